Context: an optimization exercise on an open-source flow, tuned for small area. The choices shown serve that exercise and are no tape-out recipe. At most, simulation tests tie the RTL to the original design; equivalence was not proved. The runs stand in the order in which they began. Some may have run side by side, so a run need not build on the results above it, and the first need not be the original design. Some runs may be left out. An edit can pass the tests and still lose a function that they never use. For runs 7 and 8, only the layout was checked, not whether the RTL still works. Power is estimated from default activity; no workload was simulated.

### flow/config.mk
export PLATFORM = sky130hd
export DESIGN_NAME = MatMul_top
export DESIGN_NICKNAME = MatMul_top
export VERILOG_FILES = /design/flow/design.v
export SDC_FILE = /design/flow/constraint.sdc
export NUM_CORES = 4
export LEC_CHECK = 0
export CAP_MARGIN = 20
export CORE_MARGIN = 2
export CORE_UTILIZATION = 40
export SLEW_MARGIN = 20
### flow/constraint.sdc
create_clock -name core_clock -period 12.0 [get_ports {clk}]
set_input_delay 2.4000 -clock core_clock [delete_from_list [all_inputs] [get_ports {clk}]]
set_output_delay 2.4000 -clock core_clock [all_outputs]
set_load 0.01 [all_outputs]
### flow/design.v
module TwoByTwoMatMul(
	input [31:0] a, b,
	output [63:0] c
);
wire[7:0] a0, a1, a2, a3, b0, b1, b2, b3;
assign a0 = a[31:24];
assign a1 = a[23:16];
assign a2 = a[15:8];
assign a3 = a[7:0];
assign b0 = b[31:24];
assign b1 = b[23:16];
assign b2 = b[15:8];
assign b3 = b[7:0];
assign c[63:48] = a0*b0+a1*b1;
assign c[47:32] = a0*b2+a1*b3;
assign c[31:16] = a2*b0+a3*b1;
assign c[15:0]  = a2*b2+a3*b3;
endmodule
module TwoByEightMatMul (
	input [127:0] a, b,
	output[63:0] c
);
wire [63:0] ca, cb, cc, cd;
TwoByTwoMatMul matmul1({a[127-:16],a[63-:16]},{b[127-:16],b[63-:16]},ca);
TwoByTwoMatMul matmul2({a[111-:16],a[47-:16]},{b[111-:16],b[47-:16]},cb);
TwoByTwoMatMul matmul3({a[95-:16],a[31-:16]},{b[95-:16],b[31-:16]},cc);
TwoByTwoMatMul matmul4({a[79-:16],a[15:0]},{b[79-:16],b[15:0]},cd);
genvar i;
generate
for(i=16; i<=64; i=i+16) begin: gen
	assign c[(i-1)-:16] = ca[(i-1)-:16] + cb[(i-1)-:16] + cc[(i-1)-:16] + cd[(i-1)-:16];
end
endgenerate
endmodule
module MatMul (
	input clk,
	input rw, cs, comdat,
	input[7:0] data_in,
	output[7:0] data_out
);
reg[7:0] ram_a[0:63], ram_b[0:63];
reg[7:0] a[0:15], b[0:15];
wire[63:0] c;
reg[7:0] ab[0:127];
reg[6:0] addr, ab_addr;
TwoByEightMatMul mm({a[0],a[1],a[2],a[3],a[4],a[5],a[6],a[7],a[8],a[9],a[10],a[11],a[12],a[13],a[14],a[15]},
					  {b[0],b[1],b[2],b[3],b[4],b[5],b[6],b[7],b[8],b[9],b[10],b[11],b[12],b[13],b[14],b[15]},
						c);
assign data_out = ab[addr];
localparam S0 = 4'd0, S1 = 4'd1, S2 = 4'd3, S3 = 4'd2, S4 = 4'd4, S5 = 4'd5, S6 = 4'd7, S7 = 4'd6, S8 = 4'd8, S9 = 4'd9, S10 = 4'd11, S11 = 4'd10,
			  S12 = 4'd12, S13 = 4'd13, S14 = 4'd15, S15 
			  = 4'd14;
reg[3:0] state, nextstate;
integer i;
always @(posedge clk) begin
	if(cs) begin
		if(rw == 1) begin								 
			addr <= addr + 7'b0000001;
		end else begin									 
			if(comdat == 0) begin					 
				addr <= addr + 7'b0000001;
				if(addr[6] == 0)
					ram_a[addr[5:0]] <= data_in;
				else
					ram_b[addr[5:0]] <= data_in;
			end else begin								 
				addr <= data_in[6:0];
			end
		end
	end
end
always @(posedge clk) begin
	state <= nextstate;
	ab[ab_addr] <= c[63-:8];
	ab[ab_addr+1] <= c[55-:8];
	ab[ab_addr+2] <= c[47-:8];
	ab[ab_addr+3] <= c[39-:8];
	ab[ab_addr+16] <= c[31-:8];
	ab[ab_addr+17] <= c[23-:8];
	ab[ab_addr+18] <= c[15-:8];
	ab[ab_addr+19] <= c[7:0]; 
end
always @(*)begin
	nextstate = state + 4'b1;
	case(state)
		S0: begin
			for(i=0; i<8; i=i+1)begin
				a[i] = ram_a[i];
				b[i] = ram_b[8*i];
			end
			for(i=0; i<8; i=i+1)begin
				a[8+i] = ram_a[8+i];
				b[8+i] = ram_b[8*i+1];
			end
			ab_addr = 0; 
		end
		S1: begin
			for(i=0; i<8; i=i+1)begin
				a[i] = ram_a[i];
				b[i] = ram_b[8*i+2];
			end
			for(i=0; i<8; i=i+1)begin
				a[8+i] = ram_a[8+i];
				b[8+i] = ram_b[8*i+3];
			end
			ab_addr = 4;
		end
		S2: begin
			for(i=0; i<8; i=i+1)begin
				a[i] = ram_a[i];
				b[i] = ram_b[8*i+4];
			end
			for(i=0; i<8; i=i+1)begin
				a[8+i] = ram_a[8+i];
				b[8+i] = ram_b[8*i+5];
			end
			ab_addr = 8;
		end
		S3: begin
			for(i=0; i<8; i=i+1)begin
				a[i] = ram_a[i];
				b[i] = ram_b[8*i+6];
			end
			for(i=0; i<8; i=i+1)begin
				a[8+i] = ram_a[8+i];
				b[8+i] = ram_b[8*i+7];
			end
			ab_addr = 12;
		end
		S4: begin
			for(i=0; i<8; i=i+1)begin
				a[i] = ram_a[i+16];
				b[i] = ram_b[8*i];
			end
			for(i=0; i<8; i=i+1)begin
				a[8+i] = ram_a[i+24];
				b[8+i] = ram_b[8*i+1];
			end
			ab_addr = 32;
		end
		S5: begin
			for(i=0; i<8; i=i+1)begin
				a[i] = ram_a[i+16];
				b[i] = ram_b[8*i+2];
			end
			for(i=0; i<8; i=i+1)begin
				a[8+i] = ram_a[i+24];
				b[8+i] = ram_b[8*i+3];
			end
			ab_addr = 36;
		end
		S6: begin
			for(i=0; i<8; i=i+1)begin
				a[i] = ram_a[i+16];
				b[i] = ram_b[8*i+4];
			end
			for(i=0; i<8; i=i+1)begin
				a[8+i] = ram_a[i+24];
				b[8+i] = ram_b[8*i+5];
			end
			ab_addr = 40;
		end
		S7: begin
			for(i=0; i<8; i=i+1)begin
				a[i] = ram_a[i+16];
				b[i] = ram_b[8*i+6];
			end
			for(i=0; i<8; i=i+1)begin
				a[8+i] = ram_a[i+24];
				b[8+i] = ram_b[8*i+7];
			end
			ab_addr = 44;
		end
		S8: begin
			for(i=0; i<8; i=i+1)begin
				a[i] = ram_a[i+32];
				b[i] = ram_b[8*i];
			end
			for(i=0; i<8; i=i+1)begin
				a[8+i] = ram_a[i+40];
				b[8+i] = ram_b[8*i+1];
			end
			ab_addr = 64;
		end
		S9: begin
			for(i=0; i<8; i=i+1)begin
				a[i] = ram_a[i+32];
				b[i] = ram_b[8*i+2];
			end
			for(i=0; i<8; i=i+1)begin
				a[8+i] = ram_a[i+40];
				b[8+i] = ram_b[8*i+3];
			end
			ab_addr = 68;
		end
		S10: begin
			for(i=0; i<8; i=i+1)begin
				a[i] = ram_a[i+32];
				b[i] = ram_b[8*i+4];
			end
			for(i=0; i<8; i=i+1)begin
				a[8+i] = ram_a[i+40];
				b[8+i] = ram_b[8*i+5];
			end
			ab_addr = 72;
		end
		S11: begin
			for(i=0; i<8; i=i+1)begin
				a[i] = ram_a[i+32];
				b[i] = ram_b[8*i+6];
			end
			for(i=0; i<8; i=i+1)begin
				a[8+i] = ram_a[i+40];
				b[8+i] = ram_b[8*i+7];
			end
			ab_addr = 76;
		end
		S12: begin
			for(i=0; i<8; i=i+1)begin
				a[i] = ram_a[i+48];
				b[i] = ram_b[8*i];
			end
			for(i=0; i<8; i=i+1)begin
				a[8+i] = ram_a[i+56];
				b[8+i] = ram_b[8*i+1];
			end
			ab_addr = 96;
		end
		S13: begin
			for(i=0; i<8; i=i+1)begin
				a[i] = ram_a[i+48];
				b[i] = ram_b[8*i+2];
			end
			for(i=0; i<8; i=i+1)begin
				a[8+i] = ram_a[i+56];
				b[8+i] = ram_b[8*i+3];
			end
			ab_addr = 100;
		end
		S14: begin
			for(i=0; i<8; i=i+1)begin
				a[i] = ram_a[i+48];
				b[i] = ram_b[8*i+4];
			end
			for(i=0; i<8; i=i+1)begin
				a[8+i] = ram_a[i+56];
				b[8+i] = ram_b[8*i+5];
			end
			ab_addr = 104;
		end
		S15: begin
			for(i=0; i<8; i=i+1)begin
				a[i] = ram_a[i+48];
				b[i] = ram_b[8*i+6];
			end
			for(i=0; i<8; i=i+1)begin
				a[8+i] = ram_a[i+56];
				b[8+i] = ram_b[8*i+7];
			end
			ab_addr = 108;
		end
		default: begin
			for(i=0; i<16; i=i+1)begin
				a[i] = 8'd0;
				b[i] = 8'd0;
			end
			ab_addr = 0;
		end
	endcase
end
endmodule
module MatMul_top (
	input clk, read, resetn, cs,
	input[31:0] writedata,
	output[31:0] readdata,
	output[7:0] conduit
);
wire[7:0] from_mm, to_mm;
assign conduit = from_mm;
assign readdata = {24'b0, from_mm};
assign to_mm = writedata[7:0];
MatMul mm(.clk(clk), .cs(cs), .rw(read), .comdat(to_mm[7]), .data_in({1'b0, to_mm[6:0]}), .data_out(from_mm));
endmodule 
### flow/run.sh
#!/bin/bash
# synth_recipe.tcl (not shown) runs the flow's synth.tcl, then flattens the netlist and writes it again
# the make line also repeats each setting of config.mk as NAME=value (left out here)
make -C /OpenROAD-flow-scripts/flow DESIGN_CONFIG=/design/flow/config.mk WORK_HOME=/design/flow/orfs CLKGATE_MAP_FILE= SYNTH_SCRIPT=/design/flow/synth_recipe.tcl finish
==> results of run 1 <==
[final cells by class]
| type | instances | share of cell area [%] |
|---|---|---|
| antenna | 18 | 0.0313 |
| clock buffer | 251 | 3.68 |
| clock inverter | 119 | 0.701 |
| inverter | 1884 | 4.92 |
| multi-input combinational | 5961 | 44.4 |
| sequential | 1938 | 40.4 |
| tap | 4325 | 3.77 |
| timing repair buffer | 383 | 2.12 |
[routing by layer]
metal	up-vias	track usage [%]
met2	3271	39.8
met3	679	4.66
met4	2	11.3
met5	-	0
met1	42000	33.0
li1	34300	-
[placed cells by master (no fill, tap or decap), drive strengths merged, types with 11 or more instances in the layout]
cell | synthesis | final
clkinv | 0 | 89
a222oi | 112 | 112
diode | 0 | 18
o22ai | 104 | 104
clkbuf | 351 | 251
conb | 1 | 24
a2111oi | 11 | 11
mux2i | 275 | 275
ha | 889 | 889
dfxtp | 11 | 11
buf | 127 | 364
nand3 | 15 | 15
o221ai | 48 | 48
o221a | 22 | 22
nand2 | 453 | 453
xnor2 | 52 | 52
a21oi | 139 | 139
o21a | 38 | 38
inv | 1884 | 1901
a211oi | 20 | 20
a22oi | 17 | 17
fa | 1432 | 1432
or2 | 229 | 229
nor2 | 1414 | 1414
xor2 | 18 | 18
and2 | 31 | 31
o21ai | 144 | 144
a21o | 20 | 20
bufinv | 0 | 11
and3 | 18 | 18
nor2b | 20 | 20
edfxtp | 1927 | 1927
o22a | 12 | 12
nor3 | 22 | 22
o211ai | 12 | 12
clkdlybuf4s50 | 0 | 19
nand2b | 49 | 49
mux4 | 216 | 216
[where the power goes]
group	switching, mW	total [mW]	leakage [nW]	internal [mW]
registers	0.0485	7.88	17.3	7.83
logic	1.37	2.07	38.0	0.702
clock network	2.66	6.04	3.08	3.38
total	4.08	16.0	58.4	11.9
[final timing paths]
path	endpoint	from	cells after the start
setup / recovery	mm.ab[62][7]	mm.state[0]	34
hold / removal	mm.state[0]	mm.state[0]	1
setup reg to reg	mm.ab[62][7]	mm.state[0]	34
hold reg to reg	mm.state[0]	mm.state[0]	1
[registers in the layout, summed over array words and instances, names as in the netlist, named ones only]
register  cells
mm.ab      1024
mm.addr       7
mm.ram_a    448
mm.ram_b    448
mm.state      4
[through the flow]
| step | instances | instance area (sq um) |
|---|---|---|
| after global routing | 14900 | 144000 |
| after floorplan | 10300 | 130000 |
| after global placement | 14500 | 137000 |
| final | 14900 | 144000 |
| after CTS | 14900 | 144000 |
| after detailed placement | 14500 | 137000 |
[cells by family after synthesis]
group           share of synthesized area [%]
buf+inv                                  7.00
other cells                           0.00288
flops                                    44.6
fa+ha+maj                                30.5
simple gates                             7.48
xor+xnor                                0.470
compound gates                           4.04
mux                                      5.91
==> summary.txt, run 1 <==
Route
  – Average detailed-routed wire length per instance: 27.5 um
  – Top layer reached by signal wires: met5
  – Post-route DRC: 0
  – DRT met1 WL: between 150000 and 200000 um
  – Vias post-DR: about 80000
  – Total length of routed met3 wires: 31800 um
  – Initial detailed-routing violation count: 8218
  – DRT Wirelength: between 400000 and 500000 um
  – Antenna-violating nets left: 0
  – Total iterations of the first detailed-routing run: 9
  – Drt via density: ~5.4
  – Total length of routed met2 wires: 190000 um

Synthesis
  – Most used flip-flop cell after synthesis: edfxtp_1
  – Register area share after synthesis: 44.6%
  – Most frequent cell after synthesis: edfxtp_1
  – Unique cell type count in the Yosys netlist: between 70 and 80
  – Synth Area per Inst: about 13 sq um
  – Gate count of the mapped netlist: around 10000
  – Yosys warning count: 3
  – Number of synthesized register bits: between 1500 and 2000
  – Cell accounting for the most synthesized area: edfxtp_1
  – Area share of the leading cell type in the synthesized netlist: approximately 44%
  – Number of flops mapped to enable cells by yosys: 1927
  – Main area contributors after synthesis: edfxtp_1 44%, fa_1 22%, ha_1 8.5%
  – Post-synth design cell area: 0.130 sq mm
  – Post-synth top cells: 1927 x edfxtp_1, 1884 x inv_1, 1432 x fa_1
  – Proportion of synthesized flip-flops having asynchronous set or reset: 0%

Floorplanning
  – X dimension of the die: between 500 and 600 um
  – Floorplan core area: 0.324 sq mm
  – Number of placement rows: approximately 210
  – Total die area: about 0.33 sq mm
  – Boundary pin count: 76
  – Die Span Y: ~570 um
  – Starting density of the core: about two fifths

Setup path
  – Category of the worst setup path launch point: flip-flop
  – Delay-heaviest family, CP: adder cells
  – Crit path capture type: flip-flop
  – Maximum fanout encountered on the critical timing path: 23
  – Data required, critical path: roughly 13 ns
  – CP max stage delay: 0.79 ns
  – Slack of the worst reg-to-reg path: 0.61 ns
  – Library cell contributing the largest single delay on the critical path: nor3b_2
  – Arrival time of the worst setup path: 11.92 ns
  – Path type of the worst setup path: reg2reg
  – Buf+Inv Stages, Crit Path: 10

Timing
  – Final cycle utilization of the critical path: 94.9%
  – Pin slew with the least headroom to its limit: 1.45 ns
  – Final Max Tran Viols: 0
  – Setup TNS Final: 0 ns
  – RSZ-0062 raised after global routing: false
  – Number of hold-slack violations in the final timing report: 0
  – Final Critical Period: 11.39 ns
  – Clock Skew: a little over 0.09 ns
  – Worst hold slack: 0.610 ns
  – Worst relative slew slack: under 10%
  – Setup slack of the critical path after layout: just over 0.6 ns
  – Maximum clock rate: 87.8 MHz
  – Number of endpoints failing setup at the final stage: 0

Cells and area
  – Fraction of final layout cells sized beyond drive strength 1: 11.5%
  – Fin nets: approximately 13000
  – Filler Cell Count: 29600
  – Core utilization of the finished layout: 44.3%
  – Multi-input logic area: between 0.06 and 0.07 sq mm
  – Storage element area: 0.0581 sq mm
  – Layout-stage area growth over the synthesis result: 10.3%

Global routing
  – Number of global-route vias before repair: 83800
  – GR Util All Layers: 24.9%
  – Initial antenna violation count: 15
  – Global-route wire length before repair: 590000 um
  – Maximum number of pins on one net before global-route repair: 126
  – Overflow left after global routing: 0

Clock tree
  – Worst-path clk slew: 0.08 ns
  – Hold-fix buffers, CTS: 0
  – Number of sinks on the clock net: 1938
  – H-tree depth: 4
  – Clock buffers created by TritonCTS: 203
  – Post-CTS Resized: 0
  – Clock buffer depth: 4
  – Clock latency at the later pin of the worst-skew pair: 0.95 ns
  – Clock tree from TritonCTS: yes
  – Setup repair bufs after CTS: 0
  – Root Driver: clkbuf_16

Placed design
  – Worst setup slack after placement: 0.689 ns
  – HPWL after detailed placement: 306000 um
  – PortBufs: 26
  – Gpl congestion: 1.02

Min path
  – Tightest Hold Check Type: reg2reg

Job
  – Number of maximum-capacitance violations: 0

Pwr
  – Standby leakage power: between 50 and 60 nW
  – Max VDD drop: 0.151 mV
  – Total power density per cell area: approximately 110 mW/mm^2
  – Power Total: 16.0 mW

Run status
  – Run status: timing/DRC/antenna clean
==> run 2: changes to the inputs <==
==> flow/design.v (replaced) <==
module TwoByEightMatMul (
	input [55:0] a, b,
	output[15:0] c
);
assign c = a[6:0]*b[6:0] + a[13:7]*b[13:7] + a[20:14]*b[20:14] + a[27:21]*b[27:21]
         + a[34:28]*b[34:28] + a[41:35]*b[41:35] + a[48:42]*b[48:42] + a[55:49]*b[55:49];
endmodule
module MatMul (
	input clk,
	input rw, cs, comdat,
	input[6:0] data_in,
	output[7:0] data_out
);
reg[6:0] addr;
reg[6:0] ram_a[0:63], ram_b[0:63];
always @(posedge clk) begin
	if(cs) begin
		if(rw || !comdat)
			addr <= addr + 7'd1;
		else
			addr <= data_in;
	end
end
wire we = cs && !rw && !comdat;
integer n;
always @(posedge clk) begin
	for(n=0; n<64; n=n+1) begin
		if(we && addr == n)
			ram_a[n] <= data_in;
		if(we && addr == 64+n)
			ram_b[n] <= data_in;
	end
end
wire[2:0] row = addr[6:4];
wire[2:0] col = addr[3:1];
wire[55:0] arow, bcol;
genvar k;
generate
for(k=0; k<8; k=k+1) begin: sel
	assign arow[7*k+:7] = ram_a[{row, k[2:0]}];
	assign bcol[7*k+:7] = ram_b[{k[2:0], col}];
end
endgenerate
wire[15:0] c;
TwoByEightMatMul dot(.a(arow), .b(bcol), .c(c));
assign data_out = addr[0] ? c[7:0] : c[15:8];
endmodule
module MatMul_top (
	input clk, read, resetn, cs,
	input[31:0] writedata,
	output[31:0] readdata,
	output[7:0] conduit
);
wire[7:0] from_mm;
assign conduit = from_mm;
assign readdata = {24'b0, from_mm};
MatMul mm(.clk(clk), .cs(cs), .rw(read), .comdat(writedata[7]), .data_in(writedata[6:0]), .data_out(from_mm));
endmodule
==> summary.txt, run 2 <==
Clock tree
  – Number of sinks on the clock net: 903 (was 1938)
  – Root Driver: clkbuf_16 (unchanged)
  – Worst-path clk slew: 0.06 ns (was 0.08 ns)
  – Clock tree from TritonCTS: yes (unchanged)
  – H-tree depth: 3 (was 4)
  – Clock latency at the later pin of the worst-skew pair: 0.68 ns (was 0.95 ns)
  – Clock buffers created by TritonCTS: 89 (was 203)
  – Hold-fix buffers, CTS: 0 (unchanged)
  – Clock buffer depth: 3 (was 4)

Global routing
  – Maximum number of pins on one net before global-route repair: 98 (was 126)
  – Initial antenna violation count: 0 (was 15)
  – Number of global-route vias before repair: 30100 (was 83800)
  – Global-route wire length before repair: 201000 um (was 590000 um)
  – GR Util All Layers: 21.7% (was 24.9%)
  – Overflow left after global routing: 0 (unchanged)

Cells and area
  – Core utilization of the finished layout: 46.6% (was 44.3%)
  – Fraction of final layout cells sized beyond drive strength 1: 20.5% (was 11.5%)
  – Layout-stage area growth over the synthesis result: 15.3% (was 10.3%)
  – Most common library cell in the layout ignoring fill and taps: edfxtp_1 (unchanged)
  – Filler Cell Count: 10700 (was 29600)
  – Multi-input logic area: 0.0200 sq mm (was 0.0637 sq mm)
  – Storage element area: 0.0271 sq mm (was 0.0581 sq mm)
  – Fin nets: 4349 (was 12700)
  – Top library cells by usage in the layout, fill and taps aside: 903 x edfxtp_1, 462 x inv_1, 425 x nor2_1 (was 1927 x edfxtp_1, 1884 x inv_1, 1432 x fa_1)

Timing
  – Final Max Tran Viols: 0 (unchanged)
  – Pin slew with the least headroom to its limit: 1.11 ns (was 1.45 ns)
  – Clock Skew: 0.0442 ns (was 0.0923 ns)
  – Number of hold-slack violations in the final timing report: 0 (unchanged)
  – Number of endpoints failing setup at the final stage: 0 (unchanged)
  – Maximum clock rate: 85.3 MHz (was 87.8 MHz)
  – Final Critical Period: 11.72 ns (was 11.39 ns)
  – Worst relative slew slack: 26.2% (was 3.38%)
  – Final cycle utilization of the critical path: 97.7% (was 94.9%)
  – Worst hold slack: 1.01 ns (was 0.610 ns)

Setup path
  – Category of the worst setup path launch point: flip-flop (unchanged)
  – Arrival time of the worst setup path: 9.32 ns (was 11.92 ns)
  – Top cell by count, worst path: fa_1
  – CP max stage delay: 0.57 ns (was 0.79 ns)
  – Launch instance of the worst register-to-register path: mm.addr[0] (was mm.state[0])
  – Data required, critical path: 9.60 ns (was 12.53 ns)
  – Path type of the worst setup path: reg2out (was reg2reg)
  – Maximum fanout encountered on the critical timing path: 15 (was 23)
  – Number of cells traversed by the worst register-to-register path: 5 (was 34)
  – Slack of the worst reg-to-reg path: 8.39 ns (was 0.61 ns)
  – R2R Path End: mm.ram_b[2][0] (was mm.ab[62][7])
  – Library cell contributing the largest single delay on the critical path: fa_1 (was nor3b_2)
  – Crit path capture type: primary output (was flip-flop)

Route
  – Average detailed-routed wire length per instance: 25.0 um (was 27.5 um)
  – Drt via density: 5.39 (about the same)
  – Initial detailed-routing violation count: 2869 (was 8218)
  – Post-route DRC: 0 (unchanged)
  – DRT Wirelength: 137000 um (was 409000 um)
  – Antenna-violating nets left: 0 (unchanged)
  – Total iterations of the first detailed-routing run: 5 (was 9)
  – Vias post-DR: 29400 (was 80200)

Synthesis
  – Post-synth top cells: 903 x edfxtp_1, 465 x inv_1, 428 x nor2_1 (was 1927 x edfxtp_1, 1884 x inv_1, 1432 x fa_1)
  – Synth Area per Inst: 14.2 sq um (was 12.7 sq um)
  – Most frequent cell after synthesis: edfxtp_1 (unchanged)
  – Unique cell type count in the Yosys netlist: 72 (was 73)
  – Gate count of the mapped netlist: 3469 (was 10200)
  – Area share of the leading cell type in the synthesized netlist: 55.0% (was 44.4%)
  – Most used flip-flop cell after synthesis: edfxtp_1 (unchanged)
  – Main area contributors after synthesis: edfxtp_1 55%, fa_1 14%, ha_1 5.0% (was edfxtp_1 44%, fa_1 22%, ha_1 8.5%)
  – Proportion of synthesized flip-flops having asynchronous set or reset: 0% (unchanged)
  – Yosys warning count: 3 (unchanged)
  – Cell accounting for the most synthesized area: edfxtp_1 (unchanged)
  – Number of flops mapped to enable cells by yosys: 903 (was 1927)
  – Number of synthesized register bits: 903 (was 1938)
  – Post-synth design cell area: 0.0493 sq mm (was 0.130 sq mm)
  – Register area share after synthesis: 55.0% (was 44.6%)

Floorplanning
  – Starting density of the core: 40.4% (was 40.2%)
  – Total die area: 0.126 sq mm (was 0.330 sq mm)
  – Floorplan core area: 0.122 sq mm (was 0.324 sq mm)
  – Boundary pin count: 76 (unchanged)
  – Number of placement rows: 128 (was 209)
  – X dimension of the die: 355 um (was 575 um)
  – Die Span Y: 355 um (was 575 um)

Job
  – Number of maximum-capacitance violations: 0 (unchanged)

Placed design
  – PortBufs: 26 (unchanged)
  – Gpl congestion: 0.912 (was 1.02)
  – HPWL after detailed placement: 97000 um (was 306000 um)

Min path
  – Beginning of the worst hold path: mm.addr[4] (was mm.state[0])
  – Endpoint, Worst Hold: mm.addr[5] (was mm.state[0])
  – Tightest Hold Check Type: reg2reg (unchanged)
  – Min-Delay Path Depth: 4 (was 1)

Run status
  – Run status: timing/DRC/antenna clean (unchanged)
==> run 2: worst max-delay path by stage <==
| stage | from | to | slack, ns |
|---|---|---|---|
| after floorplan | mm.addr[1] | readdata[6] | 1.21 |
| after global placement | mm.addr[5] | conduit[6] | -0.25 |
| after detailed placement | mm.addr[5] | readdata[6] | -0.20 |
| after CTS | mm.addr[1] | readdata[6] | -0.14 |
| after global routing | mm.addr[6] | conduit[6] | -0.02 |
| final | mm.addr[6] | conduit[7] | 0.28 |
==> run 2: kinds of logic after synthesis <==
kind of cell               synth area share [%]
muxes                                      7.13
buffers and inverters                      5.43
AOI/OAI and AO/OA                          6.15
DFF                                        55.0
other                                   0.00761
adders and majority gates                  19.2
and+or+nand+nor                            6.63
xor gates and xnor gates                  0.462
==> run 2: critical path: cells and delay by family, from the launching register on <==
kind	cells	cell delay, ns
and+or+nand+nor	3	0.80
buffers and inverters	10	1.21
AOI/OAI and AO/OA	6	1.25
DFF	1	0.47
adders and majority gates	10	4.87
==> run 2: repair_timing <==
item                                    in CTS  in global routing
endpoints found under the setup margin      16                 16
gates cloned                                 4                  3
pin swaps                                    7                 29
buffers inserted                            29                 36
resized for setup                           76                 84
==> run 2: layout make-up <==
type / instances / area share, %
diodes: 2 / 0.00881
clock buffers: 108 / 4.05
clock inverters: 52 / 0.879
inverters: 466 / 3.10
multi-input cells: 1967 / 35.3
flip-flops and latches: 903 / 47.7
well taps: 1625 / 3.58
repair buffers: 340 / 5.40
==> run 2: metrics by stage <==
| stage | setup TNS, ns | worst slack (ns) | cells | cell area, sq um |
|---|---|---|---|---|
| after detailed placement | -0.551 | -0.200 | 5230 | 52700 |
| after global routing | -0.0737 | -0.0207 | 5461 | 56800 |
| after CTS | -0.556 | -0.141 | 5423 | 56200 |
| final | 0 | 0.282 | 5463 | 56800 |
| after floorplan | 0 | 1.21 | 3492 | 49400 |
| after global placement | -0.644 | -0.247 | 5230 | 52700 |
==> run 2: layer usage <==
metal  track usage (%)  wire length, um  vias up
met3              2.43             8770      179
li1                  -                -    12800
met4              7.02             4930        0
met2              35.8            65400     1073
met1              30.0            57600    15300
met5                 0                0        -
Power of run 2 is left out: the tool's default activity adds up to more than one toggle a clock period on the data nets, which glitch-free logic cannot reach.
==> run 3: changes to the inputs <==
==> flow/design.v (replaced) <==
module TwoByEightMatMul (
	input [55:0] a, b,
	output[15:0] c
);
wire p0_0_0 = ~(a[0] & b[0]);
wire p0_0_1 = ~(a[0] & b[1]);
wire p0_0_2 = ~(a[0] & b[2]);
wire p0_0_3 = ~(a[0] & b[3]);
wire p0_0_4 = ~(a[0] & b[4]);
wire p0_0_5 = ~(a[0] & b[5]);
wire p0_0_6 = ~(a[0] & b[6]);
wire p0_1_0 = ~(a[1] & b[0]);
wire p0_1_1 = ~(a[1] & b[1]);
wire p0_1_2 = ~(a[1] & b[2]);
wire p0_1_3 = ~(a[1] & b[3]);
wire p0_1_4 = ~(a[1] & b[4]);
wire p0_1_5 = ~(a[1] & b[5]);
wire p0_1_6 = ~(a[1] & b[6]);
wire p0_2_0 = ~(a[2] & b[0]);
wire p0_2_1 = ~(a[2] & b[1]);
wire p0_2_2 = ~(a[2] & b[2]);
wire p0_2_3 = ~(a[2] & b[3]);
wire p0_2_4 = ~(a[2] & b[4]);
wire p0_2_5 = ~(a[2] & b[5]);
wire p0_2_6 = ~(a[2] & b[6]);
wire p0_3_0 = ~(a[3] & b[0]);
wire p0_3_1 = ~(a[3] & b[1]);
wire p0_3_2 = ~(a[3] & b[2]);
wire p0_3_3 = ~(a[3] & b[3]);
wire p0_3_4 = ~(a[3] & b[4]);
wire p0_3_5 = ~(a[3] & b[5]);
wire p0_3_6 = ~(a[3] & b[6]);
wire p0_4_0 = ~(a[4] & b[0]);
wire p0_4_1 = ~(a[4] & b[1]);
wire p0_4_2 = ~(a[4] & b[2]);
wire p0_4_3 = ~(a[4] & b[3]);
wire p0_4_4 = ~(a[4] & b[4]);
wire p0_4_5 = ~(a[4] & b[5]);
wire p0_4_6 = ~(a[4] & b[6]);
wire p0_5_0 = ~(a[5] & b[0]);
wire p0_5_1 = ~(a[5] & b[1]);
wire p0_5_2 = ~(a[5] & b[2]);
wire p0_5_3 = ~(a[5] & b[3]);
wire p0_5_4 = ~(a[5] & b[4]);
wire p0_5_5 = ~(a[5] & b[5]);
wire p0_5_6 = ~(a[5] & b[6]);
wire p0_6_0 = ~(a[6] & b[0]);
wire p0_6_1 = ~(a[6] & b[1]);
wire p0_6_2 = ~(a[6] & b[2]);
wire p0_6_3 = ~(a[6] & b[3]);
wire p0_6_4 = ~(a[6] & b[4]);
wire p0_6_5 = ~(a[6] & b[5]);
wire p0_6_6 = ~(a[6] & b[6]);
wire p1_0_0 = ~(a[7] & b[7]);
wire p1_0_1 = ~(a[7] & b[8]);
wire p1_0_2 = ~(a[7] & b[9]);
wire p1_0_3 = ~(a[7] & b[10]);
wire p1_0_4 = ~(a[7] & b[11]);
wire p1_0_5 = ~(a[7] & b[12]);
wire p1_0_6 = ~(a[7] & b[13]);
wire p1_1_0 = ~(a[8] & b[7]);
wire p1_1_1 = ~(a[8] & b[8]);
wire p1_1_2 = ~(a[8] & b[9]);
wire p1_1_3 = ~(a[8] & b[10]);
wire p1_1_4 = ~(a[8] & b[11]);
wire p1_1_5 = ~(a[8] & b[12]);
wire p1_1_6 = ~(a[8] & b[13]);
wire p1_2_0 = ~(a[9] & b[7]);
wire p1_2_1 = ~(a[9] & b[8]);
wire p1_2_2 = ~(a[9] & b[9]);
wire p1_2_3 = ~(a[9] & b[10]);
wire p1_2_4 = ~(a[9] & b[11]);
wire p1_2_5 = ~(a[9] & b[12]);
wire p1_2_6 = ~(a[9] & b[13]);
wire p1_3_0 = ~(a[10] & b[7]);
wire p1_3_1 = ~(a[10] & b[8]);
wire p1_3_2 = ~(a[10] & b[9]);
wire p1_3_3 = ~(a[10] & b[10]);
wire p1_3_4 = ~(a[10] & b[11]);
wire p1_3_5 = ~(a[10] & b[12]);
wire p1_3_6 = ~(a[10] & b[13]);
wire p1_4_0 = ~(a[11] & b[7]);
wire p1_4_1 = ~(a[11] & b[8]);
wire p1_4_2 = ~(a[11] & b[9]);
wire p1_4_3 = ~(a[11] & b[10]);
wire p1_4_4 = ~(a[11] & b[11]);
wire p1_4_5 = ~(a[11] & b[12]);
wire p1_4_6 = ~(a[11] & b[13]);
wire p1_5_0 = ~(a[12] & b[7]);
wire p1_5_1 = ~(a[12] & b[8]);
wire p1_5_2 = ~(a[12] & b[9]);
wire p1_5_3 = ~(a[12] & b[10]);
wire p1_5_4 = ~(a[12] & b[11]);
wire p1_5_5 = ~(a[12] & b[12]);
wire p1_5_6 = ~(a[12] & b[13]);
wire p1_6_0 = ~(a[13] & b[7]);
wire p1_6_1 = ~(a[13] & b[8]);
wire p1_6_2 = ~(a[13] & b[9]);
wire p1_6_3 = ~(a[13] & b[10]);
wire p1_6_4 = ~(a[13] & b[11]);
wire p1_6_5 = ~(a[13] & b[12]);
wire p1_6_6 = ~(a[13] & b[13]);
wire p2_0_0 = ~(a[14] & b[14]);
wire p2_0_1 = ~(a[14] & b[15]);
wire p2_0_2 = ~(a[14] & b[16]);
wire p2_0_3 = ~(a[14] & b[17]);
wire p2_0_4 = ~(a[14] & b[18]);
wire p2_0_5 = ~(a[14] & b[19]);
wire p2_0_6 = ~(a[14] & b[20]);
wire p2_1_0 = ~(a[15] & b[14]);
wire p2_1_1 = ~(a[15] & b[15]);
wire p2_1_2 = ~(a[15] & b[16]);
wire p2_1_3 = ~(a[15] & b[17]);
wire p2_1_4 = ~(a[15] & b[18]);
wire p2_1_5 = ~(a[15] & b[19]);
wire p2_1_6 = ~(a[15] & b[20]);
wire p2_2_0 = ~(a[16] & b[14]);
wire p2_2_1 = ~(a[16] & b[15]);
wire p2_2_2 = ~(a[16] & b[16]);
wire p2_2_3 = ~(a[16] & b[17]);
wire p2_2_4 = ~(a[16] & b[18]);
wire p2_2_5 = ~(a[16] & b[19]);
wire p2_2_6 = ~(a[16] & b[20]);
wire p2_3_0 = ~(a[17] & b[14]);
wire p2_3_1 = ~(a[17] & b[15]);
wire p2_3_2 = ~(a[17] & b[16]);
wire p2_3_3 = ~(a[17] & b[17]);
wire p2_3_4 = ~(a[17] & b[18]);
wire p2_3_5 = ~(a[17] & b[19]);
wire p2_3_6 = ~(a[17] & b[20]);
wire p2_4_0 = ~(a[18] & b[14]);
wire p2_4_1 = ~(a[18] & b[15]);
wire p2_4_2 = ~(a[18] & b[16]);
wire p2_4_3 = ~(a[18] & b[17]);
wire p2_4_4 = ~(a[18] & b[18]);
wire p2_4_5 = ~(a[18] & b[19]);
wire p2_4_6 = ~(a[18] & b[20]);
wire p2_5_0 = ~(a[19] & b[14]);
wire p2_5_1 = ~(a[19] & b[15]);
wire p2_5_2 = ~(a[19] & b[16]);
wire p2_5_3 = ~(a[19] & b[17]);
wire p2_5_4 = ~(a[19] & b[18]);
wire p2_5_5 = ~(a[19] & b[19]);
wire p2_5_6 = ~(a[19] & b[20]);
wire p2_6_0 = ~(a[20] & b[14]);
wire p2_6_1 = ~(a[20] & b[15]);
wire p2_6_2 = ~(a[20] & b[16]);
wire p2_6_3 = ~(a[20] & b[17]);
wire p2_6_4 = ~(a[20] & b[18]);
wire p2_6_5 = ~(a[20] & b[19]);
wire p2_6_6 = ~(a[20] & b[20]);
wire p3_0_0 = ~(a[21] & b[21]);
wire p3_0_1 = ~(a[21] & b[22]);
wire p3_0_2 = ~(a[21] & b[23]);
wire p3_0_3 = ~(a[21] & b[24]);
wire p3_0_4 = ~(a[21] & b[25]);
wire p3_0_5 = ~(a[21] & b[26]);
wire p3_0_6 = ~(a[21] & b[27]);
wire p3_1_0 = ~(a[22] & b[21]);
wire p3_1_1 = ~(a[22] & b[22]);
wire p3_1_2 = ~(a[22] & b[23]);
wire p3_1_3 = ~(a[22] & b[24]);
wire p3_1_4 = ~(a[22] & b[25]);
wire p3_1_5 = ~(a[22] & b[26]);
wire p3_1_6 = ~(a[22] & b[27]);
wire p3_2_0 = ~(a[23] & b[21]);
wire p3_2_1 = ~(a[23] & b[22]);
wire p3_2_2 = ~(a[23] & b[23]);
wire p3_2_3 = ~(a[23] & b[24]);
wire p3_2_4 = ~(a[23] & b[25]);
wire p3_2_5 = ~(a[23] & b[26]);
wire p3_2_6 = ~(a[23] & b[27]);
wire p3_3_0 = ~(a[24] & b[21]);
wire p3_3_1 = ~(a[24] & b[22]);
wire p3_3_2 = ~(a[24] & b[23]);
wire p3_3_3 = ~(a[24] & b[24]);
wire p3_3_4 = ~(a[24] & b[25]);
wire p3_3_5 = ~(a[24] & b[26]);
wire p3_3_6 = ~(a[24] & b[27]);
wire p3_4_0 = ~(a[25] & b[21]);
wire p3_4_1 = ~(a[25] & b[22]);
wire p3_4_2 = ~(a[25] & b[23]);
wire p3_4_3 = ~(a[25] & b[24]);
wire p3_4_4 = ~(a[25] & b[25]);
wire p3_4_5 = ~(a[25] & b[26]);
wire p3_4_6 = ~(a[25] & b[27]);
wire p3_5_0 = ~(a[26] & b[21]);
wire p3_5_1 = ~(a[26] & b[22]);
wire p3_5_2 = ~(a[26] & b[23]);
wire p3_5_3 = ~(a[26] & b[24]);
wire p3_5_4 = ~(a[26] & b[25]);
wire p3_5_5 = ~(a[26] & b[26]);
wire p3_5_6 = ~(a[26] & b[27]);
wire p3_6_0 = ~(a[27] & b[21]);
wire p3_6_1 = ~(a[27] & b[22]);
wire p3_6_2 = ~(a[27] & b[23]);
wire p3_6_3 = ~(a[27] & b[24]);
wire p3_6_4 = ~(a[27] & b[25]);
wire p3_6_5 = ~(a[27] & b[26]);
wire p3_6_6 = ~(a[27] & b[27]);
wire p4_0_0 = ~(a[28] & b[28]);
wire p4_0_1 = ~(a[28] & b[29]);
wire p4_0_2 = ~(a[28] & b[30]);
wire p4_0_3 = ~(a[28] & b[31]);
wire p4_0_4 = ~(a[28] & b[32]);
wire p4_0_5 = ~(a[28] & b[33]);
wire p4_0_6 = ~(a[28] & b[34]);
wire p4_1_0 = ~(a[29] & b[28]);
wire p4_1_1 = ~(a[29] & b[29]);
wire p4_1_2 = ~(a[29] & b[30]);
wire p4_1_3 = ~(a[29] & b[31]);
wire p4_1_4 = ~(a[29] & b[32]);
wire p4_1_5 = ~(a[29] & b[33]);
wire p4_1_6 = ~(a[29] & b[34]);
wire p4_2_0 = ~(a[30] & b[28]);
wire p4_2_1 = ~(a[30] & b[29]);
wire p4_2_2 = ~(a[30] & b[30]);
wire p4_2_3 = ~(a[30] & b[31]);
wire p4_2_4 = ~(a[30] & b[32]);
wire p4_2_5 = ~(a[30] & b[33]);
wire p4_2_6 = ~(a[30] & b[34]);
wire p4_3_0 = ~(a[31] & b[28]);
wire p4_3_1 = ~(a[31] & b[29]);
wire p4_3_2 = ~(a[31] & b[30]);
wire p4_3_3 = ~(a[31] & b[31]);
wire p4_3_4 = ~(a[31] & b[32]);
wire p4_3_5 = ~(a[31] & b[33]);
wire p4_3_6 = ~(a[31] & b[34]);
wire p4_4_0 = ~(a[32] & b[28]);
wire p4_4_1 = ~(a[32] & b[29]);
wire p4_4_2 = ~(a[32] & b[30]);
wire p4_4_3 = ~(a[32] & b[31]);
wire p4_4_4 = ~(a[32] & b[32]);
wire p4_4_5 = ~(a[32] & b[33]);
wire p4_4_6 = ~(a[32] & b[34]);
wire p4_5_0 = ~(a[33] & b[28]);
wire p4_5_1 = ~(a[33] & b[29]);
wire p4_5_2 = ~(a[33] & b[30]);
wire p4_5_3 = ~(a[33] & b[31]);
wire p4_5_4 = ~(a[33] & b[32]);
wire p4_5_5 = ~(a[33] & b[33]);
wire p4_5_6 = ~(a[33] & b[34]);
wire p4_6_0 = ~(a[34] & b[28]);
wire p4_6_1 = ~(a[34] & b[29]);
wire p4_6_2 = ~(a[34] & b[30]);
wire p4_6_3 = ~(a[34] & b[31]);
wire p4_6_4 = ~(a[34] & b[32]);
wire p4_6_5 = ~(a[34] & b[33]);
wire p4_6_6 = ~(a[34] & b[34]);
wire p5_0_0 = ~(a[35] & b[35]);
wire p5_0_1 = ~(a[35] & b[36]);
wire p5_0_2 = ~(a[35] & b[37]);
wire p5_0_3 = ~(a[35] & b[38]);
wire p5_0_4 = ~(a[35] & b[39]);
wire p5_0_5 = ~(a[35] & b[40]);
wire p5_0_6 = ~(a[35] & b[41]);
wire p5_1_0 = ~(a[36] & b[35]);
wire p5_1_1 = ~(a[36] & b[36]);
wire p5_1_2 = ~(a[36] & b[37]);
wire p5_1_3 = ~(a[36] & b[38]);
wire p5_1_4 = ~(a[36] & b[39]);
wire p5_1_5 = ~(a[36] & b[40]);
wire p5_1_6 = ~(a[36] & b[41]);
wire p5_2_0 = ~(a[37] & b[35]);
wire p5_2_1 = ~(a[37] & b[36]);
wire p5_2_2 = ~(a[37] & b[37]);
wire p5_2_3 = ~(a[37] & b[38]);
wire p5_2_4 = ~(a[37] & b[39]);
wire p5_2_5 = ~(a[37] & b[40]);
wire p5_2_6 = ~(a[37] & b[41]);
wire p5_3_0 = ~(a[38] & b[35]);
wire p5_3_1 = ~(a[38] & b[36]);
wire p5_3_2 = ~(a[38] & b[37]);
wire p5_3_3 = ~(a[38] & b[38]);
wire p5_3_4 = ~(a[38] & b[39]);
wire p5_3_5 = ~(a[38] & b[40]);
wire p5_3_6 = ~(a[38] & b[41]);
wire p5_4_0 = ~(a[39] & b[35]);
wire p5_4_1 = ~(a[39] & b[36]);
wire p5_4_2 = ~(a[39] & b[37]);
wire p5_4_3 = ~(a[39] & b[38]);
wire p5_4_4 = ~(a[39] & b[39]);
wire p5_4_5 = ~(a[39] & b[40]);
wire p5_4_6 = ~(a[39] & b[41]);
wire p5_5_0 = ~(a[40] & b[35]);
wire p5_5_1 = ~(a[40] & b[36]);
wire p5_5_2 = ~(a[40] & b[37]);
wire p5_5_3 = ~(a[40] & b[38]);
wire p5_5_4 = ~(a[40] & b[39]);
wire p5_5_5 = ~(a[40] & b[40]);
wire p5_5_6 = ~(a[40] & b[41]);
wire p5_6_0 = ~(a[41] & b[35]);
wire p5_6_1 = ~(a[41] & b[36]);
wire p5_6_2 = ~(a[41] & b[37]);
wire p5_6_3 = ~(a[41] & b[38]);
wire p5_6_4 = ~(a[41] & b[39]);
wire p5_6_5 = ~(a[41] & b[40]);
wire p5_6_6 = ~(a[41] & b[41]);
wire p6_0_0 = ~(a[42] & b[42]);
wire p6_0_1 = ~(a[42] & b[43]);
wire p6_0_2 = ~(a[42] & b[44]);
wire p6_0_3 = ~(a[42] & b[45]);
wire p6_0_4 = ~(a[42] & b[46]);
wire p6_0_5 = ~(a[42] & b[47]);
wire p6_0_6 = ~(a[42] & b[48]);
wire p6_1_0 = ~(a[43] & b[42]);
wire p6_1_1 = ~(a[43] & b[43]);
wire p6_1_2 = ~(a[43] & b[44]);
wire p6_1_3 = ~(a[43] & b[45]);
wire p6_1_4 = ~(a[43] & b[46]);
wire p6_1_5 = ~(a[43] & b[47]);
wire p6_1_6 = ~(a[43] & b[48]);
wire p6_2_0 = ~(a[44] & b[42]);
wire p6_2_1 = ~(a[44] & b[43]);
wire p6_2_2 = ~(a[44] & b[44]);
wire p6_2_3 = ~(a[44] & b[45]);
wire p6_2_4 = ~(a[44] & b[46]);
wire p6_2_5 = ~(a[44] & b[47]);
wire p6_2_6 = ~(a[44] & b[48]);
wire p6_3_0 = ~(a[45] & b[42]);
wire p6_3_1 = ~(a[45] & b[43]);
wire p6_3_2 = ~(a[45] & b[44]);
wire p6_3_3 = ~(a[45] & b[45]);
wire p6_3_4 = ~(a[45] & b[46]);
wire p6_3_5 = ~(a[45] & b[47]);
wire p6_3_6 = ~(a[45] & b[48]);
wire p6_4_0 = ~(a[46] & b[42]);
wire p6_4_1 = ~(a[46] & b[43]);
wire p6_4_2 = ~(a[46] & b[44]);
wire p6_4_3 = ~(a[46] & b[45]);
wire p6_4_4 = ~(a[46] & b[46]);
wire p6_4_5 = ~(a[46] & b[47]);
wire p6_4_6 = ~(a[46] & b[48]);
wire p6_5_0 = ~(a[47] & b[42]);
wire p6_5_1 = ~(a[47] & b[43]);
wire p6_5_2 = ~(a[47] & b[44]);
wire p6_5_3 = ~(a[47] & b[45]);
wire p6_5_4 = ~(a[47] & b[46]);
wire p6_5_5 = ~(a[47] & b[47]);
wire p6_5_6 = ~(a[47] & b[48]);
wire p6_6_0 = ~(a[48] & b[42]);
wire p6_6_1 = ~(a[48] & b[43]);
wire p6_6_2 = ~(a[48] & b[44]);
wire p6_6_3 = ~(a[48] & b[45]);
wire p6_6_4 = ~(a[48] & b[46]);
wire p6_6_5 = ~(a[48] & b[47]);
wire p6_6_6 = ~(a[48] & b[48]);
wire p7_0_0 = ~(a[49] & b[49]);
wire p7_0_1 = ~(a[49] & b[50]);
wire p7_0_2 = ~(a[49] & b[51]);
wire p7_0_3 = ~(a[49] & b[52]);
wire p7_0_4 = ~(a[49] & b[53]);
wire p7_0_5 = ~(a[49] & b[54]);
wire p7_0_6 = ~(a[49] & b[55]);
wire p7_1_0 = ~(a[50] & b[49]);
wire p7_1_1 = ~(a[50] & b[50]);
wire p7_1_2 = ~(a[50] & b[51]);
wire p7_1_3 = ~(a[50] & b[52]);
wire p7_1_4 = ~(a[50] & b[53]);
wire p7_1_5 = ~(a[50] & b[54]);
wire p7_1_6 = ~(a[50] & b[55]);
wire p7_2_0 = ~(a[51] & b[49]);
wire p7_2_1 = ~(a[51] & b[50]);
wire p7_2_2 = ~(a[51] & b[51]);
wire p7_2_3 = ~(a[51] & b[52]);
wire p7_2_4 = ~(a[51] & b[53]);
wire p7_2_5 = ~(a[51] & b[54]);
wire p7_2_6 = ~(a[51] & b[55]);
wire p7_3_0 = ~(a[52] & b[49]);
wire p7_3_1 = ~(a[52] & b[50]);
wire p7_3_2 = ~(a[52] & b[51]);
wire p7_3_3 = ~(a[52] & b[52]);
wire p7_3_4 = ~(a[52] & b[53]);
wire p7_3_5 = ~(a[52] & b[54]);
wire p7_3_6 = ~(a[52] & b[55]);
wire p7_4_0 = ~(a[53] & b[49]);
wire p7_4_1 = ~(a[53] & b[50]);
wire p7_4_2 = ~(a[53] & b[51]);
wire p7_4_3 = ~(a[53] & b[52]);
wire p7_4_4 = ~(a[53] & b[53]);
wire p7_4_5 = ~(a[53] & b[54]);
wire p7_4_6 = ~(a[53] & b[55]);
wire p7_5_0 = ~(a[54] & b[49]);
wire p7_5_1 = ~(a[54] & b[50]);
wire p7_5_2 = ~(a[54] & b[51]);
wire p7_5_3 = ~(a[54] & b[52]);
wire p7_5_4 = ~(a[54] & b[53]);
wire p7_5_5 = ~(a[54] & b[54]);
wire p7_5_6 = ~(a[54] & b[55]);
wire p7_6_0 = ~(a[55] & b[49]);
wire p7_6_1 = ~(a[55] & b[50]);
wire p7_6_2 = ~(a[55] & b[51]);
wire p7_6_3 = ~(a[55] & b[52]);
wire p7_6_4 = ~(a[55] & b[53]);
wire p7_6_5 = ~(a[55] & b[54]);
wire p7_6_6 = ~(a[55] & b[55]);
wire fc0, fs0;
assign {fc0, fs0} = p0_0_0 + p1_0_0 + p2_0_0;
wire fc1, fs1;
assign {fc1, fs1} = p3_0_0 + p4_0_0 + p5_0_0;
wire fc2, fs2;
assign {fc2, fs2} = p6_0_0 + p7_0_0 + fs0;
wire fc3, fs3;
assign {fc3, fs3} = p0_0_1 + p0_1_0 + p1_0_1;
wire fc4, fs4;
assign {fc4, fs4} = p1_1_0 + p2_0_1 + p2_1_0;
wire fc5, fs5;
assign {fc5, fs5} = p3_0_1 + p3_1_0 + p4_0_1;
wire fc6, fs6;
assign {fc6, fs6} = p4_1_0 + p5_0_1 + p5_1_0;
wire fc7, fs7;
assign {fc7, fs7} = p6_0_1 + p6_1_0 + p7_0_1;
wire fc8, fs8;
assign {fc8, fs8} = p7_1_0 + fc0 + fc1;
wire fc9, fs9;
assign {fc9, fs9} = fs3 + fs4 + fs5;
wire fc10, fs10;
assign {fc10, fs10} = fs6 + fs7 + fc2;
wire fc11, fs11;
assign {fc11, fs11} = fs8 + fs9 + fs10;
wire fc12, fs12;
assign {fc12, fs12} = p0_0_2 + p0_1_1 + p0_2_0;
wire fc13, fs13;
assign {fc13, fs13} = p1_0_2 + p1_1_1 + p1_2_0;
wire fc14, fs14;
assign {fc14, fs14} = p2_0_2 + p2_1_1 + p2_2_0;
wire fc15, fs15;
assign {fc15, fs15} = p3_0_2 + p3_1_1 + p3_2_0;
wire fc16, fs16;
assign {fc16, fs16} = p4_0_2 + p4_1_1 + p4_2_0;
wire fc17, fs17;
assign {fc17, fs17} = p5_0_2 + p5_1_1 + p5_2_0;
wire fc18, fs18;
assign {fc18, fs18} = p6_0_2 + p6_1_1 + p6_2_0;
wire fc19, fs19;
assign {fc19, fs19} = p7_0_2 + p7_1_1 + p7_2_0;
wire fc20, fs20;
assign {fc20, fs20} = fc3 + fc4 + fc5;
wire fc21, fs21;
assign {fc21, fs21} = fc6 + fc7 + fs12;
wire fc22, fs22;
assign {fc22, fs22} = fs13 + fs14 + fs15;
wire fc23, fs23;
assign {fc23, fs23} = fs16 + fs17 + fs18;
wire fc24, fs24;
assign {fc24, fs24} = fs19 + fc8 + fc9;
wire fc25, fs25;
assign {fc25, fs25} = fs20 + fs21 + fs22;
wire fc26, fs26;
assign {fc26, fs26} = fs23 + fc10 + fs24;
wire fc27, fs27;
assign {fc27, fs27} = fs25 + fc11 + fs26;
wire fc28, fs28;
assign {fc28, fs28} = p0_0_3 + p0_1_2 + p0_2_1;
wire fc29, fs29;
assign {fc29, fs29} = p0_3_0 + p1_0_3 + p1_1_2;
wire fc30, fs30;
assign {fc30, fs30} = p1_2_1 + p1_3_0 + p2_0_3;
wire fc31, fs31;
assign {fc31, fs31} = p2_1_2 + p2_2_1 + p2_3_0;
wire fc32, fs32;
assign {fc32, fs32} = p3_0_3 + p3_1_2 + p3_2_1;
wire fc33, fs33;
assign {fc33, fs33} = p3_3_0 + p4_0_3 + p4_1_2;
wire fc34, fs34;
assign {fc34, fs34} = p4_2_1 + p4_3_0 + p5_0_3;
wire fc35, fs35;
assign {fc35, fs35} = p5_1_2 + p5_2_1 + p5_3_0;
wire fc36, fs36;
assign {fc36, fs36} = p6_0_3 + p6_1_2 + p6_2_1;
wire fc37, fs37;
assign {fc37, fs37} = p6_3_0 + p7_0_3 + p7_1_2;
wire fc38, fs38;
assign {fc38, fs38} = p7_2_1 + p7_3_0 + fc12;
wire fc39, fs39;
assign {fc39, fs39} = fc13 + fc14 + fc15;
wire fc40, fs40;
assign {fc40, fs40} = fc16 + fc17 + fc18;
wire fc41, fs41;
assign {fc41, fs41} = fc19 + fs28 + fs29;
wire fc42, fs42;
assign {fc42, fs42} = fs30 + fs31 + fs32;
wire fc43, fs43;
assign {fc43, fs43} = fs33 + fs34 + fs35;
wire fc44, fs44;
assign {fc44, fs44} = fs36 + fs37 + fc20;
wire fc45, fs45;
assign {fc45, fs45} = fc21 + fc22 + fc23;
wire fc46, fs46;
assign {fc46, fs46} = fs38 + fs39 + fs40;
wire fc47, fs47;
assign {fc47, fs47} = fs41 + fs42 + fs43;
wire fc48, fs48;
assign {fc48, fs48} = fc24 + fs44 + fc25;
wire fc49, fs49;
assign {fc49, fs49} = fs45 + fs46 + fs47;
wire fc50, fs50;
assign {fc50, fs50} = fc26 + fs48 + fs49;
wire fc51, fs51;
assign {fc51, fs51} = p0_0_4 + p0_1_3 + p0_2_2;
wire fc52, fs52;
assign {fc52, fs52} = p0_3_1 + p0_4_0 + p1_0_4;
wire fc53, fs53;
assign {fc53, fs53} = p1_1_3 + p1_2_2 + p1_3_1;
wire fc54, fs54;
assign {fc54, fs54} = p1_4_0 + p2_0_4 + p2_1_3;
wire fc55, fs55;
assign {fc55, fs55} = p2_2_2 + p2_3_1 + p2_4_0;
wire fc56, fs56;
assign {fc56, fs56} = p3_0_4 + p3_1_3 + p3_2_2;
wire fc57, fs57;
assign {fc57, fs57} = p3_3_1 + p3_4_0 + p4_0_4;
wire fc58, fs58;
assign {fc58, fs58} = p4_1_3 + p4_2_2 + p4_3_1;
wire fc59, fs59;
assign {fc59, fs59} = p4_4_0 + p5_0_4 + p5_1_3;
wire fc60, fs60;
assign {fc60, fs60} = p5_2_2 + p5_3_1 + p5_4_0;
wire fc61, fs61;
assign {fc61, fs61} = p6_0_4 + p6_1_3 + p6_2_2;
wire fc62, fs62;
assign {fc62, fs62} = p6_3_1 + p6_4_0 + p7_0_4;
wire fc63, fs63;
assign {fc63, fs63} = p7_1_3 + p7_2_2 + p7_3_1;
wire fc64, fs64;
assign {fc64, fs64} = p7_4_0 + fc28 + fc29;
wire fc65, fs65;
assign {fc65, fs65} = fc30 + fc31 + fc32;
wire fc66, fs66;
assign {fc66, fs66} = fc33 + fc34 + fc35;
wire fc67, fs67;
assign {fc67, fs67} = fc36 + fc37 + fs51;
wire fc68, fs68;
assign {fc68, fs68} = fs52 + fs53 + fs54;
wire fc69, fs69;
assign {fc69, fs69} = fs55 + fs56 + fs57;
wire fc70, fs70;
assign {fc70, fs70} = fs58 + fs59 + fs60;
wire fc71, fs71;
assign {fc71, fs71} = fs61 + fs62 + fs63;
wire fc72, fs72;
assign {fc72, fs72} = fc38 + fc39 + fc40;
wire fc73, fs73;
assign {fc73, fs73} = fc41 + fc42 + fc43;
wire fc74, fs74;
assign {fc74, fs74} = fs64 + fs65 + fs66;
wire fc75, fs75;
assign {fc75, fs75} = fs67 + fs68 + fs69;
wire fc76, fs76;
assign {fc76, fs76} = fs70 + fs71 + fc44;
wire fc77, fs77;
assign {fc77, fs77} = fc45 + fc46 + fs72;
wire fc78, fs78;
assign {fc78, fs78} = fc47 + fs73 + fs74;
wire fc79, fs79;
assign {fc79, fs79} = fs75 + fs76 + fc48;
wire fc80, fs80;
assign {fc80, fs80} = fs77 + fc49 + fs78;
wire hs0 = ~(fs79 ^ fc50);
wire hc0 = fs79 | fc50;
wire fc81, fs81;
assign {fc81, fs81} = p0_0_5 + p0_1_4 + p0_2_3;
wire fc82, fs82;
assign {fc82, fs82} = p0_3_2 + p0_4_1 + p0_5_0;
wire fc83, fs83;
assign {fc83, fs83} = p1_0_5 + p1_1_4 + p1_2_3;
wire fc84, fs84;
assign {fc84, fs84} = p1_3_2 + p1_4_1 + p1_5_0;
wire fc85, fs85;
assign {fc85, fs85} = p2_0_5 + p2_1_4 + p2_2_3;
wire fc86, fs86;
assign {fc86, fs86} = p2_3_2 + p2_4_1 + p2_5_0;
wire fc87, fs87;
assign {fc87, fs87} = p3_0_5 + p3_1_4 + p3_2_3;
wire fc88, fs88;
assign {fc88, fs88} = p3_3_2 + p3_4_1 + p3_5_0;
wire fc89, fs89;
assign {fc89, fs89} = p4_0_5 + p4_1_4 + p4_2_3;
wire fc90, fs90;
assign {fc90, fs90} = p4_3_2 + p4_4_1 + p4_5_0;
wire fc91, fs91;
assign {fc91, fs91} = p5_0_5 + p5_1_4 + p5_2_3;
wire fc92, fs92;
assign {fc92, fs92} = p5_3_2 + p5_4_1 + p5_5_0;
wire fc93, fs93;
assign {fc93, fs93} = p6_0_5 + p6_1_4 + p6_2_3;
wire fc94, fs94;
assign {fc94, fs94} = p6_3_2 + p6_4_1 + p6_5_0;
wire fc95, fs95;
assign {fc95, fs95} = p7_0_5 + p7_1_4 + p7_2_3;
wire fc96, fs96;
assign {fc96, fs96} = p7_3_2 + p7_4_1 + p7_5_0;
wire fc97, fs97;
assign {fc97, fs97} = fc51 + fc52 + fc53;
wire fc98, fs98;
assign {fc98, fs98} = fc54 + fc55 + fc56;
wire fc99, fs99;
assign {fc99, fs99} = fc57 + fc58 + fc59;
wire fc100, fs100;
assign {fc100, fs100} = fc60 + fc61 + fc62;
wire fc101, fs101;
assign {fc101, fs101} = fc63 + fs81 + fs82;
wire fc102, fs102;
assign {fc102, fs102} = fs83 + fs84 + fs85;
wire fc103, fs103;
assign {fc103, fs103} = fs86 + fs87 + fs88;
wire fc104, fs104;
assign {fc104, fs104} = fs89 + fs90 + fs91;
wire fc105, fs105;
assign {fc105, fs105} = fs92 + fs93 + fs94;
wire fc106, fs106;
assign {fc106, fs106} = fs95 + fs96 + fc64;
wire fc107, fs107;
assign {fc107, fs107} = fc65 + fc66 + fc67;
wire fc108, fs108;
assign {fc108, fs108} = fc68 + fc69 + fc70;
wire fc109, fs109;
assign {fc109, fs109} = fc71 + fs100 + fs97;
wire fc110, fs110;
assign {fc110, fs110} = fs98 + fs99 + fs101;
wire fc111, fs111;
assign {fc111, fs111} = fs102 + fs103 + fs104;
wire fc112, fs112;
assign {fc112, fs112} = fs105 + fc72 + fc73;
wire fc113, fs113;
assign {fc113, fs113} = fc74 + fs106 + fc75;
wire fc114, fs114;
assign {fc114, fs114} = fs107 + fs108 + fs109;
wire fc115, fs115;
assign {fc115, fs115} = fs110 + fs111 + fc76;
wire fc116, fs116;
assign {fc116, fs116} = fc77 + fc78 + fs112;
wire fc117, fs117;
assign {fc117, fs117} = fs113 + fs114 + fs115;
wire fc118, fs118;
assign {fc118, fs118} = fc79 + fc80 + fs116;
wire hs1 = ~(fs117 ^ hc0);
wire hc1 = fs117 | hc0;
wire fc119, fs119;
assign {fc119, fs119} = p0_0_6 + p0_1_5 + p0_2_4;
wire fc120, fs120;
assign {fc120, fs120} = p0_3_3 + p0_4_2 + p0_5_1;
wire fc121, fs121;
assign {fc121, fs121} = p0_6_0 + p1_0_6 + p1_1_5;
wire fc122, fs122;
assign {fc122, fs122} = p1_2_4 + p1_3_3 + p1_4_2;
wire fc123, fs123;
assign {fc123, fs123} = p1_5_1 + p1_6_0 + p2_0_6;
wire fc124, fs124;
assign {fc124, fs124} = p2_1_5 + p2_2_4 + p2_3_3;
wire fc125, fs125;
assign {fc125, fs125} = p2_4_2 + p2_5_1 + p2_6_0;
wire fc126, fs126;
assign {fc126, fs126} = p3_0_6 + p3_1_5 + p3_2_4;
wire fc127, fs127;
assign {fc127, fs127} = p3_3_3 + p3_4_2 + p3_5_1;
wire fc128, fs128;
assign {fc128, fs128} = p3_6_0 + p4_0_6 + p4_1_5;
wire fc129, fs129;
assign {fc129, fs129} = p4_2_4 + p4_3_3 + p4_4_2;
wire fc130, fs130;
assign {fc130, fs130} = p4_5_1 + p4_6_0 + p5_0_6;
wire fc131, fs131;
assign {fc131, fs131} = p5_1_5 + p5_2_4 + p5_3_3;
wire fc132, fs132;
assign {fc132, fs132} = p5_4_2 + p5_5_1 + p5_6_0;
wire fc133, fs133;
assign {fc133, fs133} = p6_0_6 + p6_1_5 + p6_2_4;
wire fc134, fs134;
assign {fc134, fs134} = p6_3_3 + p6_4_2 + p6_5_1;
wire fc135, fs135;
assign {fc135, fs135} = p6_6_0 + p7_0_6 + p7_1_5;
wire fc136, fs136;
assign {fc136, fs136} = p7_2_4 + p7_3_3 + p7_4_2;
wire fc137, fs137;
assign {fc137, fs137} = p7_5_1 + p7_6_0 + fc81;
wire fc138, fs138;
assign {fc138, fs138} = fc82 + fc83 + fc84;
wire fc139, fs139;
assign {fc139, fs139} = fc85 + fc86 + fc87;
wire fc140, fs140;
assign {fc140, fs140} = fc88 + fc89 + fc90;
wire fc141, fs141;
assign {fc141, fs141} = fc91 + fc92 + fc93;
wire fc142, fs142;
assign {fc142, fs142} = fc94 + fc95 + fc96;
wire fc143, fs143;
assign {fc143, fs143} = fs119 + fs120 + fs121;
wire fc144, fs144;
assign {fc144, fs144} = fs122 + fs123 + fs124;
wire fc145, fs145;
assign {fc145, fs145} = fs125 + fs126 + fs127;
wire fc146, fs146;
assign {fc146, fs146} = fs128 + fs129 + fs130;
wire fc147, fs147;
assign {fc147, fs147} = fs131 + fs132 + fs133;
wire fc148, fs148;
assign {fc148, fs148} = fs134 + fs135 + fs136;
wire fc149, fs149;
assign {fc149, fs149} = fc100 + fc97 + fc98;
wire fc150, fs150;
assign {fc150, fs150} = fc99 + fc101 + fc102;
wire fc151, fs151;
assign {fc151, fs151} = fc103 + fc104 + fc105;
wire fc152, fs152;
assign {fc152, fs152} = fs137 + fs138 + fs139;
wire fc153, fs153;
assign {fc153, fs153} = fs140 + fs141 + fs142;
wire fc154, fs154;
assign {fc154, fs154} = fs143 + fs144 + fs145;
wire fc155, fs155;
assign {fc155, fs155} = fs146 + fs147 + fs148;
wire fc156, fs156;
assign {fc156, fs156} = fc106 + fc107 + fc108;
wire fc157, fs157;
assign {fc157, fs157} = fc109 + fs149 + fc110;
wire fc158, fs158;
assign {fc158, fs158} = fc111 + fs150 + fs151;
wire fc159, fs159;
assign {fc159, fs159} = fs152 + fs153 + fs154;
wire fc160, fs160;
assign {fc160, fs160} = fs155 + fc112 + fc113;
wire fc161, fs161;
assign {fc161, fs161} = fc114 + fs156 + fs157;
wire fc162, fs162;
assign {fc162, fs162} = fs158 + fc115 + fs159;
wire fc163, fs163;
assign {fc163, fs163} = fc116 + fs160 + fs161;
wire fc164, fs164;
assign {fc164, fs164} = fc117 + fs162 + fc118;
wire hs2 = ~(fs163 ^ hc1);
wire hc2 = fs163 | hc1;
wire fc165, fs165;
assign {fc165, fs165} = p0_1_6 + p0_2_5 + p0_3_4;
wire fc166, fs166;
assign {fc166, fs166} = p0_4_3 + p0_5_2 + p0_6_1;
wire fc167, fs167;
assign {fc167, fs167} = p1_1_6 + p1_2_5 + p1_3_4;
wire fc168, fs168;
assign {fc168, fs168} = p1_4_3 + p1_5_2 + p1_6_1;
wire fc169, fs169;
assign {fc169, fs169} = p2_1_6 + p2_2_5 + p2_3_4;
wire fc170, fs170;
assign {fc170, fs170} = p2_4_3 + p2_5_2 + p2_6_1;
wire fc171, fs171;
assign {fc171, fs171} = p3_1_6 + p3_2_5 + p3_3_4;
wire fc172, fs172;
assign {fc172, fs172} = p3_4_3 + p3_5_2 + p3_6_1;
wire fc173, fs173;
assign {fc173, fs173} = p4_1_6 + p4_2_5 + p4_3_4;
wire fc174, fs174;
assign {fc174, fs174} = p4_4_3 + p4_5_2 + p4_6_1;
wire fc175, fs175;
assign {fc175, fs175} = p5_1_6 + p5_2_5 + p5_3_4;
wire fc176, fs176;
assign {fc176, fs176} = p5_4_3 + p5_5_2 + p5_6_1;
wire fc177, fs177;
assign {fc177, fs177} = p6_1_6 + p6_2_5 + p6_3_4;
wire fc178, fs178;
assign {fc178, fs178} = p6_4_3 + p6_5_2 + p6_6_1;
wire fc179, fs179;
assign {fc179, fs179} = p7_1_6 + p7_2_5 + p7_3_4;
wire fc180, fs180;
assign {fc180, fs180} = p7_4_3 + p7_5_2 + p7_6_1;
wire fc181, fs181;
assign {fc181, fs181} = fc119 + fc120 + fc121;
wire fc182, fs182;
assign {fc182, fs182} = fc122 + fc123 + fc124;
wire fc183, fs183;
assign {fc183, fs183} = fc125 + fc126 + fc127;
wire fc184, fs184;
assign {fc184, fs184} = fc128 + fc129 + fc130;
wire fc185, fs185;
assign {fc185, fs185} = fc131 + fc132 + fc133;
wire fc186, fs186;
assign {fc186, fs186} = fc134 + fc135 + fc136;
wire fc187, fs187;
assign {fc187, fs187} = fs165 + fs166 + fs167;
wire fc188, fs188;
assign {fc188, fs188} = fs168 + fs169 + fs170;
wire fc189, fs189;
assign {fc189, fs189} = fs171 + fs172 + fs173;
wire fc190, fs190;
assign {fc190, fs190} = fs174 + fs175 + fs176;
wire fc191, fs191;
assign {fc191, fs191} = fs177 + fs178 + fs179;
wire fc192, fs192;
assign {fc192, fs192} = fs180 + fc137 + fc138;
wire fc193, fs193;
assign {fc193, fs193} = fc139 + fc140 + fc141;
wire fc194, fs194;
assign {fc194, fs194} = fc142 + fc143 + fc144;
wire fc195, fs195;
assign {fc195, fs195} = fc145 + fc146 + fc147;
wire fc196, fs196;
assign {fc196, fs196} = fc148 + fs181 + fs182;
wire fc197, fs197;
assign {fc197, fs197} = fs183 + fs184 + fs185;
wire fc198, fs198;
assign {fc198, fs198} = fs186 + fs187 + fs188;
wire fc199, fs199;
assign {fc199, fs199} = fs189 + fs190 + fs191;
wire fc200, fs200;
assign {fc200, fs200} = fc149 + fc150 + fc151;
wire fc201, fs201;
assign {fc201, fs201} = fc152 + fc153 + fs192;
wire fc202, fs202;
assign {fc202, fs202} = fs193 + fc154 + fc155;
wire fc203, fs203;
assign {fc203, fs203} = fs194 + fs195 + fs196;
wire fc204, fs204;
assign {fc204, fs204} = fs197 + fs198 + fs199;
wire fc205, fs205;
assign {fc205, fs205} = fc156 + fc157 + fc158;
wire fc206, fs206;
assign {fc206, fs206} = fs200 + fs201 + fc159;
wire fc207, fs207;
assign {fc207, fs207} = fs202 + fs203 + fs204;
wire fc208, fs208;
assign {fc208, fs208} = fc160 + fc161 + fs205;
wire fc209, fs209;
assign {fc209, fs209} = fc162 + fs206 + fs207;
wire fc210, fs210;
assign {fc210, fs210} = fc163 + fs208 + fs209;
wire hs3 = ~(fc164 ^ hc2);
wire hc3 = fc164 | hc2;
wire fc211, fs211;
assign {fc211, fs211} = p0_2_6 + p0_3_5 + p0_4_4;
wire fc212, fs212;
assign {fc212, fs212} = p0_5_3 + p0_6_2 + p1_2_6;
wire fc213, fs213;
assign {fc213, fs213} = p1_3_5 + p1_4_4 + p1_5_3;
wire fc214, fs214;
assign {fc214, fs214} = p1_6_2 + p2_2_6 + p2_3_5;
wire fc215, fs215;
assign {fc215, fs215} = p2_4_4 + p2_5_3 + p2_6_2;
wire fc216, fs216;
assign {fc216, fs216} = p3_2_6 + p3_3_5 + p3_4_4;
wire fc217, fs217;
assign {fc217, fs217} = p3_5_3 + p3_6_2 + p4_2_6;
wire fc218, fs218;
assign {fc218, fs218} = p4_3_5 + p4_4_4 + p4_5_3;
wire fc219, fs219;
assign {fc219, fs219} = p4_6_2 + p5_2_6 + p5_3_5;
wire fc220, fs220;
assign {fc220, fs220} = p5_4_4 + p5_5_3 + p5_6_2;
wire fc221, fs221;
assign {fc221, fs221} = p6_2_6 + p6_3_5 + p6_4_4;
wire fc222, fs222;
assign {fc222, fs222} = p6_5_3 + p6_6_2 + p7_2_6;
wire fc223, fs223;
assign {fc223, fs223} = p7_3_5 + p7_4_4 + p7_5_3;
wire fc224, fs224;
assign {fc224, fs224} = p7_6_2 + fc165 + fc166;
wire fc225, fs225;
assign {fc225, fs225} = fc167 + fc168 + fc169;
wire fc226, fs226;
assign {fc226, fs226} = fc170 + fc171 + fc172;
wire fc227, fs227;
assign {fc227, fs227} = fc173 + fc174 + fc175;
wire fc228, fs228;
assign {fc228, fs228} = fc176 + fc177 + fc178;
wire fc229, fs229;
assign {fc229, fs229} = fc179 + fc180 + fs211;
wire fc230, fs230;
assign {fc230, fs230} = fs212 + fs213 + fs214;
wire fc231, fs231;
assign {fc231, fs231} = fs215 + fs216 + fs217;
wire fc232, fs232;
assign {fc232, fs232} = fs218 + fs219 + fs220;
wire fc233, fs233;
assign {fc233, fs233} = fs221 + fs222 + fs223;
wire fc234, fs234;
assign {fc234, fs234} = fc181 + fc182 + fc183;
wire fc235, fs235;
assign {fc235, fs235} = fc184 + fc185 + fc186;
wire fc236, fs236;
assign {fc236, fs236} = fc187 + fc188 + fc189;
wire fc237, fs237;
assign {fc237, fs237} = fc190 + fc191 + fs224;
wire fc238, fs238;
assign {fc238, fs238} = fs225 + fs226 + fs227;
wire fc239, fs239;
assign {fc239, fs239} = fs228 + fs229 + fs230;
wire fc240, fs240;
assign {fc240, fs240} = fs231 + fs232 + fs233;
wire fc241, fs241;
assign {fc241, fs241} = fc192 + fc193 + fc194;
wire fc242, fs242;
assign {fc242, fs242} = fc195 + fc196 + fc197;
wire fc243, fs243;
assign {fc243, fs243} = fs234 + fs235 + fc198;
wire fc244, fs244;
assign {fc244, fs244} = fc199 + fs236 + fs237;
wire fc245, fs245;
assign {fc245, fs245} = fs238 + fs239 + fs240;
wire fc246, fs246;
assign {fc246, fs246} = fc200 + fc201 + fc202;
wire fc247, fs247;
assign {fc247, fs247} = fc203 + fs241 + fs242;
wire fc248, fs248;
assign {fc248, fs248} = fc204 + fs243 + fs244;
wire fc249, fs249;
assign {fc249, fs249} = fs245 + fc205 + fc206;
wire fc250, fs250;
assign {fc250, fs250} = fs246 + fs247 + fc207;
wire fc251, fs251;
assign {fc251, fs251} = fs248 + fc208 + fs249;
wire fc252, fs252;
assign {fc252, fs252} = fc209 + fs250 + fs251;
wire hs4 = ~(fc210 ^ hc3);
wire hc4 = fc210 | hc3;
wire fc253, fs253;
assign {fc253, fs253} = p0_3_6 + p0_4_5 + p0_5_4;
wire fc254, fs254;
assign {fc254, fs254} = p0_6_3 + p1_3_6 + p1_4_5;
wire fc255, fs255;
assign {fc255, fs255} = p1_5_4 + p1_6_3 + p2_3_6;
wire fc256, fs256;
assign {fc256, fs256} = p2_4_5 + p2_5_4 + p2_6_3;
wire fc257, fs257;
assign {fc257, fs257} = p3_3_6 + p3_4_5 + p3_5_4;
wire fc258, fs258;
assign {fc258, fs258} = p3_6_3 + p4_3_6 + p4_4_5;
wire fc259, fs259;
assign {fc259, fs259} = p4_5_4 + p4_6_3 + p5_3_6;
wire fc260, fs260;
assign {fc260, fs260} = p5_4_5 + p5_5_4 + p5_6_3;
wire fc261, fs261;
assign {fc261, fs261} = p6_3_6 + p6_4_5 + p6_5_4;
wire fc262, fs262;
assign {fc262, fs262} = p6_6_3 + p7_3_6 + p7_4_5;
wire fc263, fs263;
assign {fc263, fs263} = p7_5_4 + p7_6_3 + fc211;
wire fc264, fs264;
assign {fc264, fs264} = fc212 + fc213 + fc214;
wire fc265, fs265;
assign {fc265, fs265} = fc215 + fc216 + fc217;
wire fc266, fs266;
assign {fc266, fs266} = fc218 + fc219 + fc220;
wire fc267, fs267;
assign {fc267, fs267} = fc221 + fc222 + fc223;
wire fc268, fs268;
assign {fc268, fs268} = fs253 + fs254 + fs255;
wire fc269, fs269;
assign {fc269, fs269} = fs256 + fs257 + fs258;
wire fc270, fs270;
assign {fc270, fs270} = fs259 + fs260 + fs261;
wire fc271, fs271;
assign {fc271, fs271} = fs262 + fc224 + fc225;
wire fc272, fs272;
assign {fc272, fs272} = fc226 + fc227 + fc228;
wire fc273, fs273;
assign {fc273, fs273} = fc229 + fc230 + fc231;
wire fc274, fs274;
assign {fc274, fs274} = fc232 + fc233 + fs263;
wire fc275, fs275;
assign {fc275, fs275} = fs264 + fs265 + fs266;
wire fc276, fs276;
assign {fc276, fs276} = fs267 + fs268 + fs269;
wire fc277, fs277;
assign {fc277, fs277} = fs270 + fc234 + fc235;
wire fc278, fs278;
assign {fc278, fs278} = fc236 + fc237 + fc238;
wire fc279, fs279;
assign {fc279, fs279} = fs271 + fs272 + fc239;
wire fc280, fs280;
assign {fc280, fs280} = fc240 + fs273 + fs274;
wire fc281, fs281;
assign {fc281, fs281} = fs275 + fs276 + fc241;
wire fc282, fs282;
assign {fc282, fs282} = fc242 + fs277 + fc243;
wire fc283, fs283;
assign {fc283, fs283} = fc244 + fs278 + fc245;
wire fc284, fs284;
assign {fc284, fs284} = fs279 + fs280 + fc246;
wire fc285, fs285;
assign {fc285, fs285} = fc247 + fs281 + fc248;
wire fc286, fs286;
assign {fc286, fs286} = fs282 + fs283 + fc249;
wire fc287, fs287;
assign {fc287, fs287} = fs284 + fc250 + fs285;
wire fc288, fs288;
assign {fc288, fs288} = fc251 + fs286 + fs287;
wire hs5 = ~(hc4 ^ fc252);
wire hc5 = hc4 | fc252;
wire fc289, fs289;
assign {fc289, fs289} = p0_4_6 + p0_5_5 + p0_6_4;
wire fc290, fs290;
assign {fc290, fs290} = p1_4_6 + p1_5_5 + p1_6_4;
wire fc291, fs291;
assign {fc291, fs291} = p2_4_6 + p2_5_5 + p2_6_4;
wire fc292, fs292;
assign {fc292, fs292} = p3_4_6 + p3_5_5 + p3_6_4;
wire fc293, fs293;
assign {fc293, fs293} = p4_4_6 + p4_5_5 + p4_6_4;
wire fc294, fs294;
assign {fc294, fs294} = p5_4_6 + p5_5_5 + p5_6_4;
wire fc295, fs295;
assign {fc295, fs295} = p6_4_6 + p6_5_5 + p6_6_4;
wire fc296, fs296;
assign {fc296, fs296} = p7_4_6 + p7_5_5 + p7_6_4;
wire fc297, fs297;
assign {fc297, fs297} = fc253 + fc254 + fc255;
wire fc298, fs298;
assign {fc298, fs298} = fc256 + fc257 + fc258;
wire fc299, fs299;
assign {fc299, fs299} = fc259 + fc260 + fc261;
wire fc300, fs300;
assign {fc300, fs300} = fc262 + fs289 + fs290;
wire fc301, fs301;
assign {fc301, fs301} = fs291 + fs292 + fs293;
wire fc302, fs302;
assign {fc302, fs302} = fs294 + fs295 + fs296;
wire fc303, fs303;
assign {fc303, fs303} = fc263 + fc264 + fc265;
wire fc304, fs304;
assign {fc304, fs304} = fc266 + fc267 + fc268;
wire fc305, fs305;
assign {fc305, fs305} = fc269 + fc270 + fs297;
wire fc306, fs306;
assign {fc306, fs306} = fs298 + fs299 + fs300;
wire fc307, fs307;
assign {fc307, fs307} = fs301 + fs302 + fc271;
wire fc308, fs308;
assign {fc308, fs308} = fc272 + fc273 + fc274;
wire fc309, fs309;
assign {fc309, fs309} = fc275 + fs303 + fc276;
wire fc310, fs310;
assign {fc310, fs310} = fs304 + fs305 + fs306;
wire fc311, fs311;
assign {fc311, fs311} = fc277 + fc278 + fs307;
wire fc312, fs312;
assign {fc312, fs312} = fc279 + fc280 + fs308;
wire fc313, fs313;
assign {fc313, fs313} = fs309 + fs310 + fc281;
wire fc314, fs314;
assign {fc314, fs314} = fc282 + fs311 + fc283;
wire fc315, fs315;
assign {fc315, fs315} = fs312 + fc284 + fs313;
wire fc316, fs316;
assign {fc316, fs316} = fc285 + fs314 + fc286;
wire fc317, fs317;
assign {fc317, fs317} = fs315 + fc287 + fs316;
wire hs6 = ~(fc288 ^ hc5);
wire hc6 = fc288 | hc5;
wire fc318, fs318;
assign {fc318, fs318} = p0_5_6 + p0_6_5 + p1_5_6;
wire fc319, fs319;
assign {fc319, fs319} = p1_6_5 + p2_5_6 + p2_6_5;
wire fc320, fs320;
assign {fc320, fs320} = p3_5_6 + p3_6_5 + p4_5_6;
wire fc321, fs321;
assign {fc321, fs321} = p4_6_5 + p5_5_6 + p5_6_5;
wire fc322, fs322;
assign {fc322, fs322} = p6_5_6 + p6_6_5 + p7_5_6;
wire fc323, fs323;
assign {fc323, fs323} = p7_6_5 + fc289 + fc290;
wire fc324, fs324;
assign {fc324, fs324} = fc291 + fc292 + fc293;
wire fc325, fs325;
assign {fc325, fs325} = fc294 + fc295 + fc296;
wire fc326, fs326;
assign {fc326, fs326} = fs318 + fs319 + fs320;
wire fc327, fs327;
assign {fc327, fs327} = fs321 + fs322 + fc297;
wire fc328, fs328;
assign {fc328, fs328} = fc298 + fc299 + fc300;
wire fc329, fs329;
assign {fc329, fs329} = fc301 + fc302 + fs323;
wire fc330, fs330;
assign {fc330, fs330} = fs324 + fs325 + fs326;
wire fc331, fs331;
assign {fc331, fs331} = fc303 + fc304 + fc305;
wire fc332, fs332;
assign {fc332, fs332} = fs327 + fc306 + fs328;
wire fc333, fs333;
assign {fc333, fs333} = fs329 + fs330 + fc307;
wire fc334, fs334;
assign {fc334, fs334} = fc308 + fc309 + fs331;
wire fc335, fs335;
assign {fc335, fs335} = fc310 + fs332 + fc311;
wire fc336, fs336;
assign {fc336, fs336} = fs333 + fc312 + fs334;
wire fc337, fs337;
assign {fc337, fs337} = fc313 + fs335 + fc314;
wire fc338, fs338;
assign {fc338, fs338} = fs336 + fc315 + fs337;
wire fc339, fs339;
assign {fc339, fs339} = fc316 + fs338 + fc317;
wire fc340, fs340;
assign {fc340, fs340} = p0_6_6 + p1_6_6 + p2_6_6;
wire fc341, fs341;
assign {fc341, fs341} = p3_6_6 + p4_6_6 + p5_6_6;
wire fc342, fs342;
assign {fc342, fs342} = p6_6_6 + p7_6_6 + fc318;
wire fc343, fs343;
assign {fc343, fs343} = fc319 + fc320 + fc321;
wire fc344, fs344;
assign {fc344, fs344} = fc322 + fs340 + fs341;
wire fc345, fs345;
assign {fc345, fs345} = fc323 + fc324 + fc325;
wire fc346, fs346;
assign {fc346, fs346} = fc326 + fs342 + fs343;
wire fc347, fs347;
assign {fc347, fs347} = fs344 + fc327 + fc328;
wire fc348, fs348;
assign {fc348, fs348} = fc329 + fs345 + fc330;
wire fc349, fs349;
assign {fc349, fs349} = fs346 + fc331 + fc332;
wire fc350, fs350;
assign {fc350, fs350} = fs347 + fs348 + fc333;
wire fc351, fs351;
assign {fc351, fs351} = fc334 + fs349 + fc335;
wire fc352, fs352;
assign {fc352, fs352} = fs350 + fc336 + fs351;
wire fc353, fs353;
assign {fc353, fs353} = fc337 + fs352 + fc338;
wire fc354, fs354;
assign {fc354, fs354} = fc340 + fc341 + fc342;
wire fc355, fs355;
assign {fc355, fs355} = fc343 + fc344 + fc345;
wire fc356, fs356;
assign {fc356, fs356} = fc346 + fs354 + fc347;
wire fc357, fs357;
assign {fc357, fs357} = fs355 + fc348 + fc349;
wire fc358, fs358;
assign {fc358, fs358} = fs356 + fc350 + fs357;
wire fc359, fs359;
assign {fc359, fs359} = fc351 + fs358 + fc352;
wire fc360, fs360;
assign {fc360, fs360} = fc354 + fc355 + fc356;
wire fc361, fs361;
assign {fc361, fs361} = fc357 + fs360 + fc358;
wire[15:0] xn = {fc360, fs361, fs359, fs353, hc6, fs317, fs288, hs4, fs210, fs164, fs118, fs80, fc27, fs27, fs11, fs1};
wire[15:0] yn = {fc361, fc359, fc353, fc339, fs339, hs6, hs5, fs252, hs3, hs2, hs1, hs0, fs50, 1'b1, 1'b1, fs2};
wire[15:0] cn = xn + yn + 16'd1;
assign c = ~cn;
endmodule
module MatMul (
	input clk,
	input rw, cs, comdat,
	input[6:0] data_in,
	output[7:0] data_out
);
reg[6:0] addr;
reg[6:0] ram_a[0:63], ram_b[0:63];
reg[7:0] rsel, csel;
wire[6:0] addr_next = !cs ? addr : (rw || !comdat) ? addr + 7'd1 : data_in;
always @(posedge clk) begin
	addr <= addr_next;
	rsel <= 8'd1 << addr_next[6:4];
	csel <= 8'd1 << addr_next[3:1];
end
wire we = cs && !rw && !comdat;
integer n;
always @(posedge clk) begin
	for(n=0; n<64; n=n+1) begin
		if(we && addr == n)
			ram_a[n] <= data_in;
		if(we && addr == 64+n)
			ram_b[n] <= data_in;
	end
end
reg[55:0] arow, bcol;
integer k, r;
always @(*) begin
	arow = 56'd0;
	bcol = 56'd0;
	for(k=0; k<8; k=k+1)
		for(r=0; r<8; r=r+1) begin
			arow[7*k+:7] = arow[7*k+:7] | ({7{rsel[r]}} & ram_a[8*r+k]);
			bcol[7*k+:7] = bcol[7*k+:7] | ({7{csel[r]}} & ram_b[8*k+r]);
		end
end
wire[15:0] c;
TwoByEightMatMul dot(.a(arow), .b(bcol), .c(c));
assign data_out = addr[0] ? c[7:0] : c[15:8];
endmodule
module MatMul_top (
	input clk, read, resetn, cs,
	input[31:0] writedata,
	output[31:0] readdata,
	output[7:0] conduit
);
wire[7:0] from_mm;
assign conduit = from_mm;
assign readdata = {24'b0, from_mm};
MatMul mm(.clk(clk), .cs(cs), .rw(read), .comdat(writedata[7]), .data_in(writedata[6:0]), .data_out(from_mm));
endmodule
==> summary.txt, run 3 <==
Synthesis
  – Cell accounting for the most synthesized area: edfxtp_1 (unchanged)
  – Most used flip-flop cell after synthesis: edfxtp_1 (unchanged)
  – Yosys warning count: 3 (unchanged)
  – Register area share after synthesis: 62.5% (was 55.0%)
  – Number of synthesized register bits: 919 (was 903)
  – Area share of the leading cell type in the synthesized netlist: 61.5% (was 55.0%)
  – Number of flops mapped to enable cells by yosys: 897 (was 903)
  – Post-synth top cells: 897 x edfxtp_1, 542 x nor2_1, 449 x a22oi_1 (was 903 x edfxtp_1, 465 x inv_1, 428 x nor2_1)
  – Synth Area per Inst: 15.1 sq um (was 14.2 sq um)
  – Proportion of synthesized flip-flops having asynchronous set or reset: 0% (unchanged)
  – Main area contributors after synthesis: edfxtp_1 62%, fa_1 17%, a22oi_1 7.7% (was edfxtp_1 55%, fa_1 14%, ha_1 5.0%)
  – Post-synth design cell area: 0.0438 sq mm (was 0.0493 sq mm)
  – Unique cell type count in the Yosys netlist: 66 (was 72)
  – Gate count of the mapped netlist: 2892 (was 3469)
  – Most frequent cell after synthesis: edfxtp_1 (unchanged)

Placed design
  – Worst setup slack after placement: 0.608 ns (was -0.200 ns)
  – PortBufs: 26 (unchanged)
  – HPWL after detailed placement: 84000 um (was 97000 um)
  – Gpl congestion: 1.00 (was 0.912)

Clock tree
  – Number of sinks on the clock net: 919 (was 903)
  – Clock buffer depth: 3 (unchanged)
  – H-tree depth: 3 (unchanged)
  – Clock tree from TritonCTS: yes (unchanged)
  – Clock latency at the later pin of the worst-skew pair: 0.67 ns (was 0.68 ns)
  – Root Driver: clkbuf_16 (unchanged)
  – Clock buffers created by TritonCTS: 87 (was 89)
  – Worst-path clk slew: 0.06 ns (about the same)

Cells and area
  – Fin nets: 3244 (was 4349)
  – Fraction of final layout cells sized beyond drive strength 1: 8.72% (was 20.5%)
  – Filler Cell Count: 9400 (was 10700)
  – Most common library cell in the layout ignoring fill and taps: edfxtp_1 (unchanged)
  – Layout-stage area growth over the synthesis result: 10.7% (was 15.3%)
  – Antenna cell count: 0 (was 2)
  – Top library cells by usage in the layout, fill and taps aside: 897 x edfxtp_1, 542 x nor2_1, 449 x a22oi_1 (was 903 x edfxtp_1, 462 x inv_1, 425 x nor2_1)

Timing
  – Final cycle utilization of the critical path: 97.1% (was 97.7%)
  – Pin slew with the least headroom to its limit: 1.14 ns (was 1.11 ns)
  – Number of endpoints failing setup at the final stage: 0 (unchanged)
  – Setup TNS Final: 0 ns (unchanged)
  – Clock Skew: 0.0209 ns (was 0.0442 ns)
  – Setup slack of the critical path after layout: 0.354 ns (was 0.282 ns)
  – Maximum clock rate: 85.9 MHz (was 85.3 MHz)
  – RSZ-0062 raised after global routing: false
  – Final Critical Period: 11.65 ns (was 11.72 ns)
  – Worst relative slew slack: 23.8% (was 26.2%)
  – Final Max Tran Viols: 0 (unchanged)
  – Number of hold-slack violations in the final timing report: 0 (unchanged)

Run status
  – Run status: timing/DRC/antenna clean (unchanged)

Setup path
  – CP Launch Point: mm.csel[0] (was mm.addr[6])
  – Arrival time of the worst setup path: 9.25 ns (was 9.32 ns)
  – Path type of the worst setup path: reg2out (unchanged)
  – Crit path capture type: primary output (unchanged)
  – R2R Path End: mm.ram_a[59][1] (was mm.ram_b[2][0])
  – Buf+Inv Stages, Crit Path: 5 (was 10)
  – Top cell by count, worst path: fa_1 (unchanged)
  – Library cell contributing the largest single delay on the critical path: fa_1 (unchanged)
  – Category of the worst setup path launch point: flip-flop (unchanged)
  – Critical-path cell list: buf_12 -> a22oi_1 -> and4_1 -> nor2_1 -> fa_1 -> fa_1 -> fa_1 -> fa_1 -> fa_1 -> fa_1 -> fa_1 -> fa_1 -> inv_1 -> fa_1 -> inv_1 -> fa_1 -> inv_1 -> ha_2 -> nand3_1 -> nor2_1 -> a221o_1 -> o31a_1 -> o211ai_1 -> clkdlybuf4s50_1
  – Launch instance of the worst register-to-register path: mm.addr[0] (unchanged)
  – Worst setup path endpoint: conduit[6] (was conduit[7])
  – Number of cells traversed by the worst register-to-register path: 6 (was 5)
  – Data required, critical path: 9.60 ns (about the same)
  – Crit path depth: 24 (was 29)
  – Delay-heaviest family, CP: adder cells (unchanged)
  – CP max stage delay: 0.63 ns (was 0.57 ns)
  – Maximum fanout encountered on the critical timing path: 39 (was 15)
  – Slack of the worst reg-to-reg path: 8.30 ns (was 8.39 ns)

Global routing
  – Maximum number of pins on one net before global-route repair: 90 (was 98)
  – Overflow left after global routing: 0 (unchanged)
  – Initial antenna violation count: 0 (unchanged)
  – Global-route wire length before repair: 177000 um (was 201000 um)
  – GR Util All Layers: 21.6% (was 21.7%)
  – Number of global-route vias before repair: 25700 (was 30100)

Floorplanning
  – Boundary pin count: 76 (unchanged)
  – Die Span Y: 335 um (was 355 um)
  – X dimension of the die: 335 um (was 355 um)
  – Starting density of the core: 40.3% (was 40.4%)
  – Floorplan core area: 0.109 sq mm (was 0.122 sq mm)
  – Number of placement rows: 121 (was 128)
  – Total die area: 0.112 sq mm (was 0.126 sq mm)

Route
  – Average detailed-routed wire length per instance: 28.4 um (was 25.0 um)
  – Initial detailed-routing violation count: 2901 (was 2869)
  – DRT Wirelength: 122000 um (was 137000 um)
  – Antenna-violating nets left: 0 (unchanged)
  – Total iterations of the first detailed-routing run: 5 (unchanged)
  – Drt via density: 5.84 (was 5.39)
  – Vias post-DR: 25200 (was 29400)
  – Post-route DRC: 0 (unchanged)

Min path
  – Tightest Hold Check Type: reg2reg (unchanged)

Job
  – Number of maximum-capacitance violations: 0 (unchanged)
## run 3: how the worst min path moves through the flow
stage                           from          to  slack, ns  depth (start not counted)
after global routing      mm.addr[3]  mm.addr[3]       0.70                          1
after global placement    mm.addr[3]  mm.addr[3]       0.65                          1
final                     mm.addr[1]  mm.addr[1]       0.67                          2
after detailed placement  mm.addr[3]  mm.addr[3]       0.66                          1
after CTS                 mm.addr[1]  mm.addr[1]       0.67                          2
after floorplan           mm.addr[3]  mm.addr[3]       0.60                          1
## run 3: stage by stage
stage,hold WS [ns],instances,instance area (sq um),utilization (%)
2_1_floorplan,0.596,2915,43900,-
3_3_place_gp,0.651,4143,45300,41.7
3_5_place_dp,0.662,4143,45300,41.7
4_1_cts,0.670,4302,48400,44.5
5_1_grt,0.700,4305,48500,44.6
6_report,0.672,4305,48500,44.6
## run 3: worst register-to-register path, stage by stage, from the launching register on
cell and delay [ns]:
edfxtp_1 0.35, buf_4 0.36, ha_1 0.29, inv_1 0.09, nor4b_2 0.51, nand2_1 0.79, nor2_1 0.92
## run 3: metal layers
layer | track usage (%) | routed length [um] | up-vias
met5 | 0 | 0 | -
met4 | 6.25 | 3230 | 0
met3 | 4.31 | 10200 | 177
met2 | 34.4 | 57300 | 1156
met1 | 30.2 | 51400 | 13300
li1 | - | - | 10500
## run 3: kinds of logic (layout without fill, tap and decap cells)
group,Yosys count,in the layout,share of synthesized area (%)
DFF,919,919,62.5
other,1,24,0.00857
AOI/OAI and AO/OA,510,510,8.75
buffers and inverters,310,286,3.05
and+or+nand+nor,752,752,8.11
muxes,5,5,0.114
adders and majority gates,387,387,17.3
xor gates and xnor gates,8,8,0.160
## run 3: layout make-up
class	instances	area, sq um	share of cell area, %
clock inverter	60	791	1.63
clock buffer	99	2260	4.67
inverter	46	173	0.356
sequential	919	27400	56.6
timing repair buffer	81	871	1.80
tap	1414	1770	3.65
multi-input combinational	1686	15200	31.3
## run 3: repair_timing
action / 4_1_cts / 5_1_grt
hold buffers: 0 / 0
buffers inserted: 0 / 3
setup endpoints to repair: 4 / 8
hold endpoints to repair: 0 / 0
gates resized for setup: 4 / 20
Power of run 3 is left out for the same reason.
==> run 4: changes to the inputs <==
--- a/flow/config.mk
+++ b/flow/config.mk
@@ -9,3 +9,3 @@
 export CORE_MARGIN = 2
-export CORE_UTILIZATION = 40
+export CORE_UTILIZATION = 65
 export SLEW_MARGIN = 20
==> summary.txt, run 4 <==
Setup path
  – Launch instance of the worst register-to-register path: mm.addr[0] (unchanged)
  – Arrival time of the worst setup path: 9.37 ns (was 9.25 ns)
  – Category of the worst setup path launch point: flip-flop (unchanged)
  – Library cell contributing the largest single delay on the critical path: dfxtp_4 (was fa_1)
  – R2R Path End: mm.ram_b[7][0] (was mm.ram_a[59][1])
  – Critical-path cell list: buf_12 -> a22oi_1 -> and4_1 -> nor2_1 -> fa_1 -> fa_1 -> fa_1 -> fa_1 -> fa_1 -> fa_1 -> fa_1 -> fa_1 -> inv_1 -> fa_1 -> inv_1 -> fa_1 -> inv_1 -> ha_1 -> o211ai_1 -> a21o_1 -> a22oi_1 -> o41ai_1 -> buf_4 -> clkdlybuf4s50_1 (was buf_12 -> a22oi_1 -> and4_1 -> nor2_1 -> fa_1 -> fa_1 -> fa_1 -> fa_1 -> fa_1 -> fa_1 -> fa_1 -> fa_1 -> inv_1 -> fa_1 -> inv_1 -> fa_1 -> inv_1 -> ha_2 -> nand3_1 -> nor2_1 -> a221o_1 -> o31a_1 -> o211ai_1 -> clkdlybuf4s50_1)
  – Maximum fanout encountered on the critical timing path: 29 (was 39)
  – Data required, critical path: 9.60 ns (about the same)
  – Worst setup path endpoint: conduit[5] (was conduit[6])
  – CP Launch Point: mm.csel[1] (was mm.csel[0])
  – Crit path capture type: primary output (unchanged)
  – Slack of the worst reg-to-reg path: 8.75 ns (was 8.30 ns)
  – Path type of the worst setup path: reg2out (unchanged)
  – Number of cells traversed by the worst register-to-register path: 6 (unchanged)
  – CP max stage delay: 0.68 ns (was 0.63 ns)
  – Top cell by count, worst path: fa_1 (unchanged)

Floorplanning
  – Boundary pin count: 76 (unchanged)
  – X dimension of the die: 264 um (was 335 um)
  – Number of placement rows: 95 (was 121)
  – Starting density of the core: 65.4% (was 40.3%)
  – Total die area: 0.0694 sq mm (was 0.112 sq mm)
  – Floorplan core area: 0.0669 sq mm (was 0.109 sq mm)
  – Die Span Y: 264 um (was 335 um)

Placed design
  – Gpl congestion: 0.994 (was 1.00)
  – PortBufs: 26 (unchanged)
  – Placed standard-cell area: 0.0446 sq mm (was 0.0453 sq mm)
  – HPWL after detailed placement: 80900 um (was 84000 um)
  – Worst setup slack after placement: 0.657 ns (was 0.608 ns)

Job
  – Number of maximum-capacitance violations: 0 (unchanged)

Clock tree
  – Clock buffer depth: 3 (unchanged)
  – Number of sinks on the clock net: 919 (unchanged)
  – H-tree depth: 3 (unchanged)
  – Clock buffers created by TritonCTS: 89 (was 87)
  – Root Driver: clkbuf_16 (unchanged)
  – Clock latency at the later pin of the worst-skew pair: 0.66 ns (was 0.67 ns)
  – Clock tree from TritonCTS: yes (unchanged)
  – Worst-path clk slew: 0.06 ns (about the same)

Timing
  – Final Max Tran Viols: 0 (unchanged)
  – Number of hold-slack violations in the final timing report: 0 (unchanged)
  – Number of endpoints failing setup at the final stage: 0 (unchanged)
  – Clock Skew: 0.0348 ns (was 0.0209 ns)
  – Pin slew with the least headroom to its limit: 1.08 ns (was 1.14 ns)
  – Final Critical Period: 11.77 ns (was 11.65 ns)
  – Final cycle utilization of the critical path: 98.1% (was 97.1%)
  – Maximum clock rate: 85.0 MHz (was 85.9 MHz)
  – Worst relative slew slack: 27.8% (was 23.8%)
  – Setup slack of the critical path after layout: 0.234 ns (was 0.354 ns)

Route
  – Drt via density: 6.81 (was 5.84)
  – Initial detailed-routing violation count: 3349 (was 2901)
  – Total length of routed met2 wires: 55600 um (was 57300 um)
  – Average detailed-routed wire length per instance: 31.6 um (was 28.4 um)
  – DRT Wirelength: 119000 um (was 122000 um)
  – Top layer reached by signal wires: met4 (unchanged)
  – Vias post-DR: 25700 (was 25200)
  – DRT met1 WL: 46600 um (was 51400 um)
  – Post-route DRC: 0 (unchanged)
  – Total iterations of the first detailed-routing run: 5 (unchanged)
  – Antenna-violating nets left: 0 (unchanged)
  – Total length of routed met3 wires: 12900 um (was 10200 um)

Cells and area
  – Storage element area: 0.0274 sq mm (about the same)
  – Most common library cell in the layout ignoring fill and taps: edfxtp_1 (unchanged)
  – Fraction of final layout cells sized beyond drive strength 1: 8.02% (was 8.72%)
  – Layout-stage area growth over the synthesis result: 8.68% (was 10.7%)
  – Top library cells by usage in the layout, fill and taps aside: 897 x edfxtp_1, 542 x nor2_1, 449 x a22oi_1 (unchanged)
  – Multi-input logic area: 0.0152 sq mm (about the same)
  – Fin nets: 3250 (was 3244)
  – Filler Cell Count: 4354 (was 9400)
  – Final instance area: 0.0476 sq mm (was 0.0485 sq mm)

Synthesis
  – Proportion of synthesized flip-flops having asynchronous set or reset: 0% (unchanged)
  – Gate count of the mapped netlist: 2892 (unchanged)
  – Post-synth top cells: 897 x edfxtp_1, 542 x nor2_1, 449 x a22oi_1 (unchanged)
  – Register area share after synthesis: 62.5% (unchanged)
  – Number of synthesized register bits: 919 (unchanged)
  – Yosys warning count: 3 (unchanged)
  – Cell accounting for the most synthesized area: edfxtp_1 (unchanged)
  – Main area contributors after synthesis: edfxtp_1 62%, fa_1 17%, a22oi_1 7.7% (unchanged)
  – Post-synth design cell area: 0.0438 sq mm (unchanged)
  – Number of flops mapped to enable cells by yosys: 897 (unchanged)
  – Area share of the leading cell type in the synthesized netlist: 61.5% (unchanged)
  – Most frequent cell after synthesis: edfxtp_1 (unchanged)
  – Unique cell type count in the Yosys netlist: 66 (unchanged)
  – Synth Area per Inst: 15.1 sq um (unchanged)
  – Most used flip-flop cell after synthesis: edfxtp_1 (unchanged)

Global routing
  – Maximum number of pins on one net before global-route repair: 109 (was 90)
  – Global-route wire length before repair: 175000 um (was 177000 um)
  – Number of global-route vias before repair: 26000 (was 25700)
  – Initial antenna violation count: 0 (unchanged)
  – GR Util All Layers: 35.0% (was 21.6%)
  – Overflow left after global routing: 0 (unchanged)

Run status
  – Run status: timing/DRC/antenna clean (unchanged)

Min path
  – Tightest Hold Check Type: reg2reg (unchanged)
==> run 4: cell counts after synthesis <==
Identical to the previous run, type by type.
==> run 4: logic make-up (layout without fill, tap and decap cells) <==
kind of cell               Yosys count  in the layout  share of synthesized area [%]
other                                1             25                        0.00857
AOI/OAI and AO/OA                  510            510                           8.75
DFF                                919            919                           62.5
muxes                                5              5                          0.114
and+or+nand+nor                    752            752                           8.11
buffers and inverters              310            289                           3.05
xor gates and xnor gates             8              8                          0.160
adders and majority gates          387            387                           17.3
==> run 4: cell type report <==
class                      count  area share, %
sequential                   919           57.6
timing repair buffer          85           1.86
clock inverter                48          0.991
multi-input combinational   1686           31.9
clock buffer                 110           4.96
tap                          873           2.30
antenna                        1        0.00526
inverter                      46          0.363
==> run 4: worst min-delay path by stage <==
stage / startpoint / to / slack (ns) / cells after the start
after floorplan: mm.addr[3] / mm.addr[3] / 0.60 / 1
after global placement: mm.addr[3] / mm.addr[3] / 0.63 / 1
after detailed placement: mm.addr[3] / mm.addr[3] / 0.65 / 1
after CTS: mm.addr[3] / mm.addr[3] / 0.65 / 1
after global routing: mm.addr[3] / mm.addr[3] / 0.70 / 1
final: mm.addr[3] / mm.addr[3] / 0.68 / 1
==> run 4: metal layers <==
metal / vias up / GRT usage, %
met1: 13300 / 50.8
met5: - / 0
met2: 1519 / 53.9
met4: 0 / 11.1
li1: 10600 / -
met3: 243 / 7.62
==> run 4: metrics by stage <==
stage,std cells,setup TNS [ns],utilization (%),hold slack [ns]
6_report,3768,0,71.1,0.681
5_1_grt,3767,-0.000115,71.1,0.697
4_1_cts,3764,0,71.0,0.653
3_5_place_dp,3605,0,66.7,0.647
3_3_place_gp,3605,0,66.7,0.631
2_1_floorplan,2915,0,-,0.596
==> run 4: critical path: cells and delay by family (launching register included) <==
family / cells / cell delay [ns]
compound gates: 5 / 1.11
fa+ha+maj: 11 / 4.99
buf+inv: 6 / 1.30
flops: 1 / 0.68
simple gates: 2 / 0.59
==> run 4: what timing repair did <==
action                                  in CTS  in global routing
endpoints found under the setup margin       2                  8
buffers inserted                             1                  2
gates resized for setup                      4                 20
hold buffers                                 0                  0
pin swaps                                    0                  0
Power of run 4 is left out for the same reason.
==> run 5: changes to the inputs <==
--- a/flow/config.mk
+++ b/flow/config.mk
@@ -9,3 +9,5 @@
 export CORE_MARGIN = 2
-export CORE_UTILIZATION = 65
+export CORE_UTILIZATION = 40
+export CTS_CLUSTER_DIAMETER = 60
+export CTS_CLUSTER_SIZE = 25
 export SLEW_MARGIN = 20
==> summary.txt, run 5 <==
Floorplanning
  – Floorplan core area: 0.109 sq mm (was 0.0669 sq mm)
  – Total die area: 0.112 sq mm (was 0.0694 sq mm)
  – Starting density of the core: 40.3% (was 65.4%)
  – X dimension of the die: 335 um (was 264 um)
  – Die Span Y: 335 um (was 264 um)
  – Boundary pin count: 76 (unchanged)
  – Number of placement rows: 121 (was 95)

Min path
  – Beginning of the worst hold path: mm.addr[1] (was mm.addr[3])
  – Min-Delay Path Depth: 2 (was 1)
  – Endpoint, Worst Hold: mm.addr[1] (was mm.addr[3])
  – Tightest Hold Check Type: reg2reg (unchanged)

Cells and area
  – Fin nets: 3208 (was 3250)
  – Fraction of final layout cells sized beyond drive strength 1: 7.08% (was 8.02%)
  – Top library cells by usage in the layout, fill and taps aside: 897 x edfxtp_1, 542 x nor2_1, 449 x a22oi_1 (unchanged)
  – Most common library cell in the layout ignoring fill and taps: edfxtp_1 (unchanged)
  – Antenna cell count: 0 (was 1)
  – Layout-stage area growth over the synthesis result: 7.70% (was 8.68%)

Clock tree
  – H-tree depth: 2 (was 3)
  – Worst-path clk slew: 0.09 ns (was 0.06 ns)
  – Clock latency at the later pin of the worst-skew pair: 0.65 ns (was 0.66 ns)
  – Clock buffer depth: 3 (unchanged)
  – Number of sinks on the clock net: 919 (unchanged)
  – Root Driver: clkbuf_16 (unchanged)
  – Clock buffers created by TritonCTS: 51 (was 89)
  – Clock tree from TritonCTS: yes (unchanged)

Synthesis
  – Most used flip-flop cell after synthesis: edfxtp_1 (unchanged)
  – Cell accounting for the most synthesized area: edfxtp_1 (unchanged)
  – Main area contributors after synthesis: edfxtp_1 62%, fa_1 17%, a22oi_1 7.7% (unchanged)
  – Register area share after synthesis: 62.5% (unchanged)
  – Post-synth design cell area: 0.0438 sq mm (unchanged)
  – Unique cell type count in the Yosys netlist: 66 (unchanged)
  – Proportion of synthesized flip-flops having asynchronous set or reset: 0% (unchanged)
  – Most frequent cell after synthesis: edfxtp_1 (unchanged)
  – Area share of the leading cell type in the synthesized netlist: 61.5% (unchanged)
  – Number of synthesized register bits: 919 (unchanged)
  – Synth Area per Inst: 15.1 sq um (unchanged)
  – Yosys warning count: 3 (unchanged)
  – Gate count of the mapped netlist: 2892 (unchanged)
  – Number of flops mapped to enable cells by yosys: 897 (unchanged)
  – Post-synth top cells: 897 x edfxtp_1, 542 x nor2_1, 449 x a22oi_1 (unchanged)

Route
  – DRT Wirelength: 121000 um (was 119000 um)
  – Average detailed-routed wire length per instance: 28.6 um (was 31.6 um)
  – Total iterations of the first detailed-routing run: 6 (was 5)
  – Antenna-violating nets left: 0 (unchanged)
  – Vias post-DR: 24900 (was 25700)
  – Post-route DRC: 0 (unchanged)
  – Drt via density: 5.88 (was 6.81)
  – Initial detailed-routing violation count: 2841 (was 3349)

Placed design
  – HPWL after detailed placement: 84000 um (was 80900 um)
  – Gpl congestion: 1.00 (was 0.994)
  – PortBufs: 26 (unchanged)

Setup path
  – Crit path capture type: primary output (unchanged)
  – Arrival time of the worst setup path: 9.28 ns (was 9.37 ns)
  – Maximum fanout encountered on the critical timing path: 39 (was 29)
  – Slack of the worst reg-to-reg path: 8.35 ns (was 8.75 ns)
  – Data required, critical path: 9.60 ns (about the same)
  – Buf+Inv Stages, Crit Path: 5 (was 6)
  – CP max stage delay: 0.64 ns (was 0.68 ns)
  – Top cell by count, worst path: fa_1 (unchanged)
  – R2R Path End: mm.ram_a[59][3] (was mm.ram_b[7][0])
  – Path type of the worst setup path: reg2out (unchanged)
  – Critical-path cell list: buf_12 -> a22oi_1 -> and4_1 -> nor2_1 -> fa_1 -> fa_1 -> fa_1 -> fa_1 -> fa_1 -> fa_1 -> fa_1 -> fa_1 -> inv_1 -> fa_1 -> inv_1 -> fa_1 -> inv_1 -> ha_2 -> nand3_1 -> nor2_1 -> a221o_1 -> o31a_1 -> o211ai_1 -> clkdlybuf4s50_1 (was buf_12 -> a22oi_1 -> and4_1 -> nor2_1 -> fa_1 -> fa_1 -> fa_1 -> fa_1 -> fa_1 -> fa_1 -> fa_1 -> fa_1 -> inv_1 -> fa_1 -> inv_1 -> fa_1 -> inv_1 -> ha_1 -> o211ai_1 -> a21o_1 -> a22oi_1 -> o41ai_1 -> buf_4 -> clkdlybuf4s50_1)
  – Launch instance of the worst register-to-register path: mm.addr[0] (unchanged)
  – Library cell contributing the largest single delay on the critical path: fa_1 (was dfxtp_4)
  – Crit path depth: 24 (unchanged)
  – Number of cells traversed by the worst register-to-register path: 6 (unchanged)
  – Delay-heaviest family, CP: adder cells (unchanged)
  – Category of the worst setup path launch point: flip-flop (unchanged)

Timing
  – Maximum clock rate: 85.7 MHz (was 85.0 MHz)
  – Worst hold slack: 0.673 ns (was 0.681 ns)
  – Final Max Tran Viols: 0 (unchanged)
  – Pin slew with the least headroom to its limit: 1.14 ns (was 1.08 ns)
  – RSZ-0062 raised after global routing: false
  – Number of hold-slack violations in the final timing report: 0 (unchanged)
  – Final Critical Period: 11.68 ns (was 11.77 ns)
  – Final cycle utilization of the critical path: 97.3% (was 98.1%)
  – Clock Skew: 0.0361 ns (was 0.0348 ns)
  – Number of endpoints failing setup at the final stage: 0 (unchanged)
  – Setup TNS Final: 0 ns (unchanged)
  – Worst relative slew slack: 23.9% (was 27.8%)

Global routing
  – Maximum number of pins on one net before global-route repair: 90 (was 109)
  – Global-route wire length before repair: 175000 um (about the same)
  – GR Util All Layers: 21.3% (was 35.0%)
  – Overflow left after global routing: 0 (unchanged)
  – Initial antenna violation count: 0 (unchanged)
  – Number of global-route vias before repair: 25200 (was 26000)

Job
  – Number of maximum-capacitance violations: 0 (unchanged)

Run status
  – Run status: timing/DRC/antenna clean (unchanged)
[run 5: cell counts after synthesis]
Identical to the previous run, type by type.
[run 5: worst max path at each step]
stage	start	to	slack, ns
after floorplan	mm.csel[3]	readdata[6]	1.96
after global routing	mm.rsel[7]	readdata[7]	0.02
after detailed placement	mm.rsel[6]	readdata[7]	0.61
after global placement	mm.rsel[6]	readdata[6]	0.57
after CTS	mm.rsel[7]	readdata[7]	0.07
final	mm.csel[0]	conduit[6]	0.32
[run 5: logic make-up after synthesis]
group | after synthesis | share of synthesized area [%]
AOI/OAI and AO/OA | 510 | 8.75
xor gates and xnor gates | 8 | 0.160
adders and majority gates | 387 | 17.3
buffers and inverters | 310 | 3.05
DFF | 919 | 62.5
muxes | 5 | 0.114
other | 1 | 0.00857
and+or+nand+nor | 752 | 8.11
[run 5: layout make-up]
class | count | area, sq um
Fill cell | 9509 | 61600
Inverter | 46 | 173
Multi-Input combinational cell | 1686 | 15200
Sequential cell | 919 | 27400
Timing Repair Buffer | 81 | 871
Clock inverter | 24 | 323
Tap cell | 1414 | 1770
Clock buffer | 69 | 1410
[run 5: worst min-delay path, stage by stage, from the launching register on]
cell,delay [ns]
dfxtp_1,0.37
nor2_1,0.14
a31oi_2,0.10
[run 5: routing by layer]
metal / routed length, um / vias up / GRT usage [%]
met5: 0 / - / 0
met1: 51100 / 13200 / 30.4
met4: 3430 / 0 / 5.88
met2: 56900 / 1144 / 34.0
met3: 9760 / 158 / 3.46
li1: - / 10400 / -
[run 5: repair_timing]
| item | CTS | global route |
|---|---|---|
| gates resized for setup | 4 | 29 |
| buffers inserted | 0 | 3 |
| setup endpoints to repair | 4 | 8 |
| pin swaps | 0 | 0 |
| hold buffers | 0 | 0 |
[run 5: through the flow]
step                      setup WS, ns  cells  cell area [sq um]  util (%)
after floorplan                   1.96   2915              43900         -
after global placement           0.571   4143              45300      41.7
after detailed placement         0.608   4143              45300      41.7
after CTS                       0.0744   4236              47000      43.3
after global routing            0.0153   4239              47100      43.4
final                            0.325   4239              47100      43.4
Power of run 5 is left out for the same reason.
==> run 6: changes to the inputs <==
--- a/flow/config.mk
+++ b/flow/config.mk
@@ -10,4 +10,5 @@
 export CORE_UTILIZATION = 40
+export CTS_BUF_LIST = sky130_fd_sc_hd__clkbuf_8
 export CTS_CLUSTER_DIAMETER = 60
-export CTS_CLUSTER_SIZE = 25
+export CTS_CLUSTER_SIZE = 16
 export SLEW_MARGIN = 20
==> summary.txt, run 6 <==
Synthesis
  – Most frequent cell after synthesis: edfxtp_1 (unchanged)
  – Cell accounting for the most synthesized area: edfxtp_1 (unchanged)
  – Post-synth top cells: 897 x edfxtp_1, 542 x nor2_1, 449 x a22oi_1 (unchanged)
  – Gate count of the mapped netlist: 2892 (unchanged)
  – Most used flip-flop cell after synthesis: edfxtp_1 (unchanged)
  – Synth Area per Inst: 15.1 sq um (unchanged)
  – Proportion of synthesized flip-flops having asynchronous set or reset: 0% (unchanged)
  – Main area contributors after synthesis: edfxtp_1 62%, fa_1 17%, a22oi_1 7.7% (unchanged)
  – Area share of the leading cell type in the synthesized netlist: 61.5% (unchanged)
  – Post-synth design cell area: 0.0438 sq mm (unchanged)
  – Register area share after synthesis: 62.5% (unchanged)
  – Unique cell type count in the Yosys netlist: 66 (unchanged)
  – Yosys warning count: 3 (unchanged)
  – Number of flops mapped to enable cells by yosys: 897 (unchanged)
  – Number of synthesized register bits: 919 (unchanged)

Timing
  – Clock Skew: 0.0510 ns (was 0.0361 ns)
  – Number of hold-slack violations in the final timing report: 0 (unchanged)
  – Maximum clock rate: 85.4 MHz (was 85.7 MHz)
  – Final Critical Period: 11.70 ns (was 11.68 ns)
  – Final Max Tran Viols: 0 (unchanged)
  – Pin slew with the least headroom to its limit: 1.13 ns (was 1.14 ns)
  – Final cycle utilization of the critical path: 97.5% (was 97.3%)
  – RSZ-0062 raised after global routing: false (unchanged)
  – Setup TNS Final: 0 ns (unchanged)
  – Number of endpoints failing setup at the final stage: 0 (unchanged)
  – Worst relative slew slack: 24.7% (was 23.9%)

Clock tree
  – H-tree depth: 3 (was 2)
  – Number of sinks on the clock net: 919 (unchanged)
  – Clock buffers created by TritonCTS: 70 (was 51)
  – Clock tree from TritonCTS: yes (unchanged)
  – Root Driver: clkbuf_8 (was clkbuf_16)
  – Hold-fix buffers, CTS: 0 (unchanged)
  – Clock buffer depth: 3 (unchanged)
  – Clock latency at the later pin of the worst-skew pair: 0.72 ns (was 0.65 ns)
  – Worst-path clk slew: 0.09 ns (about the same)

Placed design
  – Gpl congestion: 1.00 (unchanged)
  – HPWL after detailed placement: 84000 um (unchanged)
  – Placed standard-cell area: 0.0453 sq mm (unchanged)
  – PortBufs: 26 (unchanged)

Setup path
  – Slack of the worst reg-to-reg path: 8.36 ns (was 8.35 ns)
  – Launch instance of the worst register-to-register path: mm.addr[0] (unchanged)
  – Crit path capture type: primary output (unchanged)
  – Arrival time of the worst setup path: 9.30 ns (was 9.28 ns)
  – Maximum fanout encountered on the critical timing path: 23 (was 39)
  – R2R Path End: mm.ram_b[59][4] (was mm.ram_a[59][3])
  – Path type of the worst setup path: reg2out (unchanged)
  – Number of cells traversed by the worst register-to-register path: 6 (unchanged)
  – Category of the worst setup path launch point: flip-flop (unchanged)
  – Data required, critical path: 9.60 ns (about the same)

Route
  – Post-route DRC: 0 (unchanged)
  – Drt via density: 5.88 (about the same)
  – Antenna-violating nets left: 0 (unchanged)
  – Vias post-DR: 25000 (was 24900)
  – Total iterations of the first detailed-routing run: 5 (was 6)
  – Average detailed-routed wire length per instance: 28.8 um (was 28.6 um)
  – Initial detailed-routing violation count: 2975 (was 2841)
  – DRT Wirelength: 122000 um (was 121000 um)

Cells and area
  – Final instance area: 0.0467 sq mm (was 0.0471 sq mm)
  – Core utilization of the finished layout: 43.0% (was 43.4%)
  – Most common library cell in the layout ignoring fill and taps: edfxtp_1 (unchanged)
  – Fraction of final layout cells sized beyond drive strength 1: 7.94% (was 7.08%)
  – Top library cells by usage in the layout, fill and taps aside: 897 x edfxtp_1, 542 x nor2_1, 449 x a22oi_1 (unchanged)
  – Fin nets: 3230 (was 3208)
  – Layout-stage area growth over the synthesis result: 6.70% (was 7.70%)

Floorplanning
  – X dimension of the die: 335 um (unchanged)
  – Boundary pin count: 76 (unchanged)
  – Die Span Y: 335 um (unchanged)
  – Number of placement rows: 121 (unchanged)
  – Total die area: 0.112 sq mm (unchanged)
  – Floorplan core area: 0.109 sq mm (unchanged)
  – Starting density of the core: 40.3% (unchanged)

Min path
  – Endpoint, Worst Hold: mm.addr[1] (unchanged)
  – Min-Delay Path Depth: 2 (unchanged)
  – Tightest Hold Check Type: reg2reg (unchanged)
  – Beginning of the worst hold path: mm.addr[1] (unchanged)

Global routing
  – GR Util All Layers: 21.4% (was 21.3%)
  – Initial antenna violation count: 2 (was 0)
  – Maximum number of pins on one net before global-route repair: 90 (unchanged)
  – Number of global-route vias before repair: 25500 (was 25200)
  – Overflow left after global routing: 0 (unchanged)
  – Global-route wire length before repair: 175000 um (about the same)

Run status
  – Run status: timing/DRC/antenna clean (unchanged)

Job
  – Number of maximum-capacitance violations: 0 (unchanged)
[run 6: area by class of cell]
class	instances	area (sq um)
flip-flops and latches	919	27400
clock buffers	72	991
inverters	46	173
well taps	1414	1770
multi-input cells	1686	15200
fillers	9581	62000
diodes	2	5.00
clock inverters	26	199
repair buffers	84	941
[run 6: cell families (layout without fill, tap and decap cells)]
| group | after synthesis | after routing | share of synthesized area (%) |
|---|---|---|---|
| flops | 919 | 919 | 62.5 |
| simple gates | 752 | 752 | 8.11 |
| compound gates | 510 | 510 | 8.75 |
| fa+ha+maj | 387 | 387 | 17.3 |
| buf+inv | 310 | 228 | 3.05 |
| xor+xnor | 8 | 8 | 0.160 |
| mux | 5 | 5 | 0.114 |
| other cells | 1 | 26 | 0.00857 |
[run 6: worst max-delay path: stages (launching register included)]
cell and delay (ns):
dfxtp_2 0.45, clkbuf_16 0.27, a22oi_1 0.27, and4_1 0.55, nor2_1 0.14, fa_1 0.44
fa_1 0.66, fa_1 0.49, fa_1 0.42, fa_1 0.47, fa_1 0.49, fa_1 0.48
fa_1 0.51, inv_1 0.05, fa_1 0.38, inv_1 0.08, fa_1 0.41, inv_1 0.07
ha_2 0.33, nand3_1 0.13, nor2_1 0.05, a221o_1 0.38, o31a_1 0.25, o211ai_1 0.20
clkdlybuf4s50_1 0.57
[run 6: per-layer routing]
layer / vias to the layer above / global-route usage (%) / part of all wire [%]
met5: - / 0 / 0
met2: 1177 / 34.3 / 47
met1: 13200 / 30.3 / 42
met4: 0 / 5.44 / 2.1
li1: 10400 / - / -
met3: 135 / 3.92 / 8.4
[run 6: what timing repair did]
action                     4_1_cts  5_1_grt
gates resized for setup          5       50
setup endpoints to repair        8        8
setup buffers                    0        4
gates cloned                     0        2
[run 6: worst max-delay path by stage]
stage | slack, ns | depth (start not counted) | end | start
2_1_floorplan | 1.96 | 27 | readdata[6] | mm.csel[3]
3_3_place_gp | 0.57 | 25 | readdata[6] | mm.rsel[6]
3_5_place_dp | 0.61 | 25 | readdata[7] | mm.rsel[6]
4_1_cts | 0.005 | 23 | readdata[7] | mm.rsel[2]
5_1_grt | 0.003 | 25 | readdata[7] | mm.rsel[7]
6_report | 0.30 | 24 | conduit[6] | mm.csel[1]
[run 6: metrics by stage]
| stage | hold slack (ns) | instances | setup WS [ns] |
|---|---|---|---|
| after global routing | 0.704 | 4249 | 0.00276 |
| after CTS | 0.674 | 4241 | 0.00550 |
| after floorplan | 0.596 | 2915 | 1.96 |
| after detailed placement | 0.662 | 4143 | 0.608 |
| final | 0.677 | 4249 | 0.297 |
| after global placement | 0.651 | 4143 | 0.571 |
Power of run 6 is left out for the same reason.
==> run 7: changes to the inputs <==
--- a/flow/design.v
+++ b/flow/design.v
@@ -1147,9 +1147,6 @@
 reg[6:0] ram_a[0:63], ram_b[0:63];
-reg[7:0] rsel, csel;
+reg[15:0] result;	 
 wire[6:0] addr_next = !cs ? addr : (rw || !comdat) ? addr + 7'd1 : data_in;
-always @(posedge clk) begin
+always @(posedge clk)
 	addr <= addr_next;
-	rsel <= 8'd1 << addr_next[6:4];
-	csel <= 8'd1 << addr_next[3:1];
-end
 wire we = cs && !rw && !comdat;
@@ -1164,2 +1161,4 @@
 end
+wire[7:0] rsel = 8'd1 << addr_next[6:4];
+wire[7:0] csel = 8'd1 << addr_next[3:1];
 reg[55:0] arow, bcol;
@@ -1177,3 +1176,5 @@
 TwoByEightMatMul dot(.a(arow), .b(bcol), .c(c));
-assign data_out = addr[0] ? c[7:0] : c[15:8];
+always @(posedge clk)
+	result <= c;
+assign data_out = addr[0] ? result[7:0] : result[15:8];
 endmodule
==> summary.txt, run 7 <==
Global routing
  – Global-route wire length before repair: 192000 um (was 175000 um)
  – Number of global-route vias before repair: 27200 (was 25500)
  – Overflow left after global routing: 0 (unchanged)
  – Met1 Usage GRT: 32.8% (was 30.3%)
  – GR Util met2: 34.8% (was 34.3%)
  – Initial antenna violation count: 3 (was 2)
  – Most Crowded Layer GR: met2 (unchanged)
  – Maximum number of pins on one net before global-route repair: 89 (was 90)
  – GRT met3 Usage: 4.47% (was 3.92%)
  – GR Util All Layers: 22.9% (was 21.4%)

Timing
  – Setup slack of the critical path after layout: 0.836 ns (was 0.297 ns)
  – Worst relative slew slack: 26.4% (was 24.7%)
  – Setup TNS Final: 0 ns (unchanged)
  – Clock Skew: 0.0582 ns (was 0.0510 ns)
  – Pin slew with the least headroom to its limit: 1.09 ns (was 1.13 ns)
  – Maximum clock rate: 89.6 MHz (was 85.4 MHz)
  – RSZ-0062 raised after global routing: false (unchanged)
  – Number of hold-slack violations in the final timing report: 0 (unchanged)
  – Number of endpoints failing setup at the final stage: 0 (unchanged)
  – Worst hold slack: 1.13 ns (was 0.677 ns)
  – Final cycle utilization of the critical path: 93.0% (was 97.5%)
  – Final Max Tran Viols: 0 (unchanged)
  – Final Critical Period: 11.16 ns (was 11.70 ns)

Floorplanning
  – Floorplan core area: 0.113 sq mm (was 0.109 sq mm)
  – X dimension of the die: 341 um (was 335 um)
  – Starting density of the core: 40.3% (about the same)
  – Number of placement rows: 123 (was 121)
  – Boundary pin count: 76 (unchanged)
  – Total die area: 0.116 sq mm (was 0.112 sq mm)
  – Die Span Y: 341 um (was 335 um)

Placed design
  – Worst setup slack after placement: 0.149 ns (was 0.608 ns)
  – PortBufs: 26 (unchanged)
  – HPWL after detailed placement: 95100 um (was 84000 um)
  – Gpl congestion: 0.933 (was 1.00)

Setup path
  – Category of the worst setup path launch point: input pin (was flip-flop)
  – CP max stage delay: 0.67 ns (was 0.66 ns)
  – Maximum fanout encountered on the critical timing path: 31 (was 23)
  – Slack of the worst reg-to-reg path: 1.99 ns (was 8.36 ns)
  – Path type of the worst setup path: in2reg (was reg2out)
  – R2R Path End: mm.result[15] (was mm.ram_b[59][4])
  – Launch instance of the worst register-to-register path: mm.addr[0] (unchanged)
  – Arrival time of the worst setup path: 11.80 ns (was 9.30 ns)
  – Number of cells traversed by the worst register-to-register path: 32 (was 6)
  – Data required, critical path: 12.64 ns (was 9.60 ns)
  – Top cell by count, worst path: fa_1 (unchanged)
  – Library cell contributing the largest single delay on the critical path: nor3_1 (was fa_1)
  – Crit path capture type: flip-flop (was primary output)

Route
  – Post-route DRC: 0 (unchanged)
  – Vias post-DR: 26900 (was 25000)
  – Initial detailed-routing violation count: 3022 (was 2975)
  – Average detailed-routed wire length per instance: 28.2 um (was 28.8 um)
  – Drt via density: 5.72 (was 5.88)
  – Total iterations of the first detailed-routing run: 5 (unchanged)
  – DRT Wirelength: 132000 um (was 122000 um)
  – Antenna-violating nets left: 0 (unchanged)

Synthesis
  – Gate count of the mapped netlist: 2977 (was 2892)
  – Synth Area per Inst: 15.3 sq um (was 15.1 sq um)
  – Main area contributors after synthesis: edfxtp_1 59%, fa_1 16%, nor2_1 4.6% (was edfxtp_1 62%, fa_1 17%, a22oi_1 7.7%)
  – Post-synth design cell area: 0.0454 sq mm (was 0.0438 sq mm)
  – Number of flops mapped to enable cells by yosys: 897 (unchanged)
  – Number of synthesized register bits: 919 (unchanged)
  – Cell accounting for the most synthesized area: edfxtp_1 (unchanged)
  – Yosys warning count: 3 (unchanged)
  – Most used flip-flop cell after synthesis: edfxtp_1 (unchanged)
  – Unique cell type count in the Yosys netlist: 67 (was 66)
  – Proportion of synthesized flip-flops having asynchronous set or reset: 0% (unchanged)
  – Most frequent cell after synthesis: edfxtp_1 (unchanged)
  – Area share of the leading cell type in the synthesized netlist: 59.3% (was 61.5%)
  – Register area share after synthesis: 60.2% (was 62.5%)
  – Post-synth top cells: 897 x edfxtp_1, 553 x nor2_1, 362 x fa_1 (was 897 x edfxtp_1, 542 x nor2_1, 449 x a22oi_1)

Cells and area
  – Top library cells by usage in the layout, fill and taps aside: 897 x edfxtp_1, 549 x nor2_1, 362 x fa_1 (was 897 x edfxtp_1, 542 x nor2_1, 449 x a22oi_1)
  – Most common library cell in the layout ignoring fill and taps: edfxtp_1 (unchanged)
  – Core utilization of the finished layout: 44.5% (was 43.0%)
  – Fin nets: 3579 (was 3230)
  – Layout-stage area growth over the synthesis result: 10.3% (was 6.70%)
  – Fraction of final layout cells sized beyond drive strength 1: 15.6% (was 7.94%)
  – Filler Cell Count: 10000 (was 9581)

Clock tree
  – Root Driver: clkbuf_8 (unchanged)
  – Clock buffer depth: 3 (unchanged)
  – Clock latency at the later pin of the worst-skew pair: 0.74 ns (was 0.72 ns)
  – H-tree depth: 3 (unchanged)
  – Worst-path clk slew: 0.09 ns (about the same)
  – Number of sinks on the clock net: 919 (unchanged)
  – Clock tree from TritonCTS: yes (unchanged)
  – Clock buffers created by TritonCTS: 74 (was 70)
  – Setup repair bufs after CTS: 0 (unchanged)
  – Post-CTS Resized: 0 (was 5)
  – Hold-fix buffers, CTS: 0 (unchanged)

Job
  – Number of maximum-capacitance violations: 0 (unchanged)

Min path
  – Endpoint, Worst Hold: mm.addr[1] (unchanged)
  – Min-Delay Path Depth: 3 (was 2)
  – Tightest Hold Check Type: reg2reg (unchanged)
  – Beginning of the worst hold path: mm.addr[1] (unchanged)

Run status
  – Run status: timing/DRC/antenna clean (unchanged)
[run 7: changes by cell type after synthesis, moves of 23 or more]
cell / previous run / this run
a22oi_1: 449 / 29
nand2_1: 37 / 156
mux2_2: 0 / 115
and4_1: 112 / 3
a221oi_1: 1 / 105
mux2i_1: 5 / 103
clkbuf_1: 148 / 66
nand3_1: 10 / 67
buf_1: 53 / 8
o22a_1: 0 / 42
a21oi_1: 10 / 41
mux4_2: 0 / 29
o2bb2ai_1: 0 / 26
a221o_1: 1 / 24
[run 7: worst max-delay path by stage]
| stage | start | end | slack (ns) |
|---|---|---|---|
| 6_report | read | mm.result[15] | 0.84 |
| 5_1_grt | writedata[7] | mm.result[15] | 0.50 |
| 4_1_cts | writedata[7] | mm.result[15] | 0.94 |
| 3_5_place_dp | writedata[7] | mm.result[15] | 0.15 |
| 3_3_place_gp | writedata[7] | mm.result[15] | 0.20 |
| 2_1_floorplan | writedata[7] | mm.result[15] | 1.62 |
[run 7: worst max-delay path: cells and delay by family]
family,cells,cell delay (ns)
AOI/OAI and AO/OA,5,1.09
xor gates and xnor gates,1,0.13
adders and majority gates,11,4.94
buffers and inverters,7,1.58
muxes,1,0.31
and+or+nand+nor,5,1.31
[run 7: routing by layer]
metal	vias up	wire length (um)
li1	11300	-
met1	14100	57000
met2	1222	59700
met3	206	10600
met4	2	4900
met5	-	13
[run 7: logic make-up (layout without fill, tap and decap cells)]
kind of cell	Yosys count	count (layout)	share of synthesized area, %
mux	252	252	6.69
simple gates	852	852	7.72
xor+xnor	14	14	0.270
flops	919	919	60.2
fa+ha+maj	387	387	16.6
other cells	1	25	0.00825
buf+inv	212	410	2.23
compound gates	340	340	6.21
[run 7: area by class of cell]
type / instances / area (sq um) / area share, %
sequential: 919 / 27400 / 54.6
multi-input combinational: 1869 / 17200 / 34.3
timing repair buffer: 241 / 2090 / 4.18
tap: 1500 / 1880 / 3.74
clock buffer: 78 / 1070 / 2.14
clock inverter: 40 / 310 / 0.619
inverter: 51 / 203 / 0.404
antenna: 1 / 2.50 / 0.00499
[run 7: per-stage QoR]
stage | cell area [sq um] | cells
floorplan | 45500 | 3000
global placement | 48700 | 4580
detailed placement | 48700 | 4580
CTS | 50100 | 4698
global route | 50100 | 4699
finish | 50100 | 4699
Power of run 7 is left out for the same reason.
==> run 8: changes to the inputs <==
==> flow/flow/run.sh (new file) <==
#!/bin/bash
# Own flow: the standard synthesis, then its combinational gates (all but
# the flip-flops, the full/half adder cells and the tie cells) mapped again by
# ABC with an area-oriented script (flow/area.abc), then the standard
# layout of that netlist. Registers keep the standard synthesis's names and
# cells. Each tool writes its full output to a log of its own here.
set -euo pipefail
W=$(pwd)
F=$W/flow
P=${FLOW_PLATFORM:-sky130hd}
R=$W/orfs/results/$P/MatMul_top/base
L=$W/orfs/logs/$P/MatMul_top/base
O=$W/orfs/objects/$P/MatMul_top/base
YOSYS=$FLOW_HOME/../tools/install/yosys/bin/yosys
[[ -x $YOSYS ]] || YOSYS=$(command -v yosys)
LIB=$FLOW_HOME/platforms/$P/lib/sky130_fd_sc_hd__tt_025C_1v80.lib

# 1. the standard synthesis
bash standard.sh synth > std_synth.log 2>&1

# 2. remap the combinational logic
python3 $F/mkfuncs.py $LIB $W/funcs.v > mkfuncs.log 2>&1
DU=$(grep -o -- '-dont_use [^ ]*' $L/1_2_yosys.log | sort -u | tr '\n' ' ')
cat > $W/remap.ys <<EOF
read_verilog $R/1_2_yosys.v
read_liberty -lib $LIB
techmap -map $W/funcs.v
techmap
opt -purge
abc -script $F/area.abc -liberty $LIB $DU -constr $O/abc.constr
splitnets
opt_clean -purge
hilomap -singleton -hicell sky130_fd_sc_hd__conb_1 HI -locell sky130_fd_sc_hd__conb_1 LO
insbuf -buf sky130_fd_sc_hd__buf_4 A X
opt_clean -purge
check -assert
stat -liberty $LIB
write_verilog -noattr -noexpr -nohex -nodec $W/remapped.v
EOF
$YOSYS -s $W/remap.ys > remap.log 2>&1

# 3. the standard layout of the remapped netlist (the standard synthesis's
# results are moved aside so make takes the remapped netlist from the start)
mkdir -p $W/std_synth
mv $R/1_* $W/std_synth/
bash standard.sh finish SYNTH_NETLIST_FILES=$W/remapped.v > std_layout.log 2>&1
==> flow/flow/area.abc (new file) <==
&get -n
&st
&dch
&nf -p -a
&put
==> flow/flow/mkfuncs.py (new file) <==
#!/usr/bin/env python3
"""Write a Yosys techmap file that turns each single-output combinational
sky130_fd_sc_hd cell (except the adders and tie cells) back into plain logic,
from the functions in the liberty file."""
import re, sys
lib = open(sys.argv[1]).read()
keep = re.compile(r"__(fa|ha|conb|fah|dlygate|dlymetal|clkdly|probe|lpflow|tap|fill|decap|diode|macro)")
out = []
for c in re.split(r'\n\s*cell\s*\(', lib)[1:]:
    name = re.match(r'"?(\w+)"?', c).group(1)
    if keep.search(name) or 'ff (' in c or 'latch (' in c or 'statetable' in c:
        continue
    pins = re.findall(r'pin\s*\(\s*"?(\w+)"?\s*\)\s*\{(.*?)\n\s{8}\}', c, re.S)
    ins, outs = [], []
    for p, body in pins:
        d = re.search(r'direction\s*:\s*"?(\w+)"?', body)
        if not d: continue
        if d.group(1) == 'input': ins.append(p)
        elif d.group(1) == 'output':
            f = re.search(r'function\s*:\s*"([^"]*)"', body)
            if f: outs.append((p, f.group(1)))
    if len(outs) != 1 or not ins: continue
    o, f = outs[0]
    f = f.replace('!', '~').replace('*', '&').replace('+', '|')
    f = re.sub(r'(\w+)\s+(?=[\w(~])', r'\1 & ', f)  # implicit AND by space
    f = re.sub(r'\)\s+(?=[\w(~])', ') & ', f)
    out.append(f"module {name}({', '.join(ins + [o])});\n  input {', '.join(ins)};\n  output {o};\n  assign {o} = {f};\nendmodule\n")
open(sys.argv[2], 'w').write("\n".join(out))
print(len(out), "cells")
==> flow/standard.sh (new file) <==
#!/bin/bash
# synth_recipe.tcl (not shown) runs the flow's synth.tcl, then flattens the netlist and writes it again
# the make line also repeats each setting of config.mk as NAME=value (left out here)
make -C /OpenROAD-flow-scripts/flow DESIGN_CONFIG=/design/flow/config.mk WORK_HOME=/design/flow/orfs CLKGATE_MAP_FILE= SYNTH_SCRIPT=/design/flow/synth_recipe.tcl "${@:-finish}"
removed: flow/run.sh
==> summary.txt, run 8 <==
Clock tree
  – Number of sinks on the clock net: 919 (unchanged)
  – H-tree depth: 3 (unchanged)
  – Clock latency at the later pin of the worst-skew pair: 0.76 ns (was 0.74 ns)
  – Clock tree from TritonCTS: yes (unchanged)
  – Root Driver: clkbuf_8 (unchanged)
  – Setup repair bufs after CTS: 0 (unchanged)
  – Hold-fix buffers, CTS: 0 (unchanged)
  – Clock buffers created by TritonCTS: 76 (was 74)
  – Clock buffer depth: 3 (unchanged)
  – Worst-path clk slew: 0.10 ns (was 0.09 ns)
  – Post-CTS Resized: 0 (unchanged)

Setup path
  – Library cell contributing the largest single delay on the critical path: nor4_1 (was nor3_1)
  – CP max stage delay: 0.56 ns (was 0.67 ns)
  – Path type of the worst setup path: in2reg (unchanged)
  – Crit path capture type: flip-flop (unchanged)
  – Top cell by count, worst path: fa_1 (unchanged)
  – Data required, critical path: 12.61 ns (was 12.64 ns)
  – Maximum fanout encountered on the critical timing path: 17 (was 31)
  – Arrival time of the worst setup path: 11.95 ns (was 11.80 ns)
  – Category of the worst setup path launch point: input pin (unchanged)

Timing
  – Setup TNS Final: 0 ns (unchanged)
  – Maximum clock rate: 88.2 MHz (was 89.6 MHz)
  – Worst relative slew slack: 22.3% (was 26.4%)
  – Pin slew with the least headroom to its limit: 1.16 ns (was 1.09 ns)
  – Final Max Tran Viols: 0 (unchanged)
  – Final cycle utilization of the critical path: 94.5% (was 93.0%)
  – Worst hold slack: 0.922 ns (was 1.13 ns)
  – Number of hold-slack violations in the final timing report: 0 (unchanged)
  – Number of endpoints failing setup at the final stage: 0 (unchanged)
  – Final Critical Period: 11.34 ns (was 11.16 ns)
  – Clock Skew: 0.0616 ns (was 0.0582 ns)
  – RSZ-0062 raised after global routing: false (unchanged)

Cells and area
  – Layout-stage area growth over the synthesis result: 12.8% (was 10.3%)
  – Fraction of final layout cells sized beyond drive strength 1: 12.7% (was 15.6%)
  – Layout Cells excl Fill: 4825 (was 4699)
  – Top library cells by usage in the layout, fill and taps aside: 897 x edfxtp_1, 509 x nor2_1, 362 x fa_1 (was 897 x edfxtp_1, 549 x nor2_1, 362 x fa_1)
  – Storage element area: 0.0274 sq mm (unchanged)
  – Multi-input logic area: 0.0171 sq mm (was 0.0172 sq mm)
  – Filler Cell Count: 9914 (was 10000)
  – Fin nets: 3717 (was 3579)
  – Most common library cell in the layout ignoring fill and taps: edfxtp_1 (unchanged)
  – Core utilization of the finished layout: 45.5% (was 44.5%)

Placed design
  – HPWL after detailed placement: 101000 um (was 95100 um)
  – Gpl congestion: 0.932 (was 0.933)
  – PortBufs: 26 (unchanged)
  – Number of placed instances, taps included: 4703 (was 4580)

Run status
  – Run status: timing/DRC/antenna clean (unchanged)

Global routing
  – Global-route wire length before repair: 204000 um (was 192000 um)
  – GR Util All Layers: 24.7% (was 22.9%)
  – Maximum number of pins on one net before global-route repair: 97 (was 89)
  – Overflow left after global routing: 0 (unchanged)
  – Initial antenna violation count: 4 (was 3)
  – Number of global-route vias before repair: 28700 (was 27200)

Floorplanning
  – Die Span Y: 338 um (was 341 um)
  – Boundary pin count: 76 (unchanged)
  – Starting density of the core: 40.4% (was 40.3%)
  – X dimension of the die: 338 um (was 341 um)
  – Number of placement rows: 122 (was 123)
  – Total die area: 0.115 sq mm (was 0.116 sq mm)
  – Floorplan core area: 0.111 sq mm (was 0.113 sq mm)

Synthesis
  – Post-synth design cell area: 0.0447 sq mm (was 0.0454 sq mm)
  – Gate count of the mapped netlist: 2940 (was 2977)
  – Synth Area per Inst: 15.2 sq um (was 15.3 sq um)
  – Yosys warning count: 0 (was 3)

Route
  – Total iterations of the first detailed-routing run: 6 (was 5)
  – Vias post-DR: 28800 (was 26900)
  – Drt via density: 5.98 (was 5.72)
  – Antenna-violating nets left: 0 (unchanged)
  – Average detailed-routed wire length per instance: 29.6 um (was 28.2 um)
  – DRT Wirelength: 143000 um (was 132000 um)
  – Initial detailed-routing violation count: 3816 (was 3022)
  – Post-route DRC: 0 (unchanged)

Job
  – Number of maximum-capacitance violations: 0 (unchanged)

Min path
  – Tightest Hold Check Type: reg2reg (unchanged)
[run 8: per-layer routing]
layer	vias to the layer above	GRT usage, %	wire length, um
li1	11900	-	-
met2	1510	38.4	65100
met1	15100	34.6	58700
met5	-	0	25
met3	281	4.74	13300
met4	4	8.81	5410
[run 8: path summary, 6_finish.rpt]
kind,startpoint,to,slack [ns],depth (start not counted)
hold reg to reg,mm.addr[3],mm.addr[3],0.92,3
setup / recovery,read,mm.result[15],0.66,29
setup reg to reg,mm.addr[5],mm.result[15],1.42,29
hold / removal,mm.addr[3],mm.addr[3],0.92,3
[run 8: cell type report]
type	count	area share [%]
diodes	1	0.00496
clock buffers	79	2.15
clock inverters	41	0.771
inverters	61	0.513
multi-input cells	1951	33.8
flip-flops and latches	919	54.2
well taps	1488	3.69
repair buffers	285	4.79
[run 8: critical path, delay by kind of cell]
family	cells	cell delay [ns]
adders and majority gates	11	4.95
AOI/OAI and AO/OA	6	1.54
and+or+nand+nor	5	1.71
xor gates and xnor gates	1	0.10
buffers and inverters	6	1.22
[run 8: through the flow]
step           cell area [sq um]  setup WS [ns]
6_report                   50500          0.659
5_1_grt                    50500          0.328
4_1_cts                    50500          0.770
3_5_place_dp               49000        -0.0363
3_3_place_gp               49000         0.0192
2_1_floorplan              44900         0.0349
Power of run 8 is left out for the same reason.
==> run 9: changes to the inputs <==
--- a/flow/design.v
+++ b/flow/design.v
@@ -1147,6 +1147,9 @@
 reg[6:0] ram_a[0:63], ram_b[0:63];
-reg[15:0] result;	 
+reg[7:0] rsel, csel;
 wire[6:0] addr_next = !cs ? addr : (rw || !comdat) ? addr + 7'd1 : data_in;
-always @(posedge clk)
+always @(posedge clk) begin
 	addr <= addr_next;
+	rsel <= 8'd1 << addr_next[6:4];
+	csel <= 8'd1 << addr_next[3:1];
+end
 wire we = cs && !rw && !comdat;
@@ -1161,4 +1164,2 @@
 end
-wire[7:0] rsel = 8'd1 << addr_next[6:4];
-wire[7:0] csel = 8'd1 << addr_next[3:1];
 reg[55:0] arow, bcol;
@@ -1176,5 +1177,3 @@
 TwoByEightMatMul dot(.a(arow), .b(bcol), .c(c));
-always @(posedge clk)
-	result <= c;
-assign data_out = addr[0] ? result[7:0] : result[15:8];
+assign data_out = addr[0] ? c[7:0] : c[15:8];
 endmodule
==> flow/run.sh (new file) <==
#!/bin/bash
# synth_recipe.tcl (not shown) runs the flow's synth.tcl, then flattens the netlist and writes it again
# the make line also repeats each setting of config.mk as NAME=value (left out here)
make -C /OpenROAD-flow-scripts/flow DESIGN_CONFIG=/design/flow/config.mk WORK_HOME=/design/flow/orfs CLKGATE_MAP_FILE= SYNTH_SCRIPT=/design/flow/synth_recipe.tcl finish
--- a/flow/config.mk
+++ b/flow/config.mk
@@ -7,5 +7,5 @@
 export LEC_CHECK = 0
-export CAP_MARGIN = 20
+export CAP_MARGIN = 10
 export CORE_MARGIN = 2
-export CORE_UTILIZATION = 40
+export CORE_UTILIZATION = 60
 export CTS_BUF_LIST = sky130_fd_sc_hd__clkbuf_8
@@ -13,2 +13,2 @@
 export CTS_CLUSTER_SIZE = 16
-export SLEW_MARGIN = 20
+export SLEW_MARGIN = 10
removed: flow/flow/run.sh
removed: flow/flow/area.abc
removed: flow/flow/mkfuncs.py
removed: flow/standard.sh
==> summary.txt, run 9 <==
Run status
  – Run status: timing/DRC/antenna clean (unchanged)

Synthesis
  – Gate count of the mapped netlist: 2892 (was 2940)
  – Post-synth design cell area: 0.0438 sq mm (was 0.0447 sq mm)
  – Register area share after synthesis: 62.5%
  – Proportion of synthesized flip-flops having asynchronous set or reset: 0%
  – Area share of the leading cell type in the synthesized netlist: about 60%
  – Main area contributors after synthesis: edfxtp_1 62%, fa_1 17%, a22oi_1 7.7%
  – Number of flops mapped to enable cells by yosys: 897
  – Yosys warning count: 3 (was 0)
  – Cell accounting for the most synthesized area: edfxtp_1
  – Post-synth top cells: 897 x edfxtp_1, 542 x nor2_1, 449 x a22oi_1
  – Synth Area per Inst: 15.1 sq um (was 15.2 sq um)
  – Unique cell type count in the Yosys netlist: 66
  – Most used flip-flop cell after synthesis: edfxtp_1
  – Number of synthesized register bits: roughly 920
  – Most frequent cell after synthesis: edfxtp_1

Setup path
  – Library cell contributing the largest single delay on the critical path: clkdlybuf4s50_1 (was nor4_1)
  – Launch instance of the worst register-to-register path: mm.addr[0] (was mm.addr[5])
  – Buf+Inv Stages, Crit Path: 5 (was 6)
  – Data required, critical path: 9.60 ns (was 12.61 ns)
  – Worst setup path endpoint: readdata[6] (was mm.result[15])
  – CP Launch Point: mm.csel[6] (was read)
  – Maximum fanout encountered on the critical timing path: 17 (unchanged)
  – Critical-path cell list: buf_16 -> a22oi_1 -> and4_1 -> nor2_1 -> fa_1 -> fa_1 -> fa_1 -> fa_1 -> fa_1 -> fa_1 -> fa_1 -> fa_1 -> inv_1 -> fa_1 -> inv_1 -> fa_1 -> inv_1 -> ha_2 -> nand3_1 -> nor2_1 -> a221o_1 -> o31a_1 -> o211ai_1 -> clkdlybuf4s50_1
  – CP max stage delay: 0.59 ns (was 0.56 ns)
  – Arrival time of the worst setup path: 9.25 ns (was 11.95 ns)
  – Top cell by count, worst path: fa_1 (unchanged)
  – Crit path depth: 24 (was 29)
  – Number of cells traversed by the worst register-to-register path: 6 (was 29)
  – Slack of the worst reg-to-reg path: 8.72 ns (was 1.42 ns)
  – Delay-heaviest family, CP: adder cells (unchanged)
  – Crit path capture type: primary output (was flip-flop)
  – R2R Path End: mm.ram_a[23][0] (was mm.result[15])
  – Path type of the worst setup path: reg2out (was in2reg)
  – Category of the worst setup path launch point: flip-flop (was input pin)

Floorplanning
  – Die Span Y: 274 um (was 338 um)
  – Starting density of the core: 60.3% (was 40.4%)
  – Floorplan core area: 0.0726 sq mm (was 0.111 sq mm)
  – Total die area: 0.0751 sq mm (was 0.115 sq mm)
  – Boundary pin count: 76 (unchanged)
  – X dimension of the die: 274 um (was 338 um)
  – Number of placement rows: 99 (was 122)

Route
  – Vias post-DR: 25300 (was 28800)
  – Antenna-violating nets left: 0 (unchanged)
  – Initial detailed-routing violation count: 3255 (was 3816)
  – Average detailed-routed wire length per instance: 31.8 um (was 29.6 um)
  – Drt via density: 6.63 (was 5.98)
  – DRT Wirelength: 121000 um (was 143000 um)
  – Post-route DRC: 0 (unchanged)
  – Total iterations of the first detailed-routing run: 8 (was 6)

Global routing
  – Overflow left after global routing: 0 (unchanged)
  – GR Util All Layers: 32.7% (was 24.7%)
  – Number of global-route vias before repair: 25200 (was 28700)
  – Maximum number of pins on one net before global-route repair: 92 (was 97)
  – Initial antenna violation count: 5 (was 4)
  – Global-route wire length before repair: 174000 um (was 204000 um)

Min path
  – Tightest Hold Check Type: reg2reg (unchanged)

Cells and area
  – Most common library cell in the layout ignoring fill and taps: edfxtp_1 (unchanged)
  – Fraction of final layout cells sized beyond drive strength 1: 8.18% (was 12.7%)
  – Layout-stage area growth over the synthesis result: 5.63% (was 12.8%)
  – Core utilization of the finished layout: 63.7% (was 45.5%)
  – Top library cells by usage in the layout, fill and taps aside: 897 x edfxtp_1, 542 x nor2_1, 449 x a22oi_1 (was 897 x edfxtp_1, 509 x nor2_1, 362 x fa_1)
  – Fin nets: 3236 (was 3717)

Clock tree
  – H-tree depth: 3 (unchanged)
  – Clock buffers created by TritonCTS: 71 (was 76)
  – Number of sinks on the clock net: 919 (unchanged)
  – Hold-fix buffers, CTS: 0 (unchanged)
  – Worst-path clk slew: 0.09 ns (was 0.10 ns)
  – Clock buffer depth: 3 (unchanged)
  – Clock latency at the later pin of the worst-skew pair: 0.72 ns (was 0.76 ns)
  – Root Driver: clkbuf_8 (unchanged)
  – Clock tree from TritonCTS: yes (unchanged)

Timing
  – RSZ-0062 raised after global routing: false (unchanged)
  – Worst relative slew slack: 28.3% (was 22.3%)
  – Final Critical Period: 11.65 ns (was 11.34 ns)
  – Number of hold-slack violations in the final timing report: 0 (unchanged)
  – Final Max Tran Viols: 0 (unchanged)
  – Setup TNS Final: 0 ns (unchanged)
  – Clock Skew: 0.0307 ns (was 0.0616 ns)
  – Number of endpoints failing setup at the final stage: 0 (unchanged)
  – Setup slack of the critical path after layout: 0.347 ns (was 0.659 ns)
  – Maximum clock rate: 85.8 MHz (was 88.2 MHz)
  – Pin slew with the least headroom to its limit: 1.08 ns (was 1.16 ns)
  – Final cycle utilization of the critical path: 97.1% (was 94.5%)

Job
  – Number of maximum-capacitance violations: 0 (unchanged)

Placed design
  – PortBufs: 26 (unchanged)
  – HPWL after detailed placement: 81900 um (was 101000 um)
  – Worst setup slack after placement: 0.569 ns (was -0.0363 ns)
  – Gpl congestion: 0.995 (was 0.932)
run 9: cell types whose count changed in the layout (fill, tap and decap cells not counted), sizes merged, moves of 32 or more:
cell,delta
a22oi,+433
buf,-196
and4,+105
nand2,-82
nand3,-79
clkinv,-73
nor3,-69
inv,+58
and3,-55
o22ai,-38
a21oi,-32
nor2,+32
run 9: worst min path at each step:
stage	startpoint	to	slack, ns	depth (start not counted)
floorplan	mm.addr[3]	mm.addr[3]	0.60	1
global placement	mm.addr[3]	mm.addr[3]	0.64	1
detailed placement	mm.addr[3]	mm.addr[3]	0.65	1
CTS	mm.addr[3]	mm.addr[3]	0.66	1
global route	mm.addr[3]	mm.addr[3]	0.68	1
finish	mm.addr[3]	mm.addr[3]	0.67	1
run 9: cell type report:
class	instances	area (sq um)
Antenna cell	4	10.0
Clock buffer	72	991
Clock inverter	38	239
Fill cell	5314	26300
Inverter	46	173
Multi-Input combinational cell	1686	15200
Sequential cell	919	27400
Tap cell	959	1200
Timing Repair Buffer	89	993
run 9: metal layers:
| layer | wire length, um | GRT usage, % |
|---|---|---|
| met2 | 55400 | 49.1 |
| met3 | 13300 | 7.39 |
| met5 | 64 | 0 |
| met4 | 3380 | 9.04 |
| met1 | 49100 | 48.8 |
run 9: through the flow:
step           hold WS, ns  cell area, sq um  std cells
2_1_floorplan        0.596             43900       2915
3_3_place_gp         0.645             44800       3691
3_5_place_dp         0.646             44800       3691
4_1_cts              0.662             46000       3801
5_1_grt              0.684             46200       3811
6_report             0.666             46200       3813
run 9: cells by family (layout without fill, tap and decap cells):
kind of cell / after synthesis / after routing / share of synthesized area, %
xor+xnor: 8 / 8 / 0.160
other cells: 1 / 28 / 0.00857
fa+ha+maj: 387 / 387 / 17.3
flops: 919 / 919 / 62.5
mux: 5 / 5 / 0.114
buf+inv: 310 / 245 / 3.05
compound gates: 510 / 510 / 8.75
simple gates: 752 / 752 / 8.11
run 9: repair_timing:
action	4_1_cts	5_1_grt
setup endpoints to repair	6	8
endpoints found under the hold margin	0	0
setup buffers	0	8
resized for setup	11	46
run 9: worst register-to-register path: stages, from the launching register on:
cell and delay [ns]:
edfxtp_1 0.33, buf_4 0.34, ha_1 0.29, inv_1 0.09, nor4b_2 0.36, nand2_1 0.60
nor2_1 0.90
Power of run 9 is left out for the same reason.
==> run 10: changes to the inputs <==
--- a/flow/config.mk
+++ b/flow/config.mk
@@ -7,5 +7,5 @@
 export LEC_CHECK = 0
-export CAP_MARGIN = 10
+export CAP_MARGIN = 20
 export CORE_MARGIN = 2
-export CORE_UTILIZATION = 60
+export CORE_UTILIZATION = 40
 export CTS_BUF_LIST = sky130_fd_sc_hd__clkbuf_8
@@ -13,2 +13,3 @@
 export CTS_CLUSTER_SIZE = 16
-export SLEW_MARGIN = 10
+export GPL_TIMING_DRIVEN = 0
+export SLEW_MARGIN = 20
==> summary.txt, run 10 <==
Run status
  – Run status: timing/DRC/antenna clean (unchanged)

Timing
  – Number of hold-slack violations in the final timing report: 0 (unchanged)
  – Final Max Tran Viols: 0 (unchanged)
  – Number of endpoints failing setup at the final stage: 0 (unchanged)
  – Maximum clock rate: 85.2 MHz (was 85.8 MHz)
  – Pin slew with the least headroom to its limit: 0.987 ns (was 1.08 ns)
  – Worst hold slack: 0.680 ns (was 0.666 ns)
  – Final Critical Period: 11.74 ns (was 11.65 ns)
  – Worst relative slew slack: 34.0% (was 28.3%)
  – Final cycle utilization of the critical path: 97.9% (was 97.1%)
  – Clock Skew: 0.0388 ns (was 0.0307 ns)

Min path
  – Endpoint, Worst Hold: mm.addr[3] (unchanged)
  – Beginning of the worst hold path: mm.addr[3] (unchanged)
  – Min-Delay Path Depth: 1 (unchanged)
  – Tightest Hold Check Type: reg2reg (unchanged)

Clock tree
  – H-tree depth: 3 (unchanged)
  – Worst-path clk slew: 0.11 ns (was 0.09 ns)
  – Clock buffers created by TritonCTS: 71 (unchanged)
  – Clock buffer depth: 3 (unchanged)
  – Clock tree from TritonCTS: yes (unchanged)
  – Root Driver: clkbuf_8 (unchanged)
  – Number of sinks on the clock net: 919 (unchanged)
  – Clock latency at the later pin of the worst-skew pair: 0.75 ns (was 0.72 ns)
  – Hold-fix buffers, CTS: 0 (unchanged)

Route
  – Top layer reached by signal wires: met5 (unchanged)
  – Vias post-DR: 27100 (was 25300)
  – Post-route DRC: 0 (unchanged)
  – Antenna-violating nets left: 0 (unchanged)
  – Average detailed-routed wire length per instance: 33.0 um (was 31.8 um)
  – DRT met1 WL: 56500 um (was 49100 um)
  – Initial detailed-routing violation count: 4076 (was 3255)
  – Total iterations of the first detailed-routing run: 5 (was 8)
  – Drt via density: 6.19 (was 6.63)
  – Total length of routed met2 wires: 65700 um (was 55400 um)
  – Total length of routed met3 wires: 16600 um (was 13300 um)
  – DRT Wirelength: 145000 um (was 121000 um)

Setup path
  – Path type of the worst setup path: reg2out (unchanged)
  – Top cell by count, worst path: fa_1 (unchanged)
  – Launch instance of the worst register-to-register path: mm.addr[0] (unchanged)
  – R2R Path End: mm.ram_a[16][0] (was mm.ram_a[23][0])
  – Maximum fanout encountered on the critical timing path: 10 (was 17)
  – CP max stage delay: 0.52 ns (was 0.59 ns)
  – Data required, critical path: 9.60 ns (about the same)
  – Crit path capture type: primary output (unchanged)
  – Arrival time of the worst setup path: 9.34 ns (was 9.25 ns)
  – Slack of the worst reg-to-reg path: 8.49 ns (was 8.72 ns)
  – CP Launch Point: mm.csel[1] (was mm.csel[6])
  – Category of the worst setup path launch point: flip-flop (unchanged)
  – Library cell contributing the largest single delay on the critical path: clkdlybuf4s50_1 (unchanged)
  – Number of cells traversed by the worst register-to-register path: 6 (unchanged)

Synthesis
  – Post-synth top cells: 897 x edfxtp_1, 542 x nor2_1, 449 x a22oi_1 (unchanged)
  – Unique cell type count in the Yosys netlist: 66 (unchanged)
  – Register area share after synthesis: 62.5% (unchanged)
  – Yosys warning count: 3 (unchanged)
  – Main area contributors after synthesis: edfxtp_1 62%, fa_1 17%, a22oi_1 7.7% (unchanged)
  – Most used flip-flop cell after synthesis: edfxtp_1 (unchanged)
  – Cell accounting for the most synthesized area: edfxtp_1 (unchanged)
  – Most frequent cell after synthesis: edfxtp_1 (unchanged)
  – Synth Area per Inst: 15.1 sq um (unchanged)
  – Post-synth design cell area: 0.0438 sq mm (unchanged)
  – Area share of the leading cell type in the synthesized netlist: 61.5% (unchanged)
  – Number of flops mapped to enable cells by yosys: 897 (unchanged)
  – Number of synthesized register bits: 919 (unchanged)
  – Proportion of synthesized flip-flops having asynchronous set or reset: 0% (unchanged)
  – Gate count of the mapped netlist: 2892 (unchanged)

Global routing
  – Overflow left after global routing: 0 (unchanged)
  – Maximum number of pins on one net before global-route repair: 100 (was 92)
  – Number of global-route vias before repair: 26700 (was 25200)
  – Initial antenna violation count: 6 (was 5)
  – GR Util All Layers: 25.7% (was 32.7%)
  – Global-route wire length before repair: 202000 um (was 174000 um)

Cells and area
  – Fin nets: 3365 (was 3236)
  – Top library cells by usage in the layout, fill and taps aside: 897 x edfxtp_1, 541 x nor2_1, 443 x a22oi_1 (was 897 x edfxtp_1, 542 x nor2_1, 449 x a22oi_1)
  – Most common library cell in the layout ignoring fill and taps: edfxtp_1 (unchanged)
  – Fraction of final layout cells sized beyond drive strength 1: 13.7% (was 8.18%)
  – Layout-stage area growth over the synthesis result: 9.26% (was 5.63%)

Placed design
  – Gpl congestion: 0.970 (was 0.995)
  – PortBufs: 26 (unchanged)
  – HPWL after detailed placement: 101000 um (was 81900 um)

Floorplanning
  – Floorplan core area: 0.109 sq mm (was 0.0726 sq mm)
  – X dimension of the die: 335 um (was 274 um)
  – Die Span Y: 335 um (was 274 um)
  – Number of placement rows: 121 (was 99)
  – Total die area: 0.112 sq mm (was 0.0751 sq mm)
  – Boundary pin count: 76 (unchanged)
  – Starting density of the core: 40.3% (was 60.3%)

Job
  – Number of maximum-capacitance violations: 0 (unchanged)
## run 10: cell families after synthesis
family,Yosys count,share of synthesized area (%)
AOI/OAI and AO/OA,510,8.75
xor gates and xnor gates,8,0.160
adders and majority gates,387,17.3
buffers and inverters,310,3.05
DFF,919,62.5
muxes,5,0.114
other,1,0.00857
and+or+nand+nor,752,8.11
## run 10: layout make-up
| cell class | count | area [sq um] |
|---|---|---|
| Fill cell | 9687 | 60900 |
| Sequential cell | 919 | 27400 |
| Multi-Input combinational cell | 1686 | 15400 |
| Tap cell | 1414 | 1770 |
| Buffer | 153 | 1160 |
| Clock buffer | 73 | 1000 |
| Timing Repair Buffer | 65 | 722 |
| Clock inverter | 27 | 211 |
| Inverter | 46 | 173 |
| Antenna cell | 2 | 5.00 |
## run 10: per-layer routing
layer | global-route usage (%) | vias to the layer above
met3 | 4.67 | 334
met1 | 36.3 | 14200
met2 | 40.2 | 1846
met4 | 8.79 | 6
met5 | 0 | -
li1 | - | 10700
## run 10: worst max-delay path by stage
stage / endpoint / cells past startpoint
after CTS: readdata[6] / 27
after detailed placement: readdata[6] / 28
after global routing: readdata[6] / 27
after floorplan: readdata[6] / 27
final: readdata[6] / 29
after global placement: readdata[6] / 28
## run 10: metrics by stage
| step | setup WS [ns] | instances | setup TNS [ns] | cell area, sq um | util (%) |
|---|---|---|---|---|---|
| global route | -0.0415 | 4384 | -0.0415 | 47800 | 44.0 |
| detailed placement | -0.231 | 4364 | -0.813 | 46100 | 42.4 |
| finish | 0.257 | 4385 | 0 | 47800 | 44.0 |
| CTS | 0.00315 | 4363 | 0 | 47300 | 43.5 |
| floorplan | 1.96 | 2915 | 0 | 43900 | - |
| global placement | -0.213 | 4355 | -0.663 | 45900 | 42.2 |
## run 10: critical path: cells and delay by family, from the launching register on
family | cells | cell delay (ns)
AOI/OAI and AO/OA | 4 | 1.10
adders and majority gates | 11 | 4.77
buffers and inverters | 10 | 1.77
DFF | 1 | 0.33
and+or+nand+nor | 4 | 0.56
## run 10: repair_timing
action                                  in CTS  in global routing
gates resized for setup                    371                152
pin swaps                                    0                 22
endpoints found under the setup margin      12                  7
hold endpoints to repair                     0                  0
buffers inserted                             0                 30
cloned                                       0                  0
Power of run 10 is left out for the same reason.
==> run 11: changes to the inputs <==
==> flow/flow/run.sh (new file) <==
#!/bin/bash
# Own flow: the standard synthesis and layout, with plain buffers (buf_2)
# on the ports and no dummy loads in the clock tree.
set -euo pipefail
bash standard.sh finish \
  "BUFFER_PORTS_ARGS=-buffer_cell sky130_fd_sc_hd__buf_2" \
  "CTS_ARGS=-sink_clustering_enable -repair_clock_nets -sink_clustering_size 16 -sink_clustering_max_diameter 60 -buf_list sky130_fd_sc_hd__clkbuf_8 -dont_use_dummy_load" \
  > std_flow.log 2>&1
==> flow/standard.sh (new file) <==
#!/bin/bash
# synth_recipe.tcl (not shown) runs the flow's synth.tcl, then flattens the netlist and writes it again
# the make line also repeats each setting of config.mk as NAME=value (left out here)
make -C /OpenROAD-flow-scripts/flow DESIGN_CONFIG=/design/flow/config.mk WORK_HOME=/design/flow/orfs CLKGATE_MAP_FILE= SYNTH_SCRIPT=/design/flow/synth_recipe.tcl "${@:-finish}"
--- a/flow/config.mk
+++ b/flow/config.mk
@@ -13,3 +13,2 @@
 export CTS_CLUSTER_SIZE = 16
-export GPL_TIMING_DRIVEN = 0
 export SLEW_MARGIN = 20
removed: flow/run.sh
==> summary.txt, run 11 <==
Synthesis
  – Main area contributors after synthesis: edfxtp_1 62%, fa_1 17%, a22oi_1 7.7% (unchanged)
  – Yosys warning count: 3 (unchanged)
  – Post-synth top cells: 897 x edfxtp_1, 542 x nor2_1, 449 x a22oi_1 (unchanged)
  – Number of synthesized register bits: 919 (unchanged)
  – Cell accounting for the most synthesized area: edfxtp_1 (unchanged)
  – Unique cell type count in the Yosys netlist: 66 (unchanged)
  – Register area share after synthesis: 62.5% (unchanged)
  – Most used flip-flop cell after synthesis: edfxtp_1 (unchanged)
  – Proportion of synthesized flip-flops having asynchronous set or reset: 0% (unchanged)
  – Post-synth design cell area: 0.0438 sq mm (unchanged)
  – Area share of the leading cell type in the synthesized netlist: 61.5% (unchanged)
  – Gate count of the mapped netlist: 2892 (unchanged)
  – Most frequent cell after synthesis: edfxtp_1 (unchanged)
  – Number of flops mapped to enable cells by yosys: 897 (unchanged)
  – Synth Area per Inst: 15.1 sq um (unchanged)

Placed design
  – PortBufs: 26 (unchanged)
  – Gpl congestion: 1.04 (was 0.970)
  – HPWL after detailed placement: 83000 um (was 101000 um)
  – Number of placed instances, taps included: 4117 (was 4364)

Setup path
  – CP max stage delay: 0.93 ns (was 0.52 ns)
  – Path type of the worst setup path: reg2out (unchanged)
  – Data required, critical path: 9.60 ns (about the same)
  – Maximum fanout encountered on the critical timing path: 56 (was 10)
  – Library cell contributing the largest single delay on the critical path: dfxtp_4 (was clkdlybuf4s50_1)
  – Top cell by count, worst path: fa_1 (unchanged)
  – Critical-path cell list: a22oi_1 -> and4_1 -> nor2_1 -> fa_1 -> fa_1 -> fa_1 -> fa_1 -> fa_1 -> fa_1 -> fa_1 -> fa_1 -> inv_1 -> fa_1 -> inv_1 -> fa_1 -> inv_1 -> ha_1 -> nand4_1 -> or2_1 -> o31ai_1 -> mux2i_1 -> a211oi_2 -> buf_2
  – Arrival time of the worst setup path: 9.20 ns (was 9.34 ns)
  – Category of the worst setup path launch point: flip-flop (unchanged)
  – Crit path capture type: primary output (unchanged)

Clock tree
  – Root Driver: clkbuf_8 (unchanged)
  – Clock latency at the later pin of the worst-skew pair: 0.71 ns (was 0.75 ns)
  – Worst-path clk slew: 0.10 ns (was 0.11 ns)
  – Clock buffers created by TritonCTS: 70 (was 71)
  – Clock buffer depth: 3 (unchanged)
  – H-tree depth: 3 (unchanged)
  – Clock tree from TritonCTS: yes (unchanged)
  – Number of sinks on the clock net: 919 (unchanged)

Floorplanning
  – Total die area: 0.112 sq mm (unchanged)
  – Die Span Y: 335 um (unchanged)
  – Boundary pin count: 76 (unchanged)
  – Starting density of the core: 40.3% (unchanged)
  – Number of placement rows: 121 (unchanged)
  – X dimension of the die: 335 um (unchanged)
  – Floorplan core area: 0.109 sq mm (unchanged)

Cells and area
  – Filler Cell Count: 9627 (was 9687)
  – Layout-stage area growth over the synthesis result: 4.98% (was 9.26%)
  – Fraction of final layout cells sized beyond drive strength 1: 5.73% (was 13.7%)
  – Top library cells by usage in the layout, fill and taps aside: 897 x edfxtp_1, 542 x nor2_1, 449 x a22oi_1 (was 897 x edfxtp_1, 541 x nor2_1, 443 x a22oi_1)
  – Layout Cells excl Fill: 4191 (was 4385)
  – Most common library cell in the layout ignoring fill and taps: edfxtp_1 (unchanged)
  – Core utilization of the finished layout: 42.3% (was 44.0%)
  – Fin nets: 3199 (was 3365)

Timing
  – Number of hold-slack violations in the final timing report: 0 (unchanged)
  – Worst relative slew slack: 27.9% (was 34.0%)
  – Number of endpoints failing setup at the final stage: 0 (unchanged)
  – Worst hold slack: 0.695 ns (was 0.680 ns)
  – Clock Skew: 0.0716 ns (was 0.0388 ns)
  – Final cycle utilization of the critical path: 96.7% (was 97.9%)
  – Maximum clock rate: 86.2 MHz (was 85.2 MHz)
  – RSZ-0062 raised after global routing: false
  – Setup TNS Final: 0 ns (unchanged)
  – Final Max Tran Viols: 0 (unchanged)
  – Pin slew with the least headroom to its limit: 1.08 ns (was 0.987 ns)
  – Final Critical Period: 11.60 ns (was 11.74 ns)

Route
  – Drt via density: 5.95 (was 6.19)
  – Post-route DRC: 0 (unchanged)
  – Vias post-DR: 24900 (was 27100)
  – Antenna-violating nets left: 0 (unchanged)
  – Average detailed-routed wire length per instance: 29.1 um (was 33.0 um)
  – Total iterations of the first detailed-routing run: 8 (was 5)
  – Initial detailed-routing violation count: 3264 (was 4076)
  – DRT Wirelength: 122000 um (was 145000 um)

Global routing
  – Maximum number of pins on one net before global-route repair: 94 (was 100)
  – Overflow left after global routing: 0 (unchanged)
  – Initial antenna violation count: 5 (was 6)
  – Number of global-route vias before repair: 25400 (was 26700)
  – GR Util All Layers: 21.8% (was 25.7%)
  – Global-route wire length before repair: 178000 um (was 202000 um)

Job
  – Number of maximum-capacitance violations: 0 (unchanged)

Run status
  – Run status: timing/DRC/antenna clean (unchanged)

Min path
  – Tightest Hold Check Type: reg2reg (unchanged)
run 11: timing repair:
action,in CTS,in global routing
hold buffers,0,0
endpoints found under the setup margin,0,2
gates resized for setup,0,1
setup buffers,0,0
endpoints found under the hold margin,0,0
run 11: layout make-up:
class	instances	area [sq um]	share of cell area, %
Sequential cell	919	27400	59.6
Multi-Input combinational cell	1686	15200	33.0
Timing Repair Buffer	53	483	1.05
Inverter	46	173	0.376
Antenna cell	3	7.51	0.0163
Clock buffer	70	963	2.10
Tap cell	1414	1770	3.85
run 11: critical path: cells and delay by family, from the launching register on:
kind | cells | cell delay (ns)
muxes | 1 | 0.12
adders and majority gates | 11 | 5.18
AOI/OAI and AO/OA | 3 | 0.70
DFF | 1 | 0.93
buffers and inverters | 4 | 0.37
and+or+nand+nor | 4 | 1.13
run 11: worst paths after layout:
kind / from / endpoint / slack (ns) / depth (start not counted)
setup / recovery: mm.csel[3] / readdata[7] / 0.40 / 23
hold / removal: mm.addr[3] / mm.addr[3] / 0.70 / 1
setup reg to reg: mm.addr[0] / mm.ram_b[11][1] / 8.58 / 5
hold reg to reg: mm.addr[3] / mm.addr[3] / 0.70 / 1
run 11: layer usage:
layer  GRT usage (%)  part of all wire [%]  vias up  routed length (um)
met4            5.29                   2.0        6                2490
li1                -                     -    10300                   -
met1            30.9                    42    13100               50900
met3            4.93                   9.6      159               11700
met5               0                 0.023        -                  28
met2            34.3                    47     1310               56900
run 11: cell families after synthesis:
family / after synthesis / synth area share (%)
adder cells (fa/ha/maj): 387 / 17.3
buffers and inverters: 310 / 3.05
multiplexers: 5 / 0.114
AO/OA/AOI/OAI: 510 / 8.75
other: 1 / 0.00857
AND/OR/NAND/NOR: 752 / 8.11
flip-flops: 919 / 62.5
XOR/XNOR: 8 / 0.160
run 11: stage by stage:
stage / setup slack, ns / cell area, sq um
6_report: 0.397 / 46000
5_1_grt: 0.0301 / 46000
4_1_cts: 0.244 / 45900
3_5_place_dp: 1.03 / 45000
3_3_place_gp: 0.972 / 45000
2_1_floorplan: 1.96 / 43900
Power of run 11 is left out for the same reason.
==> run 12: changes to the inputs <==
==> flow/flow/run.sh (replaced) <==
#!/bin/bash
# Own flow: the standard synthesis, then its combinational gates (all but
# the flip-flops, the full/half adder cells and the tie cells) mapped again by
# ABC with an area-oriented script (flow/area.abc), then the standard
# layout of that netlist. Registers keep the standard synthesis's names and
# cells. Each tool writes its full output to a log of its own here.
set -euo pipefail
W=$(pwd)
F=$W/flow
P=${FLOW_PLATFORM:-sky130hd}
R=$W/orfs/results/$P/MatMul_top/base
L=$W/orfs/logs/$P/MatMul_top/base
O=$W/orfs/objects/$P/MatMul_top/base
YOSYS=$FLOW_HOME/../tools/install/yosys/bin/yosys
[[ -x $YOSYS ]] || YOSYS=$(command -v yosys)
LIB=$FLOW_HOME/platforms/$P/lib/sky130_fd_sc_hd__tt_025C_1v80.lib

# 1. the standard synthesis
bash standard.sh synth > std_synth.log 2>&1

# 2. remap the combinational logic
python3 $F/mkfuncs.py $LIB $W/funcs.v > mkfuncs.log 2>&1
DU=$(grep -o -- '-dont_use [^ ]*' $L/1_2_yosys.log | sort -u | tr '\n' ' ')
cat > $W/remap.ys <<EOF
read_verilog $R/1_2_yosys.v
read_liberty -lib $LIB
techmap -map $W/funcs.v
techmap
opt -purge
abc -script $F/area.abc -liberty $LIB $DU -constr $O/abc.constr
splitnets
opt_clean -purge
hilomap -singleton -hicell sky130_fd_sc_hd__conb_1 HI -locell sky130_fd_sc_hd__conb_1 LO
insbuf -buf sky130_fd_sc_hd__buf_4 A X
opt_clean -purge
check -assert
stat -liberty $LIB
write_verilog -noattr -noexpr -nohex -nodec $W/remapped.v
EOF
$YOSYS -s $W/remap.ys > remap.log 2>&1

# 3. the standard layout of the remapped netlist, with plain buffers
# (buf_2) on the ports and no dummy loads in the clock tree (the standard synthesis's
# results are moved aside so make takes the remapped netlist from the start)
mkdir -p $W/std_synth
mv $R/1_* $W/std_synth/
bash standard.sh finish SYNTH_NETLIST_FILES=$W/remapped.v \
  "BUFFER_PORTS_ARGS=-buffer_cell sky130_fd_sc_hd__buf_2" \
  "CTS_ARGS=-sink_clustering_enable -repair_clock_nets -sink_clustering_size 16 -sink_clustering_max_diameter 60 -buf_list sky130_fd_sc_hd__clkbuf_8 -dont_use_dummy_load" \
  > std_layout.log 2>&1
==> flow/flow/area.abc (new file) <==
&get -n
&st
&dch
&nf
&put
==> flow/flow/mkfuncs.py (new file) <==
#!/usr/bin/env python3
"""Write a Yosys techmap file that turns each single-output combinational
sky130_fd_sc_hd cell (except the adders and tie cells) back into plain logic,
from the functions in the liberty file."""
import re, sys
lib = open(sys.argv[1]).read()
keep = re.compile(r"__(fa|ha|conb|fah|dlygate|dlymetal|clkdly|probe|lpflow|tap|fill|decap|diode|macro)")
out = []
for c in re.split(r'\n\s*cell\s*\(', lib)[1:]:
    name = re.match(r'"?(\w+)"?', c).group(1)
    if keep.search(name) or 'ff (' in c or 'latch (' in c or 'statetable' in c:
        continue
    pins = re.findall(r'pin\s*\(\s*"?(\w+)"?\s*\)\s*\{(.*?)\n\s{8}\}', c, re.S)
    ins, outs = [], []
    for p, body in pins:
        d = re.search(r'direction\s*:\s*"?(\w+)"?', body)
        if not d: continue
        if d.group(1) == 'input': ins.append(p)
        elif d.group(1) == 'output':
            f = re.search(r'function\s*:\s*"([^"]*)"', body)
            if f: outs.append((p, f.group(1)))
    if len(outs) != 1 or not ins: continue
    o, f = outs[0]
    f = f.replace('!', '~').replace('*', '&').replace('+', '|')
    f = re.sub(r'(\w+)\s+(?=[\w(~])', r'\1 & ', f)  # implicit AND by space
    f = re.sub(r'\)\s+(?=[\w(~])', ') & ', f)
    out.append(f"module {name}({', '.join(ins + [o])});\n  input {', '.join(ins)};\n  output {o};\n  assign {o} = {f};\nendmodule\n")
open(sys.argv[2], 'w').write("\n".join(out))
print(len(out), "cells")
==> summary.txt, run 12 <==
Timing
  – Final Max Tran Viols: 0 (unchanged)
  – Pin slew with the least headroom to its limit: 1.11 ns (was 1.08 ns)
  – Number of endpoints failing setup at the final stage: 0 (unchanged)
  – Final cycle utilization of the critical path: 97.2% (was 96.7%)
  – Worst relative slew slack: 25.7% (was 27.9%)
  – Number of hold-slack violations in the final timing report: 0 (unchanged)
  – Maximum clock rate: 85.8 MHz (was 86.2 MHz)
  – Clock Skew: 0.0764 ns (was 0.0716 ns)
  – Final Critical Period: 11.66 ns (was 11.60 ns)
  – Setup TNS Final: 0 ns (unchanged)

Placed design
  – PortBufs: 26 (unchanged)
  – Gpl congestion: 0.975 (was 1.04)
  – HPWL after detailed placement: 81800 um (was 83000 um)
  – Number of placed instances, taps included: 4061 (was 4117)

Global routing
  – Overflow left after global routing: 0 (unchanged)
  – Number of global-route vias before repair: 25300 (was 25400)
  – Initial antenna violation count: 4 (was 5)
  – GR Util All Layers: 22.1% (was 21.8%)
  – Global-route wire length before repair: 174000 um (was 178000 um)
  – Maximum number of pins on one net before global-route repair: 94 (unchanged)

Floorplanning
  – Starting density of the core: 40.2% (was 40.3%)
  – X dimension of the die: 329 um (was 335 um)
  – Number of placement rows: 119 (was 121)
  – Total die area: 0.108 sq mm (was 0.112 sq mm)
  – Die Span Y: 329 um (was 335 um)
  – Boundary pin count: 76 (unchanged)
  – Floorplan core area: 0.105 sq mm (was 0.109 sq mm)

Setup path
  – Top cell by count, worst path: fa_1 (unchanged)
  – Arrival time of the worst setup path: 9.26 ns (was 9.20 ns)
  – Maximum fanout encountered on the critical timing path: 33 (was 56)
  – Path type of the worst setup path: reg2out (unchanged)
  – Number of cells traversed by the worst register-to-register path: 5 (unchanged)
  – Slack of the worst reg-to-reg path: 8.69 ns (was 8.58 ns)
  – Crit path capture type: primary output (unchanged)
  – CP max stage delay: 0.58 ns (was 0.93 ns)
  – Launch instance of the worst register-to-register path: mm.addr[0] (unchanged)
  – Data required, critical path: 9.60 ns (about the same)
  – CP Launch Point: mm.csel[0] (was mm.csel[3])
  – R2R Path End: mm.ram_b[44][1] (was mm.ram_b[11][1])
  – Library cell contributing the largest single delay on the critical path: fa_1 (was dfxtp_4)
  – Worst setup path endpoint: conduit[6] (was readdata[7])
  – Category of the worst setup path launch point: flip-flop (unchanged)

Route
  – Total iterations of the first detailed-routing run: 9 (was 8)
  – Antenna-violating nets left: 0 (unchanged)
  – DRT Wirelength: 119000 um (was 122000 um)
  – Drt via density: 6.01 (was 5.95)
  – Post-route DRC: 0 (unchanged)
  – Vias post-DR: 24900 (about the same)
  – Initial detailed-routing violation count: 3845 (was 3264)
  – Average detailed-routed wire length per instance: 28.7 um (was 29.1 um)

Cells and area
  – Layout Cells excl Fill: 4137 (was 4191)
  – Layout-stage area growth over the synthesis result: 8.26% (was 4.98%)
  – Top library cells by usage in the layout, fill and taps aside: 897 x edfxtp_1, 548 x nor2_1, 362 x fa_1 (was 897 x edfxtp_1, 542 x nor2_1, 449 x a22oi_1)
  – Most common library cell in the layout ignoring fill and taps: edfxtp_1 (unchanged)
  – Fraction of final layout cells sized beyond drive strength 1: 7.14% (was 5.73%)
  – Fin nets: 3169 (was 3199)

Run status
  – Run status: timing/DRC/antenna clean (unchanged)

Job
  – Number of maximum-capacitance violations: 0 (unchanged)

Clock tree
  – Clock buffer depth: 3 (unchanged)
  – Clock tree from TritonCTS: yes (unchanged)
  – Number of sinks on the clock net: 919 (unchanged)
  – Clock buffers created by TritonCTS: 69 (was 70)
  – Worst-path clk slew: 0.09 ns (was 0.10 ns)
  – Clock latency at the later pin of the worst-skew pair: 0.71 ns (about the same)
  – Root Driver: clkbuf_8 (unchanged)
  – H-tree depth: 3 (unchanged)
  – Hold-fix buffers, CTS: 0 (unchanged)

Synthesis
  – Gate count of the mapped netlist: 2576 (was 2892)
  – Yosys warning count: 0 (was 3)
  – Synth Area per Inst: 16.4 sq um (was 15.1 sq um)
  – Post-synth design cell area: 0.0421 sq mm (was 0.0438 sq mm)

Min path
  – Tightest Hold Check Type: reg2reg (unchanged)
run 12: area by class of cell:
| cell class | instances | area [sq um] |
|---|---|---|
| clock buffers | 69 | 950 |
| well taps | 1391 | 1740 |
| multi-input cells | 1604 | 14400 |
| repair buffers | 108 | 871 |
| fillers | 9215 | 59200 |
| flip-flops and latches | 919 | 27400 |
| inverters | 44 | 165 |
| diodes | 2 | 5.00 |
run 12: metrics by stage:
| stage | worst slack [ns] | util, % | hold WS (ns) | cell area (sq um) |
|---|---|---|---|---|
| 6_report | 0.342 | 43.5 | 0.711 | 45600 |
| 5_1_grt | -0.00275 | 43.5 | 0.738 | 45600 |
| 4_1_cts | 0.0407 | 43.4 | 0.697 | 45500 |
| 3_5_place_dp | 0.881 | 42.5 | 0.682 | 44600 |
| 3_3_place_gp | 0.938 | 42.5 | 0.665 | 44600 |
| 2_1_floorplan | 1.43 | - | 0.620 | 42200 |
run 12: timing repair:
action,in CTS,in global routing
setup endpoints to repair,0,4
buffers inserted,0,5
gates resized for setup,0,14
run 12: how the worst min path moves through the flow:
stage,slack [ns],end,from,cells past startpoint
floorplan,0.62,mm.addr[5],mm.addr[5],2
global placement,0.67,mm.addr[2],mm.addr[2],1
detailed placement,0.68,mm.addr[2],mm.addr[2],1
CTS,0.70,mm.addr[2],mm.addr[2],1
global route,0.74,mm.addr[2],mm.addr[2],1
finish,0.71,mm.addr[2],mm.addr[2],1
run 12: critical path: cells and delay by family (launching register included):
family,cells,cell delay [ns]
adders and majority gates,11,5.08
and+or+nand+nor,4,0.60
AOI/OAI and AO/OA,6,1.36
DFF,1,0.52
buffers and inverters,6,0.93
run 12: routing by layer:
layer / track usage, % / share of wire [%]
met5: 0 / 0.013
met4: 6.79 / 3.1
met3: 3.93 / 9.0
met2: 35.3 / 47
met1: 30.9 / 41
Power of run 12 is left out for the same reason.
==> run 13: changes to the inputs <==
--- a/flow/design.v
+++ b/flow/design.v
@@ -558,458 +558,450 @@
 assign {fc80, fs80} = fs77 + fc49 + fs78;
-wire hs0 = ~(fs79 ^ fc50);
-wire hc0 = fs79 | fc50;
 wire fc81, fs81;
-assign {fc81, fs81} = p0_0_5 + p0_1_4 + p0_2_3;
+assign {fc81, fs81} = fs79 + fc50 + fs80;
 wire fc82, fs82;
-assign {fc82, fs82} = p0_3_2 + p0_4_1 + p0_5_0;
+assign {fc82, fs82} = p0_0_5 + p0_1_4 + p0_2_3;
 wire fc83, fs83;
-assign {fc83, fs83} = p1_0_5 + p1_1_4 + p1_2_3;
+assign {fc83, fs83} = p0_3_2 + p0_4_1 + p0_5_0;
 wire fc84, fs84;
-assign {fc84, fs84} = p1_3_2 + p1_4_1 + p1_5_0;
+assign {fc84, fs84} = p1_0_5 + p1_1_4 + p1_2_3;
 wire fc85, fs85;
-assign {fc85, fs85} = p2_0_5 + p2_1_4 + p2_2_3;
+assign {fc85, fs85} = p1_3_2 + p1_4_1 + p1_5_0;
 wire fc86, fs86;
-assign {fc86, fs86} = p2_3_2 + p2_4_1 + p2_5_0;
+assign {fc86, fs86} = p2_0_5 + p2_1_4 + p2_2_3;
 wire fc87, fs87;
-assign {fc87, fs87} = p3_0_5 + p3_1_4 + p3_2_3;
+assign {fc87, fs87} = p2_3_2 + p2_4_1 + p2_5_0;
 wire fc88, fs88;
-assign {fc88, fs88} = p3_3_2 + p3_4_1 + p3_5_0;
+assign {fc88, fs88} = p3_0_5 + p3_1_4 + p3_2_3;
 wire fc89, fs89;
-assign {fc89, fs89} = p4_0_5 + p4_1_4 + p4_2_3;
+assign {fc89, fs89} = p3_3_2 + p3_4_1 + p3_5_0;
 wire fc90, fs90;
-assign {fc90, fs90} = p4_3_2 + p4_4_1 + p4_5_0;
+assign {fc90, fs90} = p4_0_5 + p4_1_4 + p4_2_3;
 wire fc91, fs91;
-assign {fc91, fs91} = p5_0_5 + p5_1_4 + p5_2_3;
+assign {fc91, fs91} = p4_3_2 + p4_4_1 + p4_5_0;
 wire fc92, fs92;
-assign {fc92, fs92} = p5_3_2 + p5_4_1 + p5_5_0;
+assign {fc92, fs92} = p5_0_5 + p5_1_4 + p5_2_3;
 wire fc93, fs93;
-assign {fc93, fs93} = p6_0_5 + p6_1_4 + p6_2_3;
+assign {fc93, fs93} = p5_3_2 + p5_4_1 + p5_5_0;
 wire fc94, fs94;
-assign {fc94, fs94} = p6_3_2 + p6_4_1 + p6_5_0;
+assign {fc94, fs94} = p6_0_5 + p6_1_4 + p6_2_3;
 wire fc95, fs95;
-assign {fc95, fs95} = p7_0_5 + p7_1_4 + p7_2_3;
+assign {fc95, fs95} = p6_3_2 + p6_4_1 + p6_5_0;
 wire fc96, fs96;
-assign {fc96, fs96} = p7_3_2 + p7_4_1 + p7_5_0;
+assign {fc96, fs96} = p7_0_5 + p7_1_4 + p7_2_3;
 wire fc97, fs97;
-assign {fc97, fs97} = fc51 + fc52 + fc53;
+assign {fc97, fs97} = p7_3_2 + p7_4_1 + p7_5_0;
 wire fc98, fs98;
-assign {fc98, fs98} = fc54 + fc55 + fc56;
+assign {fc98, fs98} = fc51 + fc52 + fc53;
 wire fc99, fs99;
-assign {fc99, fs99} = fc57 + fc58 + fc59;
+assign {fc99, fs99} = fc54 + fc55 + fc56;
 wire fc100, fs100;
-assign {fc100, fs100} = fc60 + fc61 + fc62;
+assign {fc100, fs100} = fc57 + fc58 + fc59;
 wire fc101, fs101;
-assign {fc101, fs101} = fc63 + fs81 + fs82;
+assign {fc101, fs101} = fc60 + fc61 + fc62;
 wire fc102, fs102;
-assign {fc102, fs102} = fs83 + fs84 + fs85;
+assign {fc102, fs102} = fc63 + fs82 + fs83;
 wire fc103, fs103;
-assign {fc103, fs103} = fs86 + fs87 + fs88;
+assign {fc103, fs103} = fs84 + fs85 + fs86;
 wire fc104, fs104;
-assign {fc104, fs104} = fs89 + fs90 + fs91;
+assign {fc104, fs104} = fs87 + fs88 + fs89;
 wire fc105, fs105;
-assign {fc105, fs105} = fs92 + fs93 + fs94;
+assign {fc105, fs105} = fs90 + fs91 + fs92;
 wire fc106, fs106;
-assign {fc106, fs106} = fs95 + fs96 + fc64;
+assign {fc106, fs106} = fs93 + fs94 + fs95;
 wire fc107, fs107;
-assign {fc107, fs107} = fc65 + fc66 + fc67;
+assign {fc107, fs107} = fs96 + fs97 + fc64;
 wire fc108, fs108;
-assign {fc108, fs108} = fc68 + fc69 + fc70;
+assign {fc108, fs108} = fc65 + fc66 + fc67;
 wire fc109, fs109;
-assign {fc109, fs109} = fc71 + fs100 + fs97;
+assign {fc109, fs109} = fc68 + fc69 + fc70;
 wire fc110, fs110;
-assign {fc110, fs110} = fs98 + fs99 + fs101;
+assign {fc110, fs110} = fc71 + fs100 + fs101;
 wire fc111, fs111;
-assign {fc111, fs111} = fs102 + fs103 + fs104;
+assign {fc111, fs111} = fs98 + fs99 + fs102;
 wire fc112, fs112;
-assign {fc112, fs112} = fs105 + fc72 + fc73;
+assign {fc112, fs112} = fs103 + fs104 + fs105;
 wire fc113, fs113;
-assign {fc113, fs113} = fc74 + fs106 + fc75;
+assign {fc113, fs113} = fs106 + fc72 + fc73;
 wire fc114, fs114;
-assign {fc114, fs114} = fs107 + fs108 + fs109;
+assign {fc114, fs114} = fc74 + fs107 + fc75;
 wire fc115, fs115;
-assign {fc115, fs115} = fs110 + fs111 + fc76;
+assign {fc115, fs115} = fs108 + fs109 + fs110;
 wire fc116, fs116;
-assign {fc116, fs116} = fc77 + fc78 + fs112;
+assign {fc116, fs116} = fs111 + fs112 + fc76;
 wire fc117, fs117;
-assign {fc117, fs117} = fs113 + fs114 + fs115;
+assign {fc117, fs117} = fc77 + fc78 + fs113;
 wire fc118, fs118;
-assign {fc118, fs118} = fc79 + fc80 + fs116;
-wire hs1 = ~(fs117 ^ hc0);
-wire hc1 = fs117 | hc0;
+assign {fc118, fs118} = fs114 + fs115 + fs116;
 wire fc119, fs119;
-assign {fc119, fs119} = p0_0_6 + p0_1_5 + p0_2_4;
+assign {fc119, fs119} = fc79 + fc80 + fs117;
 wire fc120, fs120;
-assign {fc120, fs120} = p0_3_3 + p0_4_2 + p0_5_1;
+assign {fc120, fs120} = fs118 + fc81 + fs119;
 wire fc121, fs121;
-assign {fc121, fs121} = p0_6_0 + p1_0_6 + p1_1_5;
+assign {fc121, fs121} = p0_0_6 + p0_1_5 + p0_2_4;
 wire fc122, fs122;
-assign {fc122, fs122} = p1_2_4 + p1_3_3 + p1_4_2;
+assign {fc122, fs122} = p0_3_3 + p0_4_2 + p0_5_1;
 wire fc123, fs123;
-assign {fc123, fs123} = p1_5_1 + p1_6_0 + p2_0_6;
+assign {fc123, fs123} = p0_6_0 + p1_0_6 + p1_1_5;
 wire fc124, fs124;
-assign {fc124, fs124} = p2_1_5 + p2_2_4 + p2_3_3;
+assign {fc124, fs124} = p1_2_4 + p1_3_3 + p1_4_2;
 wire fc125, fs125;
-assign {fc125, fs125} = p2_4_2 + p2_5_1 + p2_6_0;
+assign {fc125, fs125} = p1_5_1 + p1_6_0 + p2_0_6;
 wire fc126, fs126;
-assign {fc126, fs126} = p3_0_6 + p3_1_5 + p3_2_4;
+assign {fc126, fs126} = p2_1_5 + p2_2_4 + p2_3_3;
 wire fc127, fs127;
-assign {fc127, fs127} = p3_3_3 + p3_4_2 + p3_5_1;
+assign {fc127, fs127} = p2_4_2 + p2_5_1 + p2_6_0;
 wire fc128, fs128;
-assign {fc128, fs128} = p3_6_0 + p4_0_6 + p4_1_5;
+assign {fc128, fs128} = p3_0_6 + p3_1_5 + p3_2_4;
 wire fc129, fs129;
-assign {fc129, fs129} = p4_2_4 + p4_3_3 + p4_4_2;
+assign {fc129, fs129} = p3_3_3 + p3_4_2 + p3_5_1;
 wire fc130, fs130;
-assign {fc130, fs130} = p4_5_1 + p4_6_0 + p5_0_6;
+assign {fc130, fs130} = p3_6_0 + p4_0_6 + p4_1_5;
 wire fc131, fs131;
-assign {fc131, fs131} = p5_1_5 + p5_2_4 + p5_3_3;
+assign {fc131, fs131} = p4_2_4 + p4_3_3 + p4_4_2;
 wire fc132, fs132;
-assign {fc132, fs132} = p5_4_2 + p5_5_1 + p5_6_0;
+assign {fc132, fs132} = p4_5_1 + p4_6_0 + p5_0_6;
 wire fc133, fs133;
-assign {fc133, fs133} = p6_0_6 + p6_1_5 + p6_2_4;
+assign {fc133, fs133} = p5_1_5 + p5_2_4 + p5_3_3;
 wire fc134, fs134;
-assign {fc134, fs134} = p6_3_3 + p6_4_2 + p6_5_1;
+assign {fc134, fs134} = p5_4_2 + p5_5_1 + p5_6_0;
 wire fc135, fs135;
-assign {fc135, fs135} = p6_6_0 + p7_0_6 + p7_1_5;
+assign {fc135, fs135} = p6_0_6 + p6_1_5 + p6_2_4;
 wire fc136, fs136;
-assign {fc136, fs136} = p7_2_4 + p7_3_3 + p7_4_2;
+assign {fc136, fs136} = p6_3_3 + p6_4_2 + p6_5_1;
 wire fc137, fs137;
-assign {fc137, fs137} = p7_5_1 + p7_6_0 + fc81;
+assign {fc137, fs137} = p6_6_0 + p7_0_6 + p7_1_5;
 wire fc138, fs138;
-assign {fc138, fs138} = fc82 + fc83 + fc84;
+assign {fc138, fs138} = p7_2_4 + p7_3_3 + p7_4_2;
 wire fc139, fs139;
-assign {fc139, fs139} = fc85 + fc86 + fc87;
+assign {fc139, fs139} = p7_5_1 + p7_6_0 + fc82;
 wire fc140, fs140;
-assign {fc140, fs140} = fc88 + fc89 + fc90;
+assign {fc140, fs140} = fc83 + fc84 + fc85;
 wire fc141, fs141;
-assign {fc141, fs141} = fc91 + fc92 + fc93;
+assign {fc141, fs141} = fc86 + fc87 + fc88;
 wire fc142, fs142;
-assign {fc142, fs142} = fc94 + fc95 + fc96;
+assign {fc142, fs142} = fc89 + fc90 + fc91;
 wire fc143, fs143;
-assign {fc143, fs143} = fs119 + fs120 + fs121;
+assign {fc143, fs143} = fc92 + fc93 + fc94;
 wire fc144, fs144;
-assign {fc144, fs144} = fs122 + fs123 + fs124;
+assign {fc144, fs144} = fc95 + fc96 + fc97;
 wire fc145, fs145;
-assign {fc145, fs145} = fs125 + fs126 + fs127;
+assign {fc145, fs145} = fs121 + fs122 + fs123;
 wire fc146, fs146;
-assign {fc146, fs146} = fs128 + fs129 + fs130;
+assign {fc146, fs146} = fs124 + fs125 + fs126;
 wire fc147, fs147;
-assign {fc147, fs147} = fs131 + fs132 + fs133;
+assign {fc147, fs147} = fs127 + fs128 + fs129;
 wire fc148, fs148;
-assign {fc148, fs148} = fs134 + fs135 + fs136;
+assign {fc148, fs148} = fs130 + fs131 + fs132;
 wire fc149, fs149;
-assign {fc149, fs149} = fc100 + fc97 + fc98;
+assign {fc149, fs149} = fs133 + fs134 + fs135;
 wire fc150, fs150;
-assign {fc150, fs150} = fc99 + fc101 + fc102;
+assign {fc150, fs150} = fs136 + fs137 + fs138;
 wire fc151, fs151;
-assign {fc151, fs151} = fc103 + fc104 + fc105;
+assign {fc151, fs151} = fc100 + fc101 + fc98;
 wire fc152, fs152;
-assign {fc152, fs152} = fs137 + fs138 + fs139;
+assign {fc152, fs152} = fc99 + fc102 + fc103;
 wire fc153, fs153;
-assign {fc153, fs153} = fs140 + fs141 + fs142;
+assign {fc153, fs153} = fc104 + fc105 + fc106;
 wire fc154, fs154;
-assign {fc154, fs154} = fs143 + fs144 + fs145;
+assign {fc154, fs154} = fs139 + fs140 + fs141;
 wire fc155, fs155;
-assign {fc155, fs155} = fs146 + fs147 + fs148;
+assign {fc155, fs155} = fs142 + fs143 + fs144;
 wire fc156, fs156;
-assign {fc156, fs156} = fc106 + fc107 + fc108;
+assign {fc156, fs156} = fs145 + fs146 + fs147;
 wire fc157, fs157;
-assign {fc157, fs157} = fc109 + fs149 + fc110;
+assign {fc157, fs157} = fs148 + fs149 + fs150;
 wire fc158, fs158;
-assign {fc158, fs158} = fc111 + fs150 + fs151;
+assign {fc158, fs158} = fc107 + fc108 + fc109;
 wire fc159, fs159;
-assign {fc159, fs159} = fs152 + fs153 + fs154;
+assign {fc159, fs159} = fc110 + fs151 + fc111;
 wire fc160, fs160;
-assign {fc160, fs160} = fs155 + fc112 + fc113;
+assign {fc160, fs160} = fc112 + fs152 + fs153;
 wire fc161, fs161;
-assign {fc161, fs161} = fc114 + fs156 + fs157;
+assign {fc161, fs161} = fs154 + fs155 + fs156;
 wire fc162, fs162;
-assign {fc162, fs162} = fs158 + fc115 + fs159;
+assign {fc162, fs162} = fs157 + fc113 + fc114;
 wire fc163, fs163;
-assign {fc163, fs163} = fc116 + fs160 + fs161;
+assign {fc163, fs163} = fc115 + fs158 + fs159;
 wire fc164, fs164;
-assign {fc164, fs164} = fc117 + fs162 + fc118;
-wire hs2 = ~(fs163 ^ hc1);
-wire hc2 = fs163 | hc1;
+assign {fc164, fs164} = fs160 + fc116 + fs161;
 wire fc165, fs165;
-assign {fc165, fs165} = p0_1_6 + p0_2_5 + p0_3_4;
+assign {fc165, fs165} = fc117 + fs162 + fs163;
 wire fc166, fs166;
-assign {fc166, fs166} = p0_4_3 + p0_5_2 + p0_6_1;
+assign {fc166, fs166} = fc118 + fs164 + fc119;
 wire fc167, fs167;
-assign {fc167, fs167} = p1_1_6 + p1_2_5 + p1_3_4;
+assign {fc167, fs167} = fs165 + fc120 + fs166;
 wire fc168, fs168;
-assign {fc168, fs168} = p1_4_3 + p1_5_2 + p1_6_1;
+assign {fc168, fs168} = p0_1_6 + p0_2_5 + p0_3_4;
 wire fc169, fs169;
-assign {fc169, fs169} = p2_1_6 + p2_2_5 + p2_3_4;
+assign {fc169, fs169} = p0_4_3 + p0_5_2 + p0_6_1;
 wire fc170, fs170;
-assign {fc170, fs170} = p2_4_3 + p2_5_2 + p2_6_1;
+assign {fc170, fs170} = p1_1_6 + p1_2_5 + p1_3_4;
 wire fc171, fs171;
-assign {fc171, fs171} = p3_1_6 + p3_2_5 + p3_3_4;
+assign {fc171, fs171} = p1_4_3 + p1_5_2 + p1_6_1;
 wire fc172, fs172;
-assign {fc172, fs172} = p3_4_3 + p3_5_2 + p3_6_1;
+assign {fc172, fs172} = p2_1_6 + p2_2_5 + p2_3_4;
 wire fc173, fs173;
-assign {fc173, fs173} = p4_1_6 + p4_2_5 + p4_3_4;
+assign {fc173, fs173} = p2_4_3 + p2_5_2 + p2_6_1;
 wire fc174, fs174;
-assign {fc174, fs174} = p4_4_3 + p4_5_2 + p4_6_1;
+assign {fc174, fs174} = p3_1_6 + p3_2_5 + p3_3_4;
 wire fc175, fs175;
-assign {fc175, fs175} = p5_1_6 + p5_2_5 + p5_3_4;
+assign {fc175, fs175} = p3_4_3 + p3_5_2 + p3_6_1;
 wire fc176, fs176;
-assign {fc176, fs176} = p5_4_3 + p5_5_2 + p5_6_1;
+assign {fc176, fs176} = p4_1_6 + p4_2_5 + p4_3_4;
 wire fc177, fs177;
-assign {fc177, fs177} = p6_1_6 + p6_2_5 + p6_3_4;
+assign {fc177, fs177} = p4_4_3 + p4_5_2 + p4_6_1;
 wire fc178, fs178;
-assign {fc178, fs178} = p6_4_3 + p6_5_2 + p6_6_1;
+assign {fc178, fs178} = p5_1_6 + p5_2_5 + p5_3_4;
 wire fc179, fs179;
-assign {fc179, fs179} = p7_1_6 + p7_2_5 + p7_3_4;
+assign {fc179, fs179} = p5_4_3 + p5_5_2 + p5_6_1;
 wire fc180, fs180;
-assign {fc180, fs180} = p7_4_3 + p7_5_2 + p7_6_1;
+assign {fc180, fs180} = p6_1_6 + p6_2_5 + p6_3_4;
 wire fc181, fs181;
-assign {fc181, fs181} = fc119 + fc120 + fc121;
+assign {fc181, fs181} = p6_4_3 + p6_5_2 + p6_6_1;
 wire fc182, fs182;
-assign {fc182, fs182} = fc122 + fc123 + fc124;
+assign {fc182, fs182} = p7_1_6 + p7_2_5 + p7_3_4;
 wire fc183, fs183;
-assign {fc183, fs183} = fc125 + fc126 + fc127;
+assign {fc183, fs183} = p7_4_3 + p7_5_2 + p7_6_1;
 wire fc184, fs184;
-assign {fc184, fs184} = fc128 + fc129 + fc130;
+assign {fc184, fs184} = fc121 + fc122 + fc123;
 wire fc185, fs185;
-assign {fc185, fs185} = fc131 + fc132 + fc133;
+assign {fc185, fs185} = fc124 + fc125 + fc126;
 wire fc186, fs186;
-assign {fc186, fs186} = fc134 + fc135 + fc136;
+assign {fc186, fs186} = fc127 + fc128 + fc129;
 wire fc187, fs187;
-assign {fc187, fs187} = fs165 + fs166 + fs167;
+assign {fc187, fs187} = fc130 + fc131 + fc132;
 wire fc188, fs188;
-assign {fc188, fs188} = fs168 + fs169 + fs170;
+assign {fc188, fs188} = fc133 + fc134 + fc135;
 wire fc189, fs189;
-assign {fc189, fs189} = fs171 + fs172 + fs173;
+assign {fc189, fs189} = fc136 + fc137 + fc138;
 wire fc190, fs190;
-assign {fc190, fs190} = fs174 + fs175 + fs176;
+assign {fc190, fs190} = fs168 + fs169 + fs170;
 wire fc191, fs191;
-assign {fc191, fs191} = fs177 + fs178 + fs179;
+assign {fc191, fs191} = fs171 + fs172 + fs173;
 wire fc192, fs192;
-assign {fc192, fs192} = fs180 + fc137 + fc138;
+assign {fc192, fs192} = fs174 + fs175 + fs176;
 wire fc193, fs193;
-assign {fc193, fs193} = fc139 + fc140 + fc141;
+assign {fc193, fs193} = fs177 + fs178 + fs179;
 wire fc194, fs194;
-assign {fc194, fs194} = fc142 + fc143 + fc144;
+assign {fc194, fs194} = fs180 + fs181 + fs182;
 wire fc195, fs195;
-assign {fc195, fs195} = fc145 + fc146 + fc147;
+assign {fc195, fs195} = fs183 + fc139 + fc140;
 wire fc196, fs196;
-assign {fc196, fs196} = fc148 + fs181 + fs182;
+assign {fc196, fs196} = fc141 + fc142 + fc143;
 wire fc197, fs197;
-assign {fc197, fs197} = fs183 + fs184 + fs185;
+assign {fc197, fs197} = fc144 + fc145 + fc146;
 wire fc198, fs198;
-assign {fc198, fs198} = fs186 + fs187 + fs188;
+assign {fc198, fs198} = fc147 + fc148 + fc149;
 wire fc199, fs199;
-assign {fc199, fs199} = fs189 + fs190 + fs191;
+assign {fc199, fs199} = fc150 + fs184 + fs185;
 wire fc200, fs200;
-assign {fc200, fs200} = fc149 + fc150 + fc151;
+assign {fc200, fs200} = fs186 + fs187 + fs188;
 wire fc201, fs201;
-assign {fc201, fs201} = fc152 + fc153 + fs192;
+assign {fc201, fs201} = fs189 + fs190 + fs191;
 wire fc202, fs202;
-assign {fc202, fs202} = fs193 + fc154 + fc155;
+assign {fc202, fs202} = fs192 + fs193 + fs194;
 wire fc203, fs203;
-assign {fc203, fs203} = fs194 + fs195 + fs196;
+assign {fc203, fs203} = fc151 + fc152 + fc153;
 wire fc204, fs204;
-assign {fc204, fs204} = fs197 + fs198 + fs199;
+assign {fc204, fs204} = fc154 + fc155 + fs195;
 wire fc205, fs205;
-assign {fc205, fs205} = fc156 + fc157 + fc158;
+assign {fc205, fs205} = fs196 + fc156 + fc157;
 wire fc206, fs206;
-assign {fc206, fs206} = fs200 + fs201 + fc159;
+assign {fc206, fs206} = fs197 + fs198 + fs199;
 wire fc207, fs207;
-assign {fc207, fs207} = fs202 + fs203 + fs204;
+assign {fc207, fs207} = fs200 + fs201 + fs202;
 wire fc208, fs208;
-assign {fc208, fs208} = fc160 + fc161 + fs205;
+assign {fc208, fs208} = fc158 + fc159 + fc160;
 wire fc209, fs209;
-assign {fc209, fs209} = fc162 + fs206 + fs207;
+assign {fc209, fs209} = fs203 + fs204 + fc161;
 wire fc210, fs210;
-assign {fc210, fs210} = fc163 + fs208 + fs209;
-wire hs3 = ~(fc164 ^ hc2);
-wire hc3 = fc164 | hc2;
+assign {fc210, fs210} = fs205 + fs206 + fs207;
 wire fc211, fs211;
-assign {fc211, fs211} = p0_2_6 + p0_3_5 + p0_4_4;
+assign {fc211, fs211} = fc162 + fc163 + fs208;
 wire fc212, fs212;
-assign {fc212, fs212} = p0_5_3 + p0_6_2 + p1_2_6;
+assign {fc212, fs212} = fc164 + fs209 + fs210;
 wire fc213, fs213;
-assign {fc213, fs213} = p1_3_5 + p1_4_4 + p1_5_3;
+assign {fc213, fs213} = fc165 + fs211 + fs212;
 wire fc214, fs214;
-assign {fc214, fs214} = p1_6_2 + p2_2_6 + p2_3_5;
+assign {fc214, fs214} = fc166 + fs213 + fc167;
 wire fc215, fs215;
-assign {fc215, fs215} = p2_4_4 + p2_5_3 + p2_6_2;
+assign {fc215, fs215} = p0_2_6 + p0_3_5 + p0_4_4;
 wire fc216, fs216;
-assign {fc216, fs216} = p3_2_6 + p3_3_5 + p3_4_4;
+assign {fc216, fs216} = p0_5_3 + p0_6_2 + p1_2_6;
 wire fc217, fs217;
-assign {fc217, fs217} = p3_5_3 + p3_6_2 + p4_2_6;
+assign {fc217, fs217} = p1_3_5 + p1_4_4 + p1_5_3;
 wire fc218, fs218;
-assign {fc218, fs218} = p4_3_5 + p4_4_4 + p4_5_3;
+assign {fc218, fs218} = p1_6_2 + p2_2_6 + p2_3_5;
 wire fc219, fs219;
-assign {fc219, fs219} = p4_6_2 + p5_2_6 + p5_3_5;
+assign {fc219, fs219} = p2_4_4 + p2_5_3 + p2_6_2;
 wire fc220, fs220;
-assign {fc220, fs220} = p5_4_4 + p5_5_3 + p5_6_2;
+assign {fc220, fs220} = p3_2_6 + p3_3_5 + p3_4_4;
 wire fc221, fs221;
-assign {fc221, fs221} = p6_2_6 + p6_3_5 + p6_4_4;
+assign {fc221, fs221} = p3_5_3 + p3_6_2 + p4_2_6;
 wire fc222, fs222;
-assign {fc222, fs222} = p6_5_3 + p6_6_2 + p7_2_6;
+assign {fc222, fs222} = p4_3_5 + p4_4_4 + p4_5_3;
 wire fc223, fs223;
-assign {fc223, fs223} = p7_3_5 + p7_4_4 + p7_5_3;
+assign {fc223, fs223} = p4_6_2 + p5_2_6 + p5_3_5;
 wire fc224, fs224;
-assign {fc224, fs224} = p7_6_2 + fc165 + fc166;
+assign {fc224, fs224} = p5_4_4 + p5_5_3 + p5_6_2;
 wire fc225, fs225;
-assign {fc225, fs225} = fc167 + fc168 + fc169;
+assign {fc225, fs225} = p6_2_6 + p6_3_5 + p6_4_4;
 wire fc226, fs226;
-assign {fc226, fs226} = fc170 + fc171 + fc172;
+assign {fc226, fs226} = p6_5_3 + p6_6_2 + p7_2_6;
 wire fc227, fs227;
-assign {fc227, fs227} = fc173 + fc174 + fc175;
+assign {fc227, fs227} = p7_3_5 + p7_4_4 + p7_5_3;
 wire fc228, fs228;
-assign {fc228, fs228} = fc176 + fc177 + fc178;
+assign {fc228, fs228} = p7_6_2 + fc168 + fc169;
 wire fc229, fs229;
-assign {fc229, fs229} = fc179 + fc180 + fs211;
+assign {fc229, fs229} = fc170 + fc171 + fc172;
 wire fc230, fs230;
-assign {fc230, fs230} = fs212 + fs213 + fs214;
+assign {fc230, fs230} = fc173 + fc174 + fc175;
 wire fc231, fs231;
-assign {fc231, fs231} = fs215 + fs216 + fs217;
+assign {fc231, fs231} = fc176 + fc177 + fc178;
 wire fc232, fs232;
-assign {fc232, fs232} = fs218 + fs219 + fs220;
+assign {fc232, fs232} = fc179 + fc180 + fc181;
 wire fc233, fs233;
-assign {fc233, fs233} = fs221 + fs222 + fs223;
+assign {fc233, fs233} = fc182 + fc183 + fs215;
 wire fc234, fs234;
-assign {fc234, fs234} = fc181 + fc182 + fc183;
+assign {fc234, fs234} = fs216 + fs217 + fs218;
 wire fc235, fs235;
-assign {fc235, fs235} = fc184 + fc185 + fc186;
+assign {fc235, fs235} = fs219 + fs220 + fs221;
 wire fc236, fs236;
-assign {fc236, fs236} = fc187 + fc188 + fc189;
+assign {fc236, fs236} = fs222 + fs223 + fs224;
 wire fc237, fs237;
-assign {fc237, fs237} = fc190 + fc191 + fs224;
+assign {fc237, fs237} = fs225 + fs226 + fs227;
 wire fc238, fs238;
-assign {fc238, fs238} = fs225 + fs226 + fs227;
+assign {fc238, fs238} = fc184 + fc185 + fc186;
 wire fc239, fs239;
-assign {fc239, fs239} = fs228 + fs229 + fs230;
+assign {fc239, fs239} = fc187 + fc188 + fc189;
 wire fc240, fs240;
-assign {fc240, fs240} = fs231 + fs232 + fs233;
+assign {fc240, fs240} = fc190 + fc191 + fc192;
 wire fc241, fs241;
-assign {fc241, fs241} = fc192 + fc193 + fc194;
+assign {fc241, fs241} = fc193 + fc194 + fs228;
 wire fc242, fs242;
-assign {fc242, fs242} = fc195 + fc196 + fc197;
+assign {fc242, fs242} = fs229 + fs230 + fs231;
 wire fc243, fs243;
-assign {fc243, fs243} = fs234 + fs235 + fc198;
+assign {fc243, fs243} = fs232 + fs233 + fs234;
 wire fc244, fs244;
-assign {fc244, fs244} = fc199 + fs236 + fs237;
+assign {fc244, fs244} = fs235 + fs236 + fs237;
 wire fc245, fs245;
-assign {fc245, fs245} = fs238 + fs239 + fs240;
+assign {fc245, fs245} = fc195 + fc196 + fc197;
 wire fc246, fs246;
-assign {fc246, fs246} = fc200 + fc201 + fc202;
+assign {fc246, fs246} = fc198 + fc199 + fc200;
 wire fc247, fs247;
-assign {fc247, fs247} = fc203 + fs241 + fs242;
+assign {fc247, fs247} = fs238 + fs239 + fc201;
 wire fc248, fs248;
-assign {fc248, fs248} = fc204 + fs243 + fs244;
+assign {fc248, fs248} = fc202 + fs240 + fs241;
 wire fc249, fs249;
-assign {fc249, fs249} = fs245 + fc205 + fc206;
+assign {fc249, fs249} = fs242 + fs243 + fs244;
 wire fc250, fs250;
-assign {fc250, fs250} = fs246 + fs247 + fc207;
+assign {fc250, fs250} = fc203 + fc204 + fc205;
 wire fc251, fs251;
-assign {fc251, fs251} = fs248 + fc208 + fs249;
+assign {fc251, fs251} = fc206 + fs245 + fs246;
 wire fc252, fs252;
-assign {fc252, fs252} = fc209 + fs250 + fs251;
-wire hs4 = ~(fc210 ^ hc3);
-wire hc4 = fc210 | hc3;
+assign {fc252, fs252} = fc207 + fs247 + fs248;
 wire fc253, fs253;
-assign {fc253, fs253} = p0_3_6 + p0_4_5 + p0_5_4;
+assign {fc253, fs253} = fs249 + fc208 + fc209;
 wire fc254, fs254;
-assign {fc254, fs254} = p0_6_3 + p1_3_6 + p1_4_5;
+assign {fc254, fs254} = fs250 + fs251 + fc210;
 wire fc255, fs255;
-assign {fc255, fs255} = p1_5_4 + p1_6_3 + p2_3_6;
+assign {fc255, fs255} = fs252 + fc211 + fs253;
 wire fc256, fs256;
-assign {fc256, fs256} = p2_4_5 + p2_5_4 + p2_6_3;
+assign {fc256, fs256} = fc212 + fs254 + fs255;
+wire hs0 = ~(fc213 ^ fs256);
+wire hc0 = fc213 | fs256;
 wire fc257, fs257;
-assign {fc257, fs257} = p3_3_6 + p3_4_5 + p3_5_4;
+assign {fc257, fs257} = p0_3_6 + p0_4_5 + p0_5_4;
 wire fc258, fs258;
-assign {fc258, fs258} = p3_6_3 + p4_3_6 + p4_4_5;
+assign {fc258, fs258} = p0_6_3 + p1_3_6 + p1_4_5;
 wire fc259, fs259;
-assign {fc259, fs259} = p4_5_4 + p4_6_3 + p5_3_6;
+assign {fc259, fs259} = p1_5_4 + p1_6_3 + p2_3_6;
 wire fc260, fs260;
-assign {fc260, fs260} = p5_4_5 + p5_5_4 + p5_6_3;
+assign {fc260, fs260} = p2_4_5 + p2_5_4 + p2_6_3;
 wire fc261, fs261;
-assign {fc261, fs261} = p6_3_6 + p6_4_5 + p6_5_4;
+assign {fc261, fs261} = p3_3_6 + p3_4_5 + p3_5_4;
 wire fc262, fs262;
-assign {fc262, fs262} = p6_6_3 + p7_3_6 + p7_4_5;
+assign {fc262, fs262} = p3_6_3 + p4_3_6 + p4_4_5;
 wire fc263, fs263;
-assign {fc263, fs263} = p7_5_4 + p7_6_3 + fc211;
+assign {fc263, fs263} = p4_5_4 + p4_6_3 + p5_3_6;
 wire fc264, fs264;
-assign {fc264, fs264} = fc212 + fc213 + fc214;
+assign {fc264, fs264} = p5_4_5 + p5_5_4 + p5_6_3;
 wire fc265, fs265;
-assign {fc265, fs265} = fc215 + fc216 + fc217;
+assign {fc265, fs265} = p6_3_6 + p6_4_5 + p6_5_4;
 wire fc266, fs266;
-assign {fc266, fs266} = fc218 + fc219 + fc220;
+assign {fc266, fs266} = p6_6_3 + p7_3_6 + p7_4_5;
 wire fc267, fs267;
-assign {fc267, fs267} = fc221 + fc222 + fc223;
+assign {fc267, fs267} = p7_5_4 + p7_6_3 + fc215;
 wire fc268, fs268;
-assign {fc268, fs268} = fs253 + fs254 + fs255;
+assign {fc268, fs268} = fc216 + fc217 + fc218;
 wire fc269, fs269;
-assign {fc269, fs269} = fs256 + fs257 + fs258;
+assign {fc269, fs269} = fc219 + fc220 + fc221;
 wire fc270, fs270;
-assign {fc270, fs270} = fs259 + fs260 + fs261;
+assign {fc270, fs270} = fc222 + fc223 + fc224;
 wire fc271, fs271;
-assign {fc271, fs271} = fs262 + fc224 + fc225;
+assign {fc271, fs271} = fc225 + fc226 + fc227;
 wire fc272, fs272;
-assign {fc272, fs272} = fc226 + fc227 + fc228;
+assign {fc272, fs272} = fs257 + fs258 + fs259;
 wire fc273, fs273;
-assign {fc273, fs273} = fc229 + fc230 + fc231;
+assign {fc273, fs273} = fs260 + fs261 + fs262;
 wire fc274, fs274;
-assign {fc274, fs274} = fc232 + fc233 + fs263;
+assign {fc274, fs274} = fs263 + fs264 + fs265;
 wire fc275, fs275;
-assign {fc275, fs275} = fs264 + fs265 + fs266;
+assign {fc275, fs275} = fs266 + fc228 + fc229;
 wire fc276, fs276;
-assign {fc276, fs276} = fs267 + fs268 + fs269;
+assign {fc276, fs276} = fc230 + fc231 + fc232;
 wire fc277, fs277;
-assign {fc277, fs277} = fs270 + fc234 + fc235;
+assign {fc277, fs277} = fc233 + fc234 + fc235;
 wire fc278, fs278;
-assign {fc278, fs278} = fc236 + fc237 + fc238;
+assign {fc278, fs278} = fc236 + fc237 + fs267;
 wire fc279, fs279;
-assign {fc279, fs279} = fs271 + fs272 + fc239;
+assign {fc279, fs279} = fs268 + fs269 + fs270;
 wire fc280, fs280;
-assign {fc280, fs280} = fc240 + fs273 + fs274;
+assign {fc280, fs280} = fs271 + fs272 + fs273;
 wire fc281, fs281;
-assign {fc281, fs281} = fs275 + fs276 + fc241;
+assign {fc281, fs281} = fs274 + fc238 + fc239;
 wire fc282, fs282;
-assign {fc282, fs282} = fc242 + fs277 + fc243;
+assign {fc282, fs282} = fc240 + fc241 + fc242;
 wire fc283, fs283;
-assign {fc283, fs283} = fc244 + fs278 + fc245;
+assign {fc283, fs283} = fs275 + fs276 + fc243;
 wire fc284, fs284;
-assign {fc284, fs284} = fs279 + fs280 + fc246;
+assign {fc284, fs284} = fc244 + fs277 + fs278;
 wire fc285, fs285;
-assign {fc285, fs285} = fc247 + fs281 + fc248;
+assign {fc285, fs285} = fs279 + fs280 + fc245;
 wire fc286, fs286;
-assign {fc286, fs286} = fs282 + fs283 + fc249;
+assign {fc286, fs286} = fc246 + fs281 + fc247;
 wire fc287, fs287;
-assign {fc287, fs287} = fs284 + fc250 + fs285;
+assign {fc287, fs287} = fc248 + fs282 + fc249;
 wire fc288, fs288;
-assign {fc288, fs288} = fc251 + fs286 + fs287;
-wire hs5 = ~(hc4 ^ fc252);
-wire hc5 = hc4 | fc252;
+assign {fc288, fs288} = fs283 + fs284 + fc250;
 wire fc289, fs289;
-assign {fc289, fs289} = p0_4_6 + p0_5_5 + p0_6_4;
+assign {fc289, fs289} = fc251 + fs285 + fc252;
 wire fc290, fs290;
-assign {fc290, fs290} = p1_4_6 + p1_5_5 + p1_6_4;
+assign {fc290, fs290} = fs286 + fs287 + fc253;
 wire fc291, fs291;
-assign {fc291, fs291} = p2_4_6 + p2_5_5 + p2_6_4;
+assign {fc291, fs291} = fs288 + fc254 + fs289;
 wire fc292, fs292;
-assign {fc292, fs292} = p3_4_6 + p3_5_5 + p3_6_4;
+assign {fc292, fs292} = fc255 + fs290 + fs291;
+wire hs1 = ~(fc256 ^ fs292);
+wire hc1 = fc256 | fs292;
 wire fc293, fs293;
-assign {fc293, fs293} = p4_4_6 + p4_5_5 + p4_6_4;
+assign {fc293, fs293} = p0_4_6 + p0_5_5 + p0_6_4;
 wire fc294, fs294;
-assign {fc294, fs294} = p5_4_6 + p5_5_5 + p5_6_4;
+assign {fc294, fs294} = p1_4_6 + p1_5_5 + p1_6_4;
 wire fc295, fs295;
-assign {fc295, fs295} = p6_4_6 + p6_5_5 + p6_6_4;
+assign {fc295, fs295} = p2_4_6 + p2_5_5 + p2_6_4;
 wire fc296, fs296;
-assign {fc296, fs296} = p7_4_6 + p7_5_5 + p7_6_4;
+assign {fc296, fs296} = p3_4_6 + p3_5_5 + p3_6_4;
 wire fc297, fs297;
-assign {fc297, fs297} = fc253 + fc254 + fc255;
+assign {fc297, fs297} = p4_4_6 + p4_5_5 + p4_6_4;
 wire fc298, fs298;
-assign {fc298, fs298} = fc256 + fc257 + fc258;
+assign {fc298, fs298} = p5_4_6 + p5_5_5 + p5_6_4;
 wire fc299, fs299;
-assign {fc299, fs299} = fc259 + fc260 + fc261;
+assign {fc299, fs299} = p6_4_6 + p6_5_5 + p6_6_4;
 wire fc300, fs300;
-assign {fc300, fs300} = fc262 + fs289 + fs290;
+assign {fc300, fs300} = p7_4_6 + p7_5_5 + p7_6_4;
 wire fc301, fs301;
-assign {fc301, fs301} = fs291 + fs292 + fs293;
+assign {fc301, fs301} = fc257 + fc258 + fc259;
 wire fc302, fs302;
-assign {fc302, fs302} = fs294 + fs295 + fs296;
+assign {fc302, fs302} = fc260 + fc261 + fc262;
 wire fc303, fs303;
@@ -1017,5 +1009,5 @@
 wire fc304, fs304;
-assign {fc304, fs304} = fc266 + fc267 + fc268;
+assign {fc304, fs304} = fc266 + fs293 + fs294;
 wire fc305, fs305;
-assign {fc305, fs305} = fc269 + fc270 + fs297;
+assign {fc305, fs305} = fs295 + fs296 + fs297;
 wire fc306, fs306;
@@ -1023,115 +1015,123 @@
 wire fc307, fs307;
-assign {fc307, fs307} = fs301 + fs302 + fc271;
+assign {fc307, fs307} = fc267 + fc268 + fc269;
 wire fc308, fs308;
-assign {fc308, fs308} = fc272 + fc273 + fc274;
+assign {fc308, fs308} = fc270 + fc271 + fc272;
 wire fc309, fs309;
-assign {fc309, fs309} = fc275 + fs303 + fc276;
+assign {fc309, fs309} = fc273 + fc274 + fs301;
 wire fc310, fs310;
-assign {fc310, fs310} = fs304 + fs305 + fs306;
+assign {fc310, fs310} = fs302 + fs303 + fs304;
 wire fc311, fs311;
-assign {fc311, fs311} = fc277 + fc278 + fs307;
+assign {fc311, fs311} = fs305 + fs306 + fc275;
 wire fc312, fs312;
-assign {fc312, fs312} = fc279 + fc280 + fs308;
+assign {fc312, fs312} = fc276 + fc277 + fc278;
 wire fc313, fs313;
-assign {fc313, fs313} = fs309 + fs310 + fc281;
+assign {fc313, fs313} = fc279 + fs307 + fc280;
 wire fc314, fs314;
-assign {fc314, fs314} = fc282 + fs311 + fc283;
+assign {fc314, fs314} = fs308 + fs309 + fs310;
 wire fc315, fs315;
-assign {fc315, fs315} = fs312 + fc284 + fs313;
+assign {fc315, fs315} = fc281 + fc282 + fs311;
 wire fc316, fs316;
-assign {fc316, fs316} = fc285 + fs314 + fc286;
+assign {fc316, fs316} = fc283 + fc284 + fs312;
 wire fc317, fs317;
-assign {fc317, fs317} = fs315 + fc287 + fs316;
-wire hs6 = ~(fc288 ^ hc5);
-wire hc6 = fc288 | hc5;
+assign {fc317, fs317} = fs313 + fs314 + fc285;
 wire fc318, fs318;
-assign {fc318, fs318} = p0_5_6 + p0_6_5 + p1_5_6;
+assign {fc318, fs318} = fc286 + fs315 + fc287;
 wire fc319, fs319;
-assign {fc319, fs319} = p1_6_5 + p2_5_6 + p2_6_5;
+assign {fc319, fs319} = fs316 + fc288 + fs317;
 wire fc320, fs320;
-assign {fc320, fs320} = p3_5_6 + p3_6_5 + p4_5_6;
+assign {fc320, fs320} = fc289 + fs318 + fc290;
 wire fc321, fs321;
-assign {fc321, fs321} = p4_6_5 + p5_5_6 + p5_6_5;
+assign {fc321, fs321} = fs319 + fc291 + fs320;
+wire hs2 = ~(fc292 ^ hc1);
+wire hc2 = fc292 | hc1;
 wire fc322, fs322;
-assign {fc322, fs322} = p6_5_6 + p6_6_5 + p7_5_6;
+assign {fc322, fs322} = p0_5_6 + p0_6_5 + p1_5_6;
 wire fc323, fs323;
-assign {fc323, fs323} = p7_6_5 + fc289 + fc290;
+assign {fc323, fs323} = p1_6_5 + p2_5_6 + p2_6_5;
 wire fc324, fs324;
-assign {fc324, fs324} = fc291 + fc292 + fc293;
+assign {fc324, fs324} = p3_5_6 + p3_6_5 + p4_5_6;
 wire fc325, fs325;
-assign {fc325, fs325} = fc294 + fc295 + fc296;
+assign {fc325, fs325} = p4_6_5 + p5_5_6 + p5_6_5;
 wire fc326, fs326;
-assign {fc326, fs326} = fs318 + fs319 + fs320;
+assign {fc326, fs326} = p6_5_6 + p6_6_5 + p7_5_6;
 wire fc327, fs327;
-assign {fc327, fs327} = fs321 + fs322 + fc297;
+assign {fc327, fs327} = p7_6_5 + fc293 + fc294;
 wire fc328, fs328;
-assign {fc328, fs328} = fc298 + fc299 + fc300;
+assign {fc328, fs328} = fc295 + fc296 + fc297;
 wire fc329, fs329;
-assign {fc329, fs329} = fc301 + fc302 + fs323;
+assign {fc329, fs329} = fc298 + fc299 + fc300;
 wire fc330, fs330;
-assign {fc330, fs330} = fs324 + fs325 + fs326;
+assign {fc330, fs330} = fs322 + fs323 + fs324;
 wire fc331, fs331;
-assign {fc331, fs331} = fc303 + fc304 + fc305;
+assign {fc331, fs331} = fs325 + fs326 + fc301;
 wire fc332, fs332;
-assign {fc332, fs332} = fs327 + fc306 + fs328;
+assign {fc332, fs332} = fc302 + fc303 + fc304;
 wire fc333, fs333;
-assign {fc333, fs333} = fs329 + fs330 + fc307;
+assign {fc333, fs333} = fc305 + fc306 + fs327;
 wire fc334, fs334;
-assign {fc334, fs334} = fc308 + fc309 + fs331;
+assign {fc334, fs334} = fs328 + fs329 + fs330;
 wire fc335, fs335;
-assign {fc335, fs335} = fc310 + fs332 + fc311;
+assign {fc335, fs335} = fc307 + fc308 + fc309;
 wire fc336, fs336;
-assign {fc336, fs336} = fs333 + fc312 + fs334;
+assign {fc336, fs336} = fs331 + fc310 + fs332;
 wire fc337, fs337;
-assign {fc337, fs337} = fc313 + fs335 + fc314;
+assign {fc337, fs337} = fs333 + fs334 + fc311;
 wire fc338, fs338;
-assign {fc338, fs338} = fs336 + fc315 + fs337;
+assign {fc338, fs338} = fc312 + fc313 + fs335;
 wire fc339, fs339;
-assign {fc339, fs339} = fc316 + fs338 + fc317;
+assign {fc339, fs339} = fc314 + fs336 + fc315;
 wire fc340, fs340;
-assign {fc340, fs340} = p0_6_6 + p1_6_6 + p2_6_6;
+assign {fc340, fs340} = fs337 + fc316 + fs338;
 wire fc341, fs341;
-assign {fc341, fs341} = p3_6_6 + p4_6_6 + p5_6_6;
+assign {fc341, fs341} = fc317 + fs339 + fc318;
 wire fc342, fs342;
-assign {fc342, fs342} = p6_6_6 + p7_6_6 + fc318;
+assign {fc342, fs342} = fs340 + fc319 + fs341;
 wire fc343, fs343;
-assign {fc343, fs343} = fc319 + fc320 + fc321;
+assign {fc343, fs343} = fc320 + fs342 + fc321;
 wire fc344, fs344;
-assign {fc344, fs344} = fc322 + fs340 + fs341;
+assign {fc344, fs344} = p0_6_6 + p1_6_6 + p2_6_6;
 wire fc345, fs345;
-assign {fc345, fs345} = fc323 + fc324 + fc325;
+assign {fc345, fs345} = p3_6_6 + p4_6_6 + p5_6_6;
 wire fc346, fs346;
-assign {fc346, fs346} = fc326 + fs342 + fs343;
+assign {fc346, fs346} = p6_6_6 + p7_6_6 + fc322;
 wire fc347, fs347;
-assign {fc347, fs347} = fs344 + fc327 + fc328;
+assign {fc347, fs347} = fc323 + fc324 + fc325;
 wire fc348, fs348;
-assign {fc348, fs348} = fc329 + fs345 + fc330;
+assign {fc348, fs348} = fc326 + fs344 + fs345;
 wire fc349, fs349;
-assign {fc349, fs349} = fs346 + fc331 + fc332;
+assign {fc349, fs349} = fc327 + fc328 + fc329;
 wire fc350, fs350;
-assign {fc350, fs350} = fs347 + fs348 + fc333;
+assign {fc350, fs350} = fc330 + fs346 + fs347;
 wire fc351, fs351;
-assign {fc351, fs351} = fc334 + fs349 + fc335;
+assign {fc351, fs351} = fs348 + fc331 + fc332;
 wire fc352, fs352;
-assign {fc352, fs352} = fs350 + fc336 + fs351;
+assign {fc352, fs352} = fc333 + fs349 + fc334;
 wire fc353, fs353;
-assign {fc353, fs353} = fc337 + fs352 + fc338;
+assign {fc353, fs353} = fs350 + fc335 + fc336;
 wire fc354, fs354;
-assign {fc354, fs354} = fc340 + fc341 + fc342;
+assign {fc354, fs354} = fs351 + fs352 + fc337;
 wire fc355, fs355;
-assign {fc355, fs355} = fc343 + fc344 + fc345;
+assign {fc355, fs355} = fc338 + fs353 + fc339;
 wire fc356, fs356;
-assign {fc356, fs356} = fc346 + fs354 + fc347;
+assign {fc356, fs356} = fs354 + fc340 + fs355;
 wire fc357, fs357;
-assign {fc357, fs357} = fs355 + fc348 + fc349;
+assign {fc357, fs357} = fc341 + fs356 + fc342;
 wire fc358, fs358;
-assign {fc358, fs358} = fs356 + fc350 + fs357;
+assign {fc358, fs358} = fc344 + fc345 + fc346;
 wire fc359, fs359;
-assign {fc359, fs359} = fc351 + fs358 + fc352;
+assign {fc359, fs359} = fc347 + fc348 + fc349;
 wire fc360, fs360;
-assign {fc360, fs360} = fc354 + fc355 + fc356;
+assign {fc360, fs360} = fc350 + fs358 + fc351;
 wire fc361, fs361;
-assign {fc361, fs361} = fc357 + fs360 + fc358;
-wire[15:0] xn = {fc360, fs361, fs359, fs353, hc6, fs317, fs288, hs4, fs210, fs164, fs118, fs80, fc27, fs27, fs11, fs1};
-wire[15:0] yn = {fc361, fc359, fc353, fc339, fs339, hs6, hs5, fs252, hs3, hs2, hs1, hs0, fs50, 1'b1, 1'b1, fs2};
+assign {fc361, fs361} = fs359 + fc352 + fc353;
+wire fc362, fs362;
+assign {fc362, fs362} = fs360 + fc354 + fs361;
+wire fc363, fs363;
+assign {fc363, fs363} = fc355 + fs362 + fc356;
+wire fc364, fs364;
+assign {fc364, fs364} = fc358 + fc359 + fc360;
+wire fc365, fs365;
+assign {fc365, fs365} = fc361 + fs364 + fc362;
+wire[15:0] xn = {fc364, fs365, fs363, fs357, hc2, fs321, hc0, fc214, fs214, fs167, fs120, fs81, fc27, fs27, fs11, fs1};
+wire[15:0] yn = {fc365, fc363, fc357, fc343, fs343, hs2, hs1, hs0, 1'b1, 1'b1, 1'b1, 1'b1, fs50, 1'b1, 1'b1, fs2};
 wire[15:0] cn = xn + yn + 16'd1;
@@ -1147,3 +1147,3 @@
 reg[6:0] ram_a[0:63], ram_b[0:63];
-reg[7:0] rsel, csel;
+reg[7:0] rsel_n, csel_n;
 wire[6:0] addr_next = !cs ? addr : (rw || !comdat) ? addr + 7'd1 : data_in;
@@ -1151,4 +1151,4 @@
 	addr <= addr_next;
-	rsel <= 8'd1 << addr_next[6:4];
-	csel <= 8'd1 << addr_next[3:1];
+	rsel_n <= ~(8'd1 << addr_next[6:4]);
+	csel_n <= ~(8'd1 << addr_next[3:1]);
 end
@@ -1167,8 +1167,8 @@
 always @(*) begin
-	arow = 56'd0;
-	bcol = 56'd0;
+	arow = {56{1'b1}};
+	bcol = {56{1'b1}};
 	for(k=0; k<8; k=k+1)
 		for(r=0; r<8; r=r+1) begin
-			arow[7*k+:7] = arow[7*k+:7] | ({7{rsel[r]}} & ram_a[8*r+k]);
-			bcol[7*k+:7] = bcol[7*k+:7] | ({7{csel[r]}} & ram_b[8*k+r]);
+			arow[7*k+:7] = arow[7*k+:7] & ({7{rsel_n[r]}} | ram_a[8*r+k]);
+			bcol[7*k+:7] = bcol[7*k+:7] & ({7{csel_n[r]}} | ram_b[8*k+r]);
 		end
==> flow/flow/run.sh (replaced) <==
#!/bin/bash
# Own flow: the standard synthesis and layout, with plain buffers (buf_2)
# on the ports and no dummy loads in the clock tree.
set -euo pipefail
bash standard.sh finish \
  "BUFFER_PORTS_ARGS=-buffer_cell sky130_fd_sc_hd__buf_2" \
  "CTS_ARGS=-sink_clustering_enable -repair_clock_nets -sink_clustering_size 10 -sink_clustering_max_diameter 50 -buf_list sky130_fd_sc_hd__clkbuf_4 -dont_use_dummy_load" \
  > std_flow.log 2>&1
removed: flow/flow/area.abc
removed: flow/flow/mkfuncs.py
==> summary.txt, run 13 <==
Global routing
  – Number of global-route vias before repair: 25500 (was 25300)
  – Met1 Usage GRT: 29.5% (was 30.9%)
  – Initial antenna violation count: 4 (unchanged)
  – Most Crowded Layer GR: met2 (unchanged)
  – GRT met3 Usage: 4.05% (was 3.93%)
  – Overflow left after global routing: 0 (unchanged)
  – GR Util met2: 34.1% (was 35.3%)
  – Maximum number of pins on one net before global-route repair: 91 (was 94)
  – GR Util All Layers: 21.4% (was 22.1%)
  – Global-route wire length before repair: 173000 um (was 174000 um)

Timing
  – RSZ-0062 raised after global routing: false
  – Final Max Tran Viols: 0 (unchanged)
  – Maximum clock rate: 85.5 MHz (was 85.8 MHz)
  – Setup TNS Final: 0 ns (unchanged)
  – Worst relative slew slack: 22.8% (was 25.7%)
  – Number of hold-slack violations in the final timing report: 0 (unchanged)
  – Setup slack of the critical path after layout: 0.307 ns (was 0.342 ns)
  – Final Critical Period: 11.69 ns (was 11.66 ns)
  – Number of endpoints failing setup at the final stage: 0 (unchanged)
  – Final cycle utilization of the critical path: 97.4% (was 97.2%)
  – Pin slew with the least headroom to its limit: 1.15 ns (was 1.11 ns)
  – Clock Skew: 0.110 ns (was 0.0764 ns)
  – Worst hold slack: 0.702 ns (was 0.711 ns)

Setup path
  – Crit path capture type: primary output (unchanged)
  – Launch instance of the worst register-to-register path: mm.addr[0] (unchanged)
  – Data required, critical path: 9.60 ns (about the same)
  – CP Launch Point: mm.rsel_n[4] (was mm.csel[0])
  – Category of the worst setup path launch point: flip-flop (unchanged)
  – Maximum fanout encountered on the critical timing path: 41 (was 33)
  – Arrival time of the worst setup path: 9.29 ns (was 9.26 ns)
  – Path type of the worst setup path: reg2out (unchanged)

Clock tree
  – Worst-path clk slew: 0.10 ns (was 0.09 ns)
  – H-tree depth: 3 (unchanged)
  – Clock latency at the later pin of the worst-skew pair: 0.99 ns (was 0.71 ns)
  – Root Driver: clkbuf_4 (was clkbuf_8)
  – Number of sinks on the clock net: 919 (unchanged)
  – Clock tree from TritonCTS: yes (unchanged)
  – Clock buffer depth: 3 (unchanged)
  – Clock buffers created by TritonCTS: 106 (was 69)
  – Hold-fix buffers, CTS: 0 (unchanged)

Route
  – Post-route DRC: 0 (unchanged)
  – Drt via density: 5.93 (was 6.01)
  – DRT Wirelength: 119000 um (about the same)
  – Vias post-DR: 24800 (was 24900)
  – Antenna-violating nets left: 0 (unchanged)
  – Total iterations of the first detailed-routing run: 5 (was 9)
  – Initial detailed-routing violation count: 2696 (was 3845)
  – Average detailed-routed wire length per instance: 28.5 um (was 28.7 um)

Synthesis
  – Gate count of the mapped netlist: 2844 (was 2576)
  – Yosys warning count: 3 (was 0)
  – Synth Area per Inst: 15.1 sq um (was 16.4 sq um)
  – Most used flip-flop cell after synthesis: edfxtp_1
  – Most frequent cell after synthesis: edfxtp_1
  – Post-synth design cell area: 0.0430 sq mm (was 0.0421 sq mm)
  – Number of synthesized register bits: 919
  – Unique cell type count in the Yosys netlist: 52
  – Cell accounting for the most synthesized area: edfxtp_1
  – Number of flops mapped to enable cells by yosys: 897
  – Post-synth top cells: 897 x edfxtp_1, 531 x nor2_1, 449 x o22ai_1
  – Area share of the leading cell type in the synthesized netlist: a little over three fifths
  – Proportion of synthesized flip-flops having asynchronous set or reset: 0%
  – Register area share after synthesis: 63.7%
  – Main area contributors after synthesis: edfxtp_1 63%, fa_1 17%, o22ai_1 6.5%

Placed design
  – Worst setup slack after placement: 0.994 ns (was 0.881 ns)
  – HPWL after detailed placement: 81500 um (was 81800 um)
  – PortBufs: 26 (unchanged)
  – Gpl congestion: 0.966 (was 0.975)

Floorplanning
  – Floorplan core area: 0.107 sq mm (was 0.105 sq mm)
  – Boundary pin count: 76 (unchanged)
  – Starting density of the core: 40.2% (about the same)
  – Total die area: 0.110 sq mm (was 0.108 sq mm)
  – Die Span Y: 332 um (was 329 um)
  – X dimension of the die: 332 um (was 329 um)
  – Number of placement rows: 120 (was 119)

Cells and area
  – Filler Cell Count: 9484 (was 9215)
  – Fraction of final layout cells sized beyond drive strength 1: 9.69% (was 7.14%)
  – Top library cells by usage in the layout, fill and taps aside: 897 x edfxtp_1, 531 x nor2_1, 449 x o22ai_1 (was 897 x edfxtp_1, 548 x nor2_1, 362 x fa_1)
  – Fin nets: 3197 (was 3169)
  – Layout-stage area growth over the synthesis result: 5.19% (was 8.26%)
  – Most common library cell in the layout ignoring fill and taps: edfxtp_1 (unchanged)

Min path
  – Beginning of the worst hold path: mm.addr[3] (was mm.addr[2])
  – Tightest Hold Check Type: reg2reg (unchanged)

Job
  – Number of maximum-capacitance violations: 0 (unchanged)

Run status
  – Run status: timing/DRC/antenna clean (unchanged)
[run 13: cell types whose count changed in the layout (fill, tap and decap cells not counted), moves of 70 or more]
| cell | previous run | this run |
|---|---|---|
| a222oi_1 | 181 | 0 |
| o22ai_1 | 1 | 449 |
| a22oi_1 | 113 | 1 |
| clkbuf_4 | 0 | 106 |
| or4_4 | 0 | 72 |
| and3_1 | 70 | 0 |
[run 13: final timing paths]
path                     endpoint  slack [ns]  cells past startpoint
setup / recovery      readdata[6]        0.31                     24
hold reg to reg        mm.addr[3]        0.70                      1
setup reg to reg  mm.ram_b[12][0]        8.09                      4
hold / removal         mm.addr[3]        0.70                      1
[run 13: per-layer routing]
layer / wire length [um] / part of all wire [%] / up-vias
met2: 55900 / 47 / 1410
met4: 3890 / 3.3 / 6
met1: 48200 / 41 / 12800
met3: 10900 / 9.2 / 234
li1: - / - / 10300
met5: 40 / 0.034 / -
[run 13: per-stage QoR]
stage,instance area [sq um],utilization (%),std cells
detailed placement,44100,41.3,4072
finish,45200,42.3,4180
CTS,44900,42.0,4178
global placement,44100,41.2,4071
global route,45200,42.3,4180
floorplan,43100,-,2867
[run 13: cell families (layout without fill, tap and decap cells)]
family | Yosys count | after routing | synth area share (%)
compound gates | 496 | 496 | 7.23
fa+ha+maj | 383 | 383 | 17.5
buf+inv | 302 | 211 | 3.56
xor+xnor | 13 | 13 | 0.265
mux | 7 | 7 | 0.166
flops | 919 | 919 | 63.7
simple gates | 723 | 723 | 7.58
other cells | 1 | 25 | 0.00872
[run 13: cell type report]
type	instances	area (sq um)	area share [%]
Clock buffer	106	796	1.76
Multi-Input combinational cell	1646	14500	32.0
Timing Repair Buffer	66	667	1.47
Antenna cell	1	2.50	0.00553
Sequential cell	919	27400	60.6
Inverter	39	146	0.324
Tap cell	1403	1760	3.88
[run 13: timing repair]
| action | 4_1_cts | 5_1_grt |
|---|---|---|
| cloned | 0 | 0 |
| gates resized for setup | 2 | 80 |
| pin swaps | 0 | 0 |
| setup buffers | 0 | 1 |
| endpoints found under the setup margin | 6 | 10 |
[run 13: critical path, cell delays in order, from the launching register on]
cell and delay, ns:
dfxtp_4 0.54, buf_12 0.29, o22ai_1 0.12, or4_1 0.73, nor2_1 0.20, fa_1 0.47
fa_1 0.49, fa_1 0.55, fa_1 0.45, fa_1 0.48, fa_1 0.47, fa_1 0.47
fa_1 0.52, inv_1 0.06, fa_1 0.39, inv_1 0.08, fa_1 0.42, inv_1 0.07
ha_1 0.29, a21oi_1 0.17, o21ai_0 0.13, a311oi_1 0.33, xnor2_1 0.10, mux2i_1 0.27
buf_2 0.20
Power of run 13 is left out for the same reason.
==> run 14: changes to the inputs <==
==> flow/flow/run.sh (replaced) <==
#!/bin/bash
# Own flow: the standard synthesis and layout, with plain buffers (buf_2)
# on the ports and no dummy loads in the clock tree.
set -euo pipefail
bash standard.sh finish \
  "BUFFER_PORTS_ARGS=-buffer_cell sky130_fd_sc_hd__buf_2" \
  "CTS_ARGS=-sink_clustering_enable -repair_clock_nets -sink_clustering_size 20 -sink_clustering_max_diameter 50 -buf_list sky130_fd_sc_hd__clkbuf_8 -dont_use_dummy_load" \
  > std_flow.log 2>&1
==> summary.txt, run 14 <==
Run status
  – Run status: timing/DRC/antenna clean (unchanged)

Synthesis
  – Register area share after synthesis: 63.7% (unchanged)
  – Gate count of the mapped netlist: 2844 (unchanged)
  – Yosys warning count: 3 (unchanged)
  – Most used flip-flop cell after synthesis: edfxtp_1 (unchanged)
  – Most frequent cell after synthesis: edfxtp_1 (unchanged)
  – Post-synth top cells: 897 x edfxtp_1, 531 x nor2_1, 449 x o22ai_1 (unchanged)
  – Cell accounting for the most synthesized area: edfxtp_1 (unchanged)
  – Number of flops mapped to enable cells by yosys: 897 (unchanged)
  – Unique cell type count in the Yosys netlist: 52 (unchanged)
  – Area share of the leading cell type in the synthesized netlist: 62.6% (unchanged)
  – Number of synthesized register bits: 919 (unchanged)
  – Main area contributors after synthesis: edfxtp_1 63%, fa_1 17%, o22ai_1 6.5% (unchanged)
  – Proportion of synthesized flip-flops having asynchronous set or reset: 0% (unchanged)
  – Synth Area per Inst: 15.1 sq um (unchanged)
  – Post-synth design cell area: 0.0430 sq mm (unchanged)

Route
  – Post-route DRC: 0 (unchanged)
  – Drt via density: 5.93 (about the same)
  – Antenna-violating nets left: 0 (unchanged)
  – Total iterations of the first detailed-routing run: 5 (unchanged)
  – Vias post-DR: 24600 (was 24800)
  – Initial detailed-routing violation count: 2646 (was 2696)
  – DRT Wirelength: 118000 um (was 119000 um)
  – Average detailed-routed wire length per instance: 28.4 um (was 28.5 um)

Setup path
  – Maximum fanout encountered on the critical timing path: 44 (was 41)
  – R2R Path End: mm.ram_b[12][0] (unchanged)
  – Delay-heaviest family, CP: adder cells (unchanged)
  – Data required, critical path: 9.60 ns (about the same)
  – Crit path depth: 24 (unchanged)
  – Launch instance of the worst register-to-register path: mm.addr[0] (unchanged)
  – Top cell by count, worst path: fa_1 (unchanged)
  – Library cell contributing the largest single delay on the critical path: or4_1 (unchanged)
  – CP max stage delay: 0.78 ns (was 0.73 ns)
  – Critical-path cell list: buf_12 -> o22ai_1 -> or4_1 -> nor2_1 -> fa_1 -> fa_1 -> fa_1 -> fa_1 -> fa_1 -> fa_1 -> fa_1 -> fa_1 -> inv_1 -> fa_1 -> inv_1 -> fa_1 -> inv_1 -> ha_1 -> a21oi_1 -> o21ai_0 -> a311oi_1 -> xnor2_1 -> mux2i_1 -> buf_2 (unchanged)
  – Slack of the worst reg-to-reg path: 8.13 ns (was 8.09 ns)
  – Crit path capture type: primary output (unchanged)
  – Number of cells traversed by the worst register-to-register path: 4 (unchanged)
  – Path type of the worst setup path: reg2out (unchanged)
  – Buf+Inv Stages, Crit Path: 5 (unchanged)
  – Category of the worst setup path launch point: flip-flop (unchanged)
  – Arrival time of the worst setup path: 9.25 ns (was 9.29 ns)

Global routing
  – Number of global-route vias before repair: 25300 (was 25500)
  – Initial antenna violation count: 3 (was 4)
  – GR Util All Layers: 21.3% (was 21.4%)
  – Global-route wire length before repair: 172000 um (was 173000 um)
  – Overflow left after global routing: 0 (unchanged)
  – Maximum number of pins on one net before global-route repair: 91 (unchanged)

Timing
  – Maximum clock rate: 85.8 MHz (was 85.5 MHz)
  – Final Critical Period: 11.65 ns (was 11.69 ns)
  – Worst relative slew slack: 21.4% (was 22.8%)
  – Setup slack of the critical path after layout: 0.351 ns (was 0.307 ns)
  – Pin slew with the least headroom to its limit: 1.18 ns (was 1.15 ns)
  – Clock Skew: 0.0768 ns (was 0.110 ns)
  – Final cycle utilization of the critical path: 97.1% (was 97.4%)
  – Final Max Tran Viols: 0 (unchanged)
  – Number of endpoints failing setup at the final stage: 0 (unchanged)
  – Number of hold-slack violations in the final timing report: 0 (unchanged)

Placed design
  – Worst setup slack after placement: 0.994 ns (unchanged)
  – Gpl congestion: 0.966 (unchanged)
  – PortBufs: 26 (unchanged)
  – HPWL after detailed placement: 81500 um (unchanged)

Clock tree
  – Root Driver: clkbuf_8 (was clkbuf_4)
  – Clock latency at the later pin of the worst-skew pair: 0.74 ns (was 0.99 ns)
  – H-tree depth: 3 (unchanged)
  – Clock buffer depth: 3 (unchanged)
  – Clock tree from TritonCTS: yes (unchanged)
  – Worst-path clk slew: 0.11 ns (was 0.10 ns)
  – Hold-fix buffers, CTS: 0 (unchanged)
  – Number of sinks on the clock net: 919 (unchanged)
  – Clock buffers created by TritonCTS: 80 (was 106)

Min path
  – Endpoint, Worst Hold: mm.addr[3] (unchanged)
  – Min-Delay Path Depth: 1 (unchanged)
  – Beginning of the worst hold path: mm.addr[3] (unchanged)
  – Tightest Hold Check Type: reg2reg (unchanged)

Cells and area
  – Fin nets: 3170 (was 3197)
  – Top library cells by usage in the layout, fill and taps aside: 897 x edfxtp_1, 531 x nor2_1, 449 x o22ai_1 (unchanged)
  – Layout-stage area growth over the synthesis result: 5.23% (was 5.19%)
  – Most common library cell in the layout ignoring fill and taps: edfxtp_1 (unchanged)
  – Fraction of final layout cells sized beyond drive strength 1: 6.37% (was 9.69%)

Floorplanning
  – Boundary pin count: 76 (unchanged)
  – Total die area: 0.110 sq mm (unchanged)
  – Floorplan core area: 0.107 sq mm (unchanged)
  – Die Span Y: 332 um (unchanged)
  – Starting density of the core: 40.2% (unchanged)
  – Number of placement rows: 120 (unchanged)
  – X dimension of the die: 332 um (unchanged)

Job
  – Number of maximum-capacitance violations: 0 (unchanged)
run 14: cells by family (layout without fill, tap and decap cells):
| logic type | after synthesis | in the layout | synth area share [%] |
|---|---|---|---|
| flops | 919 | 919 | 63.7 |
| xor+xnor | 13 | 13 | 0.265 |
| fa+ha+maj | 383 | 383 | 17.5 |
| other cells | 1 | 26 | 0.00872 |
| buf+inv | 302 | 184 | 3.56 |
| simple gates | 723 | 723 | 7.58 |
| mux | 7 | 7 | 0.166 |
| compound gates | 496 | 496 | 7.23 |
run 14: area by class of cell:
class,count,area [sq um]
fill,9482,61700
sequential,919,27400
multi-input combinational,1646,14200
tap,1403,1760
clock buffer,80,1100
timing repair buffer,65,629
inverter,39,146
antenna,2,5.00
run 14: per-layer routing:
| layer | vias up | routed length, um | track usage [%] |
|---|---|---|---|
| li1 | 10200 | - | - |
| met1 | 12900 | 48400 | 29.5 |
| met2 | 1292 | 55900 | 34.0 |
| met3 | 216 | 10200 | 3.84 |
| met4 | 0 | 3700 | 7.42 |
| met5 | - | 0 | 0 |
run 14: worst max-delay path by stage:
stage,end,slack (ns),from
after floorplan,readdata[6],2.07,mm.csel_n[3]
after global placement,readdata[6],0.99,mm.rsel_n[2]
after detailed placement,readdata[6],0.99,mm.rsel_n[2]
after CTS,readdata[6],0.14,mm.rsel_n[2]
after global routing,conduit[6],-0.001,mm.csel_n[6]
final,readdata[6],0.35,mm.csel_n[6]
run 14: stage by stage:
stage	hold WS [ns]	utilization (%)	setup TNS, ns	instance area (sq um)	instances
final	0.701	42.3	0	45200	4154
after global routing	0.733	42.3	-0.00191	45200	4154
after CTS	0.683	42.3	0	45200	4152
after detailed placement	0.673	41.3	0	44100	4072
after floorplan	0.635	-	0	43100	2867
after global placement	0.644	41.2	0	44100	4071
run 14: repair_timing:
action | CTS | global route
buffers inserted | 0 | 0
endpoints found under the setup margin | 0 | 6
gates resized for setup | 0 | 10
Power of run 14 is left out for the same reason.
==> run 15: changes to the inputs <==
==> flow/flow/run.sh (replaced) <==
#!/bin/bash
# Own flow: the standard synthesis and layout, with plain buffers (buf_2)
# on the ports and no dummy loads in the clock tree.
set -euo pipefail
bash standard.sh finish \
  "BUFFER_PORTS_ARGS=-buffer_cell sky130_fd_sc_hd__buf_2" \
  "CTS_ARGS=-sink_clustering_enable -repair_clock_nets -sink_clustering_size 16 -sink_clustering_max_diameter 60 -buf_list sky130_fd_sc_hd__clkbuf_8 -dont_use_dummy_load" \
  > std_flow.log 2>&1
==> summary.txt, run 15 <==
Synthesis
  – Fraction of the mapped netlist area in simple logic gates: 7.58% (unchanged)
  – Gate count of the mapped netlist: 2844 (unchanged)
  – Combinational family with the most area after synthesis: adder cells (unchanged)
  – Post-synth top cells: 897 x edfxtp_1, 531 x nor2_1, 449 x o22ai_1 (unchanged)
  – Most used flip-flop cell after synthesis: edfxtp_1 (unchanged)
  – Register area share after synthesis: 63.7% (unchanged)
  – Main area contributors after synthesis: edfxtp_1 63%, fa_1 17%, o22ai_1 6.5% (unchanged)
  – Compound-gate portion of the synthesized area: 7.23% (unchanged)
  – Fraction of synthesized area in multiplexers: 0.166% (unchanged)
  – Most frequent cell after synthesis: edfxtp_1 (unchanged)
  – Post-Synth XOR/XNOR Area: 0.265% (unchanged)
  – Number of flops mapped to enable cells by yosys: 897 (unchanged)
  – Post-synth design cell area: 0.0430 sq mm (unchanged)
  – Area share of the leading cell type in the synthesized netlist: 62.6% (unchanged)
  – Number of synthesized register bits: 919 (unchanged)
  – Yosys warning count: 3 (unchanged)
  – Unique cell type count in the Yosys netlist: 52 (unchanged)
  – Cell accounting for the most synthesized area: edfxtp_1 (unchanged)
  – Adder-cell area share of the yosys netlist: 17.5% (unchanged)
  – Synth Area per Inst: 15.1 sq um (unchanged)
  – Proportion of synthesized flip-flops having asynchronous set or reset: 0% (unchanged)

Clock tree
  – Clock buffers created by TritonCTS: 70 (was 80)
  – Clock latency at the later pin of the worst-skew pair: 0.73 ns (was 0.74 ns)
  – Worst-path clk slew: 0.10 ns (was 0.11 ns)
  – Root Driver: clkbuf_8 (unchanged)
  – Number of sinks on the clock net: 919 (unchanged)
  – Setup repair bufs after CTS: 0 (unchanged)
  – H-tree depth: 3 (unchanged)
  – Clock buffer depth: 3 (unchanged)
  – Clock tree from TritonCTS: yes (unchanged)

Setup path
  – Path type of the worst setup path: reg2out (unchanged)
  – Number of cells traversed by the worst register-to-register path: 4 (unchanged)
  – CP max stage delay: 0.80 ns (was 0.78 ns)
  – Critical-path cell list: buf_12 -> o22ai_1 -> or4_1 -> nor2_1 -> fa_1 -> fa_1 -> fa_1 -> fa_1 -> fa_1 -> fa_1 -> fa_1 -> fa_1 -> inv_1 -> fa_1 -> inv_1 -> fa_1 -> inv_1 -> ha_1 -> a21oi_1 -> o21ai_0 -> a311oi_1 -> xnor2_1 -> mux2i_1 -> buf_2 (unchanged)
  – Arrival time of the worst setup path: 9.23 ns (was 9.25 ns)
  – Maximum fanout encountered on the critical timing path: 44 (unchanged)
  – Data required, critical path: 9.60 ns (about the same)
  – Crit path capture type: primary output (unchanged)
  – Top cell by count, worst path: fa_1 (unchanged)
  – Category of the worst setup path launch point: flip-flop (unchanged)
  – Library cell contributing the largest single delay on the critical path: or4_1 (unchanged)

Cells and area
  – Final instance area: 0.0451 sq mm (was 0.0452 sq mm)
  – Top library cells by usage in the layout, fill and taps aside: 897 x edfxtp_1, 531 x nor2_1, 449 x o22ai_1 (unchanged)
  – Layout-stage area growth over the synthesis result: 4.89% (was 5.23%)
  – Fraction of final layout cells sized beyond drive strength 1: 5.91% (was 6.37%)
  – Most common library cell in the layout ignoring fill and taps: edfxtp_1 (unchanged)
  – Fin nets: 3160 (was 3170)

Timing
  – Setup slack of the critical path after layout: 0.371 ns (was 0.351 ns)
  – Maximum clock rate: 86.0 MHz (was 85.8 MHz)
  – Number of endpoints failing setup at the final stage: 0 (unchanged)
  – Final Max Tran Viols: 0 (unchanged)
  – Final Critical Period: 11.63 ns (was 11.65 ns)
  – Clock Skew: 0.0500 ns (was 0.0768 ns)
  – Final cycle utilization of the critical path: 96.9% (was 97.1%)
  – Setup TNS Final: 0 ns (unchanged)
  – Number of hold-slack violations in the final timing report: 0 (unchanged)
  – Worst relative slew slack: 20.6% (was 21.4%)
  – Pin slew with the least headroom to its limit: 1.19 ns (was 1.18 ns)

Placed design
  – HPWL after detailed placement: 81500 um (unchanged)
  – PortBufs: 26 (unchanged)
  – Placed standard-cell area: 0.0441 sq mm (unchanged)
  – Gpl congestion: 0.966 (unchanged)
  – Worst setup slack after placement: 0.994 ns (unchanged)

Floorplanning
  – Starting density of the core: 40.2% (unchanged)
  – Die Span Y: 332 um (unchanged)
  – Total die area: 0.110 sq mm (unchanged)
  – Number of placement rows: 120 (unchanged)
  – X dimension of the die: 332 um (unchanged)
  – Boundary pin count: 76 (unchanged)
  – Floorplan core area: 0.107 sq mm (unchanged)

Job
  – Number of maximum-capacitance violations: 0 (unchanged)

Route
  – DRT Wirelength: 118000 um (about the same)
  – Antenna-violating nets left: 0 (unchanged)
  – Vias post-DR: 24600 (about the same)
  – Initial detailed-routing violation count: 2517 (was 2646)
  – Post-route DRC: 0 (unchanged)
  – Total iterations of the first detailed-routing run: 5 (unchanged)
  – Average detailed-routed wire length per instance: 28.5 um (was 28.4 um)
  – Drt via density: 5.94 (was 5.93)

Global routing
  – Number of global-route vias before repair: 25100 (was 25300)
  – GR Util All Layers: 21.3% (about the same)
  – Overflow left after global routing: 0 (unchanged)
  – Maximum number of pins on one net before global-route repair: 91 (unchanged)
  – Global-route wire length before repair: 172000 um (about the same)
  – Initial antenna violation count: 3 (unchanged)

Min path
  – Tightest Hold Check Type: reg2reg (unchanged)
  – Min-Delay Path Depth: 1 (unchanged)

Run status
  – Run status: timing/DRC/antenna clean (unchanged)
-- run 15: cell types whose count changed in the layout (fill, tap and decap cells not counted), sizes merged --
| cell | previous run | this run |
|---|---|---|
| diode | 2 | 4 |
| clkbuf | 81 | 71 |
-- run 15: final timing paths --
path	slack (ns)	endpoint	startpoint
min	0.71	mm.addr[3]	mm.addr[3]
min reg2reg	0.71	mm.addr[3]	mm.addr[3]
max reg2reg	8.06	mm.ram_a[28][6]	mm.addr[0]
max	0.37	readdata[6]	mm.rsel_n[7]
-- run 15: worst max-delay path: cells and delay by family, from the launching register on --
kind / cells / cell delay [ns]
compound gates: 4 / 0.76
xor+xnor: 1 / 0.10
fa+ha+maj: 11 / 4.99
buf+inv: 5 / 0.72
flops: 1 / 0.58
mux: 1 / 0.27
simple gates: 2 / 1.04
-- run 15: final cells by class --
class | count | area, sq um
antenna | 4 | 10.0
multi-input combinational | 1646 | 14200
tap | 1403 | 1760
fill | 9477 | 61800
sequential | 919 | 27400
timing repair buffer | 65 | 629
clock buffer | 70 | 963
inverter | 39 | 146
-- run 15: cells by family (layout without fill, tap and decap cells) --
| family | Yosys count | in the layout |
|---|---|---|
| compound gates | 496 | 496 |
| xor+xnor | 13 | 13 |
| fa+ha+maj | 383 | 383 |
| buf+inv | 302 | 174 |
| flops | 919 | 919 |
| mux | 7 | 7 |
| other cells | 1 | 28 |
| simple gates | 723 | 723 |
-- run 15: through the flow --
step	instances	hold WS [ns]	util (%)
detailed placement	4072	0.673	41.3
CTS	4142	0.688	42.2
floorplan	2867	0.635	-
finish	4146	0.706	42.2
global placement	4071	0.644	41.2
global route	4145	0.739	42.2
-- run 15: layer usage --
layer  up-vias  wire [um]  track usage (%)
met5         -          0                0
met4         0       3770             7.12
met3       211      10200             3.43
met2      1357      55800             34.1
met1     12900      48300             29.8
li1      10200          -                -
-- run 15: what timing repair did --
item / CTS / global route
gates resized for setup: 0 / 7
setup endpoints to repair: 0 / 6
hold buffers: 0 / 0
Power of run 15 is left out for the same reason.
==> run 16: changes to the inputs <==
==> flow/run.sh (new file) <==
#!/bin/bash
# synth_recipe.tcl (not shown) runs the flow's synth.tcl, then flattens the netlist and writes it again
# the make line also repeats each setting of config.mk as NAME=value (left out here)
make -C /OpenROAD-flow-scripts/flow DESIGN_CONFIG=/design/flow/config.mk WORK_HOME=/design/flow/orfs CLKGATE_MAP_FILE= SYNTH_SCRIPT=/design/flow/synth_recipe.tcl finish
removed: flow/flow/run.sh
removed: flow/standard.sh
==> summary.txt, run 16 <==
Synthesis
  – Unique cell type count in the Yosys netlist: 52 (unchanged)
  – Main area contributors after synthesis: edfxtp_1 63%, fa_1 17%, o22ai_1 6.5% (unchanged)
  – Post-synth top cells: 897 x edfxtp_1, 531 x nor2_1, 449 x o22ai_1 (unchanged)
  – Number of synthesized register bits: 919 (unchanged)
  – Cell accounting for the most synthesized area: edfxtp_1 (unchanged)
  – Yosys warning count: 3 (unchanged)
  – Most used flip-flop cell after synthesis: edfxtp_1 (unchanged)
  – Proportion of synthesized flip-flops having asynchronous set or reset: 0% (unchanged)
  – Register area share after synthesis: 63.7% (unchanged)
  – Number of flops mapped to enable cells by yosys: 897 (unchanged)
  – Synth Area per Inst: 15.1 sq um (unchanged)
  – Post-synth design cell area: 0.0430 sq mm (unchanged)
  – Most frequent cell after synthesis: edfxtp_1 (unchanged)
  – Area share of the leading cell type in the synthesized netlist: 62.6% (unchanged)
  – Gate count of the mapped netlist: 2844 (unchanged)

Route
  – Post-route DRC: 0 (unchanged)
  – Initial detailed-routing violation count: 3140 (was 2517)
  – Vias post-DR: 25400 (was 24600)
  – Antenna-violating nets left: 0 (unchanged)
  – Drt via density: 6.01 (was 5.94)
  – DRT Wirelength: 126000 um (was 118000 um)
  – Average detailed-routed wire length per instance: 29.8 um (was 28.5 um)
  – Total iterations of the first detailed-routing run: 6 (was 5)

Clock tree
  – Clock tree from TritonCTS: yes (unchanged)
  – Clock buffers created by TritonCTS: 69 (was 70)
  – Worst-path clk slew: 0.10 ns (about the same)
  – Root Driver: clkbuf_8 (unchanged)
  – Number of sinks on the clock net: 919 (unchanged)
  – Clock buffer depth: 3 (unchanged)
  – Clock latency at the later pin of the worst-skew pair: 0.74 ns (was 0.73 ns)
  – H-tree depth: 3 (unchanged)

Floorplanning
  – Boundary pin count: 76 (unchanged)
  – Number of placement rows: 120 (unchanged)
  – Total die area: 0.110 sq mm (unchanged)
  – X dimension of the die: 332 um (unchanged)
  – Starting density of the core: 40.2% (unchanged)
  – Floorplan core area: 0.107 sq mm (unchanged)
  – Die Span Y: 332 um (unchanged)

Timing
  – Number of hold-slack violations in the final timing report: 0 (unchanged)
  – Final Max Tran Viols: 0 (unchanged)
  – Clock Skew: 0.0446 ns (was 0.0500 ns)
  – RSZ-0062 raised after global routing: false
  – Final Critical Period: 11.70 ns (was 11.63 ns)
  – Final cycle utilization of the critical path: 97.5% (was 96.9%)
  – Number of endpoints failing setup at the final stage: 0 (unchanged)
  – Setup TNS Final: 0 ns (unchanged)
  – Maximum clock rate: 85.5 MHz (was 86.0 MHz)
  – Pin slew with the least headroom to its limit: 1.20 ns (was 1.19 ns)
  – Worst relative slew slack: 19.7% (was 20.6%)

Min path
  – Tightest Hold Check Type: reg2reg (unchanged)

Setup path
  – Critical-path cell list: buf_4 -> o22ai_1 -> or4_1 -> nor2_1 -> fa_1 -> fa_1 -> fa_1 -> fa_1 -> fa_1 -> fa_1 -> fa_1 -> fa_1 -> inv_1 -> fa_1 -> inv_1 -> fa_1 -> inv_1 -> ha_1 -> a21oi_1 -> o21ai_0 -> a311oi_1 -> xnor2_1 -> mux2i_1 -> clkdlybuf4s50_1 (was buf_12 -> o22ai_1 -> or4_1 -> nor2_1 -> fa_1 -> fa_1 -> fa_1 -> fa_1 -> fa_1 -> fa_1 -> fa_1 -> fa_1 -> inv_1 -> fa_1 -> inv_1 -> fa_1 -> inv_1 -> ha_1 -> a21oi_1 -> o21ai_0 -> a311oi_1 -> xnor2_1 -> mux2i_1 -> buf_2)
  – Category of the worst setup path launch point: flip-flop (unchanged)
  – CP max stage delay: 0.65 ns (was 0.80 ns)
  – Crit path capture type: primary output (unchanged)
  – Path type of the worst setup path: reg2out (unchanged)
  – Maximum fanout encountered on the critical timing path: 23 (was 44)
  – Arrival time of the worst setup path: 9.30 ns (was 9.23 ns)
  – Data required, critical path: 9.60 ns (about the same)
  – Library cell contributing the largest single delay on the critical path: or4_1 (unchanged)
  – Top cell by count, worst path: fa_1 (unchanged)

Cells and area
  – Fin nets: 3207 (was 3160)
  – Top library cells by usage in the layout, fill and taps aside: 897 x edfxtp_1, 529 x nor2_1, 449 x o22ai_1 (was 897 x edfxtp_1, 531 x nor2_1, 449 x o22ai_1)
  – Fraction of final layout cells sized beyond drive strength 1: 10.3% (was 5.91%)
  – Layout-stage area growth over the synthesis result: 7.85% (was 4.89%)
  – Filler Cell Count: 9405 (was 9477)
  – Most common library cell in the layout ignoring fill and taps: edfxtp_1 (unchanged)

Placed design
  – PortBufs: 26 (unchanged)
  – HPWL after detailed placement: 85700 um (was 81500 um)
  – Gpl congestion: 1.04 (was 0.966)

Global routing
  – Global-route wire length before repair: 177000 um (was 172000 um)
  – Number of global-route vias before repair: 25200 (was 25100)
  – Initial antenna violation count: 1 (was 3)
  – Maximum number of pins on one net before global-route repair: 75 (was 91)
  – GR Util All Layers: 22.0% (was 21.3%)
  – Overflow left after global routing: 0 (unchanged)

Run status
  – Run status: timing/DRC/antenna clean (unchanged)

Job
  – Number of maximum-capacitance violations: 0 (unchanged)
-- run 16: per-layer routing --
metal / share of wire [%] / up-vias / GRT usage (%) / wire (um)
li1: - / 10300 / - / -
met1: 41 / 13400 / 30.9 / 50900
met2: 47 / 1450 / 35.2 / 58700
met3: 9.3 / 217 / 3.34 / 11700
met4: 3.4 / 2 / 7.69 / 4240
met5: 0.064 / - / 0.521 / 81
-- run 16: metrics by stage --
step | util (%) | instances | area [sq um] | setup WS [ns] | hold WS [ns]
after floorplan | - | 2867 | 43100 | 2.07 | 0.635
after global routing | 43.4 | 4221 | 46400 | 0.00272 | 0.737
after detailed placement | 41.5 | 4096 | 44400 | 0.703 | 0.663
after global placement | 41.5 | 4096 | 44400 | 0.767 | 0.645
final | 43.4 | 4221 | 46400 | 0.304 | 0.680
after CTS | 42.7 | 4196 | 45600 | 0.00837 | 0.679
-- run 16: cells by family after synthesis --
group	count (synthesis)	synth area share (%)
multiplexers	7	0.166
AND/OR/NAND/NOR	723	7.58
other	1	0.00872
XOR/XNOR	13	0.265
flip-flops	919	63.7
buffers and inverters	302	3.56
AO/OA/AOI/OAI	496	7.23
adder cells (fa/ha/maj)	383	17.5
-- run 16: final cells by class --
type	count	area, sq um	share of cell area (%)
antenna	1	2.50	0.00540
clock buffer	71	977	2.11
clock inverter	29	189	0.407
inverter	39	146	0.316
multi-input combinational	1646	14500	31.3
sequential	919	27400	59.1
tap	1403	1760	3.79
timing repair buffer	113	1350	2.91
-- run 16: worst paths after layout --
check / slack (ns) / depth (start not counted) / startpoint / endpoint
max: 0.30 / 24 / mm.rsel_n[2] / readdata[6]
min: 0.68 / 1 / mm.addr[3] / mm.addr[3]
min reg2reg: 0.68 / 1 / mm.addr[3] / mm.addr[3]
max reg2reg: 7.90 / 4 / mm.addr[0] / mm.ram_b[60][2]
-- run 16: what timing repair did --
action	in CTS	in global routing
hold buffers	0	0
pin swaps	0	1
setup buffers	0	17
gates resized for setup	19	95
endpoints found under the setup margin	6	10
cloned	0	7
-- run 16: worst max-delay path: cells and delay by family (launching register included) --
kind	cells	cell delay [ns]
fa+ha+maj	11	4.99
compound gates	4	0.77
mux	1	0.18
flops	1	0.60
simple gates	2	0.88
xor+xnor	1	0.10
buf+inv	5	1.01
Power of run 16 is left out for the same reason.
==> run 17: changes to the inputs <==
==> flow/flow/run.sh (new file) <==
#!/bin/bash
# Own flow: the standard synthesis, then its combinational gates (all but
# the flip-flops, the full/half adder cells and the tie cells) mapped again by
# ABC with an area-oriented script (flow/area.abc), then the standard
# layout of that netlist. Registers keep the standard synthesis's names and
# cells. Each tool writes its full output to a log of its own here.
set -euo pipefail
W=$(pwd)
F=$W/flow
P=${FLOW_PLATFORM:-sky130hd}
R=$W/orfs/results/$P/MatMul_top/base
L=$W/orfs/logs/$P/MatMul_top/base
O=$W/orfs/objects/$P/MatMul_top/base
YOSYS=$FLOW_HOME/../tools/install/yosys/bin/yosys
[[ -x $YOSYS ]] || YOSYS=$(command -v yosys)
LIB=$FLOW_HOME/platforms/$P/lib/sky130_fd_sc_hd__tt_025C_1v80.lib

# 1. the standard synthesis
bash standard.sh synth > std_synth.log 2>&1

# 2. remap the combinational logic
python3 $F/mkfuncs.py $LIB $W/funcs.v > mkfuncs.log 2>&1
DU=$(grep -o -- '-dont_use [^ ]*' $L/1_2_yosys.log | sort -u | tr '\n' ' ')
cat > $W/remap.ys <<EOF
read_verilog $R/1_2_yosys.v
read_liberty -lib $LIB
techmap -map $W/funcs.v
techmap
opt -purge
abc -script $F/area.abc -liberty $LIB $DU -constr $O/abc.constr
splitnets
opt_clean -purge
hilomap -singleton -hicell sky130_fd_sc_hd__conb_1 HI -locell sky130_fd_sc_hd__conb_1 LO
insbuf -buf sky130_fd_sc_hd__buf_4 A X
opt_clean -purge
check -assert
stat -liberty $LIB
write_verilog -noattr -noexpr -nohex -nodec $W/remapped.v
EOF
$YOSYS -s $W/remap.ys > remap.log 2>&1

# 3. the standard layout of the remapped netlist, with plain buffers
# (buf_2) on the ports and no dummy loads in the clock tree (the standard synthesis's
# results are moved aside so make takes the remapped netlist from the start)
mkdir -p $W/std_synth
mv $R/1_* $W/std_synth/
bash standard.sh finish SYNTH_NETLIST_FILES=$W/remapped.v \
  "BUFFER_PORTS_ARGS=-buffer_cell sky130_fd_sc_hd__buf_2" \
  "CTS_ARGS=-sink_clustering_enable -repair_clock_nets -sink_clustering_size 16 -sink_clustering_max_diameter 60 -buf_list sky130_fd_sc_hd__clkbuf_8 -dont_use_dummy_load" \
  > std_layout.log 2>&1
==> flow/flow/area.abc (new file) <==
&get -n
&st
&dch
&nf
&put
==> flow/flow/mkfuncs.py (new file) <==
#!/usr/bin/env python3
"""Write a Yosys techmap file that turns each single-output combinational
sky130_fd_sc_hd cell (except the adders and tie cells) back into plain logic,
from the functions in the liberty file."""
import re, sys
lib = open(sys.argv[1]).read()
keep = re.compile(r"__(fa|ha|conb|fah|dlygate|dlymetal|clkdly|probe|lpflow|tap|fill|decap|diode|macro)")
out = []
for c in re.split(r'\n\s*cell\s*\(', lib)[1:]:
    name = re.match(r'"?(\w+)"?', c).group(1)
    if keep.search(name) or 'ff (' in c or 'latch (' in c or 'statetable' in c:
        continue
    pins = re.findall(r'pin\s*\(\s*"?(\w+)"?\s*\)\s*\{(.*?)\n\s{8}\}', c, re.S)
    ins, outs = [], []
    for p, body in pins:
        d = re.search(r'direction\s*:\s*"?(\w+)"?', body)
        if not d: continue
        if d.group(1) == 'input': ins.append(p)
        elif d.group(1) == 'output':
            f = re.search(r'function\s*:\s*"([^"]*)"', body)
            if f: outs.append((p, f.group(1)))
    if len(outs) != 1 or not ins: continue
    o, f = outs[0]
    f = f.replace('!', '~').replace('*', '&').replace('+', '|')
    f = re.sub(r'(\w+)\s+(?=[\w(~])', r'\1 & ', f)  # implicit AND by space
    f = re.sub(r'\)\s+(?=[\w(~])', ') & ', f)
    out.append(f"module {name}({', '.join(ins + [o])});\n  input {', '.join(ins)};\n  output {o};\n  assign {o} = {f};\nendmodule\n")
open(sys.argv[2], 'w').write("\n".join(out))
print(len(out), "cells")
==> flow/standard.sh (new file) <==
#!/bin/bash
# synth_recipe.tcl (not shown) runs the flow's synth.tcl, then flattens the netlist and writes it again
# the make line also repeats each setting of config.mk as NAME=value (left out here)
make -C /OpenROAD-flow-scripts/flow DESIGN_CONFIG=/design/flow/config.mk WORK_HOME=/design/flow/orfs CLKGATE_MAP_FILE= SYNTH_SCRIPT=/design/flow/synth_recipe.tcl "${@:-finish}"
removed: flow/run.sh
==> summary.txt, run 17 <==
Setup path
  – Path type of the worst setup path: reg2out (unchanged)
  – Library cell contributing the largest single delay on the critical path: o221ai_1 (was or4_1)
  – Crit path capture type: primary output (unchanged)
  – Delay-heaviest family, CP: adder cells (unchanged)
  – CP max stage delay: 0.59 ns (was 0.65 ns)
  – Data required, critical path: 9.60 ns (about the same)
  – Category of the worst setup path launch point: flip-flop (unchanged)
  – Maximum fanout encountered on the critical timing path: 19 (was 23)
  – Slack of the worst reg-to-reg path: 8.07 ns (was 7.90 ns)
  – Arrival time of the worst setup path: 9.29 ns (was 9.30 ns)
  – Top cell by count, worst path: fa_1 (unchanged)
  – Buf+Inv Stages, Crit Path: 6 (was 5)

Clock tree
  – Worst-path clk slew: 0.09 ns (was 0.10 ns)
  – H-tree depth: 3 (unchanged)
  – Root Driver: clkbuf_8 (unchanged)
  – Number of sinks on the clock net: 919 (unchanged)
  – Clock latency at the later pin of the worst-skew pair: 0.72 ns (was 0.74 ns)
  – Hold-fix buffers, CTS: 0 (unchanged)
  – Clock buffers created by TritonCTS: 70 (was 69)
  – Clock tree from TritonCTS: yes (unchanged)
  – Clock buffer depth: 3 (unchanged)

Route
  – DRT Wirelength: 120000 um (was 126000 um)
  – Top layer reached by signal wires: met5 (unchanged)
  – Antenna-violating nets left: 0 (unchanged)
  – Post-route DRC: 0 (unchanged)
  – DRT met1 WL: 47700 um (was 50900 um)
  – Total length of routed met2 wires: 56400 um (was 58700 um)
  – Drt via density: 5.96 (was 6.01)
  – Initial detailed-routing violation count: 3129 (was 3140)
  – Total length of routed met3 wires: 11600 um (was 11700 um)
  – Total iterations of the first detailed-routing run: 6 (unchanged)
  – Average detailed-routed wire length per instance: 28.6 um (was 29.8 um)
  – Vias post-DR: 25000 (was 25400)

Synthesis
  – Gate count of the mapped netlist: 2610 (was 2844)
  – Yosys warning count: 0 (was 3)
  – Post-synth design cell area: 0.0418 sq mm (was 0.0430 sq mm)
  – Synth Area per Inst: 16.0 sq um (was 15.1 sq um)

Global routing
  – Number of global-route vias before repair: 25600 (was 25200)
  – GR Util All Layers: 22.4% (was 22.0%)
  – Global-route wire length before repair: 175000 um (was 177000 um)
  – Maximum number of pins on one net before global-route repair: 80 (was 75)
  – Overflow left after global routing: 0 (unchanged)
  – Initial antenna violation count: 5 (was 1)

Floorplanning
  – Boundary pin count: 76 (unchanged)
  – Die Span Y: 327 um (was 332 um)
  – Number of placement rows: 118 (was 120)
  – Floorplan core area: 0.104 sq mm (was 0.107 sq mm)
  – Starting density of the core: 40.3% (was 40.2%)
  – Total die area: 0.107 sq mm (was 0.110 sq mm)
  – X dimension of the die: 327 um (was 332 um)

Timing
  – RSZ-0062 raised after global routing: false (unchanged)
  – Final Critical Period: 11.69 ns (was 11.70 ns)
  – Clock Skew: 0.103 ns (was 0.0446 ns)
  – Maximum clock rate: 85.5 MHz (about the same)
  – Number of endpoints failing setup at the final stage: 0 (unchanged)
  – Worst relative slew slack: 15.6% (was 19.7%)
  – Setup TNS Final: 0 ns (unchanged)
  – Pin slew with the least headroom to its limit: 1.27 ns (was 1.20 ns)
  – Number of hold-slack violations in the final timing report: 0 (unchanged)
  – Final Max Tran Viols: 0 (unchanged)
  – Final cycle utilization of the critical path: 97.5% (about the same)

Job
  – Number of maximum-capacitance violations: 0 (unchanged)

Cells and area
  – Filler Cell Count: 9077 (was 9405)
  – Layout-stage area growth over the synthesis result: 9.39% (was 7.85%)
  – Fin nets: 3242 (was 3207)
  – Most common library cell in the layout ignoring fill and taps: edfxtp_1 (unchanged)
  – Top library cells by usage in the layout, fill and taps aside: 897 x edfxtp_1, 537 x nor2_1, 366 x fa_1 (was 897 x edfxtp_1, 529 x nor2_1, 449 x o22ai_1)
  – Fraction of final layout cells sized beyond drive strength 1: 9.00% (was 10.3%)

Placed design
  – HPWL after detailed placement: 84200 um (was 85700 um)
  – Gpl congestion: 0.996 (was 1.04)
  – PortBufs: 26 (unchanged)

Min path
  – Tightest Hold Check Type: reg2reg (unchanged)

Run status
  – Run status: timing/DRC/antenna clean (unchanged)
## run 17: worst paths after layout
| kind | to | from | cells after the start |
|---|---|---|---|
| worst max-delay path | readdata[5] | mm.rsel_n[5] | 25 |
| worst min-delay path | mm.addr[3] | mm.addr[1] | 2 |
| worst max register to register | mm.ram_b[18][6] | mm.addr[0] | 4 |
| worst min register to register | mm.addr[3] | mm.addr[1] | 2 |
## run 17: tightest hold or removal path, stage by stage (launching register included)
cell and delay [ns]:
dfxtp_1 0.39, nand4_1 0.12, a22oi_1 0.13
## run 17: per-stage QoR
| stage | cell area, sq um | setup WS (ns) | hold WS (ns) | cells | util [%] |
|---|---|---|---|---|---|
| 2_1_floorplan | 41900 | 1.43 | 0.597 | 2633 | - |
| 4_1_cts | 45600 | 0.0191 | 0.711 | 4201 | 44.0 |
| 3_5_place_dp | 44700 | 0.770 | 0.692 | 4131 | 43.1 |
| 5_1_grt | 45700 | 0.0227 | 0.754 | 4203 | 44.1 |
| 6_report | 45700 | 0.305 | 0.708 | 4203 | 44.1 |
| 3_3_place_gp | 44600 | 0.923 | 0.671 | 4131 | 43.1 |
## run 17: repair_timing
action,in CTS,in global routing
gates resized for setup,2,18
buffers inserted,0,0
setup endpoints to repair,2,8
## run 17: final cells by class
cell class / count / area [sq um] / area share (%)
flip-flops and latches: 919 / 27400 / 59.9
well taps: 1380 / 1730 / 3.78
inverters: 33 / 124 / 0.271
multi-input cells: 1649 / 14300 / 31.2
diodes: 2 / 5.00 / 0.0109
repair buffers: 150 / 1230 / 2.69
clock buffers: 70 / 963 / 2.11
## run 17: metal layers
layer	track usage, %	vias to the layer above
met5	0	-
met4	8.06	4
met3	5.33	268
met2	35.6	1378
met1	30.4	13000
li1	-	10400
Power of run 17 is left out for the same reason.

-- re-timing with driven ports --
How much do the figures lean on ideal ports? The routed layouts below were timed once more, with nothing changed but the port constraints.
Step 1: set_driving_cell puts a clkbuf_16 on clk and a buf_2 on each other input, an assumption about the parent block.
Step 2 moves the port delays by t, midway between the first and last clock arrival at a register: inputs arrive t later, outputs are due t later. That takes back most of the time a late clock gives input paths.
Slacks: ideal / step 1 / step 2; pairs: ideal / step 1.
run	shift t [ns]	setup WS [ns]	hold WS [ns]	clock arrival spread, ns	slew at the worst register clock pin (ns)
run 1	1.006	0.611 / 0.611 / 0.611	0.610 / 0.610 / 0.610	0.093 / 0.093	0.08 / 0.08
run 2	0.735	0.282 / 0.208 / 0.943	1.006 / 1.006 / 1.006	0.045 / 0.044	0.07 / 0.07
run 3	0.720	0.354 / 0.284 / 1.004	0.672 / 0.672 / 0.672	0.034 / 0.034	0.07 / 0.07
run 4	0.716	0.234 / 0.166 / 0.881	0.681 / 0.681 / 0.681	0.037 / 0.037	0.06 / 0.06
run 5	0.702	0.325 / 0.253 / 0.955	0.673 / 0.673 / 0.673	0.040 / 0.040	0.10 / 0.10
run 6	0.767	0.297 / 0.230 / 0.997	0.677 / 0.677 / 0.677	0.069 / 0.068	0.11 / 0.11
run 7	0.781	0.836 / 0.878 / 0.097	1.127 / 1.127 / 1.127	0.061 / 0.062	0.11 / 0.11
run 8	0.805	0.659 / 0.657 / -0.148	0.922 / 0.922 / 0.922	0.076 / 0.076	0.11 / 0.11
run 9	0.762	0.347 / 0.279 / 1.041	0.666 / 0.666 / 0.666	0.054 / 0.054	0.11 / 0.11
run 10	0.791	0.257 / 0.192 / 0.984	0.680 / 0.680 / 0.680	0.050 / 0.051	0.11 / 0.11
run 11	0.753	0.397 / 0.325 / 1.078	0.695 / 0.695 / 0.695	0.082 / 0.082	0.10 / 0.10
run 12	0.744	0.342 / 0.272 / 1.017	0.711 / 0.711 / 0.711	0.086 / 0.085	0.10 / 0.10
run 13	0.990	0.307 / 0.252 / 1.242	0.702 / 0.702 / 0.702	0.116 / 0.116	0.12 / 0.12
run 14	0.758	0.351 / 0.292 / 1.050	0.701 / 0.701 / 0.701	0.077 / 0.077	0.12 / 0.12
run 15	0.759	0.371 / 0.315 / 1.074	0.706 / 0.706 / 0.706	0.055 / 0.056	0.10 / 0.10
run 16	0.778	0.304 / 0.249 / 1.028	0.680 / 0.680 / 0.680	0.053 / 0.053	0.11 / 0.11
run 17	0.746	0.305 / 0.240 / 0.985	0.708 / 0.708 / 0.708	0.125 / 0.125	0.10 / 0.10
With both steps, setup timing fails in run 8, where it was met with ideal ports. The setup slack of run 8, which loses most, moves by -0.002 ns with the drivers and by -0.807 ns with both steps.
